What follows belongs to an exercise in optimizing a design on an open flow for small area; a production flow would make more cautious choices. RTL that was checked went through simulation tests only; none was proved equivalent to the original. Order is by start time. A run may have started before the one above it ended, and the first run may already hold edits. Some runs may be left out. An edit can pass the tests and still lose a function that they never use. Only the layout flow was run in runs 3 and 10; the RTL was not checked for function there. No activity file was given, so power comes from the tool's default toggle rates.

$ cat flow/config.mk
export PLATFORM = sky130hd
export DESIGN_NAME = hdr_core
export DESIGN_NICKNAME = hdr_core
export VERILOG_FILES = /design/flow/design.v
export SDC_FILE = /design/flow/constraint.sdc
export NUM_CORES = 4
export LEC_CHECK = 0
export CAP_MARGIN = 20
export CORE_MARGIN = 2
export CORE_UTILIZATION = 40
export SLEW_MARGIN = 20
$ cat flow/constraint.sdc
create_clock -name core_clock -period 20.0 [get_ports {clk}]
set_input_delay 4.0000 -clock core_clock [delete_from_list [all_inputs] [get_ports {clk}]]
set_output_delay 4.0000 -clock core_clock [all_outputs]
set_load 0.01 [all_outputs]
$ cat flow/design.v
module arrow_left #(
    IX=50,
	 IY=50,
	 IRandom=3
	 )
	 (
	 input clk,
	 input rst,
	 input pix_clk,
	 input animate,
    input wire [9:0] x,
    input wire [9:0] y,
	 input btnFlag,
	 output reg arrow,
	 output reg [9:0] yc
    );
	 localparam ini_x = IX;     
	 localparam ini_y = IY;
	 localparam hw = 50;			 
	 localparam ini_random = IRandom;
	 integer randomSpeed;
	 integer currentSpeed;
	 reg moveToBegin;
	 reg [9:0] xc;      
	 reg [9:0] x0;
	 reg [9:0] x1;
	 reg [9:0] x2;
	 reg [9:0] x3;
	 reg [9:0] x4;
	 reg [9:0] x5;
	 reg [9:0] x6;
	 reg [9:0] x7;
	 reg [9:0] x8;
	 reg [9:0] x9;
	 reg [9:0] x10;
	 reg [9:0] y0;	    
	 reg [9:0] y1;		 
	 reg [9:0] y2;	    
	 reg [9:0] y3;		 
	 reg [9:0] y4;	    
	 reg [9:0] y5;		 
	 reg [9:0] y6;	    
	 reg [9:0] y7;		 
	 reg [9:0] y8;	    
	 reg [9:0] y9;		 
	 reg [9:0] y10;	    
	 reg dir_x;        
	 reg dir_y;
	 always @(*) 
	 begin					 
		x0 = xc - 15;	    
		x1 = xc - 12;  	 	 
		x2 = xc - 9;   	 
		x3 = xc - 6;   	 
		x4 = xc - 3;		 
		x5 = xc; 			 
		x6 = xc + 3;		 
		x7 = xc + 6;		 
		x8 = xc + 9;		 
		x9 = xc + 12;		 
		x10 = xc + 15;		 
		y0 = yc - 15;
		y1 = yc - 12;		
		y2 = yc - 9;
		y3 = yc - 6;		
		y4 = yc - 3;
		y5 = yc;		
		y6 = yc + 3;
		y7 = yc + 6;		
		y8 = yc + 9;
		y9 = yc + 12;		
		y10 = yc + 15;
		arrow = ( (x >= x5 - 2) && (x < x9) && (y >= y3) && (y < y7) );
		for (integer i = 0; i < 10; i = i + 1) begin
		    arrow = arrow || 
			         ((x >= x1 + i) && (x < x2 + i) && (y >= y4 + 2 - i) && (y < y6 - 2 + i));
		end
	 end
    always @ (posedge clk) 
	 begin
		if (rst || moveToBegin || btnFlag)
		begin
			xc <= ini_x;
			yc <= ini_y;
			dir_x <= 1;     
			moveToBegin <= 0;
			currentSpeed <= randomSpeed;
		end
		else if (yc >= 460)
				moveToBegin <= 1;
		else 
		begin	 
			   if (x0 == 0) 	dir_x <= 1;   
				if (x1 == 640)  dir_x <= 0;
				if (y0 == 0)  dir_y <= 1;
			if (animate && pix_clk)
			begin
				if (dir_y) yc <= yc + 3 + currentSpeed;
				else yc <= yc - 1;
			end
			randomSpeed <= (randomSpeed + 1) % 4;
		end
		if (rst) begin
			randomSpeed <= ini_random;
			dir_y <= 1'b0;
		end	
	 end
endmodule
module arrow_down #(
    IX=50,
	 IY=50,
	 IRandom=0
	 )
	 (
	 input clk,
	 input rst,
	 input pix_clk,
	 input animate,
    input wire [9:0] x,
    input wire [9:0] y,
	 input btnFlag,
	 output reg arrow,
	 output reg [9:0] yc
    );
	 localparam ini_x = IX;     
	 localparam ini_y = IY;
	 localparam hw = 50;			 
	 localparam ini_random = IRandom;
	 integer randomSpeed;
	 integer currentSpeed;
	 reg moveToBegin;
	 reg [9:0] xc;      
	 reg [9:0] x0;
	 reg [9:0] x1;
	 reg [9:0] x2;
	 reg [9:0] x3;
	 reg [9:0] x4;
	 reg [9:0] x5;
	 reg [9:0] x6;
	 reg [9:0] x7;
	 reg [9:0] x8;
	 reg [9:0] x9;
	 reg [9:0] x10;
	 reg [9:0] y0;	    
	 reg [9:0] y1;		 
	 reg [9:0] y2;	    
	 reg [9:0] y3;		 
	 reg [9:0] y4;	    
	 reg [9:0] y5;		 
	 reg [9:0] y6;	    
	 reg [9:0] y7;		 
	 reg [9:0] y8;	    
	 reg [9:0] y9;		 
	 reg [9:0] y10;	    
	 reg dir_x;        
	 reg dir_y;
	 always @(*) 
	 begin					 
		x0 = xc - 15;	    
		x1 = xc - 12;  	 	 
		x2 = xc - 9;   	 
		x3 = xc - 6;   	 
		x4 = xc - 3;		 
		x5 = xc; 			 
		x6 = xc + 3;		 
		x7 = xc + 6;		 
		x8 = xc + 9;		 
		x9 = xc + 12;		 
		x10 = xc + 15;		 
		y0 = yc - 15;
		y1 = yc - 12;		
		y2 = yc - 9;
		y3 = yc - 6;		
		y4 = yc - 3;
		y5 = yc;		
		y6 = yc + 3;
		y7 = yc + 6;		
		y8 = yc + 9;
		y9 = yc + 12;		
		y10 = yc + 15;
		arrow = ( (x >= x3) && (x < x7) && (y >= y1) && (y < y5 + 2) );
		for (integer i = 0; i < 10; i = i + 1) begin
		    arrow = arrow || 
			         ((x >= x4 + 2 - i) && (x < x6 - 2 + i) && (y >= y8 - i) && (y < y9 - i));
		end
	 end
    always @ (posedge clk) 
	 begin
		if (rst || moveToBegin || btnFlag)
		begin
			xc <= ini_x;
			yc <= ini_y;
			dir_x <= 1;     
			moveToBegin <= 0;
			currentSpeed <= randomSpeed;
		end
		else if (yc >= 460)
				moveToBegin <= 1;
		else 
		begin	 
			   if (x0 == 0) 	dir_x <= 1;   
				if (x1 == 640)  dir_x <= 0;
				if (y0 == 0)  dir_y <= 1;
			if (animate && pix_clk)
			begin
				if (dir_y) yc <= yc + 3 + currentSpeed;
				else yc <= yc - 1;
			end
			randomSpeed <= (randomSpeed + 1) % 4;
		end
		if (rst) begin
			randomSpeed <= ini_random;
			dir_y <= 1'b0;
		end	
	 end
endmodule
module arrow_up #(
    IX=50,
	 IY=50,
	 IRandom=2
	 )
	 (
	 input clk,
	 input rst,
	 input pix_clk,
	 input animate,
    input wire [9:0] x,
    input wire [9:0] y,
	 input btnFlag,
	 output reg arrow,
	 output reg [9:0] yc
    );
	 localparam ini_x = IX;     
	 localparam ini_y = IY;
	 localparam hw = 50;			 
	 localparam ini_random = IRandom;
	 integer randomSpeed;
	 integer currentSpeed;
	 reg moveToBegin;
	 reg [9:0] xc;      
	 reg [9:0] x0;
	 reg [9:0] x1;
	 reg [9:0] x2;
	 reg [9:0] x3;
	 reg [9:0] x4;
	 reg [9:0] x5;
	 reg [9:0] x6;
	 reg [9:0] x7;
	 reg [9:0] x8;
	 reg [9:0] x9;
	 reg [9:0] x10;
	 reg [9:0] y0;	    
	 reg [9:0] y1;		 
	 reg [9:0] y2;	    
	 reg [9:0] y3;		 
	 reg [9:0] y4;	    
	 reg [9:0] y5;		 
	 reg [9:0] y6;	    
	 reg [9:0] y7;		 
	 reg [9:0] y8;	    
	 reg [9:0] y9;		 
	 reg [9:0] y10;	    
	 reg dir_x;        
	 reg dir_y;
	 always @(*) 
	 begin					 
		x0 = xc - 15;	    
		x1 = xc - 12;  	 	 
		x2 = xc - 9;   	 
		x3 = xc - 6;   	 
		x4 = xc - 3;		 
		x5 = xc; 			 
		x6 = xc + 3;		 
		x7 = xc + 6;		 
		x8 = xc + 9;		 
		x9 = xc + 12;		 
		x10 = xc + 15;		 
		y0 = yc - 15;
		y1 = yc - 12;		
		y2 = yc - 9;
		y3 = yc - 6;		
		y4 = yc - 3;
		y5 = yc;		
		y6 = yc + 3;
		y7 = yc + 6;		
		y8 = yc + 9;
		y9 = yc + 12;		
		y10 = yc + 15;
		arrow = ( (x >= x3) && (x < x7) && (y >= y5 - 2) && (y < y9) );
		for (integer i = 0; i < 10; i = i + 1) begin
		    arrow = arrow || 
			         ((x >= x4 + 2 - i) && (x < x6 - 2 + i) && (y >= y1 + i) && (y < y2 + i));
		end
	 end
    always @ (posedge clk) 
	 begin
		if (rst || moveToBegin || btnFlag)
		begin
			xc <= ini_x;
			yc <= ini_y;
			dir_x <= 1;     
			moveToBegin <= 0;
			currentSpeed <= randomSpeed;
		end
		else if (yc >= 460)
				moveToBegin <= 1;
		else 
		begin	 
			   if (x0 == 0) 	dir_x <= 1;   
				if (x1 == 640)  dir_x <= 0;
				if (y0 == 0)  dir_y <= 1;
			if (animate && pix_clk)
			begin
				if (dir_y) yc <= yc + 3 + currentSpeed;
				else yc <= yc - 1;
			end
			randomSpeed <= (randomSpeed + 1) % 4;
		end
		if (rst) begin
			randomSpeed <= ini_random;
			dir_y <= 1'b0;
		end	
	 end
endmodule
module arrow_right #(
    IX=50,
	 IY=50,
	 IRandom=1
	 )
	 (
	 input clk,
	 input rst,
	 input pix_clk,
	 input animate,
    input wire [9:0] x,
    input wire [9:0] y,
	 input btnFlag,
	 output reg arrow,
	 output reg [9:0] yc
    );
	 localparam ini_x = IX;     
	 localparam ini_y = IY;
	 localparam hw = 50;			 
	 localparam ini_random = IRandom;
	 integer randomSpeed;
	 integer currentSpeed;
	 reg moveToBegin;
	 reg [9:0] xc;      
	 reg [9:0] x0;
	 reg [9:0] x1;
	 reg [9:0] x2;
	 reg [9:0] x3;
	 reg [9:0] x4;
	 reg [9:0] x5;
	 reg [9:0] x6;
	 reg [9:0] x7;
	 reg [9:0] x8;
	 reg [9:0] x9;
	 reg [9:0] x10;
	 reg [9:0] y0;	    
	 reg [9:0] y1;		 
	 reg [9:0] y2;	    
	 reg [9:0] y3;		 
	 reg [9:0] y4;	    
	 reg [9:0] y5;		 
	 reg [9:0] y6;	    
	 reg [9:0] y7;		 
	 reg [9:0] y8;	    
	 reg [9:0] y9;		 
	 reg [9:0] y10;	    
	 reg dir_x;        
	 reg dir_y;
	 always @(*) 
	 begin					 
		x0 = xc - 15;	    
		x1 = xc - 12;  	 	 
		x2 = xc - 9;   	 
		x3 = xc - 6;   	 
		x4 = xc - 3;		 
		x5 = xc; 			 
		x6 = xc + 3;		 
		x7 = xc + 6;		 
		x8 = xc + 9;		 
		x9 = xc + 12;		 
		x10 = xc + 15;		 
		y0 = yc - 15;
		y1 = yc - 12;		
		y2 = yc - 9;
		y3 = yc - 6;		
		y4 = yc - 3;
		y5 = yc;		
		y6 = yc + 3;
		y7 = yc + 6;		
		y8 = yc + 9;
		y9 = yc + 12;		
		y10 = yc + 15;
		arrow = ( (x >= x1) && (x < x5 + 2) && (y >= y3) && (y < y7) );
		for (integer i = 0; i < 10; i = i + 1) begin
		    arrow = arrow || 
			         ((x >= x8 - i) && (x < x9 - i) && (y >= y4 + 2 - i) && (y < y6 - 2 + i));
		end
	 end
    always @ (posedge clk) 
	 begin
		if (rst || moveToBegin || btnFlag)
		begin
			xc <= ini_x;
			yc <= ini_y;
			dir_x <= 1;     
			moveToBegin <= 0;
			currentSpeed <= randomSpeed;
		end
		else if (yc >= 460)
				moveToBegin <= 1;
		else 
		begin	 
			   if (x0 == 0) 	dir_x <= 1;   
				if (x1 == 640)  dir_x <= 0;
				if (y0 == 0)  dir_y <= 1;
			if (animate && pix_clk)
			begin
				if (dir_y) yc <= yc + 3 + currentSpeed;
				else yc <= yc - 1;
			end
			randomSpeed <= (randomSpeed + 1) % 4;
		end
		if (rst) begin
			randomSpeed <= ini_random;
			dir_y <= 1'b0;
		end	
	 end
endmodule
module targetArrow #(
    IX=50,
	 IY=400
	 )
	 (
	 input clk,
	 input rst,
	 input pix_clk,
    input wire [9:0] x,
    input wire [9:0] y,
	 output reg arrow
    );
	 localparam ini_x = IX;     
	 localparam ini_y = IY;
	 localparam hw = 50;			 
	 reg [9:0] xc;      
	 reg [9:0] yc;
	 reg [9:0] x0;
	 reg [9:0] x1;
	 reg [9:0] x2;
	 reg [9:0] x3;
	 reg [9:0] x4;
	 reg [9:0] x5;
	 reg [9:0] x6;
	 reg [9:0] x7;
	 reg [9:0] x8;
	 reg [9:0] x9;
	 reg [9:0] x10;
	 reg [9:0] y0;	    
	 reg [9:0] y1;		 
	 reg [9:0] y2;	    
	 reg [9:0] y3;		 
	 reg [9:0] y4;	    
	 reg [9:0] y5;		 
	 reg [9:0] y6;	    
	 reg [9:0] y7;		 
	 reg [9:0] y8;	    
	 reg [9:0] y9;		 
	 reg [9:0] y10;	    
	 reg dir_x;        
	 reg dir_y;
	 always @(*) 
	 begin					 
		x0 = xc - 15;	    
		x1 = xc - 12;  	 	 
		x2 = xc - 9;   	 
		x3 = xc - 6;   	 
		x4 = xc - 3;		 
		x5 = xc; 			 
		x6 = xc + 3;		 
		x7 = xc + 6;		 
		x8 = xc + 9;		 
		x9 = xc + 12;		 
		x10 = xc + 15;		 
		y0 = yc - 15;
		y1 = yc - 12;		
		y2 = yc - 9;
		y3 = yc - 6;		
		y4 = yc - 3;
		y5 = yc;		
		y6 = yc + 3;
		y7 = yc + 6;		
		y8 = yc + 9;
		y9 = yc + 12;		
		y10 = yc + 15;
		arrow = ( (x >= x3) && (x < x7) && (y >= y1) && (y < y5 + 2) );
		for (integer i = 0; i < 10; i = i + 1) begin
		    arrow = arrow || 
			         ((x >= x4 + 2 - i) && (x < x6 - 2 + i) && (y >= y8 - i) && (y < y9 - i));
		end
	 end
    always @ (posedge clk) 
	 begin
		if (rst)
		begin
			xc <= ini_x;
			yc <= ini_y;
			dir_x <= 1;     
			dir_y <= 0;     
		end
		else 
		begin	 
			   if (x0 == 0) 	dir_x <= 1;   
				if (x1 == 640)  dir_x <= 0;
				if (y0 == 0)  dir_y <= 1;
				if (y1 == 480) dir_y <= 0;
		end	
	 end
endmodule
module targetArrow_left #(
    IX=50,
	 IY=400
	 )
	 (
	 input clk,
	 input rst,
	 input pix_clk,
    input wire [9:0] x,
    input wire [9:0] y,
	 output reg arrow
    );
	 localparam ini_x = IX;     
	 localparam ini_y = IY;
	 localparam hw = 50;			 
	 reg [9:0] xc;      
	 reg [9:0] yc;
	 reg [9:0] x0;
	 reg [9:0] x1;
	 reg [9:0] x2;
	 reg [9:0] x3;
	 reg [9:0] x4;
	 reg [9:0] x5;
	 reg [9:0] x6;
	 reg [9:0] x7;
	 reg [9:0] x8;
	 reg [9:0] x9;
	 reg [9:0] x10;
	 reg [9:0] y0;	    
	 reg [9:0] y1;		 
	 reg [9:0] y2;	    
	 reg [9:0] y3;		 
	 reg [9:0] y4;	    
	 reg [9:0] y5;		 
	 reg [9:0] y6;	    
	 reg [9:0] y7;		 
	 reg [9:0] y8;	    
	 reg [9:0] y9;		 
	 reg [9:0] y10;	    
	 reg dir_x;        
	 reg dir_y;
	 always @(*) 
	 begin					 
		x0 = xc - 15;	    
		x1 = xc - 12;  	 	 
		x2 = xc - 9;   	 
		x3 = xc - 6;   	 
		x4 = xc - 3;		 
		x5 = xc; 			 
		x6 = xc + 3;		 
		x7 = xc + 6;		 
		x8 = xc + 9;		 
		x9 = xc + 12;		 
		x10 = xc + 15;		 
		y0 = yc - 15;
		y1 = yc - 12;		
		y2 = yc - 9;
		y3 = yc - 6;		
		y4 = yc - 3;
		y5 = yc;		
		y6 = yc + 3;
		y7 = yc + 6;		
		y8 = yc + 9;
		y9 = yc + 12;		
		y10 = yc + 15;
		arrow = ( (x >= x5 - 2) && (x < x9) && (y >= y3) && (y < y7) );
		for (integer i = 0; i < 10; i = i + 1) begin
		    arrow = arrow || 
			         ((x >= x1 + i) && (x < x2 + i) && (y >= y4 + 2 - i) && (y < y6 - 2 + i));
		end
	 end
    always @ (posedge clk) 
	 begin
		if (rst)
		begin
			xc <= ini_x;
			yc <= ini_y;
			dir_x <= 1;     
			dir_y <= 0;     
		end
		else 
		begin	 
			   if (x0 == 0) 	dir_x <= 1;   
				if (x1 == 640)  dir_x <= 0;
				if (y0 == 0)  dir_y <= 1;
				if (y1 == 480) dir_y <= 0;
		end	
	 end
endmodule
module targetArrow_up #(
    IX=50,
	 IY=400
	 )
	 (
	 input clk,
	 input rst,
	 input pix_clk,
    input wire [9:0] x,
    input wire [9:0] y,
	 output reg arrow
    );
	 localparam ini_x = IX;     
	 localparam ini_y = IY;
	 localparam hw = 50;			 
	 reg [9:0] xc;      
	 reg [9:0] yc;
	 reg [9:0] x0;
	 reg [9:0] x1;
	 reg [9:0] x2;
	 reg [9:0] x3;
	 reg [9:0] x4;
	 reg [9:0] x5;
	 reg [9:0] x6;
	 reg [9:0] x7;
	 reg [9:0] x8;
	 reg [9:0] x9;
	 reg [9:0] x10;
	 reg [9:0] y0;	    
	 reg [9:0] y1;		 
	 reg [9:0] y2;	    
	 reg [9:0] y3;		 
	 reg [9:0] y4;	    
	 reg [9:0] y5;		 
	 reg [9:0] y6;	    
	 reg [9:0] y7;		 
	 reg [9:0] y8;	    
	 reg [9:0] y9;		 
	 reg [9:0] y10;	    
	 reg dir_x;        
	 reg dir_y;
	 always @(*) 
	 begin					 
		x0 = xc - 15;	    
		x1 = xc - 12;  	 	 
		x2 = xc - 9;   	 
		x3 = xc - 6;   	 
		x4 = xc - 3;		 
		x5 = xc; 			 
		x6 = xc + 3;		 
		x7 = xc + 6;		 
		x8 = xc + 9;		 
		x9 = xc + 12;		 
		x10 = xc + 15;		 
		y0 = yc - 15;
		y1 = yc - 12;		
		y2 = yc - 9;
		y3 = yc - 6;		
		y4 = yc - 3;
		y5 = yc;		
		y6 = yc + 3;
		y7 = yc + 6;		
		y8 = yc + 9;
		y9 = yc + 12;		
		y10 = yc + 15;
		arrow = ( (x >= x3) && (x < x7) && (y >= y5 - 2) && (y < y9) );
		for (integer i = 0; i < 10; i = i + 1) begin
		    arrow = arrow || 
			         ((x >= x4 + 2 - i) && (x < x6 - 2 + i) && (y >= y1 + i) && (y < y2 + i));
		end
	 end
    always @ (posedge clk) 
	 begin
		if (rst)
		begin
			xc <= ini_x;
			yc <= ini_y;
			dir_x <= 1;     
			dir_y <= 0;     
		end
		else 
		begin	 
			   if (x0 == 0) 	dir_x <= 1;   
				if (x1 == 640)  dir_x <= 0;
				if (y0 == 0)  dir_y <= 1;
				if (y1 == 480) dir_y <= 0;
		end	
	 end
endmodule
module targetArrow_right #(
    IX=50,
	 IY=400
	 )
	 (
	 input clk,
	 input rst,
	 input pix_clk,
    input wire [9:0] x,
    input wire [9:0] y,
	 output reg arrow
    );
	 localparam ini_x = IX;     
	 localparam ini_y = IY;
	 localparam hw = 50;			 
	 reg [9:0] xc;      
	 reg [9:0] yc;
	 reg [9:0] x0;
	 reg [9:0] x1;
	 reg [9:0] x2;
	 reg [9:0] x3;
	 reg [9:0] x4;
	 reg [9:0] x5;
	 reg [9:0] x6;
	 reg [9:0] x7;
	 reg [9:0] x8;
	 reg [9:0] x9;
	 reg [9:0] x10;
	 reg [9:0] y0;	    
	 reg [9:0] y1;		 
	 reg [9:0] y2;	    
	 reg [9:0] y3;		 
	 reg [9:0] y4;	    
	 reg [9:0] y5;		 
	 reg [9:0] y6;	    
	 reg [9:0] y7;		 
	 reg [9:0] y8;	    
	 reg [9:0] y9;		 
	 reg [9:0] y10;	    
	 reg dir_x;        
	 reg dir_y;
	 always @(*) 
	 begin					 
		x0 = xc - 15;	    
		x1 = xc - 12;  	 	 
		x2 = xc - 9;   	 
		x3 = xc - 6;   	 
		x4 = xc - 3;		 
		x5 = xc; 			 
		x6 = xc + 3;		 
		x7 = xc + 6;		 
		x8 = xc + 9;		 
		x9 = xc + 12;		 
		x10 = xc + 15;		 
		y0 = yc - 15;
		y1 = yc - 12;		
		y2 = yc - 9;
		y3 = yc - 6;		
		y4 = yc - 3;
		y5 = yc;		
		y6 = yc + 3;
		y7 = yc + 6;		
		y8 = yc + 9;
		y9 = yc + 12;		
		y10 = yc + 15;
		arrow = ( (x >= x1) && (x < x5 + 2) && (y >= y3) && (y < y7) );
		for (integer i = 0; i < 10; i = i + 1) begin
		    arrow = arrow || 
			         ((x >= x8 - i) && (x < x9 - i) && (y >= y4 + 2 - i) && (y < y6 - 2 + i));
		end
	 end
    always @ (posedge clk) 
	 begin
		if (rst)
		begin
			xc <= ini_x;
			yc <= ini_y;
			dir_x <= 1;     
			dir_y <= 0;     
		end
		else 
		begin	 
			   if (x0 == 0) 	dir_x <= 1;   
				if (x1 == 640)  dir_x <= 0;
				if (y0 == 0)  dir_y <= 1;
				if (y1 == 480) dir_y <= 0;
		end	
	 end
endmodule
module calDist(input clk, 
					input btnValid,
					input wire [9:0] y_coord,
					output reg [19:0] pts,
					output reg [19:0] arrowFlag);
integer y_c;
always @(posedge clk)
begin
	if (btnValid == 1)
	begin
	   y_c = y_coord;
		if (400 - y_c < 10 && 400 - y_c > -10)
			pts <= 500;
		else if (400 - y_c < 50 && 400 - y_c > -50)
			pts <= 300;
		else if (400 - y_c < 80 && 400 - y_c > -80)
			pts <= 100;
		else
			pts <= 0;
		arrowFlag <= 1;
	end
	else 
	begin
		pts <= 0;
		arrowFlag <= 0;
	end
end
endmodule
 module score #(IX = 300, IY = 100, i = 0)
					(input clk,
					input rst,
					input pix_clk,
					input wire [9:0] x,
					input wire [9:0] y,
					input wire [3:0] digit,
					output reg score);
		always @(*) begin
			score = 0;
			if (rst) begin
				score = 0;
			end
			case (digit)
					0:
					if (x < 600 - i*35 && x > 570 - i*35 && y < 100 && y > 97)
						score = 1;		
					else if (x < 600 - i*35 && x > 570 - i*35 && y < 40 && y > 37)
						score = 1;
					else if (y < 100 && y > 37 && x < 600 - i*35 && x > 597 - i*35 )
						score = 1;
					else if (y < 100 && y > 37 && x > 570 - i*35 && x < 573 - i*35)
						score = 1;
					else
						score = 0;
					1:
					if (y < 100 && y > 37 && x < 600 - i*35 && x > 597 - i*35)
						score = 1;
					else
						score = 0;
					5:
					if (x < 600 - i*35 && x > 570 - i*35 && y < 100 && y > 97)
						score = 1;
					else if (x < 600 - i*35 && x > 570 - i*35 && y < 70 && y > 67)
						score = 1;
					else if (x < 600 - i*35 && x > 570 - i*35 && y < 40 && y > 37)
						score = 1;
					else if (y < 100 && y > 67 && x < 600 - i*35 && x > 597 - i*35)
						score = 1;
					else if (y < 67 && y > 37 && x > 570 - i*35 && x < 573 - i*35)
						score = 1;
					else 
						score = 0;
					3:
					if (x < 600 - i*35 && x > 570 - i*35 && y < 100 && y > 97)
						score = 1;		
					else if (x < 600 - i*35 && x > 570 - i*35 && y < 70 && y > 67)
						score = 1;
					else if (x < 600 - i*35 && x > 570 - i*35 && y < 40 && y > 37)
						score = 1;
					else if (y < 100 && y > 37 && x < 600 - i*35 && x > 597 - i*35)
						score = 1;
					else
						score = 0;
					4:
					if (x < 600 - i*35 && x > 570 - i*35 && y < 70 && y > 67)
						score = 1;
					else if (y < 100 && y > 37 && x < 600 - i*35 && x > 597 - i*35)
						score = 1;
					else if (y < 67 && y > 37 && x > 570 - i*35 && x < 573 - i*35)
						score = 1;
					else
						score = 0;
					2:
					if (x < 600 - i*35 && x > 570 - i*35 && y < 100 && y > 97)
						score = 1;		
					else if (x < 600 - i*35 && x > 570 - i*35 && y < 70 && y > 67)
						score = 1;
					else if (x < 600 - i*35 && x > 570 - i*35 && y < 40 && y > 37)
						score = 1;
					else if (y < 100 && y > 67 && x > 570 - i*35 && x < 573 - i*35)
						score = 1;
					else if (y < 67 && y > 37 && x < 600 - i*35 && x > 597 - i*35)
						score = 1;
					else
						score = 0;
					6:
					if (x < 600 - i*35 && x > 570 - i*35 && y < 100 && y > 97)
						score = 1;		
					else if (x < 600 - i*35 && x > 570 - i*35 && y < 70 && y > 67)
						score = 1;
					else if (x < 600 - i*35 && x > 570 - i*35 && y < 40 && y > 37)
						score = 1;
					else if (y < 100 && y > 37 && x > 570 - i*35 && x < 573 - i*35)
						score = 1;
					else if (y < 100 && y > 67 && x < 600 - i*35 && x > 597 - i*35)
						score = 1;
					else
						score = 0;
					7:
					if (x < 600 - i*35 && x > 570 - i*35 && y < 40 && y > 37)
						score= 1;	
					else if (y < 100 && y > 37 && x < 600 - i*35 && x > 597 - i*35)
						score = 1;
					else
						score = 0;
					8: 
					if (x < 600 - i*35 && x > 570 - i*35 && y < 100 && y > 97)
						score = 1;		
					else if (x < 600 - i*35 && x > 570 - i*35 && y < 70 && y > 67)
						score = 1;
					else if (x < 600 - i*35 && x > 570 - i*35 && y < 40 && y > 37)
						score = 1;
					else if (y < 100 && y > 37 && x < 600 - i*35 && x > 597 - i*35)
						score = 1;
					else if (y < 100 && y > 37 && x > 570 - i*35 && x < 573 - i*35)
						score = 1;
					else
						score = 0;
					9:
					if (x < 600 - i*35 && x > 570 - i*35 && y < 40 && y > 37)
						score = 1;		
					else if (x < 600 - i*35 && x > 570 - i*35 && y < 70 && y > 67)
						score = 1;
					else if (y < 100 && y > 37 && x < 600 - i*35 && x > 597 - i*35)
						score = 1;
					else if (y < 67 && y > 37 && x < 573 - i*35 && x > 570 - i*35)
						score = 1;
					else
						score = 0;
				endcase
		end
endmodule
module color(
	input clk,
	input pix_stb,
	input rst,
	input [9:0] x,
	input [9:0] y,
	input [3:0] arrow,
	input [3:0] targetArrow,
	input [5:0] score,
	input border,
	output reg [2:0] vgaRed,
	output reg [2:0] vgaGreen,
	output reg [2:0] vgaBlue,
	input pauseState
   );
	always @(posedge clk)
	begin
   	if (rst) begin
			vgaBlue = 'b000;
			vgaGreen = 'b000;
			vgaRed = 'b000;
		end
	   if (pauseState == 0 && (arrow[0] || arrow[1] || arrow[2] || arrow[3])) begin
		    vgaBlue = 'b111;
		    vgaRed = 'b111;
		end
		else if (targetArrow[0] || targetArrow[1] || targetArrow[2] ||targetArrow[3])
		begin
			 vgaBlue = 'b111;
		    vgaRed = 'b111;
			 vgaGreen = 'b111;
		end
		else if (border)
		begin
			vgaBlue = 'b111;
		end
		else if (score != 0)
		begin
			vgaGreen = 'b111;
			vgaBlue = 'b111;
		end
	   else begin
		    vgaBlue = 'b000;
			 vgaGreen = 'b000;
			 vgaRed = 'b000;
		end
	end
endmodule
module hdr_core(
    input  wire       clk,
    input  wire       rst,         
    input  wire       pix_stb,     
    input  wire       animate,     
    input  wire [9:0] x,           
    input  wire [9:0] y,           
    input  wire       btnL,        
    input  wire       btnD,
    input  wire       btnU,
    input  wire       btnR,
    input  wire       pause,       
    output wire [2:0] vgaRed,
    output wire [2:0] vgaGreen,
    output wire [2:0] vgaBlue
    );
    wire rst_i = rst;
    wire [3:0] arrow;
    wire [3:0] targetArrow;
    wire [9:0] ycl;
    wire [9:0] ycd;
    wire [9:0] ycu;
    wire [9:0] ycr;
    wire [19:0] ptsL;
    wire [19:0] ptsD;
    wire [19:0] ptsU;
    wire [19:0] ptsR;
    reg  [19:0] totalPts;
    wire [5:0] score;
    always @(posedge clk)
    begin
        if (rst_i)
            totalPts <= 0;
        else
            totalPts <= totalPts + ptsL + ptsD + ptsU + ptsR;
    end
    localparam gap = 30;
    arrow_left #(.IX(50), .IY(50), .IRandom(3)) arrow1(
        .clk(clk), .rst(rst_i), .pix_clk(pix_stb), .animate(animate),
        .x(x), .y(y), .btnFlag(btnL), .arrow(arrow[0]), .yc(ycl));
    arrow_down #(.IX(50 + gap), .IY(50), .IRandom(0)) arrow2(
        .clk(clk), .rst(rst_i), .pix_clk(pix_stb), .animate(animate),
        .x(x), .y(y), .btnFlag(btnD), .arrow(arrow[1]), .yc(ycd));
    arrow_up #(.IX(50 + gap * 2), .IY(50), .IRandom(2)) arrow3(
        .clk(clk), .rst(rst_i), .pix_clk(pix_stb), .animate(animate),
        .x(x), .y(y), .btnFlag(btnU), .arrow(arrow[2]), .yc(ycu));
    arrow_right #(.IX(50 + gap * 3), .IY(50), .IRandom(1)) arrow4(
        .clk(clk), .rst(rst_i), .pix_clk(pix_stb), .animate(animate),
        .x(x), .y(y), .btnFlag(btnR), .arrow(arrow[3]), .yc(ycr));
    targetArrow_left #(.IX(50), .IY(400)) targetArrow1(
        .clk(clk), .rst(rst_i), .pix_clk(pix_stb), .x(x), .y(y), .arrow(targetArrow[0]));
    targetArrow #(.IX(50 + gap), .IY(400)) targetArrow2(
        .clk(clk), .rst(rst_i), .pix_clk(pix_stb), .x(x), .y(y), .arrow(targetArrow[1]));
    targetArrow_up #(.IX(50 + gap * 2), .IY(400)) targetArrow3(
        .clk(clk), .rst(rst_i), .pix_clk(pix_stb), .x(x), .y(y), .arrow(targetArrow[2]));
    targetArrow_right #(.IX(50 + gap * 3), .IY(400)) targetArrow4(
        .clk(clk), .rst(rst_i), .pix_clk(pix_stb), .x(x), .y(y), .arrow(targetArrow[3]));
    calDist calcDistL (.clk(clk), .btnValid(btnL), .y_coord(ycl), .pts(ptsL), .arrowFlag());
    calDist calcDistD (.clk(clk), .btnValid(btnD), .y_coord(ycd), .pts(ptsD), .arrowFlag());
    calDist calcDistU (.clk(clk), .btnValid(btnU), .y_coord(ycu), .pts(ptsU), .arrowFlag());
    calDist calcDistR (.clk(clk), .btnValid(btnR), .y_coord(ycr), .pts(ptsR), .arrowFlag());
    score #(.IX(300), .IY(100), .i(0)) scores
        (.clk(clk), .rst(rst_i), .pix_clk(pix_stb), .x(x), .y(y),
         .digit(totalPts % 10), .score(score[0]));
    score #(.IX(300), .IY(100), .i(1)) scores1
        (.clk(clk), .rst(rst_i), .pix_clk(pix_stb), .x(x), .y(y),
         .digit((totalPts / 10) % 10), .score(score[1]));
    score #(.IX(300), .IY(100), .i(2)) scores2
        (.clk(clk), .rst(rst_i), .pix_clk(pix_stb), .x(x), .y(y),
         .digit((totalPts / 100) % 10), .score(score[2]));
    score #(.IX(300), .IY(100), .i(3)) scores3
        (.clk(clk), .rst(rst_i), .pix_clk(pix_stb), .x(x), .y(y),
         .digit((totalPts / 1000) % 10), .score(score[3]));
    score #(.IX(300), .IY(100), .i(4)) scores4
        (.clk(clk), .rst(rst_i), .pix_clk(pix_stb), .x(x), .y(y),
         .digit((totalPts / 10000) % 10), .score(score[4]));
    score #(.IX(300), .IY(100), .i(5)) scores5
        (.clk(clk), .rst(rst_i), .pix_clk(pix_stb), .x(x), .y(y),
         .digit((totalPts / 100000) % 10), .score(score[5]));
    color clr(
        .clk(clk), .pix_stb(pix_stb), .rst(rst_i), .x(x), .y(y),
        .arrow(arrow), .targetArrow(targetArrow), .score(score),
        .border(1'b0),
        .vgaRed(vgaRed), .vgaGreen(vgaGreen), .vgaBlue(vgaBlue),
        .pauseState(pause));
endmodule
$ cat flow/run.sh
#!/bin/bash
# synth_recipe.tcl (not shown) runs the flow's synth.tcl, then flattens the netlist and writes it again
# the make line also repeats each setting of config.mk as NAME=value (left out here)
make -C /OpenROAD-flow-scripts/flow DESIGN_CONFIG=/design/flow/config.mk WORK_HOME=/design/flow/orfs CLKGATE_MAP_FILE= SYNTH_SCRIPT=/design/flow/synth_recipe.tcl finish
==> metrics.csv, run 1 <==
metric,value,unit
total CTS buffers,17,
initial drt markers,5264,
Syn Area/Cell,7.15,µm²
MaxCap Viol Count,0,
Syn-to-layout area delta,5.03,%
worst endpoint required time,20.27,ns
total wire length,197000,µm
DRC Markers,0,
Die X,376,µm
TritonCTS clock tree,yes,
Overall Global Routing Usage,0.271,
Mapped Area,0.0555,mm²
first-pass GRT wire length,310000,µm
Final Hold Fails,0,
syn_nets,8893,
CTS root buf,clkbuf_16,
final-report setup violation count,0,
Worst path slowest cell,a21oi_2,
Longest Clk Path Bufs,2,
Overflow after GRT,0,
number of synthesis warnings,23,
Yosys cell types,148,
Hold/Removal Path Class,register to register,
die area,0.142,mm²
CP arrival,15.32,ns
Syn Inst Count,7759,
P per Cell Area,19.9,mW/mm²
Via density,6.14,
Worst Slack Setup Final,4.95,ns
post-synthesis async set-or-reset flop share,0,
CTS sink count,113,
Tmin final,15.05,ns
Peak VDD IR,72.4,µV
most common cell in the netlist,ha_1,
clock skew,0.0238,ns
multi-input logic area,0.0504,mm²
Synth area leader,ha_1,
I/O Buffers,37,
RD Place Congestion,0.959,
nets@finish,8715,
vias in the first global route,53900,
final core occ,0.424,
Yosys reg bits,113,
dpl cell area,0.0577,mm²
CTS H-tree lvls,4,
Die H,376,µm
FF+latch area,0.00239,mm²
Layout fillers,14300,
"Top FF cell, synth",dfxtp_1,
largest net degree at the start of global routing,75,
unrepaired setup endpoints after global routing,false,
"top cells by area, synth","ha_1 (24%), xnor2_1 (9.4%), a21oi_1 (5.8%)",
Ports,38,
CP Class,register to register,
register area share after synthesis,0.0431,
Setup crit start kind,register,
PostCTS Resize Cnt,0,
Fmax,66.4,MHz
Max stage delay on crit path,0.89,ns
outcome,"complete, no violations",
CP dominant cell by count,inv_1,
Detail Route Antenna Nets,0,
row cnt,136,
Worst-path clk slew,0.08,ns
effective utilization at floorplan,0.403,
via count,57700,
Setup crit end kind,register,
Post CTS Setup Buffer Count,0,
layout cells sized above 1,0.0550,
Slew headroom,0.189,
Detail Placement HPWL,151000,µm
final hold slack,0.428,ns
Final Cell Area,0.0583,mm²
clock latency (worst-skew pair),0.52,ns
post-route setup TNS,0,ns
CP Max Fanout,39,
Pleak,23.7,nW
initial antenna violation count,13,
Core ar.,0.137,mm²
"EDFF count, synth",13,
DR WL/cell,21.0,µm
"Hold-fix buffers, CTS",0,
period utilization,0.753,
worst slew pin tran,1.20,ns
"Slew Viols, Final",0,
Yosys top cell area share,0.244,
DR pass1 iterations,6,
pre-CTS WS,5.21,ns
synth cell count leaders,"ha_1 (1,081), nand2_1 (755), a21oi_1 (648)",
-- stage by stage --
stage | instances | power, mW
after floorplan | 7759 | 0.638
after global placement | 9356 | 0.815
after detailed placement | 9356 | 0.830
after CTS | 9388 | 1.16
after global routing | 9391 | 1.25
final | 9394 | 1.16
-- flip-flops by register name (all words and copies together), names as in the netlist, 5 cells and up --
register / cells
totalPts: 18
arrow1.yc: 10
arrow2.yc: 10
arrow3.yc: 10
arrow4.yc: 10
calcDistD.pts: 5
calcDistL.pts: 5
calcDistR.pts: 5
calcDistU.pts: 5
-- path summary, 6_finish.rpt --
kind	start	end	slack (ns)	depth (start not counted)
max	totalPts[17]	clr.vgaGreen[1]	4.95	46
min	arrow3.randomSpeed[2]	arrow3.currentSpeed[2]	0.43	0
max reg2reg	totalPts[17]	clr.vgaGreen[1]	4.95	46
min reg2reg	arrow3.randomSpeed[2]	arrow3.currentSpeed[2]	0.43	0
-- report_power, final --
part / internal (mW) / total (mW) / switching [mW] / leakage, nW
registers: 0.236 / 0.245 / 0.00957 / 0.945
clock network: 0.185 / 0.321 / 0.136 / 0.286
logic: 0.232 / 0.591 / 0.358 / 22.4
-- metal layers --
layer | track usage | vias up | share of wire
li1 | - | 27900 | -
met1 | 0.378 | 27500 | 0.46
met4 | 0.0734 | 8 | 0.022
met2 | 0.432 | 2000 | 0.44
met3 | 0.0376 | 267 | 0.070
met5 | 0 | - | 0.00028
-- critical path, delay by kind of cell (launching register included) --
family | cells | cell delay, ns
xor gates and xnor gates | 2 | 0.77
AOI/OAI and AO/OA | 27 | 9.65
DFF | 1 | 0.31
buffers and inverters | 5 | 0.95
muxes | 3 | 0.95
and+or+nand+nor | 7 | 1.58
adders and majority gates | 2 | 0.53
-- layout by cell type (no fill, tap or decap), types with 98 or more instances in the layout --
cell | netlist | final
ha_1 | 1081 | 1081
nand2_1 | 755 | 755
a21oi_1 | 648 | 648
nor2_1 | 614 | 614
xnor2_1 | 593 | 591
o21ai_0 | 445 | 445
inv_1 | 269 | 269
nor2b_1 | 250 | 250
nand2b_1 | 246 | 246
nor3_1 | 226 | 226
nand3_1 | 198 | 198
xor2_1 | 186 | 186
buf_4 | 15 | 158
a21o_1 | 138 | 138
dfxtp_1 | 100 | 98
-- final cells by class --
| class | count | area share |
|---|---|---|
| Sequential cell | 113 | 0.0411 |
| Clock inverter | 7 | 0.000816 |
| Timing Repair Buffer | 187 | 0.0252 |
| Antenna cell | 6 | 0.000258 |
| Inverter | 307 | 0.0198 |
| Tap cell | 1794 | 0.0385 |
| Clock buffer | 25 | 0.00923 |
| Multi-Input combinational cell | 6955 | 0.865 |
-- cell families (layout without fill, tap and decap cells) --
| logic type | count (synthesis) | in the layout | synth area share |
|---|---|---|---|
| buffers and inverters | 691 | 526 | 0.0494 |
| adder cells (fa/ha/maj) | 1123 | 1123 | 0.256 |
| multiplexers | 78 | 78 | 0.0158 |
| XOR/XNOR | 783 | 783 | 0.124 |
| other | 0 | 6 | 0 |
| AO/OA/AOI/OAI | 2141 | 2141 | 0.257 |
| flip-flops | 113 | 113 | 0.0431 |
| AND/OR/NAND/NOR | 2830 | 2830 | 0.255 |
==> run 2, diff against run 1 <==
==> flow/design.v (replaced) <==
module hdr_lane #(parameter [1:0] IR = 2'd0) (
    input  wire       clk,
    input  wire       rst,
    input  wire       tick,
    input  wire       btn,
    output reg  [8:0] yc,
    output wire [2:0] code       
    );
    reg       mtb;               
    reg       dir;               
    reg [1:0] cs;                
    reg [1:0] rs;                
    always @(posedge clk) begin
        if (rst | mtb | btn) begin
            yc  <= 9'd50;
            mtb <= 1'b0;
            cs  <= rs;
        end else if (yc >= 9'd460)
            mtb <= 1'b1;
        else begin
            if (yc == 9'd15) dir <= 1'b1;
            if (tick) yc <= dir ? yc + {1'b0, cs} + 9'd3 : yc - 9'd1;
            rs <= rs + 2'd1;
        end
        if (rst) begin
            rs  <= IR;
            dir <= 1'b0;
        end
    end
    assign code = (yc >= 9'd391 && yc <= 9'd409) ? 3'd5 :
                  (yc >= 9'd351 && yc <= 9'd449) ? 3'd3 :
                  (yc >= 9'd321)                 ? 3'd1 : 3'd0;
endmodule
module hdr_core(
    input  wire       clk,
    input  wire       rst,         
    input  wire       pix_stb,     
    input  wire       animate,     
    input  wire [9:0] x,           
    input  wire [9:0] y,           
    input  wire       btnL,        
    input  wire       btnD,
    input  wire       btnU,
    input  wire       btnR,
    input  wire       pause,       
    output wire [2:0] vgaRed,
    output wire [2:0] vgaGreen,
    output wire [2:0] vgaBlue
    );
    wire tick = animate & pix_stb;
    wire [8:0] ycl, ycd, ycu, ycr;
    wire [2:0] cl, cd, cu, cr;
    hdr_lane #(.IR(2'd3)) laneL (.clk(clk), .rst(rst), .tick(tick), .btn(btnL), .yc(ycl), .code(cl));
    hdr_lane #(.IR(2'd0)) laneD (.clk(clk), .rst(rst), .tick(tick), .btn(btnD), .yc(ycd), .code(cd));
    hdr_lane #(.IR(2'd2)) laneU (.clk(clk), .rst(rst), .tick(tick), .btn(btnU), .yc(ycu), .code(cu));
    hdr_lane #(.IR(2'd1)) laneR (.clk(clk), .rst(rst), .tick(tick), .btn(btnR), .yc(ycr), .code(cr));
    reg [4:0] h;
    always @(posedge clk)
        h <= (btnL ? {2'b0, cl} : 5'd0) + (btnD ? {2'b0, cd} : 5'd0) +
             (btnU ? {2'b0, cu} : 5'd0) + (btnR ? {2'b0, cr} : 5'd0);
    reg       m;
    reg [3:0] d5, d4, d3, d2, d1, d0;
    wire [4:0] s2 = {1'b0, d2} + h;                          
    wire [1:0] c2 = (s2 >= 5'd20) ? 2'd2 : (s2 >= 5'd10) ? 2'd1 : 2'd0;
    wire [3:0] u2 = s2 - {c2, 3'b0} - {2'b0, c2, 1'b0};      
    wire [4:0] s3 = {1'b0, d3} + {3'b0, c2};
    wire       c3 = (s3 >= 5'd10);
    wire [3:0] u3 = c3 ? s3 - 5'd10 : s3;
    wire [4:0] s4 = {1'b0, d4} + {4'b0, c3};
    wire       c4 = (s4 >= 5'd10);
    wire [3:0] u4 = c4 ? s4 - 5'd10 : s4;
    wire [4:0] s5 = {1'b0, d5} + {4'b0, c4};
    wire       c5 = (s5 >= 5'd10);
    wire [3:0] u5 = c5 ? s5 - 5'd10 : s5;
    wire       um = m | c5;
    wire       b    = ~(d1 > 4'd7 || (d1 == 4'd7 && d0 >= 4'd6));    
    wire       wrap = um & ((u4 == 4'd5) |
                            ((u4 == 4'd4) & ((u3 == 4'd9) |
                                             ((u3 == 4'd8) & (u2 >= 4'd5 + {3'b0, b})))));
    wire [1:0] k    = (u4 == 4'd5) ? 2'd2 : {1'b0, u3[0]};
    wire       brw  = (u2 < 4'd5 + {3'b0, b});
    wire [4:0] w2s  = {1'b0, u2} + 5'd5 - {4'b0, b};
    wire [3:0] w2   = (w2s >= 5'd10) ? w2s - 5'd10 : w2s;
    wire [1:0] w3   = k - {1'b0, brw};
    wire [3:0] l0s  = d0 + 4'd4;
    wire       l0c  = (l0s >= 4'd10);
    wire [3:0] l0   = l0c ? l0s - 4'd10 : l0s;
    wire [3:0] l1s  = d1 + 4'd2 + {3'b0, l0c};
    wire [3:0] l1   = (l1s >= 4'd10) ? l1s - 4'd10 : l1s;
    always @(posedge clk) begin
        if (rst) begin
            m <= 1'b0; d5 <= 4'd0; d4 <= 4'd0; d3 <= 4'd0; d2 <= 4'd0; d1 <= 4'd0; d0 <= 4'd0;
        end else if (wrap) begin
            m <= 1'b0; d5 <= 4'd0; d4 <= 4'd0; d3 <= {2'b0, w3}; d2 <= w2;
            d1 <= l1; d0 <= l0;
        end else begin
            m <= um; d5 <= u5; d4 <= u4; d3 <= u3; d2 <= u2;
        end
    end
    function automatic dshape(input [4:0] a, input [4:0] b);
        reg [3:0] u;
        reg signed [4:0] sb;
        reg [4:0] ub;
        begin
            u  = a[4] ? ~a[3:0] : a[3:0];
            sb = b;
            ub = {1'b0, u} + b;
            dshape = ((u <= 4'd5) && (sb >= -5'sd12) && (sb <= 5'sd1)) ||
                     (!b[4] && (b <= 5'd11) && (u <= 4'd9) && (ub <= 5'd11));
        end
    endfunction
    wire [1:0] lane = x[7] ? 2'd3 : x[6] ? (x[5] ? 2'd2 : 2'd1) : 2'd0;
    reg  [10:0] dx;
    reg  [8:0]  ycs;
    always @(*) begin
        case (lane)
            2'd0: begin dx = {1'b0, x} - 11'd50;  ycs = ycl; end
            2'd1: begin dx = {1'b0, x} - 11'd80;  ycs = ycd; end
            2'd2: begin dx = {1'b0, x} - 11'd110; ycs = ycu; end
            default: begin dx = {1'b0, x} - 11'd140; ycs = ycr; end
        endcase
    end
    wire [10:0] dy  = {1'b0, y} - {2'b0, ycs};
    wire [10:0] dyt = {1'b0, y} - 11'd400;
    wire dx_ok  = (dx[10:4]  == 7'h00) | (dx[10:4]  == 7'h7f);
    wire dy_ok  = (dy[10:4]  == 7'h00) | (dy[10:4]  == 7'h7f);
    wire dyt_ok = (dyt[10:4] == 7'h00) | (dyt[10:4] == 7'h7f);
    wire swap = (lane == 2'd0) | (lane == 2'd3);    
    wire [4:0] bx = (lane == 2'd0) ? ~dx[4:0] : dx[4:0];
    wire [4:0] by  = (lane == 2'd2) ? ~dy[4:0]  : dy[4:0];
    wire [4:0] byt = (lane == 2'd2) ? ~dyt[4:0] : dyt[4:0];
    wire fall = dx_ok & dy_ok &
                (swap ? dshape(dy[4:0], bx) : dshape(dx[4:0], by));
    wire tgt  = dx_ok & dyt_ok &
                (swap ? dshape(dyt[4:0], bx) : dshape(dx[4:0], byt));
    wire [5:0] hc, lc, rc;
    genvar gk;
    generate
        for (gk = 0; gk < 6; gk = gk + 1) begin : col
            assign hc[gk] = (x > 570 - gk * 35) && (x < 600 - gk * 35);
            assign lc[gk] = (x > 570 - gk * 35) && (x < 573 - gk * 35);
            assign rc[gk] = (x > 597 - gk * 35) && (x < 600 - gk * 35);
        end
    endgenerate
    wire [3:0] dsel = ({4{hc[0]}} & d0) | ({4{hc[1]}} & d1) | ({4{hc[2]}} & d2) |
                      ({4{hc[3]}} & d3) | ({4{hc[4]}} & d4) | ({4{hc[5]}} & d5);
    wire yT  = (y == 10'd38) | (y == 10'd39);
    wire yM  = (y == 10'd68) | (y == 10'd69);
    wire yB  = (y == 10'd98) | (y == 10'd99);
    wire yU  = (y > 10'd37) && (y < 10'd67);
    wire y67 = (y == 10'd67);
    wire yL  = (y > 10'd67) && (y < 10'd100);
    reg sT, sM, sB, rU, r67, rL, lU, l67, lL;
    always @(*) begin
        {sT, sM, sB, rU, r67, rL, lU, l67, lL} = 9'b0;
        case (dsel)
            4'd0: {sT, sM, sB, rU, r67, rL, lU, l67, lL} = 9'b101_111_111;
            4'd1: {sT, sM, sB, rU, r67, rL, lU, l67, lL} = 9'b000_111_000;
            4'd2: {sT, sM, sB, rU, r67, rL, lU, l67, lL} = 9'b111_100_001;
            4'd3: {sT, sM, sB, rU, r67, rL, lU, l67, lL} = 9'b111_111_000;
            4'd4: {sT, sM, sB, rU, r67, rL, lU, l67, lL} = 9'b010_111_100;
            4'd5: {sT, sM, sB, rU, r67, rL, lU, l67, lL} = 9'b111_001_100;
            4'd6: {sT, sM, sB, rU, r67, rL, lU, l67, lL} = 9'b111_001_111;
            4'd7: {sT, sM, sB, rU, r67, rL, lU, l67, lL} = 9'b100_111_000;
            4'd8: {sT, sM, sB, rU, r67, rL, lU, l67, lL} = 9'b111_111_111;
            4'd9: {sT, sM, sB, rU, r67, rL, lU, l67, lL} = 9'b110_111_100;
            default: ;
        endcase
    end
    wire digit_px = (|hc & ((yT & sT) | (yM & sM) | (yB & sB))) |
                    (|rc & ((yU & rU) | (y67 & r67) | (yL & rL))) |
                    (|lc & ((yU & lU) | (y67 & l67) | (yL & lL)));
    reg r, g, bl;
    wire av = ~pause & fall;
    always @(posedge clk) begin
        bl <= av | tgt | digit_px;
        r  <= av | tgt | (digit_px & ~rst & r);
        g  <= av ? (~rst & g) : (tgt | digit_px);
    end
    assign vgaRed   = {3{r}};
    assign vgaGreen = {3{g}};
    assign vgaBlue  = {3{bl}};
endmodule
==> run 2 against run 1 <==
Compared with the run above: still clean; register-to-register slack gained 7.1 ns; clock power shrank 41%; sequential power is 22% lower; design area down 81%; critical endpoint is now g; highest routed layer is now met4.
==> metrics.csv, run 2 <==
metric,value,unit,change
outcome,"complete, no violations",,
clock skew,0.0144,ns,-0.00941 ns
Yosys cell types,78,,-47%
"top cells by area, synth","dfxtp_1 (17%), ha_1 (14%), xnor2_1 (5.0%)",,
CTS root buf,clkbuf_16,,
Via density,5.77,,-6.0%
CP Class,input port to register,,
MaxCap Viol Count,0,,unchanged
Worst path slowest cell,clkdlybuf4s50_1,,
register area share after synthesis,0.189,,+0.146
Detail Placement HPWL,20300,µm,-87%
CTS sink count,92,,-19%
FF+latch area,0.00192,mm²,-20%
Syn-to-layout area delta,7.83,%,
syn_nets,1518,,-83%
first-pass GRT wire length,44100,µm,-86%
Final Hold Fails,0,,unchanged
Detail Route Antenna Nets,0,,unchanged
CP top delay family,adder cells,,
DR top layer,met4,,
unrepaired setup endpoints after global routing,false,,
TritonCTS clock tree,yes,,
Metal-1 WL,12500,µm,-86%
DR WL met2,12200,µm,-86%
"EDFF count, synth",8,,-5
largest net degree at the start of global routing,29,,-61%
effective utilization at floorplan,0.406,,+0.00259
ant diodes,0,,-6
multi-input logic area,0.00751,mm²,-85%
worst slew pin tran,1.01,ns,-0.193 ns
Longest Clk Path Bufs,2,,unchanged
post-route setup TNS,0,ns,unchanged
Yosys reg bits,92,,-19%
via count,9602,,-83%
Synth area leader,dfxtp_1,,
layout cells sized above 1,0.0337,,-0.0213
"commonest non-fill, non-tap cell in the layout",nor2_1,,
Setup crit end kind,register,,
"Slew Viols, Final",0,,unchanged
Max stage delay on crit path,0.74,ns,-0.15 ns
clock latency (worst-skew pair),0.36,ns,-0.16 ns
Setup crit start kind,input port,,
reg2reg start,d2[0],,
I/O Buffers,37,,unchanged
"Hold-fix buffers, CTS",0,,unchanged
Pwr Total,0.567,mW,-51%
"Top FF cell, synth",dfxtp_1,,
Syn Inst Count,1357,,-83%
Worst-path clk slew,0.07,ns,about the same
met3 wire len,1660,µm,-88%
Buf/Inv on CP,4,,-1
CP arrival,10.88,ns,-4.44 ns
row cnt,58,,-57%
nets@finish,1490,,-83%
Ports,38,,unchanged
Mapped Area,0.0102,mm²,-82%
Tmin final,10.63,ns,-4.42 ns
number of synthesis warnings,5,,-78%
synth cell count leaders,"nor2_1 (126), nand2_1 (124), ha_1 (114)",,
dpl cell area,0.0106,mm²,-82%
post-synthesis async set-or-reset flop share,0,,unchanged
period utilization,0.531,,-0.221
Final Cell Area,0.0110,mm²,-81%
CP Max Fanout,21,,-46%
Overflow after GRT,0,,unchanged
CTS H-tree lvls,3,,-1
PostCTS Resize Cnt,0,,unchanged
DR WL/cell,16.2,µm,-23%
worst endpoint required time,20.25,ns,-0.02 ns
Overall Global Routing Usage,0.203,,-0.0679
Die X,163,µm,-57%
Fmax,94.1,MHz,+42%
RD Place Congestion,0.893,,-6.8%
initial antenna violation count,0,,-13
Layout fillers,2545,,-82%
Post CTS Setup Buffer Count,0,,unchanged
most frequent cells in the layout,"nor2_1 (126), nand2_1 (124), ha_1 (114)",,
Hold Crit Start,laneD.rs[1],,
DRC Markers,0,,unchanged
P per Cell Area,51.8,mW/mm²,+160%
vias in the first global route,8840,,-84%
DR pass1 iterations,6,,unchanged
Pleak,4.34,nW,-82%
total wire length,27000,µm,-86%
Slew headroom,0.329,,+0.140
Core ar.,0.0250,mm²,-82%
most common cell in the netlist,nor2_1,,
Yosys top cell area share,0.165,,-0.0784
final-report setup violation count,0,,unchanged
crit-path cells,"clkdlybuf4s50_1, nor2_1, inv_1, ha_1, inv_1, mux2i_1, ha_1, fa_1, nand2b_1, a21oi_1, xor2_1, xnor2_1, ha_1, fa_1, inv_1, a21o_1, a21oi_1, o221ai_1, o211ai_1, a21oi_1, o31ai_1, and4bb_2, mux2_2",,
total CTS buffers,9,,-8
Peak VDD IR,30.3,µV,-58%
crit path launch,x[7],,
die area,0.0267,mm²,-81%
Die H,163,µm,-57%
initial drt markers,778,,-85%
Hold/Removal Path Class,register to register,,
Syn Area/Cell,7.49,µm²,+4.8%
==> run 2: routing by layer <==
metal,track usage,vias to the layer above
met5,0,-
met4,0.0692,0
met3,0.0274,44
met2,0.333,298
met1,0.273,4452
li1,-,4808
==> run 2: cell type report <==
cell class	count	share of cell area
clock buffer	9	0.0205
multi-input combinational	1080	0.685
tap	330	0.0377
inverter	104	0.0356
timing repair buffer	42	0.0372
sequential	92	0.175
clock inverter	7	0.00890
==> run 2: kinds of logic (layout without fill, tap and decap cells) <==
| logic type | count (synthesis) | count (layout) | synth area share |
|---|---|---|---|
| AO/OA/AOI/OAI | 345 | 345 | 0.224 |
| adder cells (fa/ha/maj) | 132 | 132 | 0.176 |
| buffers and inverters | 185 | 162 | 0.0731 |
| flip-flops | 92 | 92 | 0.189 |
| multiplexers | 18 | 18 | 0.0180 |
| XOR/XNOR | 91 | 91 | 0.0798 |
| AND/OR/NAND/NOR | 494 | 494 | 0.240 |
==> run 2: metrics by stage <==
step                      hold WS, ns  instances   util  worst slack (ns)
after floorplan                 0.423       1357      -             10.51
after global placement          0.427       1648  0.425              9.31
after detailed placement        0.435       1648  0.425              9.06
after CTS                       0.453       1664  0.438              9.39
after global routing            0.463       1664  0.438              8.84
final                           0.455       1664  0.438              9.37
==> run 2: worst reg2reg max path: cells and delay by family (launching register included) <==
family / cells / cell delay [ns]
AND/OR/NAND/NOR: 1 / 0.06
XOR/XNOR: 4 / 0.85
multiplexers: 1 / 0.36
flip-flops: 1 / 0.33
adder cells (fa/ha/maj): 11 / 2.93
AO/OA/AOI/OAI: 11 / 2.74
buffers and inverters: 4 / 0.55
==> run 2: power by group <==
part / internal (mW) / switching, mW / leakage [nW]
Clock: 0.110 / 0.0797 / 0.154
Sequential: 0.189 / 0.00306 / 0.757
Combinational: 0.0739 / 0.111 / 3.43
Total: 0.373 / 0.194 / 4.34
==> run 2: path summary, 6_finish.rpt <==
kind | endpoint | cells after the start | slack, ns
hold reg to reg | laneD.cs[1] | 0 | 0.46
setup / recovery | g | 23 | 9.37
setup reg to reg | d0[2] | 32 | 12.08
hold / removal | laneD.cs[1] | 0 | 0.46
==> run 3, diff against run 2 <==
==> flow/design.v (replaced) <==
module hdr_lane #(parameter [1:0] IR = 2'd0) (
    input  wire       clk,
    input  wire       rst,
    input  wire       tick,
    input  wire       btn,
    output reg  [8:0] yc,
    output wire [2:0] code       
    );
    reg       mtb;               
    reg       dir;               
    reg [1:0] cs;                
    reg [1:0] rs;                
    always @(posedge clk) begin
        if (rst | mtb | btn) begin
            yc  <= 9'd50;
            mtb <= 1'b0;
            cs  <= rs;
        end else if (yc >= 9'd460)
            mtb <= 1'b1;
        else begin
            if (yc == 9'd15) dir <= 1'b1;
            if (tick) yc <= dir ? yc + {1'b0, cs} + 9'd3 : yc - 9'd1;
            rs <= rs + 2'd1;
        end
        if (rst) begin
            rs  <= IR;
            dir <= 1'b0;
        end
    end
    assign code = (yc >= 9'd391 && yc <= 9'd409) ? 3'd5 :
                  (yc >= 9'd351 && yc <= 9'd449) ? 3'd3 :
                  (yc >= 9'd321)                 ? 3'd1 : 3'd0;
endmodule
module hdr_acc (
    input  wire       clk,
    input  wire       rst,
    input  wire [4:0] h,         
    output reg  [3:0] d5, d4, d3, d2, d1,
    output reg  [2:0] d0h        
    );
    reg m;
    function automatic [5:0] T_S2(input [4:0] i);
        case (i)
            5'd0: T_S2 = 6'd0;
            5'd1: T_S2 = 6'd1;
            5'd2: T_S2 = 6'd2;
            5'd3: T_S2 = 6'd3;
            5'd4: T_S2 = 6'd4;
            5'd5: T_S2 = 6'd5;
            5'd6: T_S2 = 6'd6;
            5'd7: T_S2 = 6'd7;
            5'd8: T_S2 = 6'd8;
            5'd9: T_S2 = 6'd9;
            5'd10: T_S2 = 6'd16;
            5'd11: T_S2 = 6'd17;
            5'd12: T_S2 = 6'd18;
            5'd13: T_S2 = 6'd19;
            5'd14: T_S2 = 6'd20;
            5'd15: T_S2 = 6'd21;
            5'd16: T_S2 = 6'd22;
            5'd17: T_S2 = 6'd23;
            5'd18: T_S2 = 6'd24;
            5'd19: T_S2 = 6'd25;
            5'd20: T_S2 = 6'd32;
            5'd21: T_S2 = 6'd33;
            5'd22: T_S2 = 6'd34;
            5'd23: T_S2 = 6'd35;
            5'd24: T_S2 = 6'd36;
            5'd25: T_S2 = 6'd37;
            5'd26: T_S2 = 6'd38;
            5'd27: T_S2 = 6'd39;
            5'd28: T_S2 = 6'd40;
            5'd29: T_S2 = 6'd41;
            5'd30: T_S2 = 6'd0;
            5'd31: T_S2 = 6'd0;
        endcase
    endfunction
    function automatic [4:0] T_D3(input [5:0] i);
        case (i)
            6'd0: T_D3 = 5'd0;
            6'd1: T_D3 = 5'd1;
            6'd2: T_D3 = 5'd2;
            6'd3: T_D3 = 5'd3;
            6'd4: T_D3 = 5'd4;
            6'd5: T_D3 = 5'd5;
            6'd6: T_D3 = 5'd6;
            6'd7: T_D3 = 5'd7;
            6'd8: T_D3 = 5'd8;
            6'd9: T_D3 = 5'd9;
            6'd10: T_D3 = 5'd0;
            6'd11: T_D3 = 5'd0;
            6'd12: T_D3 = 5'd0;
            6'd13: T_D3 = 5'd0;
            6'd14: T_D3 = 5'd0;
            6'd15: T_D3 = 5'd0;
            6'd16: T_D3 = 5'd1;
            6'd17: T_D3 = 5'd2;
            6'd18: T_D3 = 5'd3;
            6'd19: T_D3 = 5'd4;
            6'd20: T_D3 = 5'd5;
            6'd21: T_D3 = 5'd6;
            6'd22: T_D3 = 5'd7;
            6'd23: T_D3 = 5'd8;
            6'd24: T_D3 = 5'd9;
            6'd25: T_D3 = 5'd16;
            6'd26: T_D3 = 5'd0;
            6'd27: T_D3 = 5'd0;
            6'd28: T_D3 = 5'd0;
            6'd29: T_D3 = 5'd0;
            6'd30: T_D3 = 5'd0;
            6'd31: T_D3 = 5'd0;
            6'd32: T_D3 = 5'd2;
            6'd33: T_D3 = 5'd3;
            6'd34: T_D3 = 5'd4;
            6'd35: T_D3 = 5'd5;
            6'd36: T_D3 = 5'd6;
            6'd37: T_D3 = 5'd7;
            6'd38: T_D3 = 5'd8;
            6'd39: T_D3 = 5'd9;
            6'd40: T_D3 = 5'd16;
            6'd41: T_D3 = 5'd17;
            6'd42: T_D3 = 5'd0;
            6'd43: T_D3 = 5'd0;
            6'd44: T_D3 = 5'd0;
            6'd45: T_D3 = 5'd0;
            6'd46: T_D3 = 5'd0;
            6'd47: T_D3 = 5'd0;
            6'd48: T_D3 = 5'd3;
            6'd49: T_D3 = 5'd4;
            6'd50: T_D3 = 5'd5;
            6'd51: T_D3 = 5'd6;
            6'd52: T_D3 = 5'd7;
            6'd53: T_D3 = 5'd8;
            6'd54: T_D3 = 5'd9;
            6'd55: T_D3 = 5'd16;
            6'd56: T_D3 = 5'd17;
            6'd57: T_D3 = 5'd18;
            6'd58: T_D3 = 5'd0;
            6'd59: T_D3 = 5'd0;
            6'd60: T_D3 = 5'd0;
            6'd61: T_D3 = 5'd0;
            6'd62: T_D3 = 5'd0;
            6'd63: T_D3 = 5'd0;
        endcase
    endfunction
    function automatic [4:0] T_INC(input [4:0] i);
        case (i)
            5'd0: T_INC = 5'd0;
            5'd1: T_INC = 5'd1;
            5'd2: T_INC = 5'd2;
            5'd3: T_INC = 5'd3;
            5'd4: T_INC = 5'd4;
            5'd5: T_INC = 5'd5;
            5'd6: T_INC = 5'd6;
            5'd7: T_INC = 5'd7;
            5'd8: T_INC = 5'd8;
            5'd9: T_INC = 5'd9;
            5'd10: T_INC = 5'd0;
            5'd11: T_INC = 5'd0;
            5'd12: T_INC = 5'd0;
            5'd13: T_INC = 5'd0;
            5'd14: T_INC = 5'd0;
            5'd15: T_INC = 5'd0;
            5'd16: T_INC = 5'd1;
            5'd17: T_INC = 5'd2;
            5'd18: T_INC = 5'd3;
            5'd19: T_INC = 5'd4;
            5'd20: T_INC = 5'd5;
            5'd21: T_INC = 5'd6;
            5'd22: T_INC = 5'd7;
            5'd23: T_INC = 5'd8;
            5'd24: T_INC = 5'd9;
            5'd25: T_INC = 5'd16;
            5'd26: T_INC = 5'd0;
            5'd27: T_INC = 5'd0;
            5'd28: T_INC = 5'd0;
            5'd29: T_INC = 5'd0;
            5'd30: T_INC = 5'd0;
            5'd31: T_INC = 5'd0;
        endcase
    endfunction
    function automatic [6:0] T_LO(input [6:0] i);
        case (i)
            7'd0: T_LO = 7'd18;
            7'd1: T_LO = 7'd19;
            7'd2: T_LO = 7'd20;
            7'd3: T_LO = 7'd24;
            7'd4: T_LO = 7'd25;
            7'd5: T_LO = 7'd0;
            7'd6: T_LO = 7'd0;
            7'd7: T_LO = 7'd0;
            7'd8: T_LO = 7'd26;
            7'd9: T_LO = 7'd27;
            7'd10: T_LO = 7'd28;
            7'd11: T_LO = 7'd32;
            7'd12: T_LO = 7'd33;
            7'd13: T_LO = 7'd0;
            7'd14: T_LO = 7'd0;
            7'd15: T_LO = 7'd0;
            7'd16: T_LO = 7'd34;
            7'd17: T_LO = 7'd35;
            7'd18: T_LO = 7'd36;
            7'd19: T_LO = 7'd40;
            7'd20: T_LO = 7'd41;
            7'd21: T_LO = 7'd0;
            7'd22: T_LO = 7'd0;
            7'd23: T_LO = 7'd0;
            7'd24: T_LO = 7'd42;
            7'd25: T_LO = 7'd43;
            7'd26: T_LO = 7'd44;
            7'd27: T_LO = 7'd48;
            7'd28: T_LO = 7'd49;
            7'd29: T_LO = 7'd0;
            7'd30: T_LO = 7'd0;
            7'd31: T_LO = 7'd0;
            7'd32: T_LO = 7'd50;
            7'd33: T_LO = 7'd51;
            7'd34: T_LO = 7'd52;
            7'd35: T_LO = 7'd56;
            7'd36: T_LO = 7'd57;
            7'd37: T_LO = 7'd0;
            7'd38: T_LO = 7'd0;
            7'd39: T_LO = 7'd0;
            7'd40: T_LO = 7'd58;
            7'd41: T_LO = 7'd59;
            7'd42: T_LO = 7'd60;
            7'd43: T_LO = 7'd64;
            7'd44: T_LO = 7'd65;
            7'd45: T_LO = 7'd0;
            7'd46: T_LO = 7'd0;
            7'd47: T_LO = 7'd0;
            7'd48: T_LO = 7'd66;
            7'd49: T_LO = 7'd67;
            7'd50: T_LO = 7'd68;
            7'd51: T_LO = 7'd72;
            7'd52: T_LO = 7'd73;
            7'd53: T_LO = 7'd0;
            7'd54: T_LO = 7'd0;
            7'd55: T_LO = 7'd0;
            7'd56: T_LO = 7'd74;
            7'd57: T_LO = 7'd75;
            7'd58: T_LO = 7'd76;
            7'd59: T_LO = 7'd0;
            7'd60: T_LO = 7'd1;
            7'd61: T_LO = 7'd0;
            7'd62: T_LO = 7'd0;
            7'd63: T_LO = 7'd0;
            7'd64: T_LO = 7'd2;
            7'd65: T_LO = 7'd3;
            7'd66: T_LO = 7'd4;
            7'd67: T_LO = 7'd8;
            7'd68: T_LO = 7'd9;
            7'd69: T_LO = 7'd0;
            7'd70: T_LO = 7'd0;
            7'd71: T_LO = 7'd0;
            7'd72: T_LO = 7'd10;
            7'd73: T_LO = 7'd11;
            7'd74: T_LO = 7'd12;
            7'd75: T_LO = 7'd16;
            7'd76: T_LO = 7'd17;
            7'd77: T_LO = 7'd0;
            7'd78: T_LO = 7'd0;
            7'd79: T_LO = 7'd0;
            7'd80: T_LO = 7'd0;
            7'd81: T_LO = 7'd0;
            7'd82: T_LO = 7'd0;
            7'd83: T_LO = 7'd0;
            7'd84: T_LO = 7'd0;
            7'd85: T_LO = 7'd0;
            7'd86: T_LO = 7'd0;
            7'd87: T_LO = 7'd0;
            7'd88: T_LO = 7'd0;
            7'd89: T_LO = 7'd0;
            7'd90: T_LO = 7'd0;
            7'd91: T_LO = 7'd0;
            7'd92: T_LO = 7'd0;
            7'd93: T_LO = 7'd0;
            7'd94: T_LO = 7'd0;
            7'd95: T_LO = 7'd0;
            7'd96: T_LO = 7'd0;
            7'd97: T_LO = 7'd0;
            7'd98: T_LO = 7'd0;
            7'd99: T_LO = 7'd0;
            7'd100: T_LO = 7'd0;
            7'd101: T_LO = 7'd0;
            7'd102: T_LO = 7'd0;
            7'd103: T_LO = 7'd0;
            7'd104: T_LO = 7'd0;
            7'd105: T_LO = 7'd0;
            7'd106: T_LO = 7'd0;
            7'd107: T_LO = 7'd0;
            7'd108: T_LO = 7'd0;
            7'd109: T_LO = 7'd0;
            7'd110: T_LO = 7'd0;
            7'd111: T_LO = 7'd0;
            7'd112: T_LO = 7'd0;
            7'd113: T_LO = 7'd0;
            7'd114: T_LO = 7'd0;
            7'd115: T_LO = 7'd0;
            7'd116: T_LO = 7'd0;
            7'd117: T_LO = 7'd0;
            7'd118: T_LO = 7'd0;
            7'd119: T_LO = 7'd0;
            7'd120: T_LO = 7'd0;
            7'd121: T_LO = 7'd0;
            7'd122: T_LO = 7'd0;
            7'd123: T_LO = 7'd0;
            7'd124: T_LO = 7'd0;
            7'd125: T_LO = 7'd0;
            7'd126: T_LO = 7'd0;
            7'd127: T_LO = 7'd0;
        endcase
    endfunction
    function automatic [5:0] T_W(input [6:0] i);
        case (i)
            7'd0: T_W = 6'd0;
            7'd1: T_W = 6'd0;
            7'd2: T_W = 6'd0;
            7'd3: T_W = 6'd0;
            7'd4: T_W = 6'd0;
            7'd5: T_W = 6'd0;
            7'd6: T_W = 6'd1;
            7'd7: T_W = 6'd2;
            7'd8: T_W = 6'd3;
            7'd9: T_W = 6'd4;
            7'd10: T_W = 6'd0;
            7'd11: T_W = 6'd0;
            7'd12: T_W = 6'd0;
            7'd13: T_W = 6'd0;
            7'd14: T_W = 6'd0;
            7'd15: T_W = 6'd0;
            7'd16: T_W = 6'd0;
            7'd17: T_W = 6'd0;
            7'd18: T_W = 6'd0;
            7'd19: T_W = 6'd0;
            7'd20: T_W = 6'd0;
            7'd21: T_W = 6'd0;
            7'd22: T_W = 6'd0;
            7'd23: T_W = 6'd1;
            7'd24: T_W = 6'd2;
            7'd25: T_W = 6'd3;
            7'd26: T_W = 6'd0;
            7'd27: T_W = 6'd0;
            7'd28: T_W = 6'd0;
            7'd29: T_W = 6'd0;
            7'd30: T_W = 6'd0;
            7'd31: T_W = 6'd0;
            7'd32: T_W = 6'd5;
            7'd33: T_W = 6'd6;
            7'd34: T_W = 6'd7;
            7'd35: T_W = 6'd8;
            7'd36: T_W = 6'd9;
            7'd37: T_W = 6'd16;
            7'd38: T_W = 6'd17;
            7'd39: T_W = 6'd18;
            7'd40: T_W = 6'd19;
            7'd41: T_W = 6'd20;
            7'd42: T_W = 6'd0;
            7'd43: T_W = 6'd0;
            7'd44: T_W = 6'd0;
            7'd45: T_W = 6'd0;
            7'd46: T_W = 6'd0;
            7'd47: T_W = 6'd0;
            7'd48: T_W = 6'd4;
            7'd49: T_W = 6'd5;
            7'd50: T_W = 6'd6;
            7'd51: T_W = 6'd7;
            7'd52: T_W = 6'd8;
            7'd53: T_W = 6'd9;
            7'd54: T_W = 6'd16;
            7'd55: T_W = 6'd17;
            7'd56: T_W = 6'd18;
            7'd57: T_W = 6'd19;
            7'd58: T_W = 6'd0;
            7'd59: T_W = 6'd0;
            7'd60: T_W = 6'd0;
            7'd61: T_W = 6'd0;
            7'd62: T_W = 6'd0;
            7'd63: T_W = 6'd0;
            7'd64: T_W = 6'd21;
            7'd65: T_W = 6'd22;
            7'd66: T_W = 6'd23;
            7'd67: T_W = 6'd24;
            7'd68: T_W = 6'd25;
            7'd69: T_W = 6'd32;
            7'd70: T_W = 6'd33;
            7'd71: T_W = 6'd34;
            7'd72: T_W = 6'd35;
            7'd73: T_W = 6'd36;
            7'd74: T_W = 6'd0;
            7'd75: T_W = 6'd0;
            7'd76: T_W = 6'd0;
            7'd77: T_W = 6'd0;
            7'd78: T_W = 6'd0;
            7'd79: T_W = 6'd0;
            7'd80: T_W = 6'd20;
            7'd81: T_W = 6'd21;
            7'd82: T_W = 6'd22;
            7'd83: T_W = 6'd23;
            7'd84: T_W = 6'd24;
            7'd85: T_W = 6'd25;
            7'd86: T_W = 6'd32;
            7'd87: T_W = 6'd33;
            7'd88: T_W = 6'd34;
            7'd89: T_W = 6'd35;
            7'd90: T_W = 6'd0;
            7'd91: T_W = 6'd0;
            7'd92: T_W = 6'd0;
            7'd93: T_W = 6'd0;
            7'd94: T_W = 6'd0;
            7'd95: T_W = 6'd0;
            7'd96: T_W = 6'd37;
            7'd97: T_W = 6'd38;
            7'd98: T_W = 6'd39;
            7'd99: T_W = 6'd40;
            7'd100: T_W = 6'd41;
            7'd101: T_W = 6'd0;
            7'd102: T_W = 6'd0;
            7'd103: T_W = 6'd0;
            7'd104: T_W = 6'd0;
            7'd105: T_W = 6'd0;
            7'd106: T_W = 6'd0;
            7'd107: T_W = 6'd0;
            7'd108: T_W = 6'd0;
            7'd109: T_W = 6'd0;
            7'd110: T_W = 6'd0;
            7'd111: T_W = 6'd0;
            7'd112: T_W = 6'd36;
            7'd113: T_W = 6'd37;
            7'd114: T_W = 6'd38;
            7'd115: T_W = 6'd39;
            7'd116: T_W = 6'd40;
            7'd117: T_W = 6'd41;
            7'd118: T_W = 6'd0;
            7'd119: T_W = 6'd0;
            7'd120: T_W = 6'd0;
            7'd121: T_W = 6'd0;
            7'd122: T_W = 6'd0;
            7'd123: T_W = 6'd0;
            7'd124: T_W = 6'd0;
            7'd125: T_W = 6'd0;
            7'd126: T_W = 6'd0;
            7'd127: T_W = 6'd0;
        endcase
    endfunction
    wire [4:0] s2 = {1'b0, d2} + h;                          
    wire [5:0] t2 = T_S2(s2);
    wire [3:0] u2 = t2[3:0];
    wire [1:0] c2 = t2[5:4];
    wire [4:0] t3 = T_D3({c2, d3});
    wire [3:0] u3 = t3[3:0];
    wire [4:0] t4 = T_INC({t3[4], d4});
    wire [3:0] u4 = t4[3:0];
    wire [4:0] t5 = T_INC({t4[4], d5});
    wire [3:0] u5 = t5[3:0];
    wire       um = m | t5[4];
    wire       b    = ~(d1 > 4'd7 || (d1 == 4'd7 && d0h >= 3'd3));    
    wire       u45  = u4[2] & u4[0];
    wire       wrap = um & (u45 | (u4[2] & (u3[3] & (u3[0] | (u2 >= 4'd5 + {3'b0, b})))));
    wire [1:0] k    = u45 ? 2'd2 : {1'b0, u3[0]};
    wire [5:0] wv   = T_W({k, b, u2});
    wire [6:0] lo   = T_LO({d1, d0h});
    always @(posedge clk) begin
        if (rst) begin
            m <= 1'b0; d5 <= 4'd0; d4 <= 4'd0; d3 <= 4'd0; d2 <= 4'd0; d1 <= 4'd0; d0h <= 3'd0;
        end else if (wrap) begin
            m <= 1'b0; d5 <= 4'd0; d4 <= 4'd0; d3 <= {2'b0, wv[5:4]}; d2 <= wv[3:0];
            {d1, d0h} <= lo;
        end else begin
            m <= um; d5 <= u5; d4 <= u4; d3 <= u3; d2 <= u2;
        end
    end
endmodule
module hdr_shapes (
    input  wire [9:0] x,
    input  wire [9:0] y,
    input  wire [8:0] ycl, ycd, ycu, ycr,
    output wire       fall,
    output wire       tgt
    );
    function automatic [0:0] T_D(input [8:0] i);
        case (i)
            9'd0: T_D = 1'd1;
            9'd1: T_D = 1'd1;
            9'd2: T_D = 1'd1;
            9'd3: T_D = 1'd1;
            9'd4: T_D = 1'd1;
            9'd5: T_D = 1'd1;
            9'd6: T_D = 1'd1;
            9'd7: T_D = 1'd1;
            9'd8: T_D = 1'd1;
            9'd9: T_D = 1'd1;
            9'd10: T_D = 1'd1;
            9'd11: T_D = 1'd1;
            9'd12: T_D = 1'd0;
            9'd13: T_D = 1'd0;
            9'd14: T_D = 1'd0;
            9'd15: T_D = 1'd0;
            9'd16: T_D = 1'd0;
            9'd17: T_D = 1'd0;
            9'd18: T_D = 1'd0;
            9'd19: T_D = 1'd0;
            9'd20: T_D = 1'd1;
            9'd21: T_D = 1'd1;
            9'd22: T_D = 1'd1;
            9'd23: T_D = 1'd1;
            9'd24: T_D = 1'd1;
            9'd25: T_D = 1'd1;
            9'd26: T_D = 1'd1;
            9'd27: T_D = 1'd1;
            9'd28: T_D = 1'd1;
            9'd29: T_D = 1'd1;
            9'd30: T_D = 1'd1;
            9'd31: T_D = 1'd1;
            9'd32: T_D = 1'd1;
            9'd33: T_D = 1'd1;
            9'd34: T_D = 1'd1;
            9'd35: T_D = 1'd1;
            9'd36: T_D = 1'd1;
            9'd37: T_D = 1'd1;
            9'd38: T_D = 1'd1;
            9'd39: T_D = 1'd1;
            9'd40: T_D = 1'd1;
            9'd41: T_D = 1'd1;
            9'd42: T_D = 1'd1;
            9'd43: T_D = 1'd0;
            9'd44: T_D = 1'd0;
            9'd45: T_D = 1'd0;
            9'd46: T_D = 1'd0;
            9'd47: T_D = 1'd0;
            9'd48: T_D = 1'd0;
            9'd49: T_D = 1'd0;
            9'd50: T_D = 1'd0;
            9'd51: T_D = 1'd0;
            9'd52: T_D = 1'd1;
            9'd53: T_D = 1'd1;
            9'd54: T_D = 1'd1;
            9'd55: T_D = 1'd1;
            9'd56: T_D = 1'd1;
            9'd57: T_D = 1'd1;
            9'd58: T_D = 1'd1;
            9'd59: T_D = 1'd1;
            9'd60: T_D = 1'd1;
            9'd61: T_D = 1'd1;
            9'd62: T_D = 1'd1;
            9'd63: T_D = 1'd1;
            9'd64: T_D = 1'd1;
            9'd65: T_D = 1'd1;
            9'd66: T_D = 1'd1;
            9'd67: T_D = 1'd1;
            9'd68: T_D = 1'd1;
            9'd69: T_D = 1'd1;
            9'd70: T_D = 1'd1;
            9'd71: T_D = 1'd1;
            9'd72: T_D = 1'd1;
            9'd73: T_D = 1'd1;
            9'd74: T_D = 1'd0;
            9'd75: T_D = 1'd0;
            9'd76: T_D = 1'd0;
            9'd77: T_D = 1'd0;
            9'd78: T_D = 1'd0;
            9'd79: T_D = 1'd0;
            9'd80: T_D = 1'd0;
            9'd81: T_D = 1'd0;
            9'd82: T_D = 1'd0;
            9'd83: T_D = 1'd0;
            9'd84: T_D = 1'd1;
            9'd85: T_D = 1'd1;
            9'd86: T_D = 1'd1;
            9'd87: T_D = 1'd1;
            9'd88: T_D = 1'd1;
            9'd89: T_D = 1'd1;
            9'd90: T_D = 1'd1;
            9'd91: T_D = 1'd1;
            9'd92: T_D = 1'd1;
            9'd93: T_D = 1'd1;
            9'd94: T_D = 1'd1;
            9'd95: T_D = 1'd1;
            9'd96: T_D = 1'd1;
            9'd97: T_D = 1'd1;
            9'd98: T_D = 1'd1;
            9'd99: T_D = 1'd1;
            9'd100: T_D = 1'd1;
            9'd101: T_D = 1'd1;
            9'd102: T_D = 1'd1;
            9'd103: T_D = 1'd1;
            9'd104: T_D = 1'd1;
            9'd105: T_D = 1'd0;
            9'd106: T_D = 1'd0;
            9'd107: T_D = 1'd0;
            9'd108: T_D = 1'd0;
            9'd109: T_D = 1'd0;
            9'd110: T_D = 1'd0;
            9'd111: T_D = 1'd0;
            9'd112: T_D = 1'd0;
            9'd113: T_D = 1'd0;
            9'd114: T_D = 1'd0;
            9'd115: T_D = 1'd0;
            9'd116: T_D = 1'd1;
            9'd117: T_D = 1'd1;
            9'd118: T_D = 1'd1;
            9'd119: T_D = 1'd1;
            9'd120: T_D = 1'd1;
            9'd121: T_D = 1'd1;
            9'd122: T_D = 1'd1;
            9'd123: T_D = 1'd1;
            9'd124: T_D = 1'd1;
            9'd125: T_D = 1'd1;
            9'd126: T_D = 1'd1;
            9'd127: T_D = 1'd1;
            9'd128: T_D = 1'd1;
            9'd129: T_D = 1'd1;
            9'd130: T_D = 1'd1;
            9'd131: T_D = 1'd1;
            9'd132: T_D = 1'd1;
            9'd133: T_D = 1'd1;
            9'd134: T_D = 1'd1;
            9'd135: T_D = 1'd1;
            9'd136: T_D = 1'd0;
            9'd137: T_D = 1'd0;
            9'd138: T_D = 1'd0;
            9'd139: T_D = 1'd0;
            9'd140: T_D = 1'd0;
            9'd141: T_D = 1'd0;
            9'd142: T_D = 1'd0;
            9'd143: T_D = 1'd0;
            9'd144: T_D = 1'd0;
            9'd145: T_D = 1'd0;
            9'd146: T_D = 1'd0;
            9'd147: T_D = 1'd0;
            9'd148: T_D = 1'd1;
            9'd149: T_D = 1'd1;
            9'd150: T_D = 1'd1;
            9'd151: T_D = 1'd1;
            9'd152: T_D = 1'd1;
            9'd153: T_D = 1'd1;
            9'd154: T_D = 1'd1;
            9'd155: T_D = 1'd1;
            9'd156: T_D = 1'd1;
            9'd157: T_D = 1'd1;
            9'd158: T_D = 1'd1;
            9'd159: T_D = 1'd1;
            9'd160: T_D = 1'd1;
            9'd161: T_D = 1'd1;
            9'd162: T_D = 1'd1;
            9'd163: T_D = 1'd1;
            9'd164: T_D = 1'd1;
            9'd165: T_D = 1'd1;
            9'd166: T_D = 1'd1;
            9'd167: T_D = 1'd0;
            9'd168: T_D = 1'd0;
            9'd169: T_D = 1'd0;
            9'd170: T_D = 1'd0;
            9'd171: T_D = 1'd0;
            9'd172: T_D = 1'd0;
            9'd173: T_D = 1'd0;
            9'd174: T_D = 1'd0;
            9'd175: T_D = 1'd0;
            9'd176: T_D = 1'd0;
            9'd177: T_D = 1'd0;
            9'd178: T_D = 1'd0;
            9'd179: T_D = 1'd0;
            9'd180: T_D = 1'd1;
            9'd181: T_D = 1'd1;
            9'd182: T_D = 1'd1;
            9'd183: T_D = 1'd1;
            9'd184: T_D = 1'd1;
            9'd185: T_D = 1'd1;
            9'd186: T_D = 1'd1;
            9'd187: T_D = 1'd1;
            9'd188: T_D = 1'd1;
            9'd189: T_D = 1'd1;
            9'd190: T_D = 1'd1;
            9'd191: T_D = 1'd1;
            9'd192: T_D = 1'd1;
            9'd193: T_D = 1'd1;
            9'd194: T_D = 1'd1;
            9'd195: T_D = 1'd1;
            9'd196: T_D = 1'd1;
            9'd197: T_D = 1'd1;
            9'd198: T_D = 1'd0;
            9'd199: T_D = 1'd0;
            9'd200: T_D = 1'd0;
            9'd201: T_D = 1'd0;
            9'd202: T_D = 1'd0;
            9'd203: T_D = 1'd0;
            9'd204: T_D = 1'd0;
            9'd205: T_D = 1'd0;
            9'd206: T_D = 1'd0;
            9'd207: T_D = 1'd0;
            9'd208: T_D = 1'd0;
            9'd209: T_D = 1'd0;
            9'd210: T_D = 1'd0;
            9'd211: T_D = 1'd0;
            9'd212: T_D = 1'd0;
            9'd213: T_D = 1'd0;
            9'd214: T_D = 1'd0;
            9'd215: T_D = 1'd0;
            9'd216: T_D = 1'd0;
            9'd217: T_D = 1'd0;
            9'd218: T_D = 1'd0;
            9'd219: T_D = 1'd0;
            9'd220: T_D = 1'd0;
            9'd221: T_D = 1'd0;
            9'd222: T_D = 1'd0;
            9'd223: T_D = 1'd0;
            9'd224: T_D = 1'd1;
            9'd225: T_D = 1'd1;
            9'd226: T_D = 1'd1;
            9'd227: T_D = 1'd1;
            9'd228: T_D = 1'd1;
            9'd229: T_D = 1'd0;
            9'd230: T_D = 1'd0;
            9'd231: T_D = 1'd0;
            9'd232: T_D = 1'd0;
            9'd233: T_D = 1'd0;
            9'd234: T_D = 1'd0;
            9'd235: T_D = 1'd0;
            9'd236: T_D = 1'd0;
            9'd237: T_D = 1'd0;
            9'd238: T_D = 1'd0;
            9'd239: T_D = 1'd0;
            9'd240: T_D = 1'd0;
            9'd241: T_D = 1'd0;
            9'd242: T_D = 1'd0;
            9'd243: T_D = 1'd0;
            9'd244: T_D = 1'd0;
            9'd245: T_D = 1'd0;
            9'd246: T_D = 1'd0;
            9'd247: T_D = 1'd0;
            9'd248: T_D = 1'd0;
            9'd249: T_D = 1'd0;
            9'd250: T_D = 1'd0;
            9'd251: T_D = 1'd0;
            9'd252: T_D = 1'd0;
            9'd253: T_D = 1'd0;
            9'd254: T_D = 1'd0;
            9'd255: T_D = 1'd0;
            9'd256: T_D = 1'd1;
            9'd257: T_D = 1'd1;
            9'd258: T_D = 1'd1;
            9'd259: T_D = 1'd1;
            9'd260: T_D = 1'd0;
            9'd261: T_D = 1'd0;
            9'd262: T_D = 1'd0;
            9'd263: T_D = 1'd0;
            9'd264: T_D = 1'd0;
            9'd265: T_D = 1'd0;
            9'd266: T_D = 1'd0;
            9'd267: T_D = 1'd0;
            9'd268: T_D = 1'd0;
            9'd269: T_D = 1'd0;
            9'd270: T_D = 1'd0;
            9'd271: T_D = 1'd0;
            9'd272: T_D = 1'd0;
            9'd273: T_D = 1'd0;
            9'd274: T_D = 1'd0;
            9'd275: T_D = 1'd0;
            9'd276: T_D = 1'd0;
            9'd277: T_D = 1'd0;
            9'd278: T_D = 1'd0;
            9'd279: T_D = 1'd0;
            9'd280: T_D = 1'd0;
            9'd281: T_D = 1'd0;
            9'd282: T_D = 1'd0;
            9'd283: T_D = 1'd0;
            9'd284: T_D = 1'd0;
            9'd285: T_D = 1'd0;
            9'd286: T_D = 1'd0;
            9'd287: T_D = 1'd0;
            9'd288: T_D = 1'd1;
            9'd289: T_D = 1'd1;
            9'd290: T_D = 1'd1;
            9'd291: T_D = 1'd0;
            9'd292: T_D = 1'd0;
            9'd293: T_D = 1'd0;
            9'd294: T_D = 1'd0;
            9'd295: T_D = 1'd0;
            9'd296: T_D = 1'd0;
            9'd297: T_D = 1'd0;
            9'd298: T_D = 1'd0;
            9'd299: T_D = 1'd0;
            9'd300: T_D = 1'd0;
            9'd301: T_D = 1'd0;
            9'd302: T_D = 1'd0;
            9'd303: T_D = 1'd0;
            9'd304: T_D = 1'd0;
            9'd305: T_D = 1'd0;
            9'd306: T_D = 1'd0;
            9'd307: T_D = 1'd0;
            9'd308: T_D = 1'd0;
            9'd309: T_D = 1'd0;
            9'd310: T_D = 1'd0;
            9'd311: T_D = 1'd0;
            9'd312: T_D = 1'd0;
            9'd313: T_D = 1'd0;
            9'd314: T_D = 1'd0;
            9'd315: T_D = 1'd0;
            9'd316: T_D = 1'd0;
            9'd317: T_D = 1'd0;
            9'd318: T_D = 1'd0;
            9'd319: T_D = 1'd0;
            9'd320: T_D = 1'd0;
            9'd321: T_D = 1'd0;
            9'd322: T_D = 1'd0;
            9'd323: T_D = 1'd0;
            9'd324: T_D = 1'd0;
            9'd325: T_D = 1'd0;
            9'd326: T_D = 1'd0;
            9'd327: T_D = 1'd0;
            9'd328: T_D = 1'd0;
            9'd329: T_D = 1'd0;
            9'd330: T_D = 1'd0;
            9'd331: T_D = 1'd0;
            9'd332: T_D = 1'd0;
            9'd333: T_D = 1'd0;
            9'd334: T_D = 1'd0;
            9'd335: T_D = 1'd0;
            9'd336: T_D = 1'd0;
            9'd337: T_D = 1'd0;
            9'd338: T_D = 1'd0;
            9'd339: T_D = 1'd0;
            9'd340: T_D = 1'd0;
            9'd341: T_D = 1'd0;
            9'd342: T_D = 1'd0;
            9'd343: T_D = 1'd0;
            9'd344: T_D = 1'd0;
            9'd345: T_D = 1'd0;
            9'd346: T_D = 1'd0;
            9'd347: T_D = 1'd0;
            9'd348: T_D = 1'd0;
            9'd349: T_D = 1'd0;
            9'd350: T_D = 1'd0;
            9'd351: T_D = 1'd0;
            9'd352: T_D = 1'd0;
            9'd353: T_D = 1'd0;
            9'd354: T_D = 1'd0;
            9'd355: T_D = 1'd0;
            9'd356: T_D = 1'd0;
            9'd357: T_D = 1'd0;
            9'd358: T_D = 1'd0;
            9'd359: T_D = 1'd0;
            9'd360: T_D = 1'd0;
            9'd361: T_D = 1'd0;
            9'd362: T_D = 1'd0;
            9'd363: T_D = 1'd0;
            9'd364: T_D = 1'd0;
            9'd365: T_D = 1'd0;
            9'd366: T_D = 1'd0;
            9'd367: T_D = 1'd0;
            9'd368: T_D = 1'd0;
            9'd369: T_D = 1'd0;
            9'd370: T_D = 1'd0;
            9'd371: T_D = 1'd0;
            9'd372: T_D = 1'd0;
            9'd373: T_D = 1'd0;
            9'd374: T_D = 1'd0;
            9'd375: T_D = 1'd0;
            9'd376: T_D = 1'd0;
            9'd377: T_D = 1'd0;
            9'd378: T_D = 1'd0;
            9'd379: T_D = 1'd0;
            9'd380: T_D = 1'd0;
            9'd381: T_D = 1'd0;
            9'd382: T_D = 1'd0;
            9'd383: T_D = 1'd0;
            9'd384: T_D = 1'd0;
            9'd385: T_D = 1'd0;
            9'd386: T_D = 1'd0;
            9'd387: T_D = 1'd0;
            9'd388: T_D = 1'd0;
            9'd389: T_D = 1'd0;
            9'd390: T_D = 1'd0;
            9'd391: T_D = 1'd0;
            9'd392: T_D = 1'd0;
            9'd393: T_D = 1'd0;
            9'd394: T_D = 1'd0;
            9'd395: T_D = 1'd0;
            9'd396: T_D = 1'd0;
            9'd397: T_D = 1'd0;
            9'd398: T_D = 1'd0;
            9'd399: T_D = 1'd0;
            9'd400: T_D = 1'd0;
            9'd401: T_D = 1'd0;
            9'd402: T_D = 1'd0;
            9'd403: T_D = 1'd0;
            9'd404: T_D = 1'd0;
            9'd405: T_D = 1'd0;
            9'd406: T_D = 1'd0;
            9'd407: T_D = 1'd0;
            9'd408: T_D = 1'd0;
            9'd409: T_D = 1'd0;
            9'd410: T_D = 1'd0;
            9'd411: T_D = 1'd0;
            9'd412: T_D = 1'd0;
            9'd413: T_D = 1'd0;
            9'd414: T_D = 1'd0;
            9'd415: T_D = 1'd0;
            9'd416: T_D = 1'd0;
            9'd417: T_D = 1'd0;
            9'd418: T_D = 1'd0;
            9'd419: T_D = 1'd0;
            9'd420: T_D = 1'd0;
            9'd421: T_D = 1'd0;
            9'd422: T_D = 1'd0;
            9'd423: T_D = 1'd0;
            9'd424: T_D = 1'd0;
            9'd425: T_D = 1'd0;
            9'd426: T_D = 1'd0;
            9'd427: T_D = 1'd0;
            9'd428: T_D = 1'd0;
            9'd429: T_D = 1'd0;
            9'd430: T_D = 1'd0;
            9'd431: T_D = 1'd0;
            9'd432: T_D = 1'd0;
            9'd433: T_D = 1'd0;
            9'd434: T_D = 1'd0;
            9'd435: T_D = 1'd0;
            9'd436: T_D = 1'd0;
            9'd437: T_D = 1'd0;
            9'd438: T_D = 1'd0;
            9'd439: T_D = 1'd0;
            9'd440: T_D = 1'd0;
            9'd441: T_D = 1'd0;
            9'd442: T_D = 1'd0;
            9'd443: T_D = 1'd0;
            9'd444: T_D = 1'd0;
            9'd445: T_D = 1'd0;
            9'd446: T_D = 1'd0;
            9'd447: T_D = 1'd0;
            9'd448: T_D = 1'd0;
            9'd449: T_D = 1'd0;
            9'd450: T_D = 1'd0;
            9'd451: T_D = 1'd0;
            9'd452: T_D = 1'd0;
            9'd453: T_D = 1'd0;
            9'd454: T_D = 1'd0;
            9'd455: T_D = 1'd0;
            9'd456: T_D = 1'd0;
            9'd457: T_D = 1'd0;
            9'd458: T_D = 1'd0;
            9'd459: T_D = 1'd0;
            9'd460: T_D = 1'd0;
            9'd461: T_D = 1'd0;
            9'd462: T_D = 1'd0;
            9'd463: T_D = 1'd0;
            9'd464: T_D = 1'd0;
            9'd465: T_D = 1'd0;
            9'd466: T_D = 1'd0;
            9'd467: T_D = 1'd0;
            9'd468: T_D = 1'd0;
            9'd469: T_D = 1'd0;
            9'd470: T_D = 1'd0;
            9'd471: T_D = 1'd0;
            9'd472: T_D = 1'd0;
            9'd473: T_D = 1'd0;
            9'd474: T_D = 1'd0;
            9'd475: T_D = 1'd0;
            9'd476: T_D = 1'd0;
            9'd477: T_D = 1'd0;
            9'd478: T_D = 1'd0;
            9'd479: T_D = 1'd0;
            9'd480: T_D = 1'd0;
            9'd481: T_D = 1'd0;
            9'd482: T_D = 1'd0;
            9'd483: T_D = 1'd0;
            9'd484: T_D = 1'd0;
            9'd485: T_D = 1'd0;
            9'd486: T_D = 1'd0;
            9'd487: T_D = 1'd0;
            9'd488: T_D = 1'd0;
            9'd489: T_D = 1'd0;
            9'd490: T_D = 1'd0;
            9'd491: T_D = 1'd0;
            9'd492: T_D = 1'd0;
            9'd493: T_D = 1'd0;
            9'd494: T_D = 1'd0;
            9'd495: T_D = 1'd0;
            9'd496: T_D = 1'd0;
            9'd497: T_D = 1'd0;
            9'd498: T_D = 1'd0;
            9'd499: T_D = 1'd0;
            9'd500: T_D = 1'd0;
            9'd501: T_D = 1'd0;
            9'd502: T_D = 1'd0;
            9'd503: T_D = 1'd0;
            9'd504: T_D = 1'd0;
            9'd505: T_D = 1'd0;
            9'd506: T_D = 1'd0;
            9'd507: T_D = 1'd0;
            9'd508: T_D = 1'd0;
            9'd509: T_D = 1'd0;
            9'd510: T_D = 1'd0;
            9'd511: T_D = 1'd0;
        endcase
    endfunction
    function automatic [8:0] T_X(input [5:0] i);
        case (i)
            6'd0: T_X = 9'd500;
            6'd1: T_X = 9'd469;
            6'd2: T_X = 9'd438;
            6'd3: T_X = 9'd407;
            6'd4: T_X = 9'd376;
            6'd5: T_X = 9'd345;
            6'd6: T_X = 9'd314;
            6'd7: T_X = 9'd283;
            6'd8: T_X = 9'd252;
            6'd9: T_X = 9'd221;
            6'd10: T_X = 9'd190;
            6'd11: T_X = 9'd159;
            6'd12: T_X = 9'd96;
            6'd13: T_X = 9'd65;
            6'd14: T_X = 9'd34;
            6'd15: T_X = 9'd3;
            6'd16: T_X = 9'd4;
            6'd17: T_X = 9'd37;
            6'd18: T_X = 9'd70;
            6'd19: T_X = 9'd103;
            6'd20: T_X = 9'd136;
            6'd21: T_X = 9'd169;
            6'd22: T_X = 9'd202;
            6'd23: T_X = 9'd235;
            6'd24: T_X = 9'd268;
            6'd25: T_X = 9'd301;
            6'd26: T_X = 9'd334;
            6'd27: T_X = 9'd367;
            6'd28: T_X = 9'd400;
            6'd29: T_X = 9'd433;
            6'd30: T_X = 9'd466;
            6'd31: T_X = 9'd499;
            6'd32: T_X = 9'd433;
            6'd33: T_X = 9'd400;
            6'd34: T_X = 9'd367;
            6'd35: T_X = 9'd334;
            6'd36: T_X = 9'd301;
            6'd37: T_X = 9'd268;
            6'd38: T_X = 9'd235;
            6'd39: T_X = 9'd202;
            6'd40: T_X = 9'd169;
            6'd41: T_X = 9'd136;
            6'd42: T_X = 9'd103;
            6'd43: T_X = 9'd70;
            6'd44: T_X = 9'd37;
            6'd45: T_X = 9'd4;
            6'd46: T_X = 9'd3;
            6'd47: T_X = 9'd34;
            6'd48: T_X = 9'd65;
            6'd49: T_X = 9'd96;
            6'd50: T_X = 9'd159;
            6'd51: T_X = 9'd190;
            6'd52: T_X = 9'd221;
            6'd53: T_X = 9'd252;
            6'd54: T_X = 9'd283;
            6'd55: T_X = 9'd314;
            6'd56: T_X = 9'd345;
            6'd57: T_X = 9'd376;
            6'd58: T_X = 9'd407;
            6'd59: T_X = 9'd438;
            6'd60: T_X = 9'd469;
            6'd61: T_X = 9'd500;
            6'd62: T_X = 9'd499;
            6'd63: T_X = 9'd466;
        endcase
    endfunction
    wire [8:0] xt = T_X(x[5:0]);
    wire [3:0] ux = xt[8:5];
    wire [4:0] bx = xt[4:0];
    wire lane_ok = (x[9:8] == 2'b00) & (x[7] ? (x[6:5] == 2'b00) : (x[6:5] != 2'b00));
    wire horiz = ~x[6];
    reg [8:0] ycs;
    always @(*) begin
        case (x[6:5])
            2'b01: ycs = ycl;
            2'b10: ycs = ycd;
            2'b11: ycs = ycu;
            default: ycs = ycr;
        endcase
    end
    wire [8:0] dy = y[8:0] - ycs;
    wire dy_ok = (dy[8:4] == 5'b00000) | (dy[8:4] == 5'b11111);
    wire [3:0] uy = dy[4] ? ~dy[3:0] : dy[3:0];
    wire [4:0] by = x[5] ? ~dy[4:0] : dy[4:0];      
    wire [3:0] fu = horiz ? uy : ux;
    wire [4:0] fb = horiz ? bx : by;
    assign fall = lane_ok & dy_ok & T_D({fu, fb});
    wire dyt_ok = (y[9:5] == 5'b01100);
    wire [3:0] uyt = y[4] ? y[3:0] : ~y[3:0];
    wire [4:0] byt = x[5] ? {y[4], ~y[3:0]} : {~y[4], y[3:0]};
    wire [3:0] tu = horiz ? uyt : ux;
    wire [4:0] tb = horiz ? bx : byt;
    assign tgt = lane_ok & dyt_ok & T_D({tu, tb});
endmodule
module hdr_digits (
    input  wire [9:0] x,
    input  wire [9:0] y,
    input  wire [3:0] d5, d4, d3, d2, d1,
    input  wire [2:0] d0h,
    output wire       digit_px
    );
    wire [3:0] d0 = {d0h, 1'b0};
    wire [5:0] hc, lc, rc;
    genvar gk;
    generate
        for (gk = 0; gk < 6; gk = gk + 1) begin : col
            assign hc[gk] = (x > 570 - gk * 35) && (x < 600 - gk * 35);
            assign lc[gk] = (x > 570 - gk * 35) && (x < 573 - gk * 35);
            assign rc[gk] = (x > 597 - gk * 35) && (x < 600 - gk * 35);
        end
    endgenerate
    wire [3:0] dsel = ({4{hc[0]}} & d0) | ({4{hc[1]}} & d1) | ({4{hc[2]}} & d2) |
                      ({4{hc[3]}} & d3) | ({4{hc[4]}} & d4) | ({4{hc[5]}} & d5);
    wire yT  = (y == 10'd38) | (y == 10'd39);
    wire yM  = (y == 10'd68) | (y == 10'd69);
    wire yB  = (y == 10'd98) | (y == 10'd99);
    wire yU  = (y > 10'd37) && (y < 10'd67);
    wire y67 = (y == 10'd67);
    wire yL  = (y > 10'd67) && (y < 10'd100);
    function automatic [8:0] T_SEG(input [3:0] i);
        case (i)
            4'd0: T_SEG = 9'd383;
            4'd1: T_SEG = 9'd56;
            4'd2: T_SEG = 9'd481;
            4'd3: T_SEG = 9'd504;
            4'd4: T_SEG = 9'd188;
            4'd5: T_SEG = 9'd460;
            4'd6: T_SEG = 9'd463;
            4'd7: T_SEG = 9'd312;
            4'd8: T_SEG = 9'd511;
            4'd9: T_SEG = 9'd444;
            4'd10: T_SEG = 9'd0;
            4'd11: T_SEG = 9'd0;
            4'd12: T_SEG = 9'd0;
            4'd13: T_SEG = 9'd0;
            4'd14: T_SEG = 9'd0;
            4'd15: T_SEG = 9'd0;
        endcase
    endfunction
    wire [8:0] sg = T_SEG(dsel);    
    assign digit_px = (|hc & ((yT & sg[8]) | (yM & sg[7]) | (yB & sg[6]))) |
                      (|rc & ((yU & sg[5]) | (y67 & sg[4]) | (yL & sg[3]))) |
                      (|lc & ((yU & sg[2]) | (y67 & sg[1]) | (yL & sg[0])));
endmodule
module hdr_core(
    input  wire       clk,
    input  wire       rst,         
    input  wire       pix_stb,     
    input  wire       animate,     
    input  wire [9:0] x,           
    input  wire [9:0] y,           
    input  wire       btnL,        
    input  wire       btnD,
    input  wire       btnU,
    input  wire       btnR,
    input  wire       pause,       
    output wire [2:0] vgaRed,
    output wire [2:0] vgaGreen,
    output wire [2:0] vgaBlue
    );
    wire tick = animate & pix_stb;
    wire [8:0] ycl, ycd, ycu, ycr;
    wire [2:0] cl, cd, cu, cr;
    hdr_lane #(.IR(2'd3)) laneL (.clk(clk), .rst(rst), .tick(tick), .btn(btnL), .yc(ycl), .code(cl));
    hdr_lane #(.IR(2'd0)) laneD (.clk(clk), .rst(rst), .tick(tick), .btn(btnD), .yc(ycd), .code(cd));
    hdr_lane #(.IR(2'd2)) laneU (.clk(clk), .rst(rst), .tick(tick), .btn(btnU), .yc(ycu), .code(cu));
    hdr_lane #(.IR(2'd1)) laneR (.clk(clk), .rst(rst), .tick(tick), .btn(btnR), .yc(ycr), .code(cr));
    reg [4:0] h;
    always @(posedge clk)
        h <= (btnL ? {2'b0, cl} : 5'd0) + (btnD ? {2'b0, cd} : 5'd0) +
             (btnU ? {2'b0, cu} : 5'd0) + (btnR ? {2'b0, cr} : 5'd0);
    wire [3:0] d5, d4, d3, d2, d1;
    wire [2:0] d0h;
    hdr_acc acc (.clk(clk), .rst(rst), .h(h), .d5(d5), .d4(d4), .d3(d3), .d2(d2), .d1(d1), .d0h(d0h));
    wire fall, tgt, digit_px;
    hdr_shapes shapes (.x(x), .y(y), .ycl(ycl), .ycd(ycd), .ycu(ycu), .ycr(ycr), .fall(fall), .tgt(tgt));
    hdr_digits digits (.x(x), .y(y), .d5(d5), .d4(d4), .d3(d3), .d2(d2), .d1(d1), .d0h(d0h),
                       .digit_px(digit_px));
    reg r, g, bl;
    wire av = ~pause & fall;
    always @(posedge clk) begin
        bl <= av | tgt | digit_px;
        r  <= av | tgt | (digit_px & ~rst & r);
        g  <= av ? (~rst & g) : (tgt | digit_px);
    end
    assign vgaRed   = {3{r}};
    assign vgaGreen = {3{g}};
    assign vgaBlue  = {3{bl}};
endmodule
--- a/flow/config.mk
+++ b/flow/config.mk
@@ -7,5 +7,6 @@
 export LEC_CHECK = 0
 export CAP_MARGIN = 20
 export CORE_MARGIN = 2
-export CORE_UTILIZATION = 40
+export CORE_UTILIZATION = 60
+export CTS_BUF_LIST = sky130_fd_sc_hd__clkbuf_8
 export SLEW_MARGIN = 20
==> run 3 against run 2 <==
Compared with the run above: still clean on timing, DRC and antenna; maximum frequency grew 29%; synthesized cell count decreased by 7.1%; wire length shrank 11%; clock skew rose by 0.0019 ns; count of clock-buffer cells in the layout increased by 1; worst setup slack improved by 2.4 ns; register-to-register slack better by 2.6 ns; sequential power about the same; area after synthesis fell by 5.1%; critical path type unchanged.
==> metrics.csv, run 3 <==
metric,value,unit,change
Pwr Total,0.420,mW,-26%
CP arrival,8.49,ns,-2.39 ns
total wire length,24000,µm,-11%
initial antenna violation count,0,,unchanged
"commonest non-fill, non-tap cell in the layout",nor2_1,,
Detail Placement HPWL,17900,µm,-12%
Syn Inst Count,1260,,-7.1%
worst slew pin tran,0.996,ns,-0.0108 ns
DRC Markers,0,,unchanged
largest family of logic cells by synthesized area,simple AND/OR/NAND/NOR gates,,
DR pass1 iterations,5,,-1
Overall Global Routing Usage,0.282,,+0.0794
effective utilization at floorplan,0.610,,+0.204
Overflow after GRT,0,,unchanged
total CTS buffers,9,,unchanged
I/O Buffers,37,,unchanged
CP Max Fanout,19,,-9.5%
nets@finish,1367,,-8.3%
P per Cell Area,41.5,mW/mm²,-20%
Post CTS Setup Buffer Count,0,,unchanged
most common cell in the netlist,nor2_1,,
"top cells by area, synth","dfxtp_1 (17%), ha_1 (13%), a21oi_1 (4.7%)",,
DR WL met2,10600,µm,-13%
Mapped Area,0.00965,mm²,-5.1%
RR Endpoint,acc.d5[2],,
R2R Setup Slk,14.70,ns,+2.62 ns
DR top layer,met4,,
Worst path slowest cell,clkdlybuf4s50_1,,
row cnt,46,,-21%
Fmax,121,MHz,+29%
"EDFF count, synth",8,,unchanged
Core ar.,0.0158,mm²,-37%
largest net degree at the start of global routing,55,,+90%
period utilization,0.413,,-0.119
Final Hold Fails,0,,unchanged
clock latency (worst-skew pair),0.39,ns,+0.03 ns
Longest Clk Path Bufs,2,,unchanged
Detail Route Antenna Nets,0,,unchanged
TritonCTS clock tree,yes,,
post-route setup TNS,0,ns,unchanged
unrepaired setup endpoints after global routing,false,,
Final Cell Area,0.0101,mm²,-7.5%
vias in the first global route,7933,,-10%
"Slew Viols, Final",0,,unchanged
Synth area leader,dfxtp_1,,
Hold/Removal Path Class,register to register,,
Yosys reg bits,92,,unchanged
Max stage delay on crit path,0.91,ns,+0.17 ns
dpl cell area,0.00993,mm²,-6.7%
PostCTS Resize Cnt,0,,unchanged
Syn Area/Cell,7.66,µm²,+2.2%
die area,0.0171,mm²,-36%
Layout fillers,1451,,-43%
first-pass GRT wire length,39200,µm,-11%
Worst R2R Path Depth,14,,-56%
initial drt markers,685,,-12%
"Hold-fix buffers, CTS",0,,unchanged
Die H,131,µm,-20%
clock skew,0.0162,ns,+0.00187 ns
layout cells sized above 1,0.0527,,+0.0190
CTS H-tree lvls,3,,unchanged
Synth Area in Adders,0.152,,-0.0238
Yosys cell types,84,,+7.7%
register area share after synthesis,0.199,,+0.0101
simple-gate area share of the yosys netlist,0.253,,+0.0128
Setup crit end kind,register,,
outcome,"complete, no violations",,
Worst Hold Depth,0,,unchanged
Via density,6.22,,+7.9%
Peak VDD IR,38.6,µV,+27%
RD Place Congestion,0.937,,+4.9%
worst endpoint required time,20.24,ns,about the same
final hold slack,0.467,ns,+0.0119 ns
crit-path cells,"clkdlybuf4s50_1, inv_1, ha_1, a2111oi_0, or2_2, a222oi_1, and3_1, ha_1, a21oi_1, mux2i_1, a32oi_1, a21oi_1, nor4b_1, a41oi_1",,
mux share of post-synthesis cell area,0.0450,,+0.0270
Yosys top cell area share,0.174,,+0.00884
CP Class,input port to register,,
Worst-path clk slew,0.10,ns,+0.03 ns
synth cell count leaders,"nor2_1 (115), nand2_1 (111), ha_1 (98)",,
XOR/XNOR share of the synthesized area,0.0533,,-0.0265
Metal-1 WL,11700,µm,-7.1%
syn_nets,1399,,-7.8%
Slew headroom,0.330,,+0.00150
final-report setup violation count,0,,unchanged
ant diodes,0,,unchanged
Ports,38,,unchanged
post-synthesis async set-or-reset flop share,0,,unchanged
Syn-to-layout area delta,5.04,%,
CTS sink count,92,,unchanged
Setup crit start kind,input port,,
via count,9020,,-6.1%
Tmin final,8.26,ns,-2.37 ns
number of synthesis warnings,8,,+3
CTS root buf,clkbuf_8,,
"Top FF cell, synth",dfxtp_1,,
Hold EP,laneL.cs[1],,
Die X,131,µm,-20%
MaxCap Viol Count,0,,unchanged
DR WL/cell,16.6,µm,+2.1%
Compound-Gate Fraction of Synth Area,0.221,,-0.00346
reg2reg start,acc.d2[0],,
met3 wire len,1410,µm,-15%
Hold Crit Start,laneL.rs[1],,
most frequent cells in the layout,"nor2_1 (115), nand2_1 (111), ha_1 (98)",,
Pleak,3.96,nW,-8.7%
run 3: power breakdown:
group          switching, mW  leakage, nW  internal [mW]
Sequential           0.00426        0.757          0.190
Combinational         0.0522         3.10         0.0377
Clock                 0.0741        0.109         0.0624
run 3: cell families after synthesis:
family,after synthesis
simple gates,484
flops,92
mux,30
xor+xnor,49
buf+inv,179
fa+ha+maj,110
compound gates,316
run 3: cell type report:
class / count / area, µm² / area share
timing repair buffer: 42 / 398 / 0.0392
clock buffer: 10 / 138 / 0.0136
inverter: 94 / 353 / 0.0348
clock inverter: 6 / 68.8 / 0.00679
tap: 216 / 270 / 0.0267
sequential: 92 / 1920 / 0.190
multi-input combinational: 989 / 6990 / 0.689
run 3: worst max-delay path by stage:
| stage | start | end | slack, ns | cells past startpoint |
|---|---|---|---|---|
| 2_1_floorplan | x[6] | g | 11.48 | 17 |
| 3_3_place_gp | x[3] | g | 11.37 | 14 |
| 3_5_place_dp | x[3] | g | 11.28 | 14 |
| 4_1_cts | x[3] | g | 11.66 | 14 |
| 5_1_grt | x[3] | g | 11.23 | 14 |
| 6_report | x[3] | g | 11.74 | 14 |
run 3: through the flow:
| stage | setup slack [ns] | std cells | util |
|---|---|---|---|
| after floorplan | 11.48 | 1260 | - |
| after global placement | 11.37 | 1433 | 0.627 |
| after detailed placement | 11.28 | 1433 | 0.627 |
| after CTS | 11.66 | 1449 | 0.640 |
| after global routing | 11.23 | 1449 | 0.640 |
| final | 11.74 | 1449 | 0.640 |
run 3: layer usage:
layer / up-vias / GRT usage
li1: 4457 / -
met1: 4238 / 0.419
met2: 292 / 0.438
met3: 33 / 0.0309
met4: 0 / 0.0720
met5: - / 0
run 3: critical path: cells and delay by family:
kind	cells	cell delay, ns
muxes	1	0.08
and+or+nand+nor	3	1.01
adders and majority gates	2	0.72
buffers and inverters	2	1.27
AOI/OAI and AO/OA	6	1.38
==> run 4, diff against run 3 <==
--- a/flow/design.v
+++ b/flow/design.v
@@ -4,468 +4,71 @@
     input  wire       tick,
     input  wire       btn,
     output reg  [8:0] yc,
-    output wire [2:0] code       
+    output wire [2:0] code
     );
-    reg       mtb;               
-    reg       dir;               
-    reg [1:0] cs;                
-    reg [1:0] rs;                
+    reg       mtb, dir;
+    reg [1:0] cs, rs;
+    wire restart = rst | mtb | btn;
+    wire ge   = yc[8] & yc[7] & yc[6] & (yc[4] | (yc[3] & yc[2]));    
+    wire run  = ~restart & ~ge;
+    wire mv   = run & tick;
+    wire [2:0] sp = {1'b0, cs} + 3'd3;
+    wire [5:0] dl = ~mv ? 6'd0 : dir ? {3'b000, sp} : 6'b111111;
+    wire [6:0] lo = {1'b0, yc[5:0]} + {1'b0, dl};
+    wire [2:0] hi = yc[8:6] + {2'b0, lo[6] & dir};
     always @(posedge clk) begin
-        if (rst | mtb | btn) begin
-            yc  <= 9'd50;
-            mtb <= 1'b0;
-            cs  <= rs;
-        end else if (yc >= 9'd460)
-            mtb <= 1'b1;
-        else begin
-            if (yc == 9'd15) dir <= 1'b1;
-            if (tick) yc <= dir ? yc + {1'b0, cs} + 9'd3 : yc - 9'd1;
-            rs <= rs + 2'd1;
-        end
-        if (rst) begin
-            rs  <= IR;
-            dir <= 1'b0;
-        end
+        yc  <= restart ? 9'd50 : {hi, lo[5:0]};
+        mtb <= ~restart & ge;
+        if (restart) cs <= rs;
+        rs  <= rst ? IR : run ? rs + 2'd1 : rs;
+        dir <= ~rst & (dir | (run & (yc[5:0] == 6'd15)));
     end
-    assign code = (yc >= 9'd391 && yc <= 9'd409) ? 3'd5 :
-                  (yc >= 9'd351 && yc <= 9'd449) ? 3'd3 :
-                  (yc >= 9'd321)                 ? 3'd1 : 3'd0;
+    wire c1 = (yc >= 9'd321);
+    wire c3 = (yc >= 9'd351) && (yc <= 9'd449);
+    wire c5 = (yc >= 9'd391) && (yc <= 9'd409);
+    assign code = {c5, c3 & ~c5, c1};
 endmodule
 module hdr_acc (
     input  wire       clk,
     input  wire       rst,
-    input  wire [4:0] h,         
+    input  wire [4:0] h,
     output reg  [3:0] d5, d4, d3, d2, d1,
-    output reg  [2:0] d0h        
+    output reg  [2:0] d0h
     );
     reg m;
-    function automatic [5:0] T_S2(input [4:0] i);
-        case (i)
-            5'd0: T_S2 = 6'd0;
-            5'd1: T_S2 = 6'd1;
-            5'd2: T_S2 = 6'd2;
-            5'd3: T_S2 = 6'd3;
-            5'd4: T_S2 = 6'd4;
-            5'd5: T_S2 = 6'd5;
-            5'd6: T_S2 = 6'd6;
-            5'd7: T_S2 = 6'd7;
-            5'd8: T_S2 = 6'd8;
-            5'd9: T_S2 = 6'd9;
-            5'd10: T_S2 = 6'd16;
-            5'd11: T_S2 = 6'd17;
-            5'd12: T_S2 = 6'd18;
-            5'd13: T_S2 = 6'd19;
-            5'd14: T_S2 = 6'd20;
-            5'd15: T_S2 = 6'd21;
-            5'd16: T_S2 = 6'd22;
-            5'd17: T_S2 = 6'd23;
-            5'd18: T_S2 = 6'd24;
-            5'd19: T_S2 = 6'd25;
-            5'd20: T_S2 = 6'd32;
-            5'd21: T_S2 = 6'd33;
-            5'd22: T_S2 = 6'd34;
-            5'd23: T_S2 = 6'd35;
-            5'd24: T_S2 = 6'd36;
-            5'd25: T_S2 = 6'd37;
-            5'd26: T_S2 = 6'd38;
-            5'd27: T_S2 = 6'd39;
-            5'd28: T_S2 = 6'd40;
-            5'd29: T_S2 = 6'd41;
-            5'd30: T_S2 = 6'd0;
-            5'd31: T_S2 = 6'd0;
-        endcase
-    endfunction
-    function automatic [4:0] T_D3(input [5:0] i);
-        case (i)
-            6'd0: T_D3 = 5'd0;
-            6'd1: T_D3 = 5'd1;
-            6'd2: T_D3 = 5'd2;
-            6'd3: T_D3 = 5'd3;
-            6'd4: T_D3 = 5'd4;
-            6'd5: T_D3 = 5'd5;
-            6'd6: T_D3 = 5'd6;
-            6'd7: T_D3 = 5'd7;
-            6'd8: T_D3 = 5'd8;
-            6'd9: T_D3 = 5'd9;
-            6'd10: T_D3 = 5'd0;
-            6'd11: T_D3 = 5'd0;
-            6'd12: T_D3 = 5'd0;
-            6'd13: T_D3 = 5'd0;
-            6'd14: T_D3 = 5'd0;
-            6'd15: T_D3 = 5'd0;
-            6'd16: T_D3 = 5'd1;
-            6'd17: T_D3 = 5'd2;
-            6'd18: T_D3 = 5'd3;
-            6'd19: T_D3 = 5'd4;
-            6'd20: T_D3 = 5'd5;
-            6'd21: T_D3 = 5'd6;
-            6'd22: T_D3 = 5'd7;
-            6'd23: T_D3 = 5'd8;
-            6'd24: T_D3 = 5'd9;
-            6'd25: T_D3 = 5'd16;
-            6'd26: T_D3 = 5'd0;
-            6'd27: T_D3 = 5'd0;
-            6'd28: T_D3 = 5'd0;
-            6'd29: T_D3 = 5'd0;
-            6'd30: T_D3 = 5'd0;
-            6'd31: T_D3 = 5'd0;
-            6'd32: T_D3 = 5'd2;
-            6'd33: T_D3 = 5'd3;
-            6'd34: T_D3 = 5'd4;
-            6'd35: T_D3 = 5'd5;
-            6'd36: T_D3 = 5'd6;
-            6'd37: T_D3 = 5'd7;
-            6'd38: T_D3 = 5'd8;
-            6'd39: T_D3 = 5'd9;
-            6'd40: T_D3 = 5'd16;
-            6'd41: T_D3 = 5'd17;
-            6'd42: T_D3 = 5'd0;
-            6'd43: T_D3 = 5'd0;
-            6'd44: T_D3 = 5'd0;
-            6'd45: T_D3 = 5'd0;
-            6'd46: T_D3 = 5'd0;
-            6'd47: T_D3 = 5'd0;
-            6'd48: T_D3 = 5'd3;
-            6'd49: T_D3 = 5'd4;
-            6'd50: T_D3 = 5'd5;
-            6'd51: T_D3 = 5'd6;
-            6'd52: T_D3 = 5'd7;
-            6'd53: T_D3 = 5'd8;
-            6'd54: T_D3 = 5'd9;
-            6'd55: T_D3 = 5'd16;
-            6'd56: T_D3 = 5'd17;
-            6'd57: T_D3 = 5'd18;
-            6'd58: T_D3 = 5'd0;
-            6'd59: T_D3 = 5'd0;
-            6'd60: T_D3 = 5'd0;
-            6'd61: T_D3 = 5'd0;
-            6'd62: T_D3 = 5'd0;
-            6'd63: T_D3 = 5'd0;
-        endcase
-    endfunction
-    function automatic [4:0] T_INC(input [4:0] i);
-        case (i)
-            5'd0: T_INC = 5'd0;
-            5'd1: T_INC = 5'd1;
-            5'd2: T_INC = 5'd2;
-            5'd3: T_INC = 5'd3;
-            5'd4: T_INC = 5'd4;
-            5'd5: T_INC = 5'd5;
-            5'd6: T_INC = 5'd6;
-            5'd7: T_INC = 5'd7;
-            5'd8: T_INC = 5'd8;
-            5'd9: T_INC = 5'd9;
-            5'd10: T_INC = 5'd0;
-            5'd11: T_INC = 5'd0;
-            5'd12: T_INC = 5'd0;
-            5'd13: T_INC = 5'd0;
-            5'd14: T_INC = 5'd0;
-            5'd15: T_INC = 5'd0;
-            5'd16: T_INC = 5'd1;
-            5'd17: T_INC = 5'd2;
-            5'd18: T_INC = 5'd3;
-            5'd19: T_INC = 5'd4;
-            5'd20: T_INC = 5'd5;
-            5'd21: T_INC = 5'd6;
-            5'd22: T_INC = 5'd7;
-            5'd23: T_INC = 5'd8;
-            5'd24: T_INC = 5'd9;
-            5'd25: T_INC = 5'd16;
-            5'd26: T_INC = 5'd0;
-            5'd27: T_INC = 5'd0;
-            5'd28: T_INC = 5'd0;
-            5'd29: T_INC = 5'd0;
-            5'd30: T_INC = 5'd0;
-            5'd31: T_INC = 5'd0;
-        endcase
-    endfunction
-    function automatic [6:0] T_LO(input [6:0] i);
-        case (i)
-            7'd0: T_LO = 7'd18;
-            7'd1: T_LO = 7'd19;
-            7'd2: T_LO = 7'd20;
-            7'd3: T_LO = 7'd24;
-            7'd4: T_LO = 7'd25;
-            7'd5: T_LO = 7'd0;
-            7'd6: T_LO = 7'd0;
-            7'd7: T_LO = 7'd0;
-            7'd8: T_LO = 7'd26;
-            7'd9: T_LO = 7'd27;
-            7'd10: T_LO = 7'd28;
-            7'd11: T_LO = 7'd32;
-            7'd12: T_LO = 7'd33;
-            7'd13: T_LO = 7'd0;
-            7'd14: T_LO = 7'd0;
-            7'd15: T_LO = 7'd0;
-            7'd16: T_LO = 7'd34;
-            7'd17: T_LO = 7'd35;
-            7'd18: T_LO = 7'd36;
-            7'd19: T_LO = 7'd40;
-            7'd20: T_LO = 7'd41;
-            7'd21: T_LO = 7'd0;
-            7'd22: T_LO = 7'd0;
-            7'd23: T_LO = 7'd0;
-            7'd24: T_LO = 7'd42;
-            7'd25: T_LO = 7'd43;
-            7'd26: T_LO = 7'd44;
-            7'd27: T_LO = 7'd48;
-            7'd28: T_LO = 7'd49;
-            7'd29: T_LO = 7'd0;
-            7'd30: T_LO = 7'd0;
-            7'd31: T_LO = 7'd0;
-            7'd32: T_LO = 7'd50;
-            7'd33: T_LO = 7'd51;
-            7'd34: T_LO = 7'd52;
-            7'd35: T_LO = 7'd56;
-            7'd36: T_LO = 7'd57;
-            7'd37: T_LO = 7'd0;
-            7'd38: T_LO = 7'd0;
-            7'd39: T_LO = 7'd0;
-            7'd40: T_LO = 7'd58;
-            7'd41: T_LO = 7'd59;
-            7'd42: T_LO = 7'd60;
-            7'd43: T_LO = 7'd64;
-            7'd44: T_LO = 7'd65;
-            7'd45: T_LO = 7'd0;
-            7'd46: T_LO = 7'd0;
-            7'd47: T_LO = 7'd0;
-            7'd48: T_LO = 7'd66;
-            7'd49: T_LO = 7'd67;
-            7'd50: T_LO = 7'd68;
-            7'd51: T_LO = 7'd72;
-            7'd52: T_LO = 7'd73;
-            7'd53: T_LO = 7'd0;
-            7'd54: T_LO = 7'd0;
-            7'd55: T_LO = 7'd0;
-            7'd56: T_LO = 7'd74;
-            7'd57: T_LO = 7'd75;
-            7'd58: T_LO = 7'd76;
-            7'd59: T_LO = 7'd0;
-            7'd60: T_LO = 7'd1;
-            7'd61: T_LO = 7'd0;
-            7'd62: T_LO = 7'd0;
-            7'd63: T_LO = 7'd0;
-            7'd64: T_LO = 7'd2;
-            7'd65: T_LO = 7'd3;
-            7'd66: T_LO = 7'd4;
-            7'd67: T_LO = 7'd8;
-            7'd68: T_LO = 7'd9;
-            7'd69: T_LO = 7'd0;
-            7'd70: T_LO = 7'd0;
-            7'd71: T_LO = 7'd0;
-            7'd72: T_LO = 7'd10;
-            7'd73: T_LO = 7'd11;
-            7'd74: T_LO = 7'd12;
-            7'd75: T_LO = 7'd16;
-            7'd76: T_LO = 7'd17;
-            7'd77: T_LO = 7'd0;
-            7'd78: T_LO = 7'd0;
-            7'd79: T_LO = 7'd0;
-            7'd80: T_LO = 7'd0;
-            7'd81: T_LO = 7'd0;
-            7'd82: T_LO = 7'd0;
-            7'd83: T_LO = 7'd0;
-            7'd84: T_LO = 7'd0;
-            7'd85: T_LO = 7'd0;
-            7'd86: T_LO = 7'd0;
-            7'd87: T_LO = 7'd0;
-            7'd88: T_LO = 7'd0;
-            7'd89: T_LO = 7'd0;
-            7'd90: T_LO = 7'd0;
-            7'd91: T_LO = 7'd0;
-            7'd92: T_LO = 7'd0;
-            7'd93: T_LO = 7'd0;
-            7'd94: T_LO = 7'd0;
-            7'd95: T_LO = 7'd0;
-            7'd96: T_LO = 7'd0;
-            7'd97: T_LO = 7'd0;
-            7'd98: T_LO = 7'd0;
-            7'd99: T_LO = 7'd0;
-            7'd100: T_LO = 7'd0;
-            7'd101: T_LO = 7'd0;
-            7'd102: T_LO = 7'd0;
-            7'd103: T_LO = 7'd0;
-            7'd104: T_LO = 7'd0;
-            7'd105: T_LO = 7'd0;
-            7'd106: T_LO = 7'd0;
-            7'd107: T_LO = 7'd0;
-            7'd108: T_LO = 7'd0;
-            7'd109: T_LO = 7'd0;
-            7'd110: T_LO = 7'd0;
-            7'd111: T_LO = 7'd0;
-            7'd112: T_LO = 7'd0;
-            7'd113: T_LO = 7'd0;
-            7'd114: T_LO = 7'd0;
-            7'd115: T_LO = 7'd0;
-            7'd116: T_LO = 7'd0;
-            7'd117: T_LO = 7'd0;
-            7'd118: T_LO = 7'd0;
-            7'd119: T_LO = 7'd0;
-            7'd120: T_LO = 7'd0;
-            7'd121: T_LO = 7'd0;
-            7'd122: T_LO = 7'd0;
-            7'd123: T_LO = 7'd0;
-            7'd124: T_LO = 7'd0;
-            7'd125: T_LO = 7'd0;
-            7'd126: T_LO = 7'd0;
-            7'd127: T_LO = 7'd0;
-        endcase
-    endfunction
-    function automatic [5:0] T_W(input [6:0] i);
-        case (i)
-            7'd0: T_W = 6'd0;
-            7'd1: T_W = 6'd0;
-            7'd2: T_W = 6'd0;
-            7'd3: T_W = 6'd0;
-            7'd4: T_W = 6'd0;
-            7'd5: T_W = 6'd0;
-            7'd6: T_W = 6'd1;
-            7'd7: T_W = 6'd2;
-            7'd8: T_W = 6'd3;
-            7'd9: T_W = 6'd4;
-            7'd10: T_W = 6'd0;
-            7'd11: T_W = 6'd0;
-            7'd12: T_W = 6'd0;
-            7'd13: T_W = 6'd0;
-            7'd14: T_W = 6'd0;
-            7'd15: T_W = 6'd0;
-            7'd16: T_W = 6'd0;
-            7'd17: T_W = 6'd0;
-            7'd18: T_W = 6'd0;
-            7'd19: T_W = 6'd0;
-            7'd20: T_W = 6'd0;
-            7'd21: T_W = 6'd0;
-            7'd22: T_W = 6'd0;
-            7'd23: T_W = 6'd1;
-            7'd24: T_W = 6'd2;
-            7'd25: T_W = 6'd3;
-            7'd26: T_W = 6'd0;
-            7'd27: T_W = 6'd0;
-            7'd28: T_W = 6'd0;
-            7'd29: T_W = 6'd0;
-            7'd30: T_W = 6'd0;
-            7'd31: T_W = 6'd0;
-            7'd32: T_W = 6'd5;
-            7'd33: T_W = 6'd6;
-            7'd34: T_W = 6'd7;
-            7'd35: T_W = 6'd8;
-            7'd36: T_W = 6'd9;
-            7'd37: T_W = 6'd16;
-            7'd38: T_W = 6'd17;
-            7'd39: T_W = 6'd18;
-            7'd40: T_W = 6'd19;
-            7'd41: T_W = 6'd20;
-            7'd42: T_W = 6'd0;
-            7'd43: T_W = 6'd0;
-            7'd44: T_W = 6'd0;
-            7'd45: T_W = 6'd0;
-            7'd46: T_W = 6'd0;
-            7'd47: T_W = 6'd0;
-            7'd48: T_W = 6'd4;
-            7'd49: T_W = 6'd5;
-            7'd50: T_W = 6'd6;
-            7'd51: T_W = 6'd7;
-            7'd52: T_W = 6'd8;
-            7'd53: T_W = 6'd9;
-            7'd54: T_W = 6'd16;
-            7'd55: T_W = 6'd17;
-            7'd56: T_W = 6'd18;
-            7'd57: T_W = 6'd19;
-            7'd58: T_W = 6'd0;
-            7'd59: T_W = 6'd0;
-            7'd60: T_W = 6'd0;
-            7'd61: T_W = 6'd0;
-            7'd62: T_W = 6'd0;
-            7'd63: T_W = 6'd0;
-            7'd64: T_W = 6'd21;
-            7'd65: T_W = 6'd22;
-            7'd66: T_W = 6'd23;
-            7'd67: T_W = 6'd24;
-            7'd68: T_W = 6'd25;
-            7'd69: T_W = 6'd32;
-            7'd70: T_W = 6'd33;
-            7'd71: T_W = 6'd34;
-            7'd72: T_W = 6'd35;
-            7'd73: T_W = 6'd36;
-            7'd74: T_W = 6'd0;
-            7'd75: T_W = 6'd0;
-            7'd76: T_W = 6'd0;
-            7'd77: T_W = 6'd0;
-            7'd78: T_W = 6'd0;
-            7'd79: T_W = 6'd0;
-            7'd80: T_W = 6'd20;
-            7'd81: T_W = 6'd21;
-            7'd82: T_W = 6'd22;
-            7'd83: T_W = 6'd23;
-            7'd84: T_W = 6'd24;
-            7'd85: T_W = 6'd25;
-            7'd86: T_W = 6'd32;
-            7'd87: T_W = 6'd33;
-            7'd88: T_W = 6'd34;
-            7'd89: T_W = 6'd35;
-            7'd90: T_W = 6'd0;
-            7'd91: T_W = 6'd0;
-            7'd92: T_W = 6'd0;
-            7'd93: T_W = 6'd0;
-            7'd94: T_W = 6'd0;
-            7'd95: T_W = 6'd0;
-            7'd96: T_W = 6'd37;
-            7'd97: T_W = 6'd38;
-            7'd98: T_W = 6'd39;
-            7'd99: T_W = 6'd40;
-            7'd100: T_W = 6'd41;
-            7'd101: T_W = 6'd0;
-            7'd102: T_W = 6'd0;
-            7'd103: T_W = 6'd0;
-            7'd104: T_W = 6'd0;
-            7'd105: T_W = 6'd0;
-            7'd106: T_W = 6'd0;
-            7'd107: T_W = 6'd0;
-            7'd108: T_W = 6'd0;
-            7'd109: T_W = 6'd0;
-            7'd110: T_W = 6'd0;
-            7'd111: T_W = 6'd0;
-            7'd112: T_W = 6'd36;
-            7'd113: T_W = 6'd37;
-            7'd114: T_W = 6'd38;
-            7'd115: T_W = 6'd39;
-            7'd116: T_W = 6'd40;
-            7'd117: T_W = 6'd41;
-            7'd118: T_W = 6'd0;
-            7'd119: T_W = 6'd0;
-            7'd120: T_W = 6'd0;
-            7'd121: T_W = 6'd0;
-            7'd122: T_W = 6'd0;
-            7'd123: T_W = 6'd0;
-            7'd124: T_W = 6'd0;
-            7'd125: T_W = 6'd0;
-            7'd126: T_W = 6'd0;
-            7'd127: T_W = 6'd0;
-        endcase
-    endfunction
     wire [4:0] s2 = {1'b0, d2} + h;                          
-    wire [5:0] t2 = T_S2(s2);
-    wire [3:0] u2 = t2[3:0];
-    wire [1:0] c2 = t2[5:4];
-    wire [4:0] t3 = T_D3({c2, d3});
-    wire [3:0] u3 = t3[3:0];
-    wire [4:0] t4 = T_INC({t3[4], d4});
-    wire [3:0] u4 = t4[3:0];
-    wire [4:0] t5 = T_INC({t4[4], d5});
-    wire [3:0] u5 = t5[3:0];
-    wire       um = m | t5[4];
-    wire       b    = ~(d1 > 4'd7 || (d1 == 4'd7 && d0h >= 3'd3));    
-    wire       u45  = u4[2] & u4[0];
-    wire       wrap = um & (u45 | (u4[2] & (u3[3] & (u3[0] | (u2 >= 4'd5 + {3'b0, b})))));
-    wire [1:0] k    = u45 ? 2'd2 : {1'b0, u3[0]};
-    wire [5:0] wv   = T_W({k, b, u2});
-    wire [6:0] lo   = T_LO({d1, d0h});
+    wire ge20 = s2[4] & (s2[3] | s2[2]);
+    wire ge10 = s2[4] | (s2[3] & (s2[2] | s2[1]));
+    wire [3:0] u2 = s2[3:0] + (ge20 ? 4'd12 : ge10 ? 4'd6 : 4'd0);    
+    wire [1:0] c2 = {ge20, ge10 & ~ge20};
+    wire [4:0] s3 = {1'b0, d3} + {3'b0, c2};                 
+    wire c3 = s3[3] & (s3[2] | s3[1]);
+    wire [3:0] u3 = c3 ? {3'b000, s3[0]} : s3[3:0];
+    wire c4i = c3 & (d4 == 4'd9);
+    wire [3:0] u4 = c4i ? 4'd0 : d4 + {3'b0, c3};
+    wire c5i = c4i & (d5 == 4'd9);
+    wire [3:0] u5 = c5i ? 4'd0 : d5 + {3'b0, c4i};
+    wire um = m | c5i;
+    wire b = ~(d1[3] | (d1[2] & d1[1] & d1[0] & d0h[1] & d0h[0]));    
+    wire u45 = u4[2] & u4[0];
+    wire nb  = ~b;
+    wire u2ge = u2[3] | (u2[2] & (u2[1] | (u2[0] & nb)));
+    wire wrap = um & (u45 | (u4[2] & u3[3] & (u3[0] | u2ge)));
+    wire [1:0] k = u45 ? 2'd2 : {1'b0, u3[0]};
+    wire [4:0] w = {k, 3'b000} + {1'b0, k, 1'b0} + {1'b0, u2} - 5'd5 - {4'b0, b};   
+    wire [3:0] w2 = (w >= 5'd20) ? w - 5'd20 : (w >= 5'd10) ? w - 5'd10 : w;
+    wire [1:0] w3 = (w >= 5'd20) ? 2'd2 : (w >= 5'd10) ? 2'd1 : 2'd0;
+    wire [2:0] l0s = d0h + 3'd2;                 
+    wire l0c = (l0s >= 3'd5);
+    wire [2:0] l0 = l0c ? l0s - 3'd5 : l0s;
+    wire [3:0] l1s = d1 + 4'd2 + {3'b0, l0c};
+    wire [3:0] l1 = (l1s >= 4'd10) ? l1s - 4'd10 : l1s;
     always @(posedge clk) begin
         if (rst) begin
             m <= 1'b0; d5 <= 4'd0; d4 <= 4'd0; d3 <= 4'd0; d2 <= 4'd0; d1 <= 4'd0; d0h <= 3'd0;
         end else if (wrap) begin
-            m <= 1'b0; d5 <= 4'd0; d4 <= 4'd0; d3 <= {2'b0, wv[5:4]}; d2 <= wv[3:0];
-            {d1, d0h} <= lo;
+            m <= 1'b0; d5 <= 4'd0; d4 <= 4'd0; d3 <= {2'b0, w3}; d2 <= w2;
+            d1 <= l1; d0h <= l0;
         end else begin
             m <= um; d5 <= u5; d4 <= u4; d3 <= u3; d2 <= u2;
         end
==> run 4 against run 3 <==
Compared with the run above: first-iteration DRC count down 23%; largest power group unchanged; via count down 19%; combinational power down about 10%; design area down 13%; critical endpoint is now r; worst setup slack better by 0.21 ns; still clean.
==> metrics.csv, run 4 <==
metric,value,unit,change
Max stage delay on crit path,0.94,ns,+0.03 ns
Layout fillers,1115,,-23%
crit-path cells,"clkdlybuf4s50_1, inv_1, ha_1, nand2b_1, a21boi_0, a22o_1, a32oi_1, nand2_1, a221oi_1, inv_1, ha_1, o21ai_1, o211ai_2, a2111oi_2, o2111a_1, nor4_2, o21ai_1",,
largest net degree at the start of global routing,44,,-20%
Syn-to-layout area delta,7.39,%,
post-route setup TNS,0,ns,unchanged
MaxCap Viol Count,0,,unchanged
Fmax,124,MHz,+2.6%
"top cells by area, synth","dfxtp_1 (20%), ha_1 (15%), nor2_1 (4.6%)",,
effective utilization at floorplan,0.619,,+0.00895
Die X,121,µm,-7.3%
Worst-path clk slew,0.11,ns,about the same
total CTS buffers,9,,unchanged
total wire length,20100,µm,-16%
most frequent cells in the layout,"nor2_1 (102), ha_1 (96), dfxtp_1 (84)",,
"Top FF cell, synth",dfxtp_1,,
vias in the first global route,7071,,-11%
RR Endpoint,acc.d2[1],,
Tmin final,8.05,ns,-0.208 ns
clock latency (worst-skew pair),0.40,ns,about the same
die area,0.0147,mm²,-14%
Yosys reg bits,92,,unchanged
Synth area leader,dfxtp_1,,
I/O Buffers,37,,unchanged
Detail Placement HPWL,15700,µm,-12%
Worst Hold Depth,0,,unchanged
final-report setup violation count,0,,unchanged
Die H,121,µm,-7.3%
clock skew,0.0224,ns,+0.00615 ns
Hold/Removal Path Class,register to register,,
Setup crit end kind,register,,
Peak VDD IR,53.0,µV,+37%
Slew headroom,0.422,,+0.0912
CP top delay family,compound AO/OA/AOI/OAI gates,,
met1 Resource Use GR,0.335,,-0.0840
Mapped Area,0.00826,mm²,-14%
final core occ,0.664,,+0.0239
P per Cell Area,45.0,mW/mm²,+8.5%
Worst Slack Setup Final,11.95,ns,+0.208 ns
CP Max Fanout,19,,unchanged
Syn Inst Count,989,,-22%
CP Class,input port to register,,
"commonest non-fill, non-tap cell in the layout",nor2_1,,
TritonCTS clock tree,yes,,
most common cell in the netlist,nor2_1,,
Hold Crit Start,laneD.rs[1],,
PostCTS Resize Cnt,0,,unchanged
unrepaired setup endpoints after global routing,false,,
synth cell count leaders,"nor2_1 (102), ha_1 (96), dfxtp_1 (84)",,
Yosys top cell area share,0.204,,+0.0294
layout cells sized above 1,0.0496,,-0.00311
Longest Clk Path Bufs,2,,unchanged
Ports,38,,unchanged
Final Hold Fails,0,,unchanged
initial antenna violation count,0,,unchanged
post-synthesis async set-or-reset flop share,0,,unchanged
Overall Global Routing Usage,0.279,,-0.00356
ant diodes,0,,unchanged
worst endpoint required time,20.33,ns,+0.09 ns
DR WL/cell,17.0,µm,+2.4%
met3 Resource Use GR,0.0414,,+0.0104
number of synthesis warnings,8,,unchanged
met2 GRT Util,0.497,,+0.0591
via count,7301,,-19%
pre-CTS WS,11.60,ns,+0.322 ns
CTS root buf,clkbuf_8,,
Buf/Inv on CP,3,,+1
nets@finish,1144,,-16%
Hold EP,laneD.cs[1],,
"EDFF count, synth",8,,unchanged
first-pass GRT wire length,33000,µm,-16%
Via density,6.17,,-0.94%
syn_nets,1130,,-19%
Pwr Total,0.399,mW,-5.0%
initial drt markers,530,,-23%
outcome,"complete, no violations",,
CTS H-tree lvls,3,,unchanged
Core ar.,0.0133,mm²,-16%
GRT busiest layer,met2,,
R2R Setup Slk,13.07,ns,-1.63 ns
worst slew pin tran,0.861,ns,-0.135 ns
CP arrival,8.38,ns,-0.11 ns
DR pass1 iterations,5,,unchanged
"Hold-fix buffers, CTS",0,,unchanged
Worst R2R Path Depth,28,,+14
Yosys cell types,85,,+1.2%
"Slew Viols, Final",0,,unchanged
period utilization,0.402,,-0.0104
final hold slack,0.464,ns,-0.00295 ns
Syn Area/Cell,8.35,µm²,+9.0%
Worst path slowest cell,clkdlybuf4s50_1,,
CTS sink count,92,,unchanged
row cnt,42,,-8.7%
Overflow after GRT,0,,unchanged
Detail Route Antenna Nets,0,,unchanged
DRC Markers,0,,unchanged
Pleak,3.94,nW,-0.64%
Post CTS Setup Buffer Count,0,,unchanged
reg2reg start,acc.d2[0],,
RD Place Congestion,0.914,,-2.5%
register area share after synthesis,0.233,,+0.0336
Setup crit start kind,input port,,
[run 4: cell types whose count changed after synthesis, moves of 14 or more]
cell,before,now
and2_1,4,22
clkbuf_1,63,12
nand2_1,111,69
o21ai_0,50,29
nor3_1,41,27
or3_1,29,11
a21oi_1,91,60
nand3_1,42,23
xnor2_1,24,38
[run 4: worst max path at each step]
stage / slack (ns) / end / cells after the start / start
after floorplan: 12.02 / g / 17 / x[6]
after global placement: 11.78 / g / 17 / x[3]
after detailed placement: 11.60 / g / 17 / x[3]
after CTS: 11.99 / g / 17 / x[3]
after global routing: 11.51 / g / 17 / x[3]
final: 11.95 / r / 17 / x[3]
[run 4: cell type report]
class	count	area, µm²	share of cell area
Multi-Input combinational cell	781	5840	0.659
Sequential cell	92	1920	0.217
Timing Repair Buffer	41	400	0.0451
Inverter	78	293	0.0330
Tap cell	176	220	0.0248
Clock buffer	9	124	0.0140
Clock inverter	7	67.6	0.00762
[run 4: kinds of logic (layout without fill, tap and decap cells)]
group,after synthesis,count (layout),share of synthesized area
multiplexers,22,22,0.0406
buffers and inverters,116,135,0.0598
flip-flops,92,92,0.233
AO/OA/AOI/OAI,237,237,0.197
XOR/XNOR,63,63,0.0718
AND/OR/NAND/NOR,346,346,0.212
adder cells (fa/ha/maj),113,113,0.185
[run 4: layer usage]
layer,vias up,part of all wire
met5,-,0
li1,3546,-
met1,3500,0.43
met4,0,0.028
met3,46,0.045
met2,209,0.50
[run 4: per-stage QoR]
| stage | cells | cell area [µm²] |
|---|---|---|
| floorplan | 989 | 8260 |
| CTS | 1184 | 8870 |
| global route | 1184 | 8870 |
| finish | 1184 | 8870 |
| detailed placement | 1168 | 8680 |
| global placement | 1168 | 8680 |
[run 4: report_power, final]
| group | switching (mW) | internal [mW] |
|---|---|---|
| registers | 0.00331 | 0.189 |
| logic | 0.0463 | 0.0342 |
| clock network | 0.0773 | 0.0487 |
| total | 0.127 | 0.272 |
==> run 5, diff against run 4 <==
==> flow/flow/run.sh (new file) <==
#!/bin/bash
# Standard layout with two changes in how it is made:
# - the port buffers are the smallest buffer (buf_1) instead of the resizer's default pick;
# - non-critical gates are downsized after global routing (ORFS RECOVER_POWER).
set -euo pipefail
export BUFFER_PORTS_ARGS="-buffer_cell sky130_fd_sc_hd__buf_1"
export RECOVER_POWER=100
bash standard.sh > standard_make.log 2>&1
==> flow/standard.sh (new file) <==
#!/bin/bash
# synth_recipe.tcl (not shown) runs the flow's synth.tcl, then flattens the netlist and writes it again
# the make line also repeats each setting of config.mk as NAME=value (left out here)
make -C /OpenROAD-flow-scripts/flow DESIGN_CONFIG=/design/flow/config.mk WORK_HOME=/design/flow/orfs CLKGATE_MAP_FILE= SYNTH_SCRIPT=/design/flow/synth_recipe.tcl "${@:-finish}"
removed: flow/run.sh
==> run 5 against run 4 <==
Compared with the run above: now fails the layout checks on capacitance limit, slew limit; clock skew is 0.00073 ns lower; count of clock-buffer cells in the layout stayed put; maximum frequency is 2.4% lower; sequential share of layout area is 0.64 points higher; combinational power is 4.5% lower; total power is 0.78% lower; wire length is 1.3% higher; global-route usage is 0.83 points higher; design area is 2.8% lower; critical path type unchanged.
==> metrics.csv, run 5 <==
metric,value,unit,change
outcome,finished with violations,,
Layout Check Fails,"capacitance limit, slew limit",,
worst endpoint required time,20.27,ns,-0.06 ns
Pleak,3.81,nW,-3.1%
Worst Slack Setup Final,11.75,ns,-0.201 ns
Overflow after GRT,0,,unchanged
"Hold-fix buffers, CTS",0,,unchanged
vias in the first global route,7190,,+1.7%
clock skew,0.0216,ns,-0.000734 ns
final-report setup violation count,0,,unchanged
I/O Buffers,37,,unchanged
MaxCap Viol Count,1,,+1
register area share after synthesis,0.233,,unchanged
Logic pwr share,0.194,,-0.008
clock latency (worst-skew pair),0.39,ns,about the same
largest net degree at the start of global routing,44,,unchanged
number of synthesis warnings,8,,unchanged
nets@finish,1142,,-0.17%
R2R Setup Slk,12.97,ns,-0.10 ns
Synth Area in Adders,0.185,,unchanged
Synth area leader,dfxtp_1,,
GRT busiest layer,met2,,
Compound-Gate Fraction of Synth Area,0.197,,unchanged
PostCTS Resize Cnt,0,,unchanged
period utilization,0.413,,+0.0101
RR Endpoint,acc.d2[1],,
Hold EP,laneL.cs[1],,
synth cell count leaders,"nor2_1 (102), ha_1 (96), dfxtp_1 (84)",,
Core ar.,0.0133,mm²,unchanged
worst slew pin tran,1.94,ns,+1.08 ns
CTS H-tree lvls,3,,unchanged
CP arrival,8.52,ns,+0.14 ns
DRC Markers,0,,unchanged
Tmin final,8.25,ns,+0.201 ns
Yosys reg bits,92,,unchanged
first-pass GRT wire length,33800,µm,+2.6%
layout cells sized above 1,0.0477,,-0.00189
syn_nets,1130,,unchanged
Final Hold Fails,0,,unchanged
unrepaired setup endpoints after global routing,false,,
XOR/XNOR share of the synthesized area,0.0718,,unchanged
Via density,6.15,,-0.28%
RD Place Congestion,0.954,,+4.4%
total wire length,20400,µm,+1.3%
initial drt markers,551,,+4.0%
"Slew Viols, Final",39,,+39
Fmax,121,MHz,-2.4%
most common cell in the netlist,nor2_1,,
total CTS buffers,9,,unchanged
Overall Global Routing Usage,0.287,,+0.00827
Worst R2R Path Depth,28,,unchanged
mux share of post-synthesis cell area,0.0406,,unchanged
largest family of logic cells by synthesized area,simple AND/OR/NAND/NOR gates,,
pre-CTS WS,11.80,ns,+0.197 ns
Power Internal,0.268,mW,-1.6%
dpl cell area,0.00843,mm²,-2.8%
CP Class,input port to register,,
Mapped Area,0.00826,mm²,unchanged
most frequent cells in the layout,"nor2_1 (102), ha_1 (96), dfxtp_1 (84)",,
Slew headroom,-0.293,,-0.715
Worst-path clk slew,0.11,ns,about the same
Setup crit start kind,input port,,
Hold Crit Start,laneL.rs[1],,
Hold/Removal Path Class,register to register,,
met3 Resource Use GR,0.0432,,+0.00188
met2 GRT Util,0.506,,+0.00913
Die H,121,µm,unchanged
Yosys cell types,85,,unchanged
TritonCTS clock tree,yes,,
Syn Area/Cell,8.35,µm²,unchanged
effective utilization at floorplan,0.619,,unchanged
Die X,121,µm,unchanged
reg2reg start,acc.d2[0],,
Ports,38,,unchanged
Post CTS Setup Buffer Count,0,,unchanged
"EDFF count, synth",8,,unchanged
met1 Resource Use GR,0.348,,+0.0127
"commonest non-fill, non-tap cell in the layout",nor2_1,,
CTS root buf,clkbuf_8,,
sw frac,0.323,,+0.00552
Yosys top cell area share,0.204,,unchanged
Setup crit end kind,register,,
Pwr Total,0.396,mW,-0.78%
row cnt,42,,unchanged
"top cells by area, synth","dfxtp_1 (20%), ha_1 (15%), nor2_1 (4.6%)",,
P per Cell Area,45.9,mW/mm²,+2.1%
initial antenna violation count,0,,unchanged
Syn Inst Count,989,,unchanged
Layout fillers,1184,,+6.2%
Detail Placement HPWL,16100,µm,+2.5%
ant diodes,0,,unchanged
via count,7268,,-0.45%
CTS sink count,92,,unchanged
post-route setup TNS,0,ns,unchanged
"Top FF cell, synth",dfxtp_1,,
CP Max Fanout,38,,+19
DR WL/cell,17.2,µm,+1.5%
Final Cell Area,0.00862,mm²,-2.8%
Seq pwr share,0.487,,+0.004
simple-gate area share of the yosys netlist,0.212,,unchanged
Syn-to-layout area delta,4.33,%,
power share of the clock group,0.319,,+0.003
DR pass1 iterations,5,,unchanged
Net Switching,0.128,mW,+0.94%
Longest Clk Path Bufs,2,,unchanged
Worst Hold Depth,0,,unchanged
post-synthesis async set-or-reset flop share,0,,unchanged
Peak VDD IR,54.9,µV,+3.6%
die area,0.0147,mm²,unchanged
Detail Route Antenna Nets,0,,unchanged
run 5: cell families (layout without fill, tap and decap cells):
family | count (synthesis) | after routing
xor gates and xnor gates | 63 | 63
and+or+nand+nor | 346 | 346
buffers and inverters | 116 | 133
adders and majority gates | 113 | 113
DFF | 92 | 92
AOI/OAI and AO/OA | 237 | 237
muxes | 22 | 22
run 5: worst max path at each step:
stage               from           to  slack, ns  cells after the start
CTS                 x[3]            g      12.21                     17
global placement    x[6]            g      12.09                     14
global route         rst  laneU.yc[8]      11.29                     20
finish               rst  laneU.yc[7]      11.75                     19
floorplan           x[6]            g      12.02                     17
detailed placement  x[3]            g      11.80                     17
run 5: metal layers:
metal,wire length (µm),share of wire
met3,984,0.048
met1,8640,0.42
met2,10100,0.49
met4,675,0.033
met5,0,0
run 5: cell type report:
class | count | area (µm²) | share of cell area
clock inverters | 7 | 71.3 | 0.00828
multi-input cells | 781 | 5840 | 0.677
inverters | 78 | 293 | 0.0340
flip-flops and latches | 92 | 1920 | 0.223
clock buffers | 9 | 124 | 0.0144
repair buffers | 39 | 150 | 0.0174
well taps | 176 | 220 | 0.0256
run 5: per-stage QoR:
stage,util,hold slack [ns],std cells
2_1_floorplan,-,0.422,989
3_3_place_gp,0.632,0.427,1166
3_5_place_dp,0.632,0.442,1166
4_1_cts,0.647,0.469,1182
5_1_grt,0.645,0.488,1182
6_report,0.645,0.466,1182
run 5: critical path: stages:
cell	delay, ns
clkbuf_2	0.08
clkbuf_1	0.73
nor3_1	0.75
inv_1	0.29
nor2_1	0.41
nand3_1	0.20
a21oi_1	0.17
ha_1	0.18
inv_1	0.06
fa_1	0.38
nor2b_1	0.16
o21ai_0	0.10
nand2b_1	0.12
a21o_1	0.15
a21oi_1	0.08
nor2b_1	0.14
ha_1	0.18
ha_1	0.22
and2_1	0.13
run 5: power by group through the flow:
| stage | Clock, mW | Sequential (mW) | Combinational (mW) |
|---|---|---|---|
| finish | 0.126 | 0.193 | 0.0769 |
| global placement | 0 | 0.197 | 0.0726 |
| global route | 0.135 | 0.193 | 0.0853 |
| CTS | 0.127 | 0.193 | 0.0760 |
| detailed placement | 0 | 0.197 | 0.0755 |
| floorplan | 0 | 0.196 | 0.0574 |
==> run 6, diff against run 5 <==
==> flow/flow/run.sh (replaced) <==
#!/bin/bash
# Standard layout with two changes in how it is made:
# - the port buffers are the smallest buffer (buf_1) instead of the resizer's default pick;
set -euo pipefail
export BUFFER_PORTS_ARGS="-buffer_cell sky130_fd_sc_hd__buf_1"
bash standard.sh > standard_make.log 2>&1
==> run 6 against run 5 <==
Compared with the run above: the run now finishes clean; critical path depth down 5; die area unchanged; area after synthesis unchanged; sequential power about the same; largest power group unchanged.
==> metrics.csv, run 6 <==
metric,value,unit,change
DR pass1 iterations,5,,unchanged
CTS root buf,clkbuf_8,,
first-pass GRT wire length,33800,µm,unchanged
total wire length,20400,µm,+0.27%
Fmax,127,MHz,+5.1%
via count,7277,,+0.12%
Core ar.,0.0133,mm²,unchanged
CTS sink count,92,,unchanged
DRC Markers,0,,unchanged
Layout fillers,1182,,-0.17%
Syn-to-layout area delta,4.50,%,
CP arrival,8.16,ns,-0.36 ns
"Slew Viols, Final",0,,-100%
Yosys top cell area share,0.204,,unchanged
initial drt markers,469,,-15%
initial antenna violation count,0,,unchanged
Final Hold Fails,0,,unchanged
Pwr Total,0.396,mW,about the same
layout cells sized above 1,0.0507,,+0.00298
XOR/XNOR share of the synthesized area,0.0718,,unchanged
"commonest non-fill, non-tap cell in the layout",nor2_1,,
Slew headroom,0.337,,+0.630
CTS H-tree lvls,3,,unchanged
"Hold-fix buffers, CTS",0,,unchanged
Detail Route Antenna Nets,0,,unchanged
Ports,38,,unchanged
largest family of logic cells by synthesized area,simple AND/OR/NAND/NOR gates,,
largest net degree at the start of global routing,44,,unchanged
Syn Area/Cell,8.35,µm²,unchanged
Longest Clk Path Bufs,2,,unchanged
Compound-Gate Fraction of Synth Area,0.197,,unchanged
syn_nets,1130,,unchanged
worst endpoint required time,20.32,ns,+0.05 ns
simple-gate area share of the yosys netlist,0.212,,unchanged
post-route setup TNS,0,ns,unchanged
Hold/Removal Path Class,register to register,,
Via density,6.16,,+0.12%
DR WL/cell,17.3,µm,+0.27%
"Top FF cell, synth",dfxtp_1,,
clock skew,0.0227,ns,+0.00105 ns
post-synthesis async set-or-reset flop share,0,,unchanged
Setup crit end kind,register,,
Synth area leader,dfxtp_1,,
CP Max Fanout,43,,+13%
final-report setup violation count,0,,unchanged
"top cells by area, synth","dfxtp_1 (20%), ha_1 (15%), nor2_1 (4.6%)",,
most frequent cells in the layout,"nor2_1 (102), ha_1 (96), dfxtp_1 (84)",,
ant diodes,0,,unchanged
Yosys cell types,85,,unchanged
Die X,121,µm,unchanged
row cnt,42,,unchanged
P per Cell Area,45.8,mW/mm²,-0.24%
TritonCTS clock tree,yes,,
unrepaired setup endpoints after global routing,false,,
FF+latch area,0.00192,mm²,unchanged
period utilization,0.392,,-0.0201
Peak VDD IR,54.8,µV,about the same
Pleak,3.83,nW,+0.44%
number of synthesis warnings,8,,unchanged
Post CTS Setup Buffer Count,0,,unchanged
outcome,"complete, no violations",,
Tmin final,7.85,ns,-0.402 ns
most common cell in the netlist,nor2_1,,
multi-input logic area,0.00584,mm²,+0.11%
worst slew pin tran,0.994,ns,-0.945 ns
Synth Area in Adders,0.185,,unchanged
Setup crit start kind,input port,,
die area,0.0147,mm²,unchanged
mux share of post-synthesis cell area,0.0406,,unchanged
Overall Global Routing Usage,0.287,,unchanged
CP Class,input port to register,,
effective utilization at floorplan,0.619,,unchanged
total CTS buffers,9,,unchanged
"EDFF count, synth",8,,unchanged
MaxCap Viol Count,0,,-1
I/O Buffers,37,,unchanged
RD Place Congestion,0.954,,unchanged
clock latency (worst-skew pair),0.39,ns,about the same
register area share after synthesis,0.233,,unchanged
vias in the first global route,7190,,unchanged
Yosys reg bits,92,,unchanged
synth cell count leaders,"nor2_1 (102), ha_1 (96), dfxtp_1 (84)",,
Overflow after GRT,0,,unchanged
Worst-path clk slew,0.11,ns,about the same
PostCTS Resize Cnt,0,,unchanged
Die H,121,µm,unchanged
Syn Inst Count,989,,unchanged
Detail Placement HPWL,16100,µm,unchanged
nets@finish,1142,,unchanged
Mapped Area,0.00826,mm²,unchanged
## run 6: cell counts after synthesis
Identical to the previous run, type by type.
## run 6: final timing paths
kind	from	end	slack [ns]	cells after the start
max	x[6]	g	12.15	14
min reg2reg	laneL.rs[1]	laneL.cs[1]	0.47	0
max reg2reg	acc.d2[0]	acc.d2[1]	13.02	28
min	laneL.rs[1]	laneL.cs[1]	0.47	0
## run 6: logic make-up (layout without fill, tap and decap cells)
logic type	Yosys count	in the layout
adders and majority gates	113	113
DFF	92	92
and+or+nand+nor	346	346
muxes	22	22
xor gates and xnor gates	63	63
AOI/OAI and AO/OA	237	237
buffers and inverters	116	133
## run 6: power breakdown
group,total [mW],internal [mW],switching (mW)
sequential,0.193,0.189,0.00346
combinational,0.0771,0.0303,0.0468
clock,0.126,0.0483,0.0774
## run 6: layer usage
layer  up-vias  part of all wire  global-route usage
li1       3534                 -                   -
met1      3466              0.43               0.348
met2       223              0.49               0.506
met3        54             0.044              0.0432
met4         0             0.036               0.119
met5         -                 0                   0
## run 6: area by class of cell
cell class / instances / share of cell area
Clock buffer: 9 / 0.0144
Multi-Input combinational cell: 781 / 0.677
Sequential cell: 92 / 0.223
Timing Repair Buffer: 39 / 0.0183
Clock inverter: 7 / 0.00826
Inverter: 78 / 0.0339
Tap cell: 176 / 0.0255
## run 6: worst max-delay path: stages
cell	delay (ns)
clkbuf_2	0.72
mux4_2	0.60
ha_1	0.22
fa_1	0.40
nand2b_1	0.17
o2bb2ai_1	0.24
xnor3_1	0.26
mux2i_1	0.33
nor4bb_1	0.28
nor2_1	0.07
o31ai_1	0.24
a2bb2oi_1	0.28
a21oi_1	0.14
a32oi_1	0.18
## run 6: through the flow
stage               instances  worst slack [ns]   util  hold slack [ns]  cell area, µm²
floorplan                 989             12.02      -            0.422            8260
finish                   1182             12.15  0.647            0.465            8630
global placement         1166             12.09  0.632            0.427            8430
detailed placement       1166             11.80  0.632            0.442            8430
global route             1182             11.68  0.647            0.488            8630
CTS                      1182             12.21  0.647            0.469            8630
==> run 7, diff against run 6 <==
==> flow/run.sh (new file) <==
#!/bin/bash
# synth_recipe.tcl (not shown) runs the flow's synth.tcl, then flattens the netlist and writes it again
# the make line also repeats each setting of config.mk as NAME=value (left out here)
make -C /OpenROAD-flow-scripts/flow DESIGN_CONFIG=/design/flow/config.mk WORK_HOME=/design/flow/orfs CLKGATE_MAP_FILE= SYNTH_SCRIPT=/design/flow/synth_recipe.tcl finish
--- a/flow/config.mk
+++ b/flow/config.mk
@@ -9,4 +9,6 @@
 export CORE_MARGIN = 2
 export CORE_UTILIZATION = 60
 export CTS_BUF_LIST = sky130_fd_sc_hd__clkbuf_8
+export CTS_CLUSTER_DIAMETER = 100
+export CTS_CLUSTER_SIZE = 30
 export SLEW_MARGIN = 20
removed: flow/flow/run.sh
removed: flow/standard.sh
==> run 7 against run 6 <==
Compared with the run above: still clean; total power grew 0.87%; die area is the same; non-clock buffer count grew 2; critical path type unchanged; critical endpoint is now r; largest power group unchanged.
==> metrics.csv, run 7 <==
metric,value,unit,change
outcome,"complete, no violations",,
final hold slack,0.464,ns,-0.00126 ns
clock skew,0.0224,ns,-0.000313 ns
"commonest non-fill, non-tap cell in the layout",nor2_1,,
Overflow after GRT,0,,unchanged
most frequent cells in the layout,"nor2_1 (102), ha_1 (96), dfxtp_1 (84)",,
Post CTS Setup Buffer Count,0,,unchanged
Core ar.,0.0133,mm²,unchanged
Final Hold Fails,0,,unchanged
"Hold-fix buffers, CTS",0,,unchanged
post-route setup TNS,0,ns,unchanged
Slew headroom,0.422,,+0.0844
Net Switching,0.127,mW,-0.66%
"Top FF cell, synth",dfxtp_1,,
initial drt markers,530,,+13%
Syn-to-layout area delta,7.39,%,
die area,0.0147,mm²,unchanged
DR pass1 iterations,5,,unchanged
Pleak,3.94,nW,+2.7%
Worst Slack Setup Final,11.95,ns,-0.201 ns
Peak VDD IR,53.0,µV,-3.4%
Fmax,124,MHz,-2.5%
Synth area leader,dfxtp_1,,
Die H,121,µm,unchanged
synth cell count leaders,"nor2_1 (102), ha_1 (96), dfxtp_1 (84)",,
unrepaired setup endpoints after global routing,false,,
total CTS buffers,9,,unchanged
CTS H-tree lvls,3,,unchanged
initial antenna violation count,0,,unchanged
clock latency (worst-skew pair),0.40,ns,about the same
Longest Clk Path Bufs,2,,unchanged
effective utilization at floorplan,0.619,,unchanged
Worst-path clk slew,0.11,ns,about the same
"Slew Viols, Final",0,,unchanged
dpl cells,1168,,+0.17%
largest net degree at the start of global routing,44,,unchanged
ant diodes,0,,unchanged
PostCTS Resize Cnt,0,,unchanged
Tmin final,8.05,ns,+0.201 ns
CTS root buf,clkbuf_8,,
dpl cell area,0.00868,mm²,+2.9%
vias in the first global route,7071,,-1.7%
Hold/Removal Path Class,register to register,,
most common cell in the netlist,nor2_1,,
TritonCTS clock tree,yes,,
power share of the clock group,0.316,,-0.002
pre-CTS WS,11.60,ns,-0.197 ns
Ports,38,,unchanged
first-pass GRT wire length,33000,µm,-2.5%
Logic pwr share,0.202,,+0.007
post-synthesis async set-or-reset flop share,0,,unchanged
Setup crit start kind,input port,,
CP arrival,8.38,ns,+0.22 ns
"top cells by area, synth","dfxtp_1 (20%), ha_1 (15%), nor2_1 (4.6%)",,
Power Internal,0.272,mW,+1.6%
CP Max Fanout,19,,-56%
Detail Placement HPWL,15700,µm,-2.5%
MaxCap Viol Count,0,,unchanged
syn_nets,1130,,unchanged
"EDFF count, synth",8,,unchanged
DRC Markers,0,,unchanged
Yosys top cell area share,0.204,,unchanged
CP Class,input port to register,,
worst slew pin tran,0.861,ns,-0.133 ns
DR WL/cell,17.0,µm,-1.7%
Setup crit end kind,register,,
number of synthesis warnings,8,,unchanged
Overall Global Routing Usage,0.279,,-0.00827
worst endpoint required time,20.33,ns,about the same
period utilization,0.402,,+0.0100
row cnt,42,,unchanged
final-report setup violation count,0,,unchanged
total wire length,20100,µm,-1.5%
nets@finish,1144,,+0.18%
Syn Inst Count,989,,unchanged
Yosys cell types,85,,unchanged
sw frac,0.318,,-0.00491
P per Cell Area,45.0,mW/mm²,-1.8%
layout cells sized above 1,0.0496,,-0.00109
Yosys reg bits,92,,unchanged
via count,7301,,+0.33%
Detail Route Antenna Nets,0,,unchanged
RD Place Congestion,0.914,,-4.2%
I/O Buffers,37,,unchanged
Via density,6.17,,+0.16%
Die X,121,µm,unchanged
register area share after synthesis,0.233,,unchanged
CTS sink count,92,,unchanged
Syn Area/Cell,8.35,µm²,unchanged
Seq pwr share,0.483,,-0.004
Final Cell Area,0.00887,mm²,+2.8%
Mapped Area,0.00826,mm²,unchanged
final cell count without fillers,1184,,+0.17%
[run 7: per-layer routing]
layer  global-route usage  vias up  share of wire
met4                0.111        0          0.028
met3               0.0414       46          0.045
met2                0.497      209           0.50
met1                0.335     3500           0.43
li1                     -     3546              -
met5                    0        -              0
[run 7: final cells by class]
class | count | area (µm²)
Multi-Input combinational cell | 781 | 5840
Fill cell | 1115 | 4480
Sequential cell | 92 | 1920
Timing Repair Buffer | 41 | 400
Inverter | 78 | 293
Tap cell | 176 | 220
Clock buffer | 9 | 124
Clock inverter | 7 | 67.6
[run 7: worst paths after layout]
check	from	end	slack (ns)	cells past startpoint
setup reg to reg	acc.d2[0]	acc.d2[1]	13.07	28
setup / recovery	x[3]	r	11.95	17
hold reg to reg	laneD.rs[1]	laneD.cs[1]	0.46	0
hold / removal	laneD.rs[1]	laneD.cs[1]	0.46	0
[run 7: power by group through the flow]
stage | Sequential [mW] | Clock (mW) | Combinational (mW)
after floorplan | 0.196 | 0 | 0.0574
after global placement | 0.197 | 0 | 0.0768
after detailed placement | 0.197 | 0 | 0.0789
after CTS | 0.193 | 0.127 | 0.0794
after global routing | 0.193 | 0.135 | 0.0883
final | 0.193 | 0.126 | 0.0805
[run 7: cells by family (layout without fill, tap and decap cells)]
logic type / Yosys count / after routing / synth area share
compound gates: 237 / 237 / 0.197
xor+xnor: 63 / 63 / 0.0718
fa+ha+maj: 113 / 113 / 0.185
buf+inv: 116 / 135 / 0.0598
flops: 92 / 92 / 0.233
mux: 22 / 22 / 0.0406
simple gates: 346 / 346 / 0.212
[run 7: stage by stage]
step | utilization | total power, mW
3_5_place_dp | 0.650 | 0.276
5_1_grt | 0.664 | 0.416
3_3_place_gp | 0.650 | 0.274
2_1_floorplan | - | 0.253
4_1_cts | 0.664 | 0.399
6_report | 0.664 | 0.399
[run 7: critical path, stage by stage]
cell and delay (ns):
clkdlybuf4s50_1 0.94, inv_1 0.26, ha_1 0.33, nand2b_1 0.12
a21boi_0 0.15, a22o_1 0.31, a32oi_1 0.17, nand2_1 0.08
a221oi_1 0.57, inv_1 0.15, ha_1 0.21, o21ai_1 0.12
o211ai_2 0.13, a2111oi_2 0.36, o2111a_1 0.26, nor4_2 0.07
o21ai_1 0.15
==> run 8, diff against run 7 <==
--- a/flow/config.mk
+++ b/flow/config.mk
@@ -8,7 +8,5 @@
 export CAP_MARGIN = 20
 export CORE_MARGIN = 2
 export CORE_UTILIZATION = 60
-export CTS_BUF_LIST = sky130_fd_sc_hd__clkbuf_8
-export CTS_CLUSTER_DIAMETER = 100
-export CTS_CLUSTER_SIZE = 30
+export CTS_BUF_LIST = sky130_fd_sc_hd__clkbuf_4 sky130_fd_sc_hd__clkbuf_8
 export SLEW_MARGIN = 20
==> run 8 against run 7 <==
Compared with the run above: still clean on timing, DRC and antenna; maximum frequency is the same; synthesized cell count is the same; sequential power barely moved; highest routed layer unchanged.
==> metrics.csv, run 8 <==
metric,value,unit,change
Die X,121,µm,unchanged
Worst path slowest cell,clkdlybuf4s50_1,,
die area,0.0147,mm²,unchanged
RD Place Congestion,0.914,,unchanged
Peak VDD IR,53.0,µV,unchanged
register area share after synthesis,0.233,,unchanged
synth cell count leaders,"nor2_1 (102), ha_1 (96), dfxtp_1 (84)",,
"Slew Viols, Final",0,,unchanged
ant diodes,0,,unchanged
DR WL/cell,17.0,µm,unchanged
Slew headroom,0.422,,unchanged
Seq pwr share,0.483,,about the same
Die H,121,µm,unchanged
reg2reg start,acc.d2[0],,
Final Cell Area,0.00887,mm²,unchanged
vias in the first global route,7071,,unchanged
Hold EP,laneD.cs[1],,
Hold/Removal Path Class,register to register,,
Syn-to-layout area delta,7.39,%,unchanged
dpl cells,1168,,unchanged
post-route setup TNS,0,ns,unchanged
post-synthesis async set-or-reset flop share,0,,unchanged
Setup crit end kind,register,,
worst slew pin tran,0.861,ns,unchanged
most frequent cells in the layout,"nor2_1 (102), ha_1 (96), dfxtp_1 (84)",,
dpl cell area,0.00868,mm²,unchanged
Yosys cell types,85,,unchanged
Tmin final,8.05,ns,unchanged
initial drt markers,530,,unchanged
Setup crit start kind,input port,,
R2R Setup Slk,13.07,ns,about the same
clock skew,0.0224,ns,unchanged
CTS root buf,clkbuf_8,,
Ports,38,,unchanged
I/O Buffers,37,,unchanged
power share of the clock group,0.316,,about the same
layout cells sized above 1,0.0496,,unchanged
Worst R2R Path Depth,28,,unchanged
first-pass GRT wire length,33000,µm,unchanged
Final Hold Fails,0,,unchanged
"Hold-fix buffers, CTS",0,,unchanged
WP depth,17,,unchanged
"top cells by area, synth","dfxtp_1 (20%), ha_1 (15%), nor2_1 (4.6%)",,
Detail Placement HPWL,15700,µm,unchanged
"commonest non-fill, non-tap cell in the layout",nor2_1,,
MaxCap Viol Count,0,,unchanged
most common cell in the netlist,nor2_1,,
Longest Clk Path Bufs,2,,unchanged
syn_nets,1130,,unchanged
final cell count without fillers,1184,,unchanged
Worst-path clk slew,0.11,ns,about the same
largest net degree at the start of global routing,44,,unchanged
CP top delay family,compound AO/OA/AOI/OAI gates,,
sw frac,0.318,,unchanged
CTS sink count,92,,unchanged
effective utilization at floorplan,0.619,,unchanged
P per Cell Area,45.0,mW/mm²,unchanged
outcome,"complete, no violations",,
total wire length,20100,µm,unchanged
Buf/Inv on CP,3,,unchanged
Overflow after GRT,0,,unchanged
Net Switching,0.127,mW,unchanged
initial antenna violation count,0,,unchanged
final-report setup violation count,0,,unchanged
DR pass1 iterations,5,,unchanged
CTS H-tree lvls,3,,unchanged
Post CTS Setup Buffer Count,0,,unchanged
Power Internal,0.272,mW,unchanged
Syn Inst Count,989,,unchanged
Synth area leader,dfxtp_1,,
TritonCTS clock tree,yes,,
PostCTS Resize Cnt,0,,unchanged
Yosys reg bits,92,,unchanged
Yosys top cell area share,0.204,,unchanged
Fmax,124,MHz,unchanged
CP Class,input port to register,,
RR Endpoint,acc.d2[1],,
Via density,6.17,,unchanged
number of synthesis warnings,8,,unchanged
Pleak,3.94,nW,unchanged
unrepaired setup endpoints after global routing,false,,
Hold Crit Start,laneD.rs[1],,
Mapped Area,0.00826,mm²,unchanged
nets@finish,1144,,unchanged
worst endpoint required time,20.33,ns,about the same
clock latency (worst-skew pair),0.40,ns,about the same
CP arrival,8.38,ns,about the same
period utilization,0.402,,unchanged
CP Max Fanout,19,,unchanged
crit-path cells,"clkdlybuf4s50_1, inv_1, ha_1, nand2b_1, a21boi_0, a22o_1, a32oi_1, nand2_1, a221oi_1, inv_1, ha_1, o21ai_1, o211ai_2, a2111oi_2, o2111a_1, nor4_2, o21ai_1",,
DRC Markers,0,,unchanged
row cnt,42,,unchanged
via count,7301,,unchanged
Max stage delay on crit path,0.94,ns,about the same
Core ar.,0.0133,mm²,unchanged
Overall Global Routing Usage,0.279,,unchanged
final hold slack,0.464,ns,unchanged
final core occ,0.664,,unchanged
Worst Hold Depth,0,,unchanged
Logic pwr share,0.202,,about the same
"Top FF cell, synth",dfxtp_1,,
Syn Area/Cell,8.35,µm²,unchanged
Detail Route Antenna Nets,0,,unchanged
"EDFF count, synth",8,,unchanged
total CTS buffers,9,,unchanged
-- run 8: cell counts in the layout (fill, tap and decap cells not counted) --
Identical to the previous run, type by type.
-- run 8: power groups by stage --
| stage | registers, mW | logic, mW | clock network [mW] |
|---|---|---|---|
| 6_report | 0.193 | 0.0805 | 0.126 |
| 2_1_floorplan | 0.196 | 0.0574 | 0 |
| 5_1_grt | 0.193 | 0.0883 | 0.135 |
| 3_3_place_gp | 0.197 | 0.0768 | 0 |
| 4_1_cts | 0.193 | 0.0794 | 0.127 |
| 3_5_place_dp | 0.197 | 0.0789 | 0 |
-- run 8: worst max-delay path by stage --
stage	slack, ns	startpoint	to
final	11.95	x[3]	r
after global routing	11.51	x[3]	g
after CTS	11.99	x[3]	g
after detailed placement	11.60	x[3]	g
after global placement	11.78	x[3]	g
after floorplan	12.02	x[6]	g
-- run 8: cell type report --
class                   count  area (µm²)
clock buffers               9         124
well taps                 176         220
multi-input cells         781        5840
flip-flops and latches     92        1920
inverters                  78         293
repair buffers             41         400
clock inverters             7        67.6
fillers                  1115        4480
-- run 8: logic make-up (layout without fill, tap and decap cells) --
logic type,after synthesis,in the layout,share of synthesized area
and+or+nand+nor,346,346,0.212
AOI/OAI and AO/OA,237,237,0.197
buffers and inverters,116,135,0.0598
adders and majority gates,113,113,0.185
DFF,92,92,0.233
xor gates and xnor gates,63,63,0.0718
muxes,22,22,0.0406
-- run 8: worst reg2reg max path: cells and delay by family (launching register included) --
kind / cells / cell delay, ns
and+or+nand+nor: 8 / 1.28
buffers and inverters: 2 / 0.12
AOI/OAI and AO/OA: 4 / 1.36
DFF: 1 / 0.37
adders and majority gates: 10 / 2.93
xor gates and xnor gates: 4 / 0.77
-- run 8: stage by stage --
step	power [mW]	setup slack [ns]
after floorplan	0.253	12.02
after global placement	0.274	11.78
after detailed placement	0.276	11.60
after CTS	0.399	11.99
after global routing	0.416	11.51
final	0.399	11.95
-- run 8: routing by layer --
layer | share of wire | up-vias | track usage
met5 | 0 | - | 0
met4 | 0.028 | 0 | 0.111
met1 | 0.43 | 3500 | 0.335
met2 | 0.50 | 209 | 0.497
li1 | - | 3546 | -
met3 | 0.045 | 46 | 0.0414
==> run 9, diff against run 8 <==
--- a/flow/design.v
+++ b/flow/design.v
@@ -6,10 +6,11 @@
     output reg  [8:0] yc,
     output wire [2:0] code
     );
-    reg       mtb, dir;
+    reg       dir;
     reg [1:0] cs, rs;
-    wire restart = rst | mtb | btn;
     wire ge   = yc[8] & yc[7] & yc[6] & (yc[4] | (yc[3] & yc[2]));    
+    wire mtb  = ge & ~dir;
+    wire restart = rst | mtb | btn;
     wire run  = ~restart & ~ge;
     wire mv   = run & tick;
     wire [2:0] sp = {1'b0, cs} + 3'd3;
@@ -18,10 +19,9 @@
     wire [2:0] hi = yc[8:6] + {2'b0, lo[6] & dir};
     always @(posedge clk) begin
         yc  <= restart ? 9'd50 : {hi, lo[5:0]};
-        mtb <= ~restart & ge;
         if (restart) cs <= rs;
         rs  <= rst ? IR : run ? rs + 2'd1 : rs;
-        dir <= ~rst & (dir | (run & (yc[5:0] == 6'd15)));
+        dir <= ~rst & (restart ? (dir | ge) : ~ge & (dir | (yc[5:0] == 6'd15)));
     end
     wire c1 = (yc >= 9'd321);
     wire c3 = (yc >= 9'd351) && (yc <= 9'd449);
@@ -54,10 +54,9 @@
     wire nb  = ~b;
     wire u2ge = u2[3] | (u2[2] & (u2[1] | (u2[0] & nb)));
     wire wrap = um & (u45 | (u4[2] & u3[3] & (u3[0] | u2ge)));
-    wire [1:0] k = u45 ? 2'd2 : {1'b0, u3[0]};
-    wire [4:0] w = {k, 3'b000} + {1'b0, k, 1'b0} + {1'b0, u2} - 5'd5 - {4'b0, b};   
-    wire [3:0] w2 = (w >= 5'd20) ? w - 5'd20 : (w >= 5'd10) ? w - 5'd10 : w;
-    wire [1:0] w3 = (w >= 5'd20) ? 2'd2 : (w >= 5'd10) ? 2'd1 : 2'd0;
+    wire [3:0] e  = u2 + 4'd5 - {3'b0, b};
+    wire [3:0] w2 = u2ge ? e - 4'd10 : e;
+    wire [1:0] w3 = {u45 & u2ge, u45 ? ~u2ge : (u3[0] & u2ge)};
     wire [2:0] l0s = d0h + 3'd2;                 
     wire l0c = (l0s >= 3'd5);
     wire [2:0] l0 = l0c ? l0s - 3'd5 : l0s;
==> flow/flow/run.sh (new file) <==
#!/bin/bash
# Standard layout with two changes in how it is made:
# - the port buffers are the smallest buffer (buf_1) instead of the resizer's default pick;
set -euo pipefail
export BUFFER_PORTS_ARGS="-buffer_cell sky130_fd_sc_hd__buf_1"
bash standard.sh > standard_make.log 2>&1
==> flow/standard.sh (new file) <==
#!/bin/bash
# synth_recipe.tcl (not shown) runs the flow's synth.tcl, then flattens the netlist and writes it again
# the make line also repeats each setting of config.mk as NAME=value (left out here)
make -C /OpenROAD-flow-scripts/flow DESIGN_CONFIG=/design/flow/config.mk WORK_HOME=/design/flow/orfs CLKGATE_MAP_FILE= SYNTH_SCRIPT=/design/flow/synth_recipe.tcl "${@:-finish}"
--- a/flow/config.mk
+++ b/flow/config.mk
@@ -8,5 +8,5 @@
 export CAP_MARGIN = 20
 export CORE_MARGIN = 2
 export CORE_UTILIZATION = 60
-export CTS_BUF_LIST = sky130_fd_sc_hd__clkbuf_4 sky130_fd_sc_hd__clkbuf_8
+export CTS_BUF_LIST = sky130_fd_sc_hd__clkbuf_8
 export SLEW_MARGIN = 20
removed: flow/run.sh
==> run 9 against run 8 <==
Compared with the run above: still clean; non-clock buffer count up 1; via count up 1.9%; maximum frequency down 4.8%; die area up 0.72%; clock skew down 0.0072 ns; register-to-register slack better by 1.4 ns; sequential power down 4%; global-route usage up 0.42 points; first-iteration DRC count up 15%; flip-flop and latch count down 4; utilization down 3.0 points; wire length up 1.4%; critical path type unchanged.
==> metrics.csv, run 9 <==
metric,value,unit,change
Peak VDD IR,44.3,µV,-16%
Syn Inst Count,992,,+0.30%
post-synthesis async set-or-reset flop share,0,,unchanged
Core ar.,0.0137,mm²,+2.8%
Syn-to-layout area delta,4.60,%,
"Slew Viols, Final",0,,unchanged
total wire length,20400,µm,+1.4%
most frequent cells in the layout,"ha_1 (93), inv_1 (82), dfxtp_1 (80)",,
DR WL/cell,17.1,µm,+0.96%
CTS sink count,88,,-4.3%
ant diodes,0,,unchanged
RD Place Congestion,0.964,,+5.5%
CP Class,input port to register,,
Layout fillers,1200,,+7.6%
"EDFF count, synth",8,,unchanged
Ports,38,,unchanged
"top cells by area, synth","dfxtp_1 (19%), ha_1 (14%), xnor2_1 (3.9%)",,
Die H,122,µm,+0.36%
Overflow after GRT,0,,unchanged
Synth area leader,dfxtp_1,,
initial antenna violation count,0,,unchanged
clock skew,0.0152,ns,-0.00715 ns
I/O Buffers,37,,unchanged
Worst-path clk slew,0.09,ns,-0.02 ns
outcome,"complete, no violations",,
Syn Area/Cell,8.39,µm²,+0.44%
final-report setup violation count,0,,unchanged
"Top FF cell, synth",dfxtp_1,,
final hold slack,0.462,ns,-0.00205 ns
Detail Route Antenna Nets,0,,unchanged
post-route setup TNS,0,ns,unchanged
effective utilization at floorplan,0.606,,-0.0123
clock latency (worst-skew pair),0.38,ns,-0.02 ns
nets@finish,1140,,-0.35%
Slew headroom,0.390,,-0.0311
Seq pwr share,0.471,,-0.012
number of synthesis warnings,8,,unchanged
"commonest non-fill, non-tap cell in the layout",ha_1,,
DRC Markers,0,,unchanged
most common cell in the netlist,ha_1,,
layout cells sized above 1,0.0595,,+0.00986
Tmin final,8.46,ns,+0.408 ns
TritonCTS clock tree,yes,,
register area share after synthesis,0.221,,-0.0113
crit-path cells,"buf_1, inv_1, ha_1, a21bo_2, a2111oi_4, or2_1, a22oi_1, o2111ai_1, inv_1, ha_1, a222oi_1, a21oi_1, o21ai_0, o211ai_1, a2111oi_2, o21ai_1",,
Mapped Area,0.00832,mm²,+0.74%
pre-CTS WS,11.20,ns,-0.407 ns
Pleak,3.69,nW,-6.2%
Final Hold Fails,0,,unchanged
syn_nets,1128,,-0.18%
CP Max Fanout,23,,+4
Net Switching,0.122,mW,-3.7%
CTS H-tree lvls,3,,unchanged
CP arrival,8.70,ns,+0.32 ns
Yosys top cell area share,0.193,,-0.0111
Overall Global Routing Usage,0.283,,+0.00416
Fmax,118,MHz,-4.8%
Yosys reg bits,88,,-4.3%
unrepaired setup endpoints after global routing,false,,
vias in the first global route,7209,,+2.0%
Worst path slowest cell,buf_1,,
sw frac,0.310,,-0.00829
initial drt markers,609,,+15%
power share of the clock group,0.328,,+0.012
dpl cell area,0.00850,mm²,-2.0%
Power Internal,0.272,mW,about the same
Longest Clk Path Bufs,2,,unchanged
worst endpoint required time,20.24,ns,-0.09 ns
first-pass GRT wire length,33700,µm,+2.2%
period utilization,0.423,,+0.0204
largest net degree at the start of global routing,53,,+20%
via count,7441,,+1.9%
MaxCap Viol Count,0,,unchanged
Via density,6.26,,+1.5%
Setup crit end kind,register,,
synth cell count leaders,"ha_1 (93), inv_1 (81), dfxtp_1 (80)",,
CTS root buf,clkbuf_8,,
Worst Slack Setup Final,11.54,ns,-0.408 ns
die area,0.0148,mm²,+0.72%
Die X,122,µm,+0.36%
Hold/Removal Path Class,register to register,,
PostCTS Resize Cnt,0,,unchanged
P per Cell Area,45.3,mW/mm²,+0.76%
Max stage delay on crit path,0.65,ns,-0.29 ns
"Hold-fix buffers, CTS",0,,unchanged
Logic pwr share,0.201,,about the same
DR pass1 iterations,6,,+1
Setup crit start kind,input port,,
total CTS buffers,9,,unchanged
Detail Placement HPWL,16200,µm,+3.2%
row cnt,43,,+2.4%
worst slew pin tran,0.913,ns,+0.0516 ns
Yosys cell types,85,,unchanged
Post CTS Setup Buffer Count,0,,unchanged
Final Cell Area,0.00870,mm²,-1.9%
==> run 9: cell count changes after synthesis, moves of 8 or more <==
cell and change:
nand4_1 +10, a21oi_1 -8, nor2_1 -30, nand2_1 -8
==> run 9: path summary, 6_finish.rpt <==
kind	start	to	slack [ns]	depth (start not counted)
worst min-delay path	laneR.rs[0]	laneR.cs[0]	0.46	0
worst max-delay path	x[3]	r	11.54	16
worst min register to register	laneR.rs[0]	laneR.cs[0]	0.46	0
worst max register to register	acc.d2[0]	acc.d1[3]	14.52	21
==> run 9: metrics by stage <==
stage / std cells / utilization / power [mW]
after floorplan: 992 / - / 0.248
after global placement: 1173 / 0.620 / 0.265
after detailed placement: 1173 / 0.620 / 0.268
after CTS: 1189 / 0.634 / 0.396
after global routing: 1189 / 0.634 / 0.415
final: 1189 / 0.634 / 0.395
==> run 9: cells by family after synthesis <==
kind of cell,count (synthesis),synth area share
AOI/OAI and AO/OA,238,0.203
xor gates and xnor gates,63,0.0672
adders and majority gates,108,0.175
buffers and inverters,123,0.0641
DFF,88,0.221
muxes,19,0.0367
and+or+nand+nor,353,0.233
==> run 9: routing by layer <==
layer	part of all wire	GRT usage	wire (µm)	up-vias
met3	0.050	0.0501	1010	65
met1	0.42	0.338	8550	3524
met2	0.49	0.495	10000	235
met5	0	0	0	-
met4	0.039	0.127	797	0
li1	-	-	-	3617
==> run 9: area by class of cell <==
cell class / instances / area (µm²) / area share
Inverter: 82 / 308 / 0.0354
Clock inverter: 7 / 78.8 / 0.00906
Sequential cell: 88 / 1840 / 0.212
Multi-Input combinational cell: 781 / 5940 / 0.683
Timing Repair Buffer: 42 / 180 / 0.0207
Tap cell: 180 / 225 / 0.0259
Clock buffer: 9 / 124 / 0.0142
==> run 9: power groups by stage <==
stage / clock network [mW] / logic, mW / registers (mW)
floorplan: 0 / 0.0594 / 0.189
global placement: 0 / 0.0756 / 0.189
detailed placement: 0 / 0.0778 / 0.190
CTS: 0.133 / 0.0784 / 0.186
global route: 0.140 / 0.0885 / 0.186
finish: 0.129 / 0.0794 / 0.186
==> run 9: worst max-delay path: cells and delay by family <==
family / cells / cell delay, ns
AO/OA/AOI/OAI: 10 / 2.58
buffers and inverters: 3 / 1.18
adder cells (fa/ha/maj): 2 / 0.74
AND/OR/NAND/NOR: 1 / 0.20
==> run 10, diff against run 9 <==
--- a/flow/design.v
+++ b/flow/design.v
@@ -54,9 +54,10 @@
     wire nb  = ~b;
     wire u2ge = u2[3] | (u2[2] & (u2[1] | (u2[0] & nb)));
     wire wrap = um & (u45 | (u4[2] & u3[3] & (u3[0] | u2ge)));
-    wire [3:0] e  = u2 + 4'd5 - {3'b0, b};
-    wire [3:0] w2 = u2ge ? e - 4'd10 : e;
-    wire [1:0] w3 = {u45 & u2ge, u45 ? ~u2ge : (u3[0] & u2ge)};
+    wire [1:0] k = u45 ? 2'd2 : {1'b0, u3[0]};
+    wire [4:0] w = {k, 3'b000} + {1'b0, k, 1'b0} + {1'b0, u2} - 5'd5 - {4'b0, b};   
+    wire [3:0] w2 = (w >= 5'd20) ? w - 5'd20 : (w >= 5'd10) ? w - 5'd10 : w;
+    wire [1:0] w3 = (w >= 5'd20) ? 2'd2 : (w >= 5'd10) ? 2'd1 : 2'd0;
     wire [2:0] l0s = d0h + 3'd2;                 
     wire l0c = (l0s >= 3'd5);
     wire [2:0] l0 = l0c ? l0s - 3'd5 : l0s;
==> run 10 against run 9 <==
Compared with the run above: critical endpoint is now g; largest cell class unchanged; cell count grew 1.2%; total power shrank 1.9%; largest power group unchanged; highest routed layer unchanged; sequential share of layout area grew 0.10 points; non-clock buffer count is the same; utilization grew 1.2 points.
==> metrics.csv, run 10 <==
metric,value,unit,change
unrepaired setup endpoints after global routing,false,,
worst endpoint required time,20.26,ns,+0.02 ns
XOR/XNOR share of the synthesized area,0.0591,,-0.00816
vias in the first global route,6932,,-3.8%
clock skew,0.00870,ns,-0.00654 ns
Peak VDD IR,41.9,µV,-5.5%
Slew headroom,0.367,,-0.0233
final-report setup violation count,0,,unchanged
Syn Inst Count,1011,,+1.9%
Layout fillers,1250,,+4.2%
Buf/Inv on CP,2,,-1
Worst path slowest cell,a221oi_1,,
initial antenna violation count,0,,unchanged
CP Class,input port to register,,
first-pass GRT wire length,32600,µm,-3.1%
pre-CTS WS,12.06,ns,+0.865 ns
Mapped Area,0.00830,mm²,-0.20%
Hold Crit Start,laneD.rs[1],,
Hold/Removal Path Class,register to register,,
Syn-to-layout area delta,4.29,%,
RD Place Congestion,0.962,,-0.13%
register area share after synthesis,0.222,,+0.000434
"EDFF count, synth",8,,unchanged
period utilization,0.377,,-0.0462
total wire length,19500,µm,-4.2%
number of synthesis warnings,8,,unchanged
Core ar.,0.0134,mm²,-2.3%
DRC Markers,0,,unchanged
I/O Buffers,37,,unchanged
post-route setup TNS,0,ns,unchanged
Synth Area in Adders,0.186,,+0.0109
CP arrival,7.79,ns,-0.91 ns
initial drt markers,622,,+2.1%
Synth area leader,dfxtp_1,,
DR pass1 iterations,6,,unchanged
MaxCap Viol Count,0,,unchanged
"top cells by area, synth","dfxtp_1 (19%), ha_1 (14%), inv_1 (4.0%)",,
most common cell in the netlist,ha_1,,
TritonCTS clock tree,yes,,
outcome,"complete, no violations",,
most frequent cells in the layout,"ha_1 (96), inv_1 (90), nor2_1 (88)",,
ant diodes,0,,unchanged
Worst Slack Setup Final,12.47,ns,+0.924 ns
PostCTS Resize Cnt,0,,unchanged
crit path launch,x[3],,
"commonest non-fill, non-tap cell in the layout",ha_1,,
Compound-Gate Fraction of Synth Area,0.204,,+0.00100
CTS sink count,88,,unchanged
P per Cell Area,44.7,mW/mm²,-1.5%
nets@finish,1163,,+2.0%
"Top FF cell, synth",dfxtp_1,,
"Slew Viols, Final",0,,unchanged
CTS H-tree lvls,3,,unchanged
Yosys cell types,86,,+1.2%
Setup crit start kind,input port,,
Worst-path clk slew,0.09,ns,about the same
Die X,122,µm,about the same
mux share of post-synthesis cell area,0.0381,,+0.00143
Post CTS Setup Buffer Count,0,,unchanged
die area,0.0148,mm²,-0.19%
Yosys reg bits,88,,unchanged
reg2reg start,acc.d2[0],,
synth cell count leaders,"ha_1 (96), inv_1 (88), nor2_1 (88)",,
clock latency (worst-skew pair),0.38,ns,about the same
syn_nets,1152,,+2.1%
CTS root buf,clkbuf_8,,
effective utilization at floorplan,0.620,,+0.0132
Yosys top cell area share,0.193,,+0.000377
Tmin final,7.53,ns,-0.924 ns
Overflow after GRT,0,,unchanged
total CTS buffers,9,,unchanged
Detail Route Antenna Nets,0,,unchanged
Final Hold Fails,0,,unchanged
CP top delay family,compound AO/OA/AOI/OAI gates,,
CP Max Fanout,17,,-26%
largest net degree at the start of global routing,54,,+1.9%
Via density,6.03,,-3.6%
row cnt,42,,-2.3%
Die H,122,µm,about the same
DR WL/cell,16.2,µm,-5.3%
Max stage delay on crit path,0.68,ns,+0.03 ns
worst slew pin tran,0.937,ns,+0.0247 ns
simple-gate area share of the yosys netlist,0.222,,-0.0105
largest family of logic cells by synthesized area,simple AND/OR/NAND/NOR gates,,
Overall Global Routing Usage,0.276,,-0.00704
Longest Clk Path Bufs,2,,unchanged
Fmax,133,MHz,+12%
Ports,38,,unchanged
"Hold-fix buffers, CTS",0,,unchanged
Detail Placement HPWL,15100,µm,-6.4%
post-synthesis async set-or-reset flop share,0,,unchanged
Pleak,3.72,nW,+0.83%
layout cells sized above 1,0.0526,,-0.00688
via count,7254,,-2.5%
crit-path cells,"buf_1, inv_1, ha_1, nor2b_1, o21ai_0, a21oi_2, a221oi_1, ha_1, nor2_1, o21ai_0, o311ai_2, a21oi_1, nor4_2, a31oi_1",,
Setup crit end kind,register,,
Syn Area/Cell,8.21,µm²,-2.1%
-- run 10: cell types whose count changed after synthesis, sizes merged, moves of 6 or more --
cell	before	now
inv	81	89
nand4	14	7
o21ai	29	42
nand2	61	79
nand2b	24	13
nor2	72	88
xor2	26	20
-- run 10: path summary, 6_finish.rpt --
kind                                    end  slack (ns)  cells past startpoint
worst max register to register    acc.d2[1]       13.20                     30
worst min-delay path            laneD.cs[1]        0.46                      0
worst min register to register  laneD.cs[1]        0.46                      0
worst max-delay path                      g       12.47                     14
-- run 10: area by class of cell --
| class | count | area [µm²] | area share |
|---|---|---|---|
| inverters | 89 | 334 | 0.0386 |
| clock buffers | 10 | 138 | 0.0159 |
| repair buffers | 42 | 179 | 0.0207 |
| clock inverters | 6 | 58.8 | 0.00679 |
| flip-flops and latches | 88 | 1840 | 0.213 |
| multi-input cells | 792 | 5890 | 0.680 |
| well taps | 176 | 220 | 0.0254 |
-- run 10: metal layers --
layer,track usage,vias to the layer above,part of all wire
li1,-,3635,-
met1,0.358,3395,0.46
met2,0.473,188,0.48
met3,0.0360,36,0.044
met4,0.0955,0,0.024
met5,0,-,0
-- run 10: through the flow --
| step | cell area (µm²) | hold slack, ns | power (mW) | utilization | std cells |
|---|---|---|---|---|---|
| after floorplan | 8300 | 0.423 | 0.245 | - | 1011 |
| after global placement | 8460 | 0.429 | 0.262 | 0.632 | 1187 |
| after detailed placement | 8460 | 0.440 | 0.263 | 0.632 | 1187 |
| after CTS | 8660 | 0.462 | 0.389 | 0.646 | 1203 |
| after global routing | 8660 | 0.478 | 0.406 | 0.646 | 1203 |
| final | 8660 | 0.459 | 0.387 | 0.646 | 1203 |
-- run 10: cell families after synthesis --
| family | Yosys count |
|---|---|
| buf+inv | 131 |
| fa+ha+maj | 114 |
| compound gates | 244 |
| mux | 20 |
| simple gates | 358 |
| flops | 88 |
| xor+xnor | 56 |
-- run 10: worst register-to-register path, delay by kind of cell (launching register included) --
| family | cells | cell delay [ns] |
|---|---|---|
| buffers and inverters | 2 | 0.10 |
| AND/OR/NAND/NOR | 9 | 1.39 |
| flip-flops | 1 | 0.35 |
| adder cells (fa/ha/maj) | 11 | 3.19 |
| AO/OA/AOI/OAI | 5 | 1.14 |
| XOR/XNOR | 3 | 0.52 |
-- run 10: where the power goes --
part / internal [mW] / switching (mW)
Clock: 0.0605 / 0.0670
Combinational: 0.0286 / 0.0445
Sequential: 0.182 / 0.00396
==> run 11, diff against run 10 <==
--- a/flow/design.v
+++ b/flow/design.v
@@ -6,11 +6,10 @@
     output reg  [8:0] yc,
     output wire [2:0] code
     );
-    reg       dir;
+    reg       mtb, dir;
     reg [1:0] cs, rs;
-    wire ge   = yc[8] & yc[7] & yc[6] & (yc[4] | (yc[3] & yc[2]));    
-    wire mtb  = ge & ~dir;
     wire restart = rst | mtb | btn;
+    wire ge   = yc[8] & yc[7] & yc[6] & (yc[4] | (yc[3] & yc[2]));    
     wire run  = ~restart & ~ge;
     wire mv   = run & tick;
     wire [2:0] sp = {1'b0, cs} + 3'd3;
@@ -19,9 +18,10 @@
     wire [2:0] hi = yc[8:6] + {2'b0, lo[6] & dir};
     always @(posedge clk) begin
         yc  <= restart ? 9'd50 : {hi, lo[5:0]};
+        mtb <= ~restart & ge;
         if (restart) cs <= rs;
         rs  <= rst ? IR : run ? rs + 2'd1 : rs;
-        dir <= ~rst & (restart ? (dir | ge) : ~ge & (dir | (yc[5:0] == 6'd15)));
+        dir <= ~rst & (dir | (run & (yc[5:0] == 6'd15)));
     end
     wire c1 = (yc >= 9'd321);
     wire c3 = (yc >= 9'd351) && (yc <= 9'd449);
==> flow/flow/run.sh (replaced) <==
#!/bin/bash
# The standard layout (standard.sh), with one change in how it is made: the port
# buffers that buffer_ports inserts are the smallest buffer (buf_1) instead of the
# resizer's default pick. The make output goes to standard_make.log; ORFS keeps each
# step's log under orfs/logs/.
set -euo pipefail
export BUFFER_PORTS_ARGS="-buffer_cell sky130_fd_sc_hd__buf_1"
bash standard.sh > standard_make.log 2>&1
==> run 11 against run 10 <==
Compared with the run above: combinational power increased by 5.6%; register-to-register slack worse by 0.18 ns; largest cell class unchanged; utilization is essentially flat; sequential share of layout area increased by 1.0 points; count of clock-buffer cells in the layout decreased by 1; largest power group unchanged; critical path depth unchanged; synthesized cell count shrank 2.2%.
==> metrics.csv, run 11 <==
metric,value,unit,change
outcome,"complete, no violations",,
most common cell in the netlist,nor2_1,,
PostCTS Resize Cnt,0,,unchanged
DR WL/cell,17.3,µm,+6.4%
clock latency (worst-skew pair),0.39,ns,about the same
Detail Route Antenna Nets,0,,unchanged
Worst Hold Depth,0,,unchanged
row cnt,42,,unchanged
multi-input logic area,0.00584,mm²,-0.79%
CTS root buf,clkbuf_8,,
Yosys reg bits,92,,+4.5%
Yosys top cell area share,0.204,,+0.0107
"EDFF count, synth",8,,unchanged
FF+latch area,0.00192,mm²,+4.3%
total CTS buffers,9,,unchanged
Fmax,127,MHz,-4.0%
Post CTS Setup Buffer Count,0,,unchanged
Compound-Gate Fraction of Synth Area,0.197,,-0.00661
Longest Clk Path Bufs,2,,unchanged
RD Place Congestion,0.954,,-0.86%
Die H,121,µm,-0.26%
TritonCTS clock tree,yes,,
simple-gate area share of the yosys netlist,0.212,,-0.0102
Tmin final,7.85,ns,+0.315 ns
initial drt markers,469,,-25%
post-synthesis async set-or-reset flop share,0,,unchanged
Core ar.,0.0133,mm²,-0.39%
CTS sink count,92,,+4.5%
effective utilization at floorplan,0.619,,-0.000935
DR pass1 iterations,5,,-1
CP top delay family,compound AO/OA/AOI/OAI gates,,
Synth area leader,dfxtp_1,,
total wire length,20400,µm,+4.5%
MaxCap Viol Count,0,,unchanged
Overall Global Routing Usage,0.287,,+0.0111
syn_nets,1130,,-1.9%
unrepaired setup endpoints after global routing,false,,
Setup crit end kind,register,,
Synth Area in Adders,0.185,,-0.000199
largest net degree at the start of global routing,44,,-19%
Syn Area/Cell,8.35,µm²,+1.7%
Slew headroom,0.337,,-0.0300
WP depth,14,,unchanged
DRC Markers,0,,unchanged
Yosys cell types,85,,-1.2%
CP arrival,8.16,ns,+0.37 ns
clock skew,0.0227,ns,+0.0140 ns
synth cell count leaders,"nor2_1 (102), ha_1 (96), dfxtp_1 (84)",,
worst endpoint required time,20.32,ns,+0.06 ns
Worst R2R Path Depth,28,,-6.7%
Setup crit start kind,input port,,
"Top FF cell, synth",dfxtp_1,,
Overflow after GRT,0,,unchanged
Pwr Total,0.396,mW,+2.2%
Ports,38,,unchanged
die area,0.0147,mm²,-0.53%
via count,7277,,+0.32%
first-pass GRT wire length,33800,µm,+3.7%
most frequent cells in the layout,"nor2_1 (102), ha_1 (96), dfxtp_1 (84)",,
"top cells by area, synth","dfxtp_1 (20%), ha_1 (15%), nor2_1 (4.6%)",,
Peak VDD IR,54.8,µV,+31%
Pleak,3.83,nW,+2.9%
period utilization,0.392,,+0.0158
CP Max Fanout,43,,+26
Buf/Inv on CP,1,,-1
largest family of logic cells by synthesized area,simple AND/OR/NAND/NOR gates,,
"Hold-fix buffers, CTS",0,,unchanged
Final Cell Area,0.00863,mm²,-0.35%
Final Hold Fails,0,,unchanged
CTS H-tree lvls,3,,unchanged
Max stage delay on crit path,0.72,ns,+0.04 ns
crit-path cells,"clkbuf_2, mux4_2, ha_1, fa_1, nand2b_1, o2bb2ai_1, xnor3_1, mux2i_1, nor4bb_1, nor2_1, o31ai_1, a2bb2oi_1, a21oi_1, a32oi_1",,
P per Cell Area,45.8,mW/mm²,+2.6%
vias in the first global route,7190,,+3.7%
layout cells sized above 1,0.0507,,-0.00188
mux share of post-synthesis cell area,0.0406,,+0.00248
I/O Buffers,37,,unchanged
"commonest non-fill, non-tap cell in the layout",nor2_1,,
Syn Inst Count,989,,-2.2%
post-route setup TNS,0,ns,unchanged
Die X,121,µm,-0.26%
register area share after synthesis,0.233,,+0.0109
dpl cell area,0.00843,mm²,-0.34%
number of synthesis warnings,8,,unchanged
Worst path slowest cell,clkbuf_2,,
Hold/Removal Path Class,register to register,,
worst slew pin tran,0.994,ns,+0.0569 ns
ant diodes,0,,unchanged
Detail Placement HPWL,16100,µm,+6.1%
Mapped Area,0.00826,mm²,-0.54%
final-report setup violation count,0,,unchanged
initial antenna violation count,0,,unchanged
Layout fillers,1182,,-5.4%
Worst-path clk slew,0.11,ns,+0.02 ns
CP Class,input port to register,,
Via density,6.16,,+2.1%
nets@finish,1142,,-1.8%
Syn-to-layout area delta,4.50,%,
"Slew Viols, Final",0,,unchanged
XOR/XNOR share of the synthesized area,0.0718,,+0.0127
run 11: routing by layer:
metal | vias to the layer above | global-route usage | wire [µm]
met2 | 223 | 0.506 | 10000
li1 | 3534 | - | -
met4 | 0 | 0.119 | 725
met3 | 54 | 0.0432 | 898
met1 | 3466 | 0.348 | 8750
met5 | - | 0 | 0
run 11: kinds of logic after synthesis:
| group | Yosys count |
|---|---|
| xor+xnor | 63 |
| simple gates | 346 |
| flops | 92 |
| compound gates | 237 |
| fa+ha+maj | 113 |
| mux | 22 |
| buf+inv | 116 |
run 11: final timing paths:
path          startpoint          end  slack [ns]
max                 x[6]            g       12.15
min          laneL.rs[1]  laneL.cs[1]        0.47
max reg2reg    acc.d2[0]    acc.d2[1]       13.02
min reg2reg  laneL.rs[1]  laneL.cs[1]        0.47
run 11: area by class of cell:
class,instances,share of cell area
Clock inverter,7,0.00826
Tap cell,176,0.0255
Timing Repair Buffer,39,0.0183
Sequential cell,92,0.223
Clock buffer,9,0.0144
Multi-Input combinational cell,781,0.677
Inverter,78,0.0339
run 11: worst reg2reg max path, delay by kind of cell, from the launching register on:
kind            cells  cell delay (ns)
compound gates      4             1.31
flops               1             0.38
xor+xnor            4             0.81
fa+ha+maj          10             2.96
simple gates        8             1.32
buf+inv             2             0.12
run 11: stage by stage:
stage	std cells	util	hold slack (ns)	worst slack [ns]
final	1182	0.647	0.465	12.15
after detailed placement	1166	0.632	0.442	11.80
after global routing	1182	0.647	0.488	11.68
after floorplan	989	-	0.422	12.02
after global placement	1166	0.632	0.427	12.09
after CTS	1182	0.647	0.469	12.21
run 11: report_power, final:
part,total (mW),switching [mW],internal [mW]
clock,0.126,0.0774,0.0483
combinational,0.0771,0.0468,0.0303
sequential,0.193,0.00346,0.189
total,0.396,0.128,0.268
==> run 12, diff against run 11 <==
==> flow/flow/run.sh (replaced) <==
#!/bin/bash
set -euo pipefail
export BUFFER_PORTS_ARGS="-buffer_cell sky130_fd_sc_hd__buf_1"
export CTS_ARGS="-sink_clustering_enable -repair_clock_nets -dont_use_dummy_load -buf_list sky130_fd_sc_hd__clkbuf_8"
bash standard.sh > standard_make.log 2>&1
==> run 12 against run 11 <==
Compared with the run above: global-route usage decreased by 0.077 points; flip-flop and latch count did not move; register-to-register slack is essentially flat; hold slack worse by 0.0021 ns; count of clock-buffer cells in the layout did not move; total power fell by 6.4%; wire length shrank 0.62%.
==> metrics.csv, run 12 <==
metric,value,unit,change
"commonest non-fill, non-tap cell in the layout",nor2_1,,
final-report setup violation count,0,,unchanged
Synth area leader,dfxtp_1,,
final hold slack,0.463,ns,-0.00210 ns
FF+latch area,0.00192,mm²,unchanged
Detail Placement HPWL,16100,µm,unchanged
syn_nets,1130,,unchanged
multi-input logic area,0.00584,mm²,unchanged
Setup crit end kind,register,,
period utilization,0.392,,about the same
vias in the first global route,7195,,+0.070%
"top cells by area, synth","dfxtp_1 (20%), ha_1 (15%), nor2_1 (4.6%)",,
TritonCTS clock tree,yes,,
Pleak,3.80,nW,-0.72%
effective utilization at floorplan,0.619,,unchanged
simple-gate area share of the yosys netlist,0.212,,unchanged
outcome,"complete, no violations",,
row cnt,42,,unchanged
final cell count without fillers,1175,,-0.59%
initial antenna violation count,0,,unchanged
CP Class,input port to register,,
number of synthesis warnings,8,,unchanged
Worst-path clk slew,0.08,ns,-0.03 ns
Core ar.,0.0133,mm²,unchanged
dpl cell area,0.00843,mm²,unchanged
RD Place Congestion,0.954,,unchanged
total CTS buffers,9,,unchanged
post-synthesis async set-or-reset flop share,0,,unchanged
total wire length,20300,µm,-0.62%
die area,0.0147,mm²,unchanged
Tmin final,7.84,ns,-0.00340 ns
Final Hold Fails,0,,unchanged
PostCTS Resize Cnt,0,,unchanged
Post CTS Setup Buffer Count,0,,unchanged
Compound-Gate Fraction of Synth Area,0.197,,unchanged
nets@finish,1142,,unchanged
P per Cell Area,43.3,mW/mm²,-5.6%
Detail Route Antenna Nets,0,,unchanged
Layout fillers,1192,,+0.85%
MaxCap Viol Count,0,,unchanged
"EDFF count, synth",8,,unchanged
synth cell count leaders,"nor2_1 (102), ha_1 (96), dfxtp_1 (84)",,
pre-CTS WS,11.80,ns,unchanged
"Slew Viols, Final",0,,unchanged
register area share after synthesis,0.233,,unchanged
DR WL/cell,17.3,µm,about the same
Synth Area in Adders,0.185,,unchanged
ant diodes,0,,unchanged
Syn-to-layout area delta,3.64,%,
XOR/XNOR share of the synthesized area,0.0718,,unchanged
CTS H-tree lvls,3,,unchanged
Die H,121,µm,unchanged
most common cell in the netlist,nor2_1,,
"Hold-fix buffers, CTS",0,,unchanged
Mapped Area,0.00826,mm²,unchanged
largest family of logic cells by synthesized area,simple AND/OR/NAND/NOR gates,,
Hold/Removal Path Class,register to register,,
final core occ,0.641,,-0.00534
worst endpoint required time,20.28,ns,-0.04 ns
Syn Area/Cell,8.35,µm²,unchanged
clock skew,0.0329,ns,+0.0102 ns
Setup crit start kind,input port,,
post-route setup TNS,0,ns,unchanged
Overflow after GRT,0,,unchanged
DRC Markers,0,,unchanged
Ports,38,,unchanged
CP Max Fanout,19,,-56%
first-pass GRT wire length,33800,µm,-0.16%
Fmax,127,MHz,about the same
Yosys top cell area share,0.204,,unchanged
Yosys reg bits,92,,unchanged
Syn Inst Count,989,,unchanged
dpl cells,1166,,unchanged
Via density,6.16,,about the same
Final Cell Area,0.00856,mm²,-0.83%
via count,7238,,-0.54%
largest net degree at the start of global routing,44,,unchanged
mux share of post-synthesis cell area,0.0406,,unchanged
"Top FF cell, synth",dfxtp_1,,
initial drt markers,530,,+13%
worst slew pin tran,0.995,ns,+0.000463 ns
I/O Buffers,37,,unchanged
CP arrival,8.13,ns,-0.03 ns
Overall Global Routing Usage,0.286,,-0.000770
unrepaired setup endpoints after global routing,false,,
Worst Slack Setup Final,12.16,ns,+0.00340 ns
layout cells sized above 1,0.0440,,-0.00665
clock latency (worst-skew pair),0.37,ns,-0.02 ns
Pwr Total,0.370,mW,-6.4%
most frequent cells in the layout,"nor2_1 (102), ha_1 (96), dfxtp_1 (84)",,
DR pass1 iterations,5,,unchanged
Longest Clk Path Bufs,2,,unchanged
CTS sink count,92,,unchanged
CTS root buf,clkbuf_8,,
Peak VDD IR,49.2,µV,-10%
Die X,121,µm,unchanged
Slew headroom,0.337,,about the same
Yosys cell types,85,,unchanged
-- run 12: power by group --
group	internal, mW	leakage [nW]	switching (mW)
Clock	0.0404	0.0647	0.0603
Sequential	0.189	0.756	0.00345
Combinational	0.0303	2.98	0.0466
Total	0.260	3.80	0.110
-- run 12: logic make-up after synthesis --
family,after synthesis
AO/OA/AOI/OAI,237
XOR/XNOR,63
adder cells (fa/ha/maj),113
buffers and inverters,116
flip-flops,92
multiplexers,22
AND/OR/NAND/NOR,346
-- run 12: area by class of cell --
type / instances / area share
clock buffers: 9 / 0.0145
inverters: 78 / 0.0342
multi-input cells: 781 / 0.683
flip-flops and latches: 92 / 0.225
well taps: 176 / 0.0257
repair buffers: 39 / 0.0184
-- run 12: path summary, 6_finish.rpt --
kind,start,depth (start not counted),endpoint,slack (ns)
worst max register to register,acc.d2[0],28,acc.d2[1],13.01
worst max-delay path,x[3],17,g,12.16
worst min register to register,laneD.rs[1],0,laneD.cs[1],0.46
worst min-delay path,laneD.rs[1],0,laneD.cs[1],0.46
-- run 12: worst max-delay path, stage by stage --
cell and delay, ns:
buf_1 0.60, inv_1 0.28, ha_1 0.35, nand2b_1 0.12
a21boi_0 0.14, a22o_1 0.32, a32oi_1 0.16, nand2_1 0.08
a221oi_1 0.55, inv_1 0.16, ha_1 0.22, o21ai_1 0.11
o211ai_2 0.13, a2111oi_2 0.42, o2111a_1 0.26, nor4_2 0.06
a32oi_1 0.16
-- run 12: routing by layer --
layer  part of all wire  global-route usage
met1               0.42               0.345
met2               0.50               0.511
met3              0.048              0.0456
met4              0.031               0.107
met5                  0                   0
==> run 13, diff against run 12 <==
==> flow/flow/run.sh (replaced) <==
#!/bin/bash
# The standard layout (standard.sh) with two changes in how it is made:
# - synthesis maps the logic with an area-oriented ABC script (flow/area.abc) and without
#   the adder-cell extraction; everything else in it is ORFS's and the standard flow's synthesis
#   (synth_recipe.tcl: synth -nofsm -noshare, flatten, rename), so the registers are the same;
# - the port buffers that buffer_ports inserts are the smallest buffer (buf_1).
# The make output goes to standard_make.log; ORFS keeps each step's log under orfs/logs/.
set -euo pipefail
W=$(pwd)
# ORFS's synthesis script, its ABC call given flow/area.abc
sed 's#^  log_cmd abc {\*}$abc_args$#  log_cmd abc {*}[lreplace $abc_args 1 1 '"$W"'/flow/area.abc]#' \
    "$FLOW_HOME/scripts/synth.tcl" > "$W/synth_area.tcl"
grep -q "flow/area.abc" "$W/synth_area.tcl"
# The standard flow's synthesis wrapper around it
sed 's#source $::env(SCRIPTS_DIR)/synth.tcl#source '"$W"'/synth_area.tcl#' "$W/synth_recipe.tcl" > "$W/area_synth.tcl"
grep -q "synth_area.tcl" "$W/area_synth.tcl"
# standard.sh with that synthesis script
S=$(grep -o 'SYNTH_SCRIPT=[^ ]*' "$W/standard.sh")
NEW="$W/area_synth.tcl"
if [[ "$S" == */srcline/synth.tcl ]]; then
  sed "s#$W/synth_recipe.tcl#$W/area_synth.tcl#g" "$W/srcline/synth.tcl" > "$W/srcline_area_synth.tcl"
  NEW="$W/srcline_area_synth.tcl"
fi
sed "s#$S#SYNTH_SCRIPT=$NEW#" "$W/standard.sh" > "$W/area_standard.sh"
grep -q "SYNTH_SCRIPT=$NEW" "$W/area_standard.sh"
export ADDER_MAP_FILE=
export BUFFER_PORTS_ARGS="-buffer_cell sky130_fd_sc_hd__buf_1"
bash "$W/area_standard.sh" > standard_make.log 2>&1
==> flow/flow/area.abc (new file) <==
strash
ifraig
dc2
dch -f
amap
topo
==> run 13 against run 12 <==
Compared with the run above: design area down 18%; synthesized cell count up 2.8%; flip-flop and latch count unchanged; count of clock-buffer cells in the layout up 1; via count up 2.4%; register-to-register slack better by 1.4 ns; combinational power down 15%; first-iteration DRC count up 68%.
==> metrics.csv, run 13 <==
metric,value,unit,change
outcome,"complete, no violations",,
clock skew,0.00932,ns,-0.0236 ns
Yosys top cell area share,0.254,,+0.0503
Via density,6.16,,about the same
PostCTS Resize Cnt,0,,unchanged
Ports,38,,unchanged
Syn Area/Cell,6.51,µm²,-22%
P per Cell Area,52.7,mW/mm²,+22%
Detail Route Antenna Nets,0,,unchanged
Worst Slack Setup Final,10.84,ns,-1.32 ns
period utilization,0.458,,+0.0658
"commonest non-fill, non-tap cell in the layout",nor2_1,,
layout cells sized above 1,0.0151,,-0.0290
final core occ,0.653,,+0.0123
worst slew pin tran,0.857,ns,-0.138 ns
MaxCap Viol Count,0,,unchanged
unrepaired setup endpoints after global routing,false,,
power share of the clock group,0.305,,+0.033
CP Max Fanout,17,,-2
sw frac,0.308,,+0.0105
largest family of logic cells by synthesized area,compound AO/OA/AOI/OAI gates,,
"EDFF count, synth",8,,unchanged
Compound-Gate Fraction of Synth Area,0.349,,+0.152
Die X,109,µm,-10%
ant diodes,0,,unchanged
simple-gate area share of the yosys netlist,0.275,,+0.0632
"Top FF cell, synth",dfxtp_1,,
CP arrival,9.44,ns,+1.31 ns
register area share after synthesis,0.290,,+0.0575
first-pass GRT wire length,28700,µm,-15%
worst endpoint required time,20.28,ns,about the same
Hold/Removal Path Class,register to register,,
Overflow after GRT,0,,unchanged
Final Cell Area,0.00705,mm²,-18%
DR pass1 iterations,7,,+2
CTS sink count,92,,unchanged
Overall Global Routing Usage,0.306,,+0.0198
DR WL/cell,15.0,µm,-13%
XOR/XNOR share of the synthesized area,0,,-0.0718
"Slew Viols, Final",0,,unchanged
row cnt,38,,-9.5%
TritonCTS clock tree,yes,,
Synth area leader,dfxtp_1,,
clock latency (worst-skew pair),0.38,ns,about the same
Syn-to-layout area delta,6.52,%,
Seq pwr share,0.519,,-0.002
Core ar.,0.0108,mm²,-19%
most frequent cells in the layout,"nor2_1 (194), clkinv_1 (133), o21ai_0 (109)",,
Synth Area in Adders,0,,-0.185
Pwr Total,0.372,mW,+0.41%
Slew headroom,0.414,,+0.0773
vias in the first global route,6019,,-16%
total wire length,18100,µm,-11%
Power Internal,0.257,mW,-1.1%
most common cell in the netlist,nor2_1,,
pre-CTS WS,10.66,ns,-1.14 ns
"Hold-fix buffers, CTS",0,,unchanged
Tmin final,9.16,ns,+1.32 ns
Peak VDD IR,74.3,µV,+51%
dpl cell area,0.00688,mm²,-18%
final-report setup violation count,0,,unchanged
Longest Clk Path Bufs,2,,unchanged
CTS H-tree lvls,3,,unchanged
post-synthesis async set-or-reset flop share,0,,unchanged
Yosys cell types,47,,-45%
syn_nets,1046,,-7.4%
initial antenna violation count,0,,unchanged
multi-input logic area,0.00414,mm²,-29%
total CTS buffers,9,,unchanged
I/O Buffers,37,,unchanged
CTS root buf,clkbuf_8,,
Yosys reg bits,92,,unchanged
CP Class,input port to register,,
via count,7415,,+2.4%
RD Place Congestion,0.957,,+0.29%
Setup crit end kind,register,,
post-route setup TNS,0,ns,unchanged
Net Switching,0.115,mW,+3.9%
die area,0.0119,mm²,-19%
Mapped Area,0.00662,mm²,-20%
Logic pwr share,0.176,,-0.031
FF+latch area,0.00192,mm²,unchanged
Syn Inst Count,1017,,+2.8%
Die H,109,µm,-10%
Layout fillers,1023,,-14%
mux share of post-synthesis cell area,0,,-0.0406
Detail Placement HPWL,13900,µm,-14%
nets@finish,1087,,-4.8%
number of synthesis warnings,8,,unchanged
DRC Markers,0,,unchanged
initial drt markers,892,,+68%
largest net degree at the start of global routing,19,,-57%
Setup crit start kind,input port,,
Pleak,2.29,nW,-40%
effective utilization at floorplan,0.613,,-0.00518
synth cell count leaders,"nor2_1 (194), clkinv_1 (132), o21ai_0 (109)",,
Worst-path clk slew,0.09,ns,about the same
Final Hold Fails,0,,unchanged
"top cells by area, synth","dfxtp_1 (25%), nor2_1 (11%), o21ai_0 (8.2%)",,
Fmax,109,MHz,-14%
Post CTS Setup Buffer Count,0,,unchanged
-- run 13: cell count changes after synthesis, sizes merged, moves of 22 or more --
| cell | previous run | this run |
|---|---|---|
| o21ai | 32 | 109 |
| o22ai | 2 | 38 |
| clkinv | 0 | 132 |
| a21o | 28 | 6 |
| xor2 | 22 | 0 |
| nand2 | 69 | 102 |
| nor2 | 102 | 194 |
| xnor2 | 38 | 0 |
| ha | 96 | 0 |
| inv | 78 | 0 |
-- run 13: logic make-up after synthesis --
kind of cell    Yosys count
simple gates            418
compound gates          366
buf+inv                 141
flops                    92
-- run 13: critical path, cell delays in order --
cell      delay, ns
buf_1          0.46
clkinv_1       0.61
nor2_1         0.48
clkinv_1       0.43
nor2_1         0.19
o32ai_1        0.12
nand2_1        0.11
o21a_1         0.14
nand2_1        0.06
nand2_1        0.09
o21ai_0        0.10
nor2_1         0.13
a21oi_1        0.08
o21ai_0        0.61
clkinv_1       0.33
o22ai_1        0.18
o21ai_0        0.11
or2_0          0.27
a222oi_1       0.28
o21a_1         0.16
o21ai_0        0.07
nand2b_1       0.10
o41ai_1        0.09
nor2_1         0.15
clkinv_1       0.07
-- run 13: per-layer routing --
layer	track usage	vias to the layer above	share of wire	wire length [µm]
li1	-	3785	-	-
met1	0.439	3259	0.48	8650
met2	0.444	320	0.41	7350
met3	0.0717	51	0.090	1630
met4	0.112	0	0.025	443
met5	0	-	0	0
-- run 13: layout make-up --
type,count,area share
sequential,92,0.272
multi-input combinational,784,0.586
tap,140,0.0248
inverter,132,0.0703
clock inverter,6,0.00461
timing repair buffer,39,0.0218
clock buffer,10,0.0195
-- run 13: through the flow --
step | hold slack, ns | cells
final | 0.457 | 1203
after floorplan | 0.419 | 1017
after global placement | 0.429 | 1187
after CTS | 0.459 | 1203
after global routing | 0.479 | 1203
after detailed placement | 0.441 | 1187
-- run 13: worst paths after layout --
path               startpoint     endpoint  slack [ns]  cells past startpoint
setup / recovery         x[5]           bl       10.84                     25
setup reg to reg    acc.d2[1]    acc.d2[1]       14.41                     31
hold reg to reg   laneR.rs[0]  laneR.cs[0]        0.46                      0
hold / removal    laneR.rs[0]  laneR.cs[0]        0.46                      0
-- run 13: power by group through the flow --
stage	sequential, mW	combinational (mW)	clock [mW]
after floorplan	0.196	0.0462	0
after detailed placement	0.197	0.0630	0
final	0.193	0.0655	0.114
after global placement	0.197	0.0629	0
after global routing	0.194	0.0724	0.123
after CTS	0.193	0.0634	0.116
==> run 14, diff against run 13 <==
--- a/flow/design.v
+++ b/flow/design.v
@@ -6,10 +6,11 @@
     output reg  [8:0] yc,
     output wire [2:0] code
     );
-    reg       mtb, dir;
+    reg       dir;
     reg [1:0] cs, rs;
-    wire restart = rst | mtb | btn;
     wire ge   = yc[8] & yc[7] & yc[6] & (yc[4] | (yc[3] & yc[2]));    
+    wire mtb  = ge & ~dir;
+    wire restart = rst | mtb | btn;
     wire run  = ~restart & ~ge;
     wire mv   = run & tick;
     wire [2:0] sp = {1'b0, cs} + 3'd3;
@@ -18,10 +19,9 @@
     wire [2:0] hi = yc[8:6] + {2'b0, lo[6] & dir};
     always @(posedge clk) begin
         yc  <= restart ? 9'd50 : {hi, lo[5:0]};
-        mtb <= ~restart & ge;
         if (restart) cs <= rs;
         rs  <= rst ? IR : run ? rs + 2'd1 : rs;
-        dir <= ~rst & (dir | (run & (yc[5:0] == 6'd15)));
+        dir <= ~rst & (restart ? (dir | ge) : ~ge & (dir | (yc[5:0] == 6'd15)));
     end
     wire c1 = (yc >= 9'd321);
     wire c3 = (yc >= 9'd351) && (yc <= 9'd449);
@@ -54,10 +54,9 @@
     wire nb  = ~b;
     wire u2ge = u2[3] | (u2[2] & (u2[1] | (u2[0] & nb)));
     wire wrap = um & (u45 | (u4[2] & u3[3] & (u3[0] | u2ge)));
-    wire [1:0] k = u45 ? 2'd2 : {1'b0, u3[0]};
-    wire [4:0] w = {k, 3'b000} + {1'b0, k, 1'b0} + {1'b0, u2} - 5'd5 - {4'b0, b};   
-    wire [3:0] w2 = (w >= 5'd20) ? w - 5'd20 : (w >= 5'd10) ? w - 5'd10 : w;
-    wire [1:0] w3 = (w >= 5'd20) ? 2'd2 : (w >= 5'd10) ? 2'd1 : 2'd0;
+    wire [3:0] e  = u2 + 4'd5 - {3'b0, b};
+    wire [3:0] w2 = u2ge ? e - 4'd10 : e;
+    wire [1:0] w3 = {u45 & u2ge, u45 ? ~u2ge : (u3[0] & u2ge)};
     wire [2:0] l0s = d0h + 3'd2;                 
     wire l0c = (l0s >= 3'd5);
     wire [2:0] l0 = l0c ? l0s - 3'd5 : l0s;
--- a/flow/flow/run.sh
+++ b/flow/flow/run.sh
@@ -3,7 +3,9 @@
 # - synthesis maps the logic with an area-oriented ABC script (flow/area.abc) and without
 #   the adder-cell extraction; everything else in it is ORFS's and the standard flow's synthesis
 #   (synth_recipe.tcl: synth -nofsm -noshare, flatten, rename), so the registers are the same;
-# - the port buffers that buffer_ports inserts are the smallest buffer (buf_1).
+# - the port buffers that buffer_ports inserts are the smallest buffer (buf_1);
+# - clock tree synthesis adds no dummy loads (CTS_ARGS: ORFS's own arguments plus
+#   -dont_use_dummy_load).
 # The make output goes to standard_make.log; ORFS keeps each step's log under orfs/logs/.
 set -euo pipefail
 W=$(pwd)
@@ -25,4 +27,5 @@
 grep -q "SYNTH_SCRIPT=$NEW" "$W/area_standard.sh"
 export ADDER_MAP_FILE=
 export BUFFER_PORTS_ARGS="-buffer_cell sky130_fd_sc_hd__buf_1"
+export CTS_ARGS="-sink_clustering_enable -repair_clock_nets -dont_use_dummy_load -buf_list sky130_fd_sc_hd__clkbuf_8"
 bash "$W/area_standard.sh" > standard_make.log 2>&1
==> flow/flow/area.abc (replaced) <==
strash
&get -n
&deepsyn -J 30 -T 300
&put
dch -f
amap
topo
==> run 14 against run 13 <==
Compared with the run above: hold slack better by 0.0036 ns; highest routed layer unchanged; cell count shrank 9.2%; first-iteration DRC count fell by 48%; non-clock buffer count grew 3; utilization grew 0.40 points; via count fell by 7.6%.
==> metrics.csv, run 14 <==
metric,value,unit,change
post-synthesis async set-or-reset flop share,0,,unchanged
Hold EP,laneU.cs[1],,
Hold/Removal Path Class,register to register,,
Overall Global Routing Usage,0.315,,+0.00966
"top cells by area, synth","dfxtp_1 (27%), nor2_1 (11%), clkinv_1 (8.8%)",,
CTS H-tree lvls,3,,unchanged
CP top delay family,compound AO/OA/AOI/OAI gates,,
first-pass GRT wire length,28200,µm,-1.6%
effective utilization at floorplan,0.617,,+0.00328
I/O Buffers,37,,unchanged
reg2reg start,acc.d2[1],,
largest net degree at the start of global routing,19,,unchanged
most frequent cells in the layout,"nor2_1 (182), clkinv_1 (140), o21ai_0 (96)",,
CP dominant cell by count,nand2_1,,
Tmin final,9.23,ns,+0.0718 ns
Syn Inst Count,917,,-9.8%
clock latency (worst-skew pair),0.36,ns,-0.02 ns
WP depth,27,,+8.0%
DRC Markers,0,,unchanged
Core ar.,0.00973,mm²,-9.9%
CTS root buf,clkbuf_8,,
"Top FF cell, synth",dfxtp_1,,
Worst R2R Path Depth,26,,-16%
Post CTS Setup Buffer Count,0,,unchanged
Syn Area/Cell,6.54,µm²,+0.51%
R2R Setup Slk,14.98,ns,+0.57 ns
DR pass1 iterations,7,,unchanged
Yosys top cell area share,0.267,,+0.0129
Worst-path clk slew,0.07,ns,-0.02 ns
Yosys reg bits,88,,-4.3%
CTS sink count,88,,-4.3%
period utilization,0.462,,+0.00359
Worst path slowest cell,o21ai_0,,
DR WL/cell,15.9,µm,+5.6%
Layout fillers,921,,-10%
crit path launch,x[6],,
"Slew Viols, Final",0,,unchanged
Die X,104,µm,-4.6%
"EDFF count, synth",8,,unchanged
simple-gate area share of the yosys netlist,0.262,,-0.0132
largest family of logic cells by synthesized area,compound AO/OA/AOI/OAI gates,,
Setup crit start kind,input port,,
ant diodes,0,,unchanged
die area,0.0108,mm²,-9.0%
CP Max Fanout,12,,-5
Longest Clk Path Bufs,2,,unchanged
MaxCap Viol Count,0,,unchanged
Via density,6.28,,+1.8%
Detail Route Antenna Nets,0,,unchanged
XOR/XNOR share of the synthesized area,0,,unchanged
P per Cell Area,53.8,mW/mm²,+2.0%
Synth area leader,dfxtp_1,,
CP Class,input port to register,,
outcome,"complete, no violations",,
CP arrival,9.53,ns,+0.09 ns
via count,6853,,-7.6%
Fmax,108,MHz,-0.78%
Max stage delay on crit path,0.60,ns,about the same
RD Place Congestion,0.922,,-3.6%
vias in the first global route,6307,,+4.8%
post-route setup TNS,0,ns,unchanged
Compound-Gate Fraction of Synth Area,0.332,,-0.0172
"commonest non-fill, non-tap cell in the layout",nor2_1,,
Die H,104,µm,-4.6%
nets@finish,990,,-8.9%
final hold slack,0.460,ns,+0.00364 ns
TritonCTS clock tree,yes,,
syn_nets,946,,-9.6%
row cnt,36,,-5.3%
Slew headroom,0.309,,-0.105
register area share after synthesis,0.307,,+0.0167
final-report setup violation count,0,,unchanged
worst slew pin tran,1.03,ns,+0.170 ns
Pleak,2.07,nW,-10%
Syn-to-layout area delta,6.61,%,about the same
Final Hold Fails,0,,unchanged
RR Endpoint,acc.d1[2],,
Buf/Inv on CP,5,,unchanged
initial drt markers,462,,-48%
Setup crit end kind,register,,
synth cell count leaders,"nor2_1 (182), clkinv_1 (140), o21ai_0 (97)",,
Ports,38,,unchanged
unrepaired setup endpoints after global routing,false,,
Worst Hold Depth,0,,unchanged
Overflow after GRT,0,,unchanged
Detail Placement HPWL,13700,µm,-1.6%
PostCTS Resize Cnt,0,,unchanged
Synth Area in Adders,0,,unchanged
Hold Crit Start,laneU.rs[1],,
most common cell in the netlist,nor2_1,,
total CTS buffers,9,,unchanged
"Hold-fix buffers, CTS",0,,unchanged
clock skew,0.0218,ns,+0.0125 ns
worst endpoint required time,20.30,ns,+0.02 ns
initial antenna violation count,0,,unchanged
total wire length,17300,µm,-4.1%
Peak VDD IR,63.3,µV,-15%
mux share of post-synthesis cell area,0,,unchanged
Yosys cell types,44,,-6.4%
Mapped Area,0.00600,mm²,-9.4%
number of synthesis warnings,8,,unchanged
layout cells sized above 1,0.0146,,-0.000453
==> run 14: worst max path at each step <==
stage | slack [ns] | endpoint
after floorplan | 12.16 | g
after global placement | 11.06 | g
after detailed placement | 10.64 | g
after CTS | 11.01 | g
after global routing | 10.37 | g
final | 10.77 | g
==> run 14: through the flow <==
step,area (µm²),util,std cells,power (mW),setup slack [ns]
2_1_floorplan,6000,-,917,0.230,12.16
3_5_place_dp,6270,0.644,1082,0.249,10.64
6_report,6400,0.658,1092,0.344,10.77
3_3_place_gp,6270,0.644,1082,0.247,11.06
4_1_cts,6390,0.657,1091,0.342,11.01
5_1_grt,6400,0.658,1092,0.358,10.37
==> run 14: power breakdown <==
part | internal (mW) | switching (mW) | total (mW)
clock network | 0.0403 | 0.0562 | 0.0965
logic | 0.0192 | 0.0422 | 0.0614
registers | 0.182 | 0.00384 | 0.186
total | 0.242 | 0.102 | 0.344
==> run 14: logic make-up after synthesis <==
group,after synthesis
AND/OR/NAND/NOR,367
AO/OA/AOI/OAI,313
buffers and inverters,149
flip-flops,88
==> run 14: routing by layer <==
layer  vias up  part of all wire  global-route usage
met5         -                 0                   0
met3        66             0.077              0.0514
met4         0             0.037               0.150
li1       3386                 -                   -
met1      3079              0.41               0.384
met2       322              0.47               0.544
==> run 14: layout make-up <==
cell class                      count  area, µm²  area share
Clock buffer                        9        124      0.0194
Inverter                          140        526      0.0821
Multi-Input combinational cell    680       3570       0.557
Sequential cell                    88       1840       0.288
Tap cell                          133        166      0.0260
Timing Repair Buffer               42        174      0.0272
==> run 15, diff against run 14 <==
==> flow/flow/area.abc (replaced) <==
strash
&get -n
&deepsyn -J 30 -T 300
&put
dch -f
amap -F 4 -A 8
==> run 15 against run 14 <==
Compared with the run above: hold slack worse by 0.0053 ns; die area fell by 0.76%; still clean; critical endpoint unchanged; cell count shrank 2.6%; largest cell class unchanged; total power decreased by 0.26%; first-iteration DRC count is 17% higher; critical path depth fell by 2.
==> metrics.csv, run 15 <==
metric,value,unit,change
clock skew,0.0314,ns,+0.00955 ns
outcome,"complete, no violations",,
Worst R2R Path Depth,25,,-3.8%
Detail Route Antenna Nets,0,,unchanged
Syn Area/Cell,6.68,µm²,+2.1%
Power Internal,0.241,mW,-0.18%
unrepaired setup endpoints after global routing,false,,
Setup crit start kind,input port,,
DRC Markers,0,,unchanged
Post CTS Setup Buffer Count,0,,unchanged
Worst Hold Depth,0,,unchanged
RD Place Congestion,1.04,,+13%
sw frac,0.297,,-0.000627
pre-CTS WS,10.49,ns,-0.155 ns
Yosys top cell area share,0.269,,+0.00213
R2R Setup Slk,15.14,ns,+0.16 ns
worst endpoint required time,20.29,ns,about the same
"Top FF cell, synth",dfxtp_1,,
register area share after synthesis,0.309,,+0.00245
CP Max Fanout,14,,+2
MaxCap Viol Count,0,,unchanged
final-report setup violation count,0,,unchanged
Via density,6.38,,+1.6%
Tmin final,9.40,ns,+0.166 ns
synth cell count leaders,"nor2_1 (172), clkinv_1 (128), o21ai_0 (96)",,
Pleak,2.04,nW,-1.3%
total wire length,17100,µm,-1.1%
Slew headroom,0.338,,+0.0289
period utilization,0.470,,+0.00832
final cell count without fillers,1064,,-2.6%
CTS H-tree lvls,3,,unchanged
"commonest non-fill, non-tap cell in the layout",nor2_1,,
Syn-to-layout area delta,6.45,%,
clock latency (worst-skew pair),0.37,ns,about the same
P per Cell Area,54.1,mW/mm²,+0.68%
total CTS buffers,9,,unchanged
"Hold-fix buffers, CTS",0,,unchanged
Final Cell Area,0.00634,mm²,-0.94%
most common cell in the netlist,nor2_1,,
Net Switching,0.102,mW,-0.48%
number of synthesis warnings,8,,unchanged
Worst Slack Setup Final,10.60,ns,-0.166 ns
Seq pwr share,0.542,,about the same
Pwr Total,0.343,mW,-0.26%
Syn Inst Count,891,,-2.8%
Yosys cell types,46,,+4.5%
ant diodes,0,,unchanged
reg2reg start,acc.d2[1],,
Die X,104,µm,-0.38%
die area,0.0107,mm²,-0.76%
post-synthesis async set-or-reset flop share,0,,unchanged
Hold Crit Start,laneR.rs[1],,
Synth area leader,dfxtp_1,,
DR pass1 iterations,9,,+2
CTS sink count,88,,unchanged
Peak VDD IR,47.3,µV,-25%
Fmax,106,MHz,-1.8%
"top cells by area, synth","dfxtp_1 (27%), nor2_1 (11%), o21ai_0 (8.1%)",,
nets@finish,962,,-2.8%
Hold EP,laneR.cs[1],,
initial drt markers,540,,+17%
"Slew Viols, Final",0,,unchanged
syn_nets,920,,-2.7%
most frequent cells in the layout,"nor2_1 (172), clkinv_1 (128), o21ai_0 (95)",,
initial antenna violation count,0,,unchanged
CP top delay family,simple AND/OR/NAND/NOR gates,,
CP Class,input port to register,,
first-pass GRT wire length,28600,µm,+1.3%
layout cells sized above 1,0.0129,,-0.00171
Buf/Inv on CP,4,,-1
worst slew pin tran,0.968,ns,-0.0589 ns
TritonCTS clock tree,yes,,
largest net degree at the start of global routing,21,,+2
Worst path slowest cell,nor2_1,,
vias in the first global route,6188,,-1.9%
CP arrival,9.69,ns,+0.16 ns
Overflow after GRT,0,,unchanged
effective utilization at floorplan,0.615,,-0.00204
Logic pwr share,0.176,,-0.003
Layout fillers,912,,-0.98%
CP dominant cell by count,nor2_1,,
Overall Global Routing Usage,0.320,,+0.00457
Hold/Removal Path Class,register to register,,
dpl cells,1054,,-2.6%
final core occ,0.654,,-0.00314
Die H,104,µm,-0.38%
I/O Buffers,37,,unchanged
row cnt,36,,unchanged
Mapped Area,0.00595,mm²,-0.79%
Core ar.,0.00968,mm²,-0.46%
Max stage delay on crit path,0.65,ns,+0.05 ns
power share of the clock group,0.282,,about the same
RR Endpoint,acc.d1[2],,
CTS root buf,clkbuf_8,,
"EDFF count, synth",8,,unchanged
Longest Clk Path Bufs,2,,unchanged
Worst-path clk slew,0.09,ns,+0.02 ns
dpl cell area,0.00621,mm²,-1.0%
DR WL/cell,16.1,µm,+1.5%
PostCTS Resize Cnt,0,,unchanged
Detail Placement HPWL,13200,µm,-3.3%
Final Hold Fails,0,,unchanged
via count,6787,,-0.96%
final hold slack,0.455,ns,-0.00525 ns
Yosys reg bits,88,,unchanged
post-route setup TNS,0,ns,unchanged
Ports,38,,unchanged
Setup crit end kind,register,,
==> run 15: changes by cell type in the layout (fill, tap and decap cells not counted), moves of 6 or more <==
cell | before | now
a222oi_1 | 4 | 12
nor3_1 | 44 | 27
nand2_1 | 83 | 77
clkinv_1 | 140 | 128
a211oi_1 | 19 | 13
nor2_1 | 182 | 172
o221ai_1 | 28 | 22
a21o_1 | 0 | 8
==> run 15: cells by family (layout without fill, tap and decap cells) <==
| family | after synthesis | after routing | share of synthesized area |
|---|---|---|---|
| AND/OR/NAND/NOR | 340 | 340 | 0.247 |
| AO/OA/AOI/OAI | 326 | 326 | 0.352 |
| buffers and inverters | 137 | 177 | 0.0921 |
| flip-flops | 88 | 88 | 0.309 |
==> run 15: cell type report <==
class / count / area [µm²] / area share
timing repair buffer: 40 / 161 / 0.0255
clock buffer: 9 / 124 / 0.0195
inverter: 128 / 480 / 0.0758
tap: 133 / 166 / 0.0263
sequential: 88 / 1840 / 0.291
multi-input combinational: 666 / 3560 / 0.562
==> run 15: metal layers <==
layer | vias to the layer above | track usage | wire length (µm)
met5 | - | 0 | 0
met2 | 332 | 0.541 | 7950
met1 | 3057 | 0.400 | 7060
met3 | 77 | 0.0592 | 1420
met4 | 0 | 0.137 | 710
li1 | 3321 | - | -
==> run 15: worst max path at each step <==
stage	from	to	slack, ns	cells past startpoint
floorplan	x[6]	g	11.96	25
global placement	x[6]	g	10.75	25
detailed placement	x[6]	g	10.49	25
CTS	x[6]	g	10.82	25
global route	x[6]	g	9.94	25
finish	x[6]	g	10.60	25
==> run 15: power by group through the flow <==
| stage | combinational (mW) | sequential [mW] | clock, mW |
|---|---|---|---|
| final | 0.0605 | 0.186 | 0.0967 |
| after global routing | 0.0676 | 0.186 | 0.105 |
| after CTS | 0.0585 | 0.186 | 0.0980 |
| after detailed placement | 0.0582 | 0.190 | 0 |
| after global placement | 0.0564 | 0.189 | 0 |
| after floorplan | 0.0413 | 0.189 | 0 |
==> run 16, diff against run 15 <==
--- a/flow/flow/run.sh
+++ b/flow/flow/run.sh
@@ -27,5 +27,5 @@
 grep -q "SYNTH_SCRIPT=$NEW" "$W/area_standard.sh"
 export ADDER_MAP_FILE=
 export BUFFER_PORTS_ARGS="-buffer_cell sky130_fd_sc_hd__buf_1"
-export CTS_ARGS="-sink_clustering_enable -repair_clock_nets -dont_use_dummy_load -buf_list sky130_fd_sc_hd__clkbuf_8"
+export CTS_ARGS="-sink_clustering_enable -repair_clock_nets -dont_use_dummy_load -buf_list sky130_fd_sc_hd__clkbuf_8 -sink_clustering_size 44 -sink_clustering_max_diameter 400"
 bash "$W/area_standard.sh" > standard_make.log 2>&1
==> run 16 against run 15 <==
Compared with the run above: still clean on timing, DRC and antenna; worst setup slack is the same; synthesized cell count unchanged; design area unchanged; critical path depth stayed put; critical path type unchanged.
==> metrics.csv, run 16 <==
metric,value,unit,change
clock latency (worst-skew pair),0.37,ns,about the same
Overflow after GRT,0,,unchanged
outcome,"complete, no violations",,
initial antenna violation count,0,,unchanged
final hold slack,0.455,ns,unchanged
total wire length,17100,µm,unchanged
CP dominant cell by count,nor2_1,,
Syn Area/Cell,6.68,µm²,unchanged
nets@finish,962,,unchanged
layout cells sized above 1,0.0129,,unchanged
CP Class,input port to register,,
I/O Buffers,37,,unchanged
final core occ,0.654,,unchanged
Via density,6.38,,unchanged
final-report setup violation count,0,,unchanged
reg2reg start,acc.d2[1],,
Syn-to-layout area delta,6.45,%,unchanged
Ports,38,,unchanged
DR pass1 iterations,9,,unchanged
mux share of post-synthesis cell area,0,,unchanged
TritonCTS clock tree,yes,,
Pleak,2.04,nW,unchanged
Max stage delay on crit path,0.65,ns,about the same
CTS sink count,88,,unchanged
Hold Crit Start,laneR.rs[1],,
effective utilization at floorplan,0.615,,unchanged
initial drt markers,540,,unchanged
Overall Global Routing Usage,0.320,,unchanged
Longest Clk Path Bufs,2,,unchanged
period utilization,0.470,,unchanged
dpl cells,1054,,unchanged
number of synthesis warnings,8,,unchanged
CTS root buf,clkbuf_8,,
Detail Route Antenna Nets,0,,unchanged
Die H,104,µm,unchanged
dpl cell area,0.00621,mm²,unchanged
Final Cell Area,0.00634,mm²,unchanged
P per Cell Area,54.1,mW/mm²,unchanged
post-synthesis async set-or-reset flop share,0,,unchanged
Worst path slowest cell,nor2_1,,
Buf/Inv on CP,4,,unchanged
Layout fillers,912,,unchanged
syn_nets,920,,unchanged
MaxCap Viol Count,0,,unchanged
CP Max Fanout,14,,unchanged
Compound-Gate Fraction of Synth Area,0.352,,unchanged
synth cell count leaders,"nor2_1 (172), clkinv_1 (128), o21ai_0 (96)",,
"commonest non-fill, non-tap cell in the layout",nor2_1,,
Hold EP,laneR.cs[1],,
Worst R2R Path Depth,25,,unchanged
first-pass GRT wire length,28600,µm,unchanged
vias in the first global route,6188,,unchanged
Detail Placement HPWL,13200,µm,unchanged
clock skew,0.0314,ns,unchanged
RR Endpoint,acc.d1[2],,
Yosys reg bits,88,,unchanged
PostCTS Resize Cnt,0,,unchanged
XOR/XNOR share of the synthesized area,0,,unchanged
via count,6787,,unchanged
largest family of logic cells by synthesized area,compound AO/OA/AOI/OAI gates,,
"Slew Viols, Final",0,,unchanged
row cnt,36,,unchanged
Worst Hold Depth,0,,unchanged
Synth Area in Adders,0,,unchanged
Yosys cell types,46,,unchanged
"EDFF count, synth",8,,unchanged
CP arrival,9.69,ns,about the same
"Hold-fix buffers, CTS",0,,unchanged
DRC Markers,0,,unchanged
pre-CTS WS,10.49,ns,unchanged
Post CTS Setup Buffer Count,0,,unchanged
CP top delay family,simple AND/OR/NAND/NOR gates,,
Yosys top cell area share,0.269,,unchanged
CTS H-tree lvls,3,,unchanged
Final Hold Fails,0,,unchanged
Syn Inst Count,891,,unchanged
R2R Setup Slk,15.14,ns,about the same
Core ar.,0.00968,mm²,unchanged
register area share after synthesis,0.309,,unchanged
unrepaired setup endpoints after global routing,false,,
Peak VDD IR,47.3,µV,unchanged
total CTS buffers,9,,unchanged
"Top FF cell, synth",dfxtp_1,,
"top cells by area, synth","dfxtp_1 (27%), nor2_1 (11%), o21ai_0 (8.1%)",,
most common cell in the netlist,nor2_1,,
Hold/Removal Path Class,register to register,,
Pwr Total,0.343,mW,unchanged
Synth area leader,dfxtp_1,,
Fmax,106,MHz,unchanged
Setup crit end kind,register,,
post-route setup TNS,0,ns,unchanged
final cell count without fillers,1064,,unchanged
Die X,104,µm,unchanged
DR WL/cell,16.1,µm,unchanged
Worst Slack Setup Final,10.60,ns,unchanged
largest net degree at the start of global routing,21,,unchanged
simple-gate area share of the yosys netlist,0.247,,unchanged
die area,0.0107,mm²,unchanged
Worst-path clk slew,0.09,ns,about the same
ant diodes,0,,unchanged
worst endpoint required time,20.29,ns,about the same
RD Place Congestion,1.04,,unchanged
Tmin final,9.40,ns,unchanged
most frequent cells in the layout,"nor2_1 (172), clkinv_1 (128), o21ai_0 (95)",,
worst slew pin tran,0.968,ns,unchanged
Mapped Area,0.00595,mm²,unchanged
Slew headroom,0.338,,unchanged
Setup crit start kind,input port,,
[run 16: layer usage]
layer | GRT usage | vias up | share of wire
li1 | - | 3321 | -
met2 | 0.541 | 332 | 0.46
met3 | 0.0592 | 77 | 0.083
met5 | 0 | - | 0
met4 | 0.137 | 0 | 0.041
met1 | 0.400 | 3057 | 0.41
[run 16: worst max-delay path by stage]
stage | slack (ns) | to | cells after the start | startpoint
floorplan | 11.96 | g | 25 | x[6]
global placement | 10.75 | g | 25 | x[6]
detailed placement | 10.49 | g | 25 | x[6]
CTS | 10.82 | g | 25 | x[6]
global route | 9.94 | g | 25 | x[6]
finish | 10.60 | g | 25 | x[6]
[run 16: where the power goes]
group | internal, mW | leakage [nW] | switching (mW)
clock | 0.0403 | 0.0647 | 0.0564
combinational | 0.0188 | 1.25 | 0.0417
sequential | 0.182 | 0.727 | 0.00370
total | 0.241 | 2.04 | 0.102
[run 16: layout make-up]
cell class | count | area [µm²] | share of cell area
clock buffers | 9 | 124 | 0.0195
flip-flops and latches | 88 | 1840 | 0.291
well taps | 133 | 166 | 0.0263
multi-input cells | 666 | 3560 | 0.562
repair buffers | 40 | 161 | 0.0255
inverters | 128 | 480 | 0.0758
[run 16: logic make-up (layout without fill, tap and decap cells)]
logic type,after synthesis,after routing
DFF,88,88
and+or+nand+nor,340,340
buffers and inverters,137,177
AOI/OAI and AO/OA,326,326
[run 16: worst reg2reg max path, cell delays in order, from the launching register on]
cell	delay, ns
dfxtp_1	0.41
nor2_1	0.07
a21oi_1	0.15
nand2_1	0.08
o21ai_0	0.11
nor2_1	0.10
a21oi_1	0.18
nor2_1	0.08
a21oi_1	0.15
nand2_1	0.06
o21ai_0	0.11
clkinv_1	0.21
nand2_1	0.15
o211ai_1	0.13
o21ai_0	0.26
nor2_1	0.11
a21oi_1	0.27
and3_1	0.25
nor2_1	0.07
nand2_1	0.11
o21ai_0	0.15
o22ai_1	0.40
clkinv_1	0.31
nor2_1	0.24
clkinv_1	0.24
o41ai_1	0.34
==> run 17, diff against run 16 <==
--- a/flow/flow/run.sh
+++ b/flow/flow/run.sh
@@ -27,5 +27,5 @@
 grep -q "SYNTH_SCRIPT=$NEW" "$W/area_standard.sh"
 export ADDER_MAP_FILE=
 export BUFFER_PORTS_ARGS="-buffer_cell sky130_fd_sc_hd__buf_1"
-export CTS_ARGS="-sink_clustering_enable -repair_clock_nets -dont_use_dummy_load -buf_list sky130_fd_sc_hd__clkbuf_8 -sink_clustering_size 44 -sink_clustering_max_diameter 400"
+export CTS_ARGS="-sink_clustering_enable -repair_clock_nets -dont_use_dummy_load -buf_list sky130_fd_sc_hd__clkbuf_4 -root_buf sky130_fd_sc_hd__clkbuf_8 -sink_clustering_size 8 -sink_clustering_max_diameter 60"
 bash "$W/area_standard.sh" > standard_make.log 2>&1
--- a/flow/config.mk
+++ b/flow/config.mk
@@ -8,5 +8,5 @@
 export CAP_MARGIN = 20
 export CORE_MARGIN = 2
 export CORE_UTILIZATION = 60
-export CTS_BUF_LIST = sky130_fd_sc_hd__clkbuf_8
+export CTS_BUF_LIST = sky130_fd_sc_hd__clkbuf_4
 export SLEW_MARGIN = 20
==> run 17 against run 16 <==
Compared with the run above: cell count unchanged; global-route usage stayed put; clock skew unchanged; wire length stayed put; synthesized cell count unchanged; clock power about the same; combinational power about the same; hold slack is the same; utilization is the same; first-iteration DRC count stayed put; count of clock-buffer cells in the layout unchanged; flip-flop and latch count unchanged.
==> metrics.csv, run 17 <==
metric,value,unit,change
Overflow after GRT,0,,unchanged
Peak VDD IR,47.3,µV,unchanged
CP arrival,9.69,ns,about the same
CP dominant cell by count,nor2_1,,
final-report setup violation count,0,,unchanged
worst slew pin tran,0.968,ns,unchanged
Post CTS Setup Buffer Count,0,,unchanged
die area,0.0107,mm²,unchanged
Detail Placement HPWL,13200,µm,unchanged
Syn Area/Cell,6.68,µm²,unchanged
"commonest non-fill, non-tap cell in the layout",nor2_1,,
via count,6787,,unchanged
post-route setup TNS,0,ns,unchanged
post-synthesis async set-or-reset flop share,0,,unchanged
period utilization,0.470,,unchanged
register area share after synthesis,0.309,,unchanged
RD Place Congestion,1.04,,unchanged
"EDFF count, synth",8,,unchanged
vias in the first global route,6188,,unchanged
synth cell count leaders,"nor2_1 (172), clkinv_1 (128), o21ai_0 (96)",,
most frequent cells in the layout,"nor2_1 (172), clkinv_1 (128), o21ai_0 (95)",,
Yosys top cell area share,0.269,,unchanged
Setup crit end kind,register,,
number of synthesis warnings,8,,unchanged
Die H,104,µm,unchanged
DR WL/cell,16.1,µm,unchanged
first-pass GRT wire length,28600,µm,unchanged
Overall Global Routing Usage,0.320,,unchanged
R2R Setup Slk,15.14,ns,about the same
PostCTS Resize Cnt,0,,unchanged
CP Class,input port to register,,
Syn-to-layout area delta,6.45,%,unchanged
largest net degree at the start of global routing,21,,unchanged
TritonCTS clock tree,yes,,
Pleak,2.04,nW,unchanged
Fmax,106,MHz,unchanged
"Hold-fix buffers, CTS",0,,unchanged
Worst-path clk slew,0.09,ns,about the same
Final Hold Fails,0,,unchanged
"Slew Viols, Final",0,,unchanged
CP top delay family,simple AND/OR/NAND/NOR gates,,
Yosys cell types,46,,unchanged
effective utilization at floorplan,0.615,,unchanged
initial antenna violation count,0,,unchanged
Longest Clk Path Bufs,2,,unchanged
Tmin final,9.40,ns,unchanged
CTS root buf,clkbuf_8,,
total CTS buffers,9,,unchanged
Core ar.,0.00968,mm²,unchanged
clock skew,0.0314,ns,unchanged
I/O Buffers,37,,unchanged
Die X,104,µm,unchanged
Worst path slowest cell,nor2_1,,
most common cell in the netlist,nor2_1,,
CTS sink count,88,,unchanged
DR pass1 iterations,9,,unchanged
ant diodes,0,,unchanged
"Top FF cell, synth",dfxtp_1,,
CTS H-tree lvls,3,,unchanged
Mapped Area,0.00595,mm²,unchanged
Syn Inst Count,891,,unchanged
Buf/Inv on CP,4,,unchanged
Final Cell Area,0.00634,mm²,unchanged
Detail Route Antenna Nets,0,,unchanged
dpl cell area,0.00621,mm²,unchanged
Max stage delay on crit path,0.65,ns,about the same
dpl cells,1054,,unchanged
total wire length,17100,µm,unchanged
P per Cell Area,54.1,mW/mm²,unchanged
layout cells sized above 1,0.0129,,unchanged
"top cells by area, synth","dfxtp_1 (27%), nor2_1 (11%), o21ai_0 (8.1%)",,
outcome,"complete, no violations",,
Via density,6.38,,unchanged
Slew headroom,0.338,,unchanged
Yosys reg bits,88,,unchanged
final hold slack,0.455,ns,unchanged
Ports,38,,unchanged
Synth area leader,dfxtp_1,,
MaxCap Viol Count,0,,unchanged
syn_nets,920,,unchanged
clock latency (worst-skew pair),0.37,ns,about the same
CP Max Fanout,14,,unchanged
Setup crit start kind,input port,,
row cnt,36,,unchanged
worst endpoint required time,20.29,ns,about the same
final cell count without fillers,1064,,unchanged
Pwr Total,0.343,mW,unchanged
nets@finish,962,,unchanged
initial drt markers,540,,unchanged
DRC Markers,0,,unchanged
Hold/Removal Path Class,register to register,,
unrepaired setup endpoints after global routing,false,,
## run 17: cell families (layout without fill, tap and decap cells)
family / after synthesis / after routing / synth area share
AND/OR/NAND/NOR: 340 / 340 / 0.247
buffers and inverters: 137 / 177 / 0.0921
AO/OA/AOI/OAI: 326 / 326 / 0.352
flip-flops: 88 / 88 / 0.309
## run 17: metal layers
layer  up-vias  GRT usage  share of wire  routed length (µm)
met5         -          0              0                   0
met4         0      0.137          0.041                 710
met3        77     0.0592          0.083                1420
met2       332      0.541           0.46                7950
met1      3057      0.400           0.41                7060
li1       3321          -              -                   -
## run 17: cell type report
class / count / area, µm²
well taps: 133 / 166
multi-input cells: 666 / 3560
fillers: 912 / 3350
inverters: 128 / 480
repair buffers: 40 / 161
clock buffers: 9 / 124
flip-flops and latches: 88 / 1840
## run 17: metrics by stage
stage,setup slack (ns),utilization
2_1_floorplan,11.96,-
3_3_place_gp,10.75,0.641
3_5_place_dp,10.49,0.641
4_1_cts,10.82,0.654
5_1_grt,9.94,0.654
6_report,10.60,0.654
## run 17: path summary, 6_finish.rpt
| check | depth (start not counted) | endpoint | startpoint |
|---|---|---|---|
| worst max-delay path | 25 | g | x[6] |
| worst min-delay path | 0 | laneR.cs[1] | laneR.rs[1] |
| worst max register to register | 25 | acc.d1[2] | acc.d2[1] |
| worst min register to register | 0 | laneR.cs[1] | laneR.rs[1] |
## run 17: power by group
group	switching, mW	leakage (nW)	total, mW	internal [mW]
logic	0.0417	1.25	0.0605	0.0188
registers	0.00370	0.727	0.186	0.182
clock network	0.0564	0.0647	0.0967	0.0403
total	0.102	2.04	0.343	0.241
==> run 18, diff against run 17 <==
--- a/flow/flow/run.sh
+++ b/flow/flow/run.sh
@@ -27,5 +27,5 @@
 grep -q "SYNTH_SCRIPT=$NEW" "$W/area_standard.sh"
 export ADDER_MAP_FILE=
 export BUFFER_PORTS_ARGS="-buffer_cell sky130_fd_sc_hd__buf_1"
-export CTS_ARGS="-sink_clustering_enable -repair_clock_nets -dont_use_dummy_load -buf_list sky130_fd_sc_hd__clkbuf_4 -root_buf sky130_fd_sc_hd__clkbuf_8 -sink_clustering_size 8 -sink_clustering_max_diameter 60"
+export CTS_ARGS="-sink_clustering_enable -repair_clock_nets -dont_use_dummy_load -buf_list sky130_fd_sc_hd__clkbuf_8 -sink_buffer_max_cap_derate 1.0 -sink_clustering_size 30 -sink_clustering_max_diameter 200"
 bash "$W/area_standard.sh" > standard_make.log 2>&1
--- a/flow/config.mk
+++ b/flow/config.mk
@@ -8,5 +8,5 @@
 export CAP_MARGIN = 20
 export CORE_MARGIN = 2
 export CORE_UTILIZATION = 60
-export CTS_BUF_LIST = sky130_fd_sc_hd__clkbuf_4
+export CTS_BUF_LIST = sky130_fd_sc_hd__clkbuf_8
 export SLEW_MARGIN = 20
==> run 18 against run 17 <==
Compared with the run above: critical path type unchanged; critical path depth is the same; flip-flop and latch count is the same; combinational power is essentially flat; global-route usage is the same; first-iteration DRC count is the same; sequential power is essentially flat; count of clock-buffer cells in the layout is the same; wire length is the same; maximum frequency is the same; design area is the same.
==> metrics.csv, run 18 <==
metric,value,unit,change
period utilization,0.470,,unchanged
Core ar.,0.00968,mm²,unchanged
Final Cell Area,0.00634,mm²,unchanged
Worst Hold Depth,0,,unchanged
DRC Markers,0,,unchanged
PostCTS Resize Cnt,0,,unchanged
Slew headroom,0.338,,unchanged
first-pass GRT wire length,28600,µm,unchanged
sw frac,0.297,,unchanged
"Slew Viols, Final",0,,unchanged
Detail Placement HPWL,13200,µm,unchanged
reg2reg start,acc.d2[1],,
Final Hold Fails,0,,unchanged
Mapped Area,0.00595,mm²,unchanged
CTS H-tree lvls,3,,unchanged
DR pass1 iterations,9,,unchanged
Worst R2R Path Depth,25,,unchanged
Longest Clk Path Bufs,2,,unchanged
Layout fillers,912,,unchanged
Worst-path clk slew,0.09,ns,about the same
layout cells sized above 1,0.0129,,unchanged
"Top FF cell, synth",dfxtp_1,,
Overall Global Routing Usage,0.320,,unchanged
MaxCap Viol Count,0,,unchanged
effective utilization at floorplan,0.615,,unchanged
clock skew,0.0314,ns,unchanged
dpl cell area,0.00621,mm²,unchanged
P per Cell Area,54.1,mW/mm²,unchanged
Ports,38,,unchanged
worst slew pin tran,0.968,ns,unchanged
DR WL/cell,16.1,µm,unchanged
syn_nets,920,,unchanged
post-route setup TNS,0,ns,unchanged
"Hold-fix buffers, CTS",0,,unchanged
power share of the clock group,0.282,,about the same
pre-CTS WS,10.49,ns,unchanged
most frequent cells in the layout,"nor2_1 (172), clkinv_1 (128), o21ai_0 (95)",,
ant diodes,0,,unchanged
Die X,104,µm,unchanged
"commonest non-fill, non-tap cell in the layout",nor2_1,,
synth cell count leaders,"nor2_1 (172), clkinv_1 (128), o21ai_0 (96)",,
via count,6787,,unchanged
Yosys cell types,46,,unchanged
Pleak,2.04,nW,unchanged
total wire length,17100,µm,unchanged
total CTS buffers,9,,unchanged
Via density,6.38,,unchanged
CTS sink count,88,,unchanged
Hold Crit Start,laneR.rs[1],,
unrepaired setup endpoints after global routing,false,,
Die H,104,µm,unchanged
Syn-to-layout area delta,6.45,%,unchanged
I/O Buffers,37,,unchanged
initial antenna violation count,0,,unchanged
CP Max Fanout,14,,unchanged
RD Place Congestion,1.04,,unchanged
clock latency (worst-skew pair),0.37,ns,about the same
largest net degree at the start of global routing,21,,unchanged
post-synthesis async set-or-reset flop share,0,,unchanged
"top cells by area, synth","dfxtp_1 (27%), nor2_1 (11%), o21ai_0 (8.1%)",,
Pwr Total,0.343,mW,unchanged
die area,0.0107,mm²,unchanged
Detail Route Antenna Nets,0,,unchanged
CP arrival,9.69,ns,about the same
Setup crit end kind,register,,
R2R Setup Slk,15.14,ns,about the same
"EDFF count, synth",8,,unchanged
Fmax,106,MHz,unchanged
CTS root buf,clkbuf_8,,
vias in the first global route,6188,,unchanged
Overflow after GRT,0,,unchanged
Worst Slack Setup Final,10.60,ns,unchanged
Post CTS Setup Buffer Count,0,,unchanged
Setup crit start kind,input port,,
Yosys reg bits,88,,unchanged
Yosys top cell area share,0.269,,unchanged
Hold EP,laneR.cs[1],,
Net Switching,0.102,mW,unchanged
Seq pwr share,0.542,,about the same
RR Endpoint,acc.d1[2],,
initial drt markers,540,,unchanged
Power Internal,0.241,mW,unchanged
most common cell in the netlist,nor2_1,,
outcome,"complete, no violations",,
Tmin final,9.40,ns,unchanged
CP Class,input port to register,,
Synth area leader,dfxtp_1,,
register area share after synthesis,0.309,,unchanged
number of synthesis warnings,8,,unchanged
nets@finish,962,,unchanged
Syn Area/Cell,6.68,µm²,unchanged
TritonCTS clock tree,yes,,
Syn Inst Count,891,,unchanged
Hold/Removal Path Class,register to register,,
crit path launch,x[6],,
row cnt,36,,unchanged
Peak VDD IR,47.3,µV,unchanged
Logic pwr share,0.176,,about the same
final-report setup violation count,0,,unchanged
worst endpoint required time,20.29,ns,about the same
[run 18: cell counts after synthesis]
No cell type changed its count.
[run 18: metal layers]
metal | up-vias | global-route usage | wire (µm)
met2 | 332 | 0.541 | 7950
met5 | - | 0 | 0
li1 | 3321 | - | -
met3 | 77 | 0.0592 | 1420
met1 | 3057 | 0.400 | 7060
met4 | 0 | 0.137 | 710
[run 18: power groups by stage]
| stage | logic [mW] | registers (mW) | clock network [mW] |
|---|---|---|---|
| global placement | 0.0564 | 0.189 | 0 |
| floorplan | 0.0413 | 0.189 | 0 |
| CTS | 0.0585 | 0.186 | 0.0980 |
| finish | 0.0605 | 0.186 | 0.0967 |
| detailed placement | 0.0582 | 0.190 | 0 |
| global route | 0.0676 | 0.186 | 0.105 |
[run 18: layout make-up]
cell class                 count  area (µm²)  share of cell area
clock buffer                   9         124              0.0195
inverter                     128         480              0.0758
multi-input combinational    666        3560               0.562
sequential                    88        1840               0.291
tap                          133         166              0.0263
timing repair buffer          40         161              0.0255
[run 18: how the worst max path moves through the flow]
stage | to | slack, ns | depth (start not counted)
after CTS | g | 10.82 | 25
final | g | 10.60 | 25
after detailed placement | g | 10.49 | 25
after global routing | g | 9.94 | 25
after floorplan | g | 11.96 | 25
after global placement | g | 10.75 | 25
[run 18: cell families (layout without fill, tap and decap cells)]
logic type,after synthesis,count (layout),share of synthesized area
compound gates,326,326,0.352
buf+inv,137,177,0.0921
flops,88,88,0.309
simple gates,340,340,0.247
[run 18: through the flow]
step / hold slack, ns / std cells / util
2_1_floorplan: 0.420 / 891 / -
3_3_place_gp: 0.431 / 1054 / 0.641
3_5_place_dp: 0.436 / 1054 / 0.641
4_1_cts: 0.458 / 1063 / 0.654
5_1_grt: 0.471 / 1064 / 0.654
6_report: 0.455 / 1064 / 0.654
[run 18: critical path, cell delays in order]
cell and delay, ns:
buf_1 0.32, clkinv_1 0.42, nor2_1 0.65, clkinv_1 0.48, o221ai_1 0.35, nor2_1 0.10, a21o_1 0.17, nor2_1 0.14
nor2_1 0.08, nor2_1 0.15, nor2_1 0.07, nor2_1 0.12, nor2_1 0.08, a21oi_1 0.42, clkinv_1 0.16, nand2_1 0.15
o221ai_1 0.20, o21ai_0 0.30, nand2_1 0.11, o32ai_1 0.27, o21ai_0 0.14, or3_1 0.41, o41ai_1 0.10, or2_0 0.18
o21a_1 0.12

[port drivers added, routing unchanged]
Ports are ideal in the flow. The routed layouts listed here were re-timed in OpenROAD. Step 1 (the two cells are an assumption about what drives the block):
set clk [get_ports {clk}]
set_driving_cell -lib_cell sky130_fd_sc_hd__clkbuf_16 $clk
set_driving_cell -lib_cell sky130_fd_sc_hd__buf_2 [delete_from_list [all_inputs] $clk]
Step 2 times the ports against the registers' clock, not the clock port: input delays grow and output delays shrink by t, the midpoint of the rising clock arrivals with the driver on. Slacks: no drivers / after step 1 / after step 2; pairs: no drivers / after step 1.
| run | t (ns) | setup WS [ns] | hold slack, ns | clock arrival spread, ns | pins driven straight from the clock port |
|---|---|---|---|---|---|
| run 1 | 0.593 | 4.947 / 4.947 / 4.947 | 0.428 / 0.428 / 0.428 | 0.024 / 0.024 | 1 |
| run 2 | 0.398 | 9.371 / 9.397 / 8.999 | 0.455 / 0.455 / 0.455 | 0.015 / 0.015 | 1 |
| run 3 | 0.417 | 11.743 / 11.756 / 11.339 | 0.467 / 0.467 / 0.467 | 0.016 / 0.016 | 1 |
| run 4 | 0.426 | 11.951 / 11.963 / 11.537 | 0.464 / 0.464 / 0.464 | 0.025 / 0.025 | 1 |
| run 5 | 0.417 | 11.750 / 11.766 / 11.349 | 0.466 / 0.466 / 0.466 | 0.022 / 0.022 | 1 |
| run 6 | 0.419 | 12.152 / 12.162 / 11.743 | 0.465 / 0.465 / 0.465 | 0.023 / 0.023 | 1 |
| run 7 | 0.426 | 11.951 / 11.963 / 11.537 | 0.464 / 0.464 / 0.464 | 0.025 / 0.025 | 1 |
| run 8 | 0.426 | 11.951 / 11.963 / 11.537 | 0.464 / 0.464 / 0.464 | 0.025 / 0.025 | 1 |
| run 9 | 0.410 | 11.543 / 11.552 / 11.142 | 0.462 / 0.462 / 0.462 | 0.018 / 0.019 | 1 |
| run 10 | 0.411 | 12.467 / 12.477 / 12.065 | 0.459 / 0.459 / 0.459 | 0.011 / 0.011 | 1 |
| run 11 | 0.419 | 12.152 / 12.162 / 11.743 | 0.465 / 0.465 / 0.465 | 0.023 / 0.023 | 1 |
| run 12 | 0.399 | 12.155 / 12.168 / 11.769 | 0.463 / 0.463 / 0.463 | 0.046 / 0.046 | 1 |
| run 13 | 0.406 | 10.839 / 10.844 / 10.438 | 0.457 / 0.457 / 0.457 | 0.009 / 0.009 | 1 |
| run 14 | 0.386 | 10.767 / 10.777 / 10.391 | 0.460 / 0.460 / 0.460 | 0.031 / 0.032 | 1 |
| run 15 | 0.390 | 10.601 / 10.607 / 10.217 | 0.455 / 0.455 / 0.455 | 0.032 / 0.032 | 1 |
| run 16 | 0.390 | 10.601 / 10.607 / 10.217 | 0.455 / 0.455 / 0.455 | 0.032 / 0.032 | 1 |
| run 17 | 0.390 | 10.601 / 10.607 / 10.217 | 0.455 / 0.455 / 0.455 | 0.032 / 0.032 | 1 |
| run 18 | 0.390 | 10.601 / 10.607 / 10.217 | 0.455 / 0.455 / 0.455 | 0.032 / 0.032 | 1 |
